Context: an optimization exercise on an open-source flow, tuned for small area, a short achievable clock period and few clock cycles per item. The choices shown serve that exercise and are no tape-out recipe.
Where RTL was checked, it was by simulation tests only, not by an equivalence proof against the original.
The runs stand in the order in which they began. Some may have run side by side, so a run need not build on the results above it, and the first need not be the original design.
The series may have gaps, and a smaller design here may also do less where the tests do not look.
Function not checked in runs 1 to 5, 16, 18, 20 and 21: the RTL went through the layout flow alone.
No driver is modelled on the clock port, so clocking that relies on it looks cheaper here than on a real chip.
No activity file was given, so power comes from the tool's default toggle rates.

**flow/design.v**
```verilog
module alu(
    input wire clk,
    input wire reset,
    input wire start,
    input wire [1:0] op_select,    
    input wire [15:0] op1,
    input wire [7:0] op2,
    output reg [15:0] res,
    output reg done
);
    wire [15:0] sx = {{8{op2[7]}}, op2};
    wire [15:0] addres = op1 + (sx ^ {16{op_select[0]}}) + {15'd0, op_select[0]};
    wire signed [15:0] prod = $signed(op1[7:0]) * $signed(op2);
    reg        busy;
    reg  [7:0] rem_r;
    reg  [4:0] q_r;
    wire [7:0] rem [0:8];
    wire [7:0] q;
    assign rem[0] = op1[15:8];
    genvar i;
    generate
        for (i = 0; i < 8; i = i + 1) begin : row
            wire [7:0] rin = (i == 5) ? rem_r : rem[i];
            wire [8:0] t = {rin, op1[7-i]};
            wire [9:0] d = {1'b0, t} - {2'b00, op2};
            assign q[7-i] = ~d[9];
            assign rem[i+1] = d[9] ? t[7:0] : d[7:0];
        end
    endgenerate
    always @(posedge clk or posedge reset)
        if (reset) busy <= 1'b0;
        else       busy <= start & op_select[1] & op_select[0];
    always @(posedge clk) begin
        rem_r <= rem[5];
        q_r   <= q[7:3];
    end
    wire [15:0] divres = {q_r, q[2:0], rem[8]};
    wire done_div = busy;
    always @(*) begin
        case (op_select)
            2'b10:   begin res = prod;   done = 1'b1;     end
            2'b11:   begin res = divres; done = done_div; end
            default: begin res = addres; done = 1'b1;     end
        endcase
    end
endmodule
```
**flow/run.sh**
```bash
#!/bin/bash
# synth_recipe.tcl (not shown) runs the flow's synth.tcl, then flattens the netlist and writes it again
# the make line also repeats each setting of config.mk as NAME=value (left out here)
make -C /OpenROAD-flow-scripts/flow DESIGN_CONFIG=/design/flow/config.mk WORK_HOME=/design/flow/orfs CLKGATE_MAP_FILE= SYNTH_SCRIPT=/design/flow/synth_recipe.tcl finish
```
**flow/config.mk**
```make
export PLATFORM = sky130hd
export DESIGN_NAME = alu
export DESIGN_NICKNAME = alu
export VERILOG_FILES = /design/flow/design.v
export SDC_FILE = /design/flow/constraint.sdc
export NUM_CORES = 4
export LEC_CHECK = 0
export CAP_MARGIN = 20
export CORE_MARGIN = 2
export CORE_UTILIZATION = 40
export SLEW_MARGIN = 20
```
**flow/constraint.sdc**
```tcl
create_clock -name core_clock -period 14.0 [get_ports {clk}]
set_input_delay 2.8000 -clock core_clock [delete_from_list [all_inputs] [get_ports {clk}]]
set_output_delay 2.8000 -clock core_clock [all_outputs]
set_load 0.01 [all_outputs]
```
==> results of run 1 <==
==> final cells by class <==
cell class	count	share of cell area, %
clock buffers	4	1.13
well taps	225	3.58
flip-flops and latches	14	3.63
inverters	112	5.38
repair buffers	62	7.36
multi-input cells	716	78.9
==> sequential cells by signal (all words and copies together), names as in the netlist <==
signal	flops
q_r	5
busy	1
rem_r	8
==> worst max-delay path: cells and delay by family <==
| kind | cells | cell delay (ns) |
|---|---|---|
| AOI/OAI and AO/OA | 18 | 3.64 |
| and+or+nand+nor | 10 | 2.34 |
| muxes | 6 | 2.01 |
| adders and majority gates | 5 | 1.47 |
| buffers and inverters | 4 | 1.04 |
==> metal layers <==
layer | wire length (um) | global-route usage [%]
met5 | 0 | 0
met4 | 244 | 3.53
met3 | 667 | 0.783
met2 | 8390 | 35.1
met1 | 8920 | 28.9
==> stage by stage <==
step / cell area, sq um / worst slack (ns)
global route: 7860 / 0.0805
CTS: 7860 / 0.777
floorplan: 6970 / 1.74
global placement: 7770 / 0.891
finish: 7860 / 0.815
detailed placement: 7770 / 0.643
==> cells by family (layout without fill, tap and decap cells) <==
logic type                 after synthesis  count (layout)
xor gates and xnor gates                61              61
muxes                                   53              53
DFF                                     14              14
and+or+nand+nor                        221             221
buffers and inverters                  125             178
adders and majority gates              179             179
AOI/OAI and AO/OA                      202             202
==> cell usage in the layout (no fill, tap or decap), types with 16 or more instances in the layout <==
| cell | instances |
|---|---|
| xor2_1 | 30 |
| nand2_1 | 63 |
| fa_1 | 64 |
| o21ai_0 | 49 |
| o21a_1 | 19 |
| nor2b_1 | 19 |
| ha_1 | 115 |
| clkdlybuf4s50_1 | 45 |
| inv_1 | 108 |
| a21oi_1 | 50 |
| mux2i_1 | 16 |
| nor3_1 | 17 |
| nor2_1 | 81 |
| xnor2_1 | 31 |
| buf_4 | 17 |
| mux2_2 | 26 |
==> worst min path at each step <==
stage / endpoint
floorplan: busy
global placement: busy
detailed placement: busy
CTS: busy
global route: busy
finish: busy
==> impl_metrics.toml, run 1 <==
[critical_path]
cp-endpoint = "rem_r[7]"
critPathLaunchType = "input port"
worstPathMaxFanout = 9
critical-path-max-stage-delay_ns = 0.48
cp_slowest_cell = "clkdlybuf4s50_1"
end_kind = "flop"
crit_type = "in2reg"
crit_start = "op2[2]"
cp_data_required_time_ns = 14.13
cp.arrival_ns = 13.32

[yosys]
synth_top_family_by_area = "adder cells"
synth-seq-area-share_pct = 4.09
synth_commonest_cells = "ha_1, inv_1, nor2_1"
synth_top_cell_by_area = "ha_1"
yosysMostFrequentCell = "ha_1"
synth_cells = 855
ys_ff_latch = 14
synth_compound_area_share_pct = 19.1
synthFlopType = "dfxtp_1"
synth_fa_ha_area_share_pct = 39.0
syn_area_sq_um = 6970
yosys_warnings = 1
ys_top_cells_by_area = "ha_1, fa_1, inv_1"
async_reset_ff_share_pct = 7.14
yosys.area_share.simple_pct = 14.5
synth_mux_area_share_pct = 8.63
ys_types = 68
synth.top_cell.area_share_pct = 20.6
synth-xor-area-share_pct = 7.66
avgSynthCellArea_sq_um = 8.16
synth_edf_count = 0

[finish]
drive_above_1_share_pct = 7.60
nFillCells = 1736
fin_cells = 1133
register_area_sq_um = 285
post-route-util_pct = 45.7
nets = 1117
multiInputGateArea_sq_um = 6200
insertedDiodeCount = 0
area_growth_pct = 12.7

[route]
drtAntennaViolNets = 0
firstDrtPassIters = 5
vias = 6028
vias_per_cell = 5.32
drc_errors = 0
wl_per_cell_um = 16.1
wirelength_mm = 18.2
initialDrtViolationCount = 244

[timing]
timing.final.crit_share_pct = 94.2
relSlewSlack_pct = 30.9
finalHoldViolCount = 0
slew_viol_final = 0
rsz0062_at_grt = "false"
timing.fmax_mhz = 75.8
hold_slack_ns = 2.71
setup_viol = 0
fin_crit_ns = 13.18
worst_slew_pin_slew_ns = 1.03
setup_tns_ns = 0

[job]
drv_cap = 0

[placement]
dp_cells = 1129
place.gp.congestion = 0.868
numPortBuffers = 45
dp_hpwl_mm = 15.2

[outcome]
status = "finished clean"

[cts]
cts_root_buffer = "clkbuf_16"
tritoncts = "built"
cts_setup_buffers = 0
clock_path_buffers = 2
clock_sinks = 14
postCtsHoldBufs = 0
cts_buffers = 3
cts-htree-levels = 1
clkSlewWorstSetupHoldPaths_ns = 0.05
cts-resized-gates = 0

[min_path]
min_path_type = "in2async"

[grt]
grt_max_degree = 30
grt.overflow.total = 0
grt_pass1_vias = 5989
grt_pass1_wl_mm = 30.1
grt_usage_pct = 20.5
antenna_found_initial = 0

[floorplanning]
std_cell_rows = 48
die_y_um = 136
start_util_pct = 40.6
die_area_sq_um = 18500
io_pins = 46
core_sq_um = 17200
dieWidth_um = 136
Power of run 1 is not shown: the default activity estimate is doubtful for this run.
==> run 2, diff against run 1 <==
==> flow/design.v (replaced) <==
module control_unit(
    input wire [2:0] booth_bits,
    output reg [2:0] operation
);
    always @(*) begin
        case (booth_bits)
            3'b000, 3'b111: operation = 3'b000;  
            3'b001, 3'b010: operation = 3'b001;  
            3'b011:         operation = 3'b011;  
            3'b100:         operation = 3'b100;  
            3'b101, 3'b110: operation = 3'b101;  
            default:        operation = 3'b000;
        endcase
    end
endmodule
module fac (
    input  A,
    input  B,
    input  Cin,
    output Sum,
    output Cout
);
    assign Sum  = A ^ B ^ Cin;
    assign Cout = (A & B) | (B & Cin) | (A & Cin);
endmodule
module adder (
    input  [17:0] op1,
    input  [17:0] op2,
    input         s,     
    output [17:0] res
);
    wire [17:0] op2_xor;
    wire [17:0] carry;
    assign op2_xor = op2 ^ {18{s}};
    fac fac0 (
        .A(op1[0]), .B(op2_xor[0]), .Cin(s),   
        .Sum(res[0]), .Cout(carry[0])
    );
    genvar i;
    generate
        for (i = 1; i < 18; i = i + 1) begin : rca_loop
            fac fac (
                .A(op1[i]), .B(op2_xor[i]), .Cin(carry[i-1]),
                .Sum(res[i]), .Cout(carry[i])
            );
        end
    endgenerate
endmodule
module booth_multiplier(
    input wire clk,
    input wire reset,
    input wire start,
    input wire signed [7:0] multiplicand,
    input wire signed [7:0] multiplier,
    output reg signed [15:0] product,
    output reg done
);
    reg [1:0] state, next_state;
    reg signed [17:0] A, next_A;
    reg signed [8:0] M;
    reg signed [8:0] Q;
    wire [2:0] booth_bits;
    wire [2:0] operation;
    reg [2:0] count;
    wire signed [17:0] op1, op2;
    wire signed [17:0] adder_res;
    reg adder_s;
    reg [17:0] M_shifted;
    localparam IDLE = 2'b00, WORK = 2'b01, DONE = 2'b10;
    assign booth_bits = Q[2:0];
    assign op1 = A;
    assign op2 = M_shifted;
    control_unit CU (
        .booth_bits(booth_bits),
        .operation(operation)
    );
    adder ADDER (
        .op1(op1),
        .op2(op2),
        .s(adder_s),
        .res(adder_res)
    );
    always @(posedge clk or posedge reset) begin
        if (reset)
            state <= IDLE;
        else
            state <= next_state;
    end
    always @(*) begin
        case (state)
            IDLE: next_state = start ? WORK : IDLE;
            WORK: next_state = (count == 3) ? DONE : WORK;
            DONE: next_state = IDLE;
            default: next_state = IDLE;
        endcase
    end
    always @(posedge clk or posedge reset) begin
        if (reset) begin
            A <= 0;
            count <= 0;
            done <= 0;
            product <= 0;
            M <= 0;
            Q <= 0;
        end
        else begin
            case (state)
                IDLE: begin
                    A <= 18'd0;
                    count <= 0;
                    done <= 0;
                    M <= {multiplicand[7], multiplicand};  
                    Q <= {multiplier, 1'b0};               
                end
                WORK: begin
                    A <= next_A;
                    Q <= Q >>> 2;
                    count <= count + 1;
                end
                DONE: begin
                    product <= A[15:0];
                    done <= 1;
                end
            endcase
        end
    end
    always @(*) begin
        M_shifted = 0;
        adder_s = 0;
        next_A = A;
        case (operation)
            3'b001, 3'b010: begin  
                M_shifted = {{9{M[8]}}, M} <<< (count * 2);
                adder_s = 0;
                next_A = adder_res;
            end
            3'b011: begin  
                M_shifted = ({{9{M[8]}}, M} <<< 1) <<< (count * 2);
                adder_s = 0;
                next_A = adder_res;
            end
            3'b100: begin  
                M_shifted = ({{9{M[8]}}, M} <<< 1) <<< (count * 2);
                adder_s = 1;
                next_A = adder_res;
            end
            3'b101, 3'b110: begin  
                M_shifted = {{9{M[8]}}, M} <<< (count * 2);
                adder_s = 1;
                next_A = adder_res;
            end
            default: begin
                next_A = A;  
            end
        endcase
    end
endmodule
module non_restoring_division (
    input wire clk,
    input wire rst,        
    input wire start,      
    input wire [15:0] dividend,  
    input wire [7:0] divisor,   
    output reg [7:0] quotient,   
    output reg [7:0] remainder,  
    output reg done              
);
    reg [8:0] A;         
    reg [7:0] Q;        
    reg [7:0] M;        
    reg s;              
    reg [3:0] count;    
    parameter IDLE = 3'b000;
    parameter SHIFT = 3'b001;
    parameter OPERATE = 3'b010;
    parameter CORRECT = 3'b011;  
    parameter DONE = 3'b100;
    reg [2:0] state, next_state;
    reg [7:0] corrected_remainder;
    wire [9:0] op_res = s ? ({s, A} + {2'b00, M}) : ({s, A} - {2'b00, M});
    always @(*) begin
    case (state)
        IDLE: next_state = start ? SHIFT : IDLE;
        SHIFT: next_state = OPERATE;
        OPERATE: next_state = (count == 4'd7) ? CORRECT : SHIFT;
        CORRECT: next_state = DONE;
        DONE: next_state = IDLE;
        default: next_state = IDLE;
    endcase
end
    always @(posedge clk or posedge rst) begin
    if (rst) begin
        state <= IDLE;
        done <= 0;
        quotient <= 0;
        remainder <= 0;
        corrected_remainder <= 0;
        A <= 0;
        Q <= 0;
        M <= 0;
        s <= 0;
        count <= 0;
    end else begin
        state <= next_state;
        case (state)
            IDLE: begin
                done <= 0;
                if (start) begin
                    A <= {1'b0, dividend[15:8]};
                    Q <= dividend[7:0];
                    M <= divisor;
                    s <= 0;
                    count <= 0;
                end
            end
            SHIFT: begin
                {s, A, Q} <= {s, A, Q} << 1;
            end
            OPERATE: begin
                {s, A} <= op_res;
                Q[0] <= ~op_res[9];
                count <= count + 1;
            end
            CORRECT: begin
                if (s == 1)
    			corrected_remainder <= A[7:0] + M;
		else
    			corrected_remainder <= A[7:0];
            end
            DONE: begin
                remainder <= corrected_remainder;
		quotient <= Q;
		done <= 1;
            end
        endcase
    end
end
endmodule
module alu(
    input wire clk,
    input wire reset,
    input wire start, 
    input wire [1:0] op_select,    
    input wire signed [15:0] op1,             
    input wire signed [7:0] op2,             
    output reg signed [15:0] res,             
    output reg done                           
);
    wire signed [15:0] product;
    wire mult_done;
    wire [7:0] quotient;
    wire [7:0] remainder;
    wire div_done;
    wire [17:0] adder_result;
    wire mult_start = start && (op_select == 2'b10);
    wire div_start  = start && (op_select == 2'b11);
    wire [17:0] op1_ext = {{2{op1[15]}}, op1};
    wire [17:0] op2_ext = {{10{op2[7]}}, op2};
    wire adder_sub = (op_select == 2'b01);  
    booth_multiplier mult (
        .clk(clk),
        .reset(reset),
        .start(mult_start),
        .multiplicand(op1[7:0]),
        .multiplier(op2),
        .product(product),
        .done(mult_done)
    );
    non_restoring_division div (
        .clk(clk),
        .rst(reset),
        .start(div_start),
        .dividend(op1),
        .divisor(op2),
        .quotient(quotient),
        .remainder(remainder),
        .done(div_done)
    );
    adder addsub (
        .op1(op1_ext),
        .op2(op2_ext),
        .s(adder_sub),
        .res(adder_result)
    );
    always @(*) begin
        case (op_select)
            2'b00: begin  
                res = adder_result[15:0];
                done = 1'b1;
            end
            2'b01: begin  
                res = adder_result[15:0];
                done = 1'b1;
            end
            2'b10: begin  
                res = product;
                done = mult_done;
            end
            2'b11: begin  
                res = {quotient, remainder};
                done = div_done;
            end
            default: begin
                res = 16'b0;
                done = 1'b0;
            end
        endcase
    end
endmodule
==> impl_metrics.toml, run 2 <==
[floorplanning]
io_pins = 46
die_area_sq_um = 19700
start_util_pct = 41.0
std_cell_rows = 49
die_y_um = 140
dieWidth_um = 140
core_sq_um = 18100

[placement]
place.gp.congestion = 0.844
numPortBuffers = 45
dp_hpwl_mm = 13.8
dp_cells = 969

[route]
dr.max_layer_used = "met4"
firstDrtPassIters = 5
vias_per_cell = 5.44
wl_per_cell_um = 18.6
routed-wl-met2_mm = 9.53
drt-met1-wl_mm = 8.24
wirelength_mm = 18.6
drtAntennaViolNets = 0
drc_errors = 0
initialDrtViolationCount = 331
vias = 5446
wl_met3_um = 490

[cts]
cts-resized-gates = 0
cts-htree-levels = 4
cts_buffers = 17
tritoncts = "built"
clk_latency_ns = 0.41
clock_path_buffers = 2
clock_sinks = 113
cts_root_buffer = "clkbuf_16"
postCtsHoldBufs = 0
clkSlewWorstSetupHoldPaths_ns = 0.05
cts_setup_buffers = 0

[yosys]
synth_commonest_cells = "dfrtp_1, nand2_1, mux2i_1"
synth_cells = 727
synth.top_cell.area_share_pct = 38.0
async_reset_ff_share_pct = 100
yosys_warnings = 4
avgSynthCellArea_sq_um = 10.2
ys_types = 60
ys_ff_latch = 113
yosysMostFrequentCell = "dfrtp_1"
synth_edf_count = 0
synth-seq-area-share_pct = 38.0
synth_top_cell_by_area = "dfrtp_1"
synthFlopType = "dfrtp_1"
syn_area_sq_um = 7450
ys_top_cells_by_area = "dfrtp_1, fa_1, mux2_2"

[finish]
drive_above_1_share_pct = 14.5
nFillCells = 1658
nets = 844
register_area_sq_um = 2830
insertedDiodeCount = 0
multiInputGateArea_sq_um = 4290
layout_common_cells = "dfrtp_1, nand2_1, mux2i_1"
largest_registers = "mult.A (16), mult.product (16)"
area_growth_pct = 16.7
fin_cells = 1001
post-route-util_pct = 47.9
final_common_cell = "dfrtp_1"

[critical_path]
end_kind = "output port"
worstPathMaxFanout = 3
cp.arrival_ns = 10.72
crit_type = "in2out"
cp_data_required_time_ns = 11.20
critPathLaunchType = "input port"

[grt]
grt_pass1_wl_mm = 31.0
grt_max_degree = 60
antenna_found_initial = 0
grt_pass1_vias = 5767
grt_usage_pct = 20.2
grt.overflow.total = 0

[timing]
setup_viol = 0
hold_slack_ns = 0.480
timing.final.crit_share_pct = 96.6
rsz0062_at_grt = "false"
setup_tns_ns = 0
finalHoldViolCount = 0
worst_slew_pin_slew_ns = 1.07
worst_clock_skew_ns = 0.0156
fin_crit_ns = 13.52
slew_viol_final = 0
timing.fmax_mhz = 74.0
relSlewSlack_pct = 28.5

[job]
drv_cap = 0

[min_path]
min_path_type = "reg2reg"

[outcome]
status = "finished clean"
run 2: area by class of cell:
| type | instances | area share (%) |
|---|---|---|
| clock buffer | 17 | 4.89 |
| clock inverter | 15 | 2.40 |
| inverter | 40 | 1.76 |
| multi-input combinational | 536 | 49.4 |
| sequential | 113 | 32.5 |
| tap | 229 | 3.30 |
| timing repair buffer | 51 | 5.70 |
run 2: stage by stage:
stage | area (sq um) | setup WS (ns)
2_1_floorplan | 7450 | 1.82
3_3_place_gp | 8060 | 0.478
3_5_place_dp | 8060 | 0.484
4_1_cts | 8690 | 0.462
5_1_grt | 8690 | 0.184
6_report | 8690 | 0.481
run 2: cell families after synthesis:
| logic type | after synthesis | share of synthesized area (%) |
|---|---|---|
| multiplexers | 112 | 16.3 |
| AO/OA/AOI/OAI | 150 | 13.2 |
| AND/OR/NAND/NOR | 177 | 10.8 |
| flip-flops | 113 | 38.0 |
| buffers and inverters | 78 | 4.38 |
| XOR/XNOR | 41 | 4.92 |
| adder cells (fa/ha/maj) | 56 | 12.4 |
run 2: path summary, 6_finish.rpt:
kind / from / to / slack (ns) / cells past startpoint
setup / recovery: op_select[0] / res[15] / 0.48 / 23
hold / removal: div.corrected_remainder[2] / div.corrected_remainder[2] / 0.48 / 2
setup reg to reg: mult.Q[0] / mult.A[15] / 5.53 / 28
hold reg to reg: div.corrected_remainder[2] / div.corrected_remainder[2] / 0.48 / 2
max in group asynchronous: reset / div.corrected_remainder[4] / 9.89 / 3
min in group asynchronous: reset / div.M[7] / 2.88 / 2
run 2: critical path, cell delays in order:
cell and delay [ns]:
clkdlybuf4s50_1 0.47, nor2b_1 0.50, mux2i_1 0.19, fa_1 0.42, fa_1 0.39, fa_1 0.40, fa_1 0.40, fa_1 0.39
fa_1 0.43, fa_1 0.43, fa_1 0.40, fa_1 0.39, fa_1 0.39, fa_1 0.39, fa_1 0.39, fa_1 0.39
fa_1 0.38, xnor2_1 0.14, xnor2_1 0.13, nand2b_1 0.10, a21oi_1 0.06, a31oi_1 0.15, clkdlybuf4s50_1 0.56
run 2: metal layers:
layer | up-vias | GRT usage (%)
met5 | - | 0
met4 | 0 | 6.21
met3 | 25 | 3.79
met2 | 91 | 35.5
met1 | 2731 | 25.4
li1 | 2599 | -
Power of run 2 is not shown: the default activity estimate is doubtful for this run.
==> run 3, diff against run 2 <==
==> flow/design.v (replaced) <==
module addsub(input mul, input sub, input [15:0] a, input [7:0] b,
              input [15:0] mx, input [15:0] my, output [15:0] y);
    wire [15:0] bx = {{8{b[7]}}, b} ^ {16{sub}};
    wire [15:0] p  = mul ? mx : a;
    wire [15:0] q  = mul ? my : bx;
    assign y = p + q + {15'd0, ~mul & sub};
endmodule
module mul8s_tree(input [7:0] a, input [7:0] b, output [15:0] x, output [15:0] y);
    wire m1 = (a[0] & b[0]);
    wire m2 = (a[0] & b[1]);
    wire m3 = (a[1] & b[0]);
    wire m4 = (a[0] & b[2]);
    wire m5 = (a[1] & b[1]);
    wire m6 = (a[2] & b[0]);
    wire m7 = (a[0] & b[3]);
    wire m8 = (a[1] & b[2]);
    wire m9 = (a[2] & b[1]);
    wire m10 = (a[3] & b[0]);
    wire m11 = (a[0] & b[4]);
    wire m12 = (a[1] & b[3]);
    wire m13 = (a[2] & b[2]);
    wire m14 = (a[3] & b[1]);
    wire m15 = (a[4] & b[0]);
    wire m16 = (a[0] & b[5]);
    wire m17 = (a[1] & b[4]);
    wire m18 = (a[2] & b[3]);
    wire m19 = (a[3] & b[2]);
    wire m20 = (a[4] & b[1]);
    wire m21 = (a[5] & b[0]);
    wire m22 = (a[0] & b[6]);
    wire m23 = (a[1] & b[5]);
    wire m24 = (a[2] & b[4]);
    wire m25 = (a[3] & b[3]);
    wire m26 = (a[4] & b[2]);
    wire m27 = (a[5] & b[1]);
    wire m28 = (a[6] & b[0]);
    wire m29 = ~(a[0] & b[7]);
    wire m30 = (a[1] & b[6]);
    wire m31 = (a[2] & b[5]);
    wire m32 = (a[3] & b[4]);
    wire m33 = (a[4] & b[3]);
    wire m34 = (a[5] & b[2]);
    wire m35 = (a[6] & b[1]);
    wire m36 = ~(a[7] & b[0]);
    wire m37 = ~(a[1] & b[7]);
    wire m38 = (a[2] & b[6]);
    wire m39 = (a[3] & b[5]);
    wire m40 = (a[4] & b[4]);
    wire m41 = (a[5] & b[3]);
    wire m42 = (a[6] & b[2]);
    wire m43 = ~(a[7] & b[1]);
    wire m44 = ~(a[2] & b[7]);
    wire m45 = (a[3] & b[6]);
    wire m46 = (a[4] & b[5]);
    wire m47 = (a[5] & b[4]);
    wire m48 = (a[6] & b[3]);
    wire m49 = ~(a[7] & b[2]);
    wire m50 = ~(a[3] & b[7]);
    wire m51 = (a[4] & b[6]);
    wire m52 = (a[5] & b[5]);
    wire m53 = (a[6] & b[4]);
    wire m54 = ~(a[7] & b[3]);
    wire m55 = ~(a[4] & b[7]);
    wire m56 = (a[5] & b[6]);
    wire m57 = (a[6] & b[5]);
    wire m58 = ~(a[7] & b[4]);
    wire m59 = ~(a[5] & b[7]);
    wire m60 = (a[6] & b[6]);
    wire m61 = ~(a[7] & b[5]);
    wire m62 = ~(a[6] & b[7]);
    wire m63 = ~(a[7] & b[6]);
    wire m64 = (a[7] & b[7]);
    wire m65 = m22 ^ m23;
    wire m66 = m22 & m23;
    wire m67 = m29 ^ m30 ^ m31;
    wire m68 = (m29 & m30) | (m31 & (m29 ^ m30));
    wire m69 = m32 ^ m33;
    wire m70 = m32 & m33;
    wire m71 = m37 ^ m38 ^ m39;
    wire m72 = (m37 & m38) | (m39 & (m37 ^ m38));
    wire m73 = m40 ^ m41 ^ m42;
    wire m74 = (m40 & m41) | (m42 & (m40 ^ m41));
    wire m75 = m44 ^ m45 ^ m46;
    wire m76 = (m44 & m45) | (m46 & (m44 ^ m45));
    wire m77 = m11 ^ m12;
    wire m78 = m11 & m12;
    wire m79 = m16 ^ m17 ^ m18;
    wire m80 = (m16 & m17) | (m18 & (m16 ^ m17));
    wire m81 = m19 ^ m20;
    wire m82 = m19 & m20;
    wire m83 = m24 ^ m25 ^ m26;
    wire m84 = (m24 & m25) | (m26 & (m24 ^ m25));
    wire m85 = m27 ^ m28 ^ m65;
    wire m86 = (m27 & m28) | (m65 & (m27 ^ m28));
    wire m87 = m34 ^ m35 ^ m36;
    wire m88 = (m34 & m35) | (m36 & (m34 ^ m35));
    wire m89 = m67 ^ m69 ^ m66;
    wire m90 = (m67 & m69) | (m66 & (m67 ^ m69));
    wire m91 = m43 ^ 1'b1 ^ m71;
    wire m92 = (m43 & 1'b1) | (m71 & (m43 ^ 1'b1));
    wire m93 = m73 ^ m68 ^ m70;
    wire m94 = (m73 & m68) | (m70 & (m73 ^ m68));
    wire m95 = m47 ^ m48 ^ m49;
    wire m96 = (m47 & m48) | (m49 & (m47 ^ m48));
    wire m97 = m75 ^ m72 ^ m74;
    wire m98 = (m75 & m72) | (m74 & (m75 ^ m72));
    wire m99 = m50 ^ m51 ^ m52;
    wire m100 = (m50 & m51) | (m52 & (m50 ^ m51));
    wire m101 = m53 ^ m54 ^ m76;
    wire m102 = (m53 & m54) | (m76 & (m53 ^ m54));
    wire m103 = m55 ^ m56 ^ m57;
    wire m104 = (m55 & m56) | (m57 & (m55 ^ m56));
    wire m105 = m7 ^ m8;
    wire m106 = m7 & m8;
    wire m107 = m13 ^ m14 ^ m15;
    wire m108 = (m13 & m14) | (m15 & (m13 ^ m14));
    wire m109 = m21 ^ m79 ^ m81;
    wire m110 = (m21 & m79) | (m81 & (m21 ^ m79));
    wire m111 = m83 ^ m85 ^ m80;
    wire m112 = (m83 & m85) | (m80 & (m83 ^ m85));
    wire m113 = m87 ^ m89 ^ m84;
    wire m114 = (m87 & m89) | (m84 & (m87 ^ m89));
    wire m115 = m91 ^ m93 ^ m88;
    wire m116 = (m91 & m93) | (m88 & (m91 ^ m93));
    wire m117 = m95 ^ m97 ^ m92;
    wire m118 = (m95 & m97) | (m92 & (m95 ^ m97));
    wire m119 = m99 ^ m101 ^ m96;
    wire m120 = (m99 & m101) | (m96 & (m99 ^ m101));
    wire m121 = m58 ^ m103 ^ m100;
    wire m122 = (m58 & m103) | (m100 & (m58 ^ m103));
    wire m123 = m59 ^ m60 ^ m61;
    wire m124 = (m59 & m60) | (m61 & (m59 ^ m60));
    wire m125 = m4 ^ m5;
    wire m126 = m4 & m5;
    wire m127 = m9 ^ m10 ^ m105;
    wire m128 = (m9 & m10) | (m105 & (m9 ^ m10));
    wire m129 = m77 ^ m107 ^ m106;
    wire m130 = (m77 & m107) | (m106 & (m77 ^ m107));
    wire m131 = m78 ^ m109 ^ m108;
    wire m132 = (m78 & m109) | (m108 & (m78 ^ m109));
    wire m133 = m82 ^ m111 ^ m110;
    wire m134 = (m82 & m111) | (m110 & (m82 ^ m111));
    wire m135 = m86 ^ m113 ^ m112;
    wire m136 = (m86 & m113) | (m112 & (m86 ^ m113));
    wire m137 = m90 ^ m115 ^ m114;
    wire m138 = (m90 & m115) | (m114 & (m90 ^ m115));
    wire m139 = m94 ^ m117 ^ m116;
    wire m140 = (m94 & m117) | (m116 & (m94 ^ m117));
    wire m141 = m98 ^ m119 ^ m118;
    wire m142 = (m98 & m119) | (m118 & (m98 ^ m119));
    wire m143 = m102 ^ m121 ^ m120;
    wire m144 = (m102 & m121) | (m120 & (m102 ^ m121));
    wire m145 = m104 ^ m123 ^ m122;
    wire m146 = (m104 & m123) | (m122 & (m104 ^ m123));
    wire m147 = m62 ^ m63 ^ m124;
    wire m148 = (m62 & m63) | (m124 & (m62 ^ m63));
    assign x = {1'b1, m64, m147, m145, m143, m141, m139, m137, m135, m133, m131, m129, m127, m6, m2, m1};
    assign y = {1'b0, m148, m146, m144, m142, m140, m138, m136, m134, m132, m130, m128, m126, m125, m3, 1'b0};
endmodule
module divrow(input [8:0] t, input [7:0] d, output c, output [7:0] r);
    wire [7:0] g = t[7:0] & ~d;
    wire [7:0] p = t[7:0] | ~d;
    wire [7:0] x = ~(t[7:0] ^ d);
    wire G1 = g[1] | (p[1] & p[0]);
    wire G2 = g[3] | (p[3] & g[2]);
    wire P2 = p[3] & p[2];
    wire G3 = g[5] | (p[5] & g[4]);
    wire P3 = p[5] & p[4];
    wire G4 = g[7] | (p[7] & g[6]);
    wire P4 = p[7] & p[6];
    wire G5 = g[2] | (p[2] & G1);
    wire G6 = G2 | (P2 & G1);
    wire G7 = g[6] | (p[6] & G3);
    wire P7 = p[6] & P3;
    wire G8 = G4 | (P4 & G3);
    wire P8 = P4 & P3;
    wire G9 = g[4] | (p[4] & G6);
    wire G10 = G3 | (P3 & G6);
    wire G11 = G7 | (P7 & G6);
    wire G12 = G8 | (P8 & G6);
    assign c = t[8] | G12;
    assign r[0] = c ? (x[0] ^ 1'b1) : t[0];
    assign r[1] = c ? (x[1] ^ p[0]) : t[1];
    assign r[2] = c ? (x[2] ^ G1) : t[2];
    assign r[3] = c ? (x[3] ^ G5) : t[3];
    assign r[4] = c ? (x[4] ^ G6) : t[4];
    assign r[5] = c ? (x[5] ^ G9) : t[5];
    assign r[6] = c ? (x[6] ^ G10) : t[6];
    assign r[7] = c ? (x[7] ^ G11) : t[7];
endmodule
module alu(
    input wire clk,
    input wire reset,
    input wire start,
    input wire [1:0] op_select,    
    input wire [15:0] op1,
    input wire [7:0] op2,
    output reg [15:0] res,
    output reg done
);
    wire [15:0] mx, my;
    mul8s_tree u_mul (.a(op1[7:0]), .b(op2), .x(mx), .y(my));
    wire [15:0] sum;
    addsub u_add (.mul(op_select[1]), .sub(op_select[0]), .a(op1), .b(op2),
                  .mx(mx), .my(my), .y(sum));
    wire [7:0] rem1 [0:4];
    wire [7:4] qa;
    assign rem1[0] = op1[15:8];
    genvar i;
    generate
        for (i = 0; i < 4; i = i + 1) begin : s1
            divrow u (.t({rem1[i], op1[7-i]}), .d(op2), .c(qa[7-i]), .r(rem1[i+1]));
        end
    endgenerate
    reg        busy;         
    reg  [7:0] rem_r;        
    reg  [7:4] q_r;          
    reg  [7:0] d_r;          
    reg  [3:0] n_r;          
    always @(posedge clk or posedge reset)
        if (reset) busy <= 1'b0;
        else       busy <= start & op_select[1] & op_select[0];
    always @(posedge clk) begin
        rem_r <= rem1[4];
        q_r   <= qa;
        d_r   <= op2;
        n_r   <= op1[3:0];
    end
    wire [7:0] rem2 [4:8];
    wire [3:0] qb;
    assign rem2[4] = rem_r;
    generate
        for (i = 4; i < 8; i = i + 1) begin : s2
            divrow u (.t({rem2[i], n_r[7-i]}), .d(d_r), .c(qb[7-i]), .r(rem2[i+1]));
        end
    endgenerate
    always @(*) begin
        if (op_select == 2'b11) begin
            res  = {q_r, qb, rem2[8]};
            done = busy;
        end else begin
            res  = sum;
            done = 1'b1;
        end
    end
endmodule
==> flow/flow/run.sh (new file) <==
#!/bin/bash
# Layout flow: the standard synthesis, then the combinational logic re-mapped
# by ABC (flip-flops untouched), then the standard ORFS flow from floorplan on.
# Each tool's output goes to a log file of its own in the work folder.
set -euo pipefail
W=$(pwd)
F=$W/flow
R=$W/orfs/results/${FLOW_PLATFORM}/alu/base
ABC_D=$(cat $F/abc_delay_ps)
bash standard.sh synth > $W/log_1_standard_synth.txt 2>&1
cp $R/1_2_yosys.v $W/standard_1_2_yosys.v
DU=$(make -s -C $FLOW_HOME DESIGN_CONFIG=$FLOW_CONFIG WORK_HOME=$W/orfs print-DONT_USE_CELLS | sed 's/^DONT_USE_CELLS: //')
printf 'set_driving_cell sky130_fd_sc_hd__buf_1\nset_load 5\n' > $W/abc.constr
sed "s/{D}/-D $ABC_D/g" $F/s.abc > $W/resynth.abc
RS_IN=$W/standard_1_2_yosys.v RS_OUT=$W/resynth.v \
  RS_LIB=$FLOW_HOME/platforms/${FLOW_PLATFORM}/lib/sky130_fd_sc_hd__tt_025C_1v80.lib \
  RS_DONTUSE="$DU" RS_D=$ABC_D RS_SCRIPT=$W/resynth.abc RS_CONSTR=$W/abc.constr \
  yosys -c $F/resynth.tcl > $W/log_2_resynth.txt 2>&1
cp $W/resynth.v $R/1_2_yosys.v
rm -f $R/1_synth.odb $R/1_synth.sdc
EXTRA=$(cat $F/orfs_vars 2>/dev/null || true)
bash standard.sh finish $EXTRA > $W/log_3_standard_finish.txt 2>&1
==> flow/flow/abc_delay_ps (new file) <==
3500
==> flow/flow/resynth.tcl (new file) <==
# Re-map the combinational logic of the standard synthesis netlist with ABC.
# The flip-flops are left as they are (same instances, names and cell types).
# env: RS_IN (netlist in), RS_OUT (netlist out), RS_LIB, RS_DONTUSE, RS_D (ABC delay target, ps),
#      RS_SCRIPT (optional ABC script)
yosys -import
set lib $::env(RS_LIB)
set du {}
foreach c $::env(RS_DONTUSE) { lappend du -dont_use $c }
read_liberty -ignore_miss_func $lib
# keep the sequential and tie cells as black boxes
foreach m [split [string trim [tee -q -s result.string select -list-mod sky130_fd_sc_hd__df* sky130_fd_sc_hd__conb_*]] "\n"] {
  blackbox $m
}
read_verilog $::env(RS_IN)
hierarchy -top alu
flatten alu
select -module alu
opt -purge
select -clear
hierarchy -top alu
set abc_args [list -liberty $lib {*}$du -D $::env(RS_D)]
if {[info exists ::env(RS_SCRIPT)] && $::env(RS_SCRIPT) ne ""} { lappend abc_args -script $::env(RS_SCRIPT) }
if {[info exists ::env(RS_CONSTR)] && $::env(RS_CONSTR) ne ""} { lappend abc_args -constr $::env(RS_CONSTR) }
abc {*}$abc_args
opt_clean -purge
hilomap -singleton -hicell sky130_fd_sc_hd__conb_1 HI -locell sky130_fd_sc_hd__conb_1 LO
splitnets
opt_clean -purge
tee -o $::env(RS_OUT).stat stat -liberty $lib
write_verilog -noattr -noexpr -nohex -nodec $::env(RS_OUT)
==> flow/flow/s.abc (new file) <==
strash
&get -n
&fraig -x
&put
scorr
dc2
strash
dch -f
balance
resub -K 6
rewrite
resub -K 6 -N 2
refactor
resub -K 8
balance
resub -K 8 -N 2
rewrite
resub -K 10
rewrite -z
resub -K 10 -N 2
balance
resub -K 12
refactor -z
resub -K 12 -N 2
rewrite -z
balance
dch -f
map {D}
topo
buffer -p
upsize {D}
dnsize {D}
stime -p
==> flow/standard.sh (new file) <==
#!/bin/bash
# synth_recipe.tcl (not shown) runs the flow's synth.tcl, then flattens the netlist and writes it again
# the make line also repeats each setting of config.mk as NAME=value (left out here)
make -C /OpenROAD-flow-scripts/flow DESIGN_CONFIG=/design/flow/config.mk WORK_HOME=/design/flow/orfs CLKGATE_MAP_FILE= SYNTH_SCRIPT=/design/flow/synth_recipe.tcl "${@:-finish}"
removed: flow/run.sh
==> impl_metrics.toml, run 3 <==
[finish]
design_area_sq_um = 6470
layout_common_cells = "nand2_1, nor2_1, inv_1"
drive_above_1_share_pct = 6.77
largest_registers = "d_r (8), rem_r (8)"
nFillCells = 1578
nets = 1093
insertedDiodeCount = 0
area_growth_pct = 11.4
final_common_cell = "nand2_1"
post-route-util_pct = 45.0

[cts]
tritoncts = "built"
cts_buffers = 3
cts-htree-levels = 1
clock_path_buffers = 2
clkSlewWorstSetupHoldPaths_ns = 0.08
cts_setup_buffers = 0
cts-resized-gates = 0
clock_sinks = 25
postCtsHoldBufs = 0
cts_root_buffer = "clkbuf_16"

[timing]
rsz0062_at_grt = "false"
fin_crit_ns = 12.44
timing.final.crit_share_pct = 88.9
slew_viol_final = 0
relSlewSlack_pct = 47.2
layout_setup_ws_ns = 1.56
setup_viol = 0
timing.fmax_mhz = 80.4
finalHoldViolCount = 0
setup_tns_ns = 0
worst_slew_pin_slew_ns = 0.790

[yosys]
yosys_warnings = 1
avgSynthCellArea_sq_um = 5.58
synth_cells = 1040
syn_area_sq_um = 5810

[floorplanning]
die_y_um = 124
io_pins = 46
die_area_sq_um = 15500
dieWidth_um = 124
std_cell_rows = 44
start_util_pct = 40.4
core_sq_um = 14400

[critical_path]
critical-path-max-stage-delay_ns = 0.98
cp.arrival_ns = 9.64
crit_type = "in2out"
cp_slowest_cell = "clkdlybuf4s50_1"
end_kind = "output port"
worstPathMaxFanout = 19
timing.critical_path.mode_cell = "nand2_1"
cp_data_required_time_ns = 11.20
critPathLaunchType = "input port"

[route]
vias = 6731
vias_per_cell = 5.40
wl_per_cell_um = 15.1
firstDrtPassIters = 5
drtAntennaViolNets = 0
initialDrtViolationCount = 476
wirelength_mm = 18.8
drc_errors = 0

[grt]
grt_usage_pct = 24.0
grt_max_degree = 27
grt_pass1_wl_mm = 30.8
antenna_found_initial = 0
grt.overflow.total = 0
grt_pass1_vias = 6182

[placement]
place_area_sq_um = 6390
numPortBuffers = 45
dp_hpwl_mm = 14.8
dp_slack_ns = 1.73
place.gp.congestion = 0.917

[min_path]
min_path_type = "in2async"

[outcome]
status = "finished clean"

[job]
drv_cap = 0
[run 3: critical path, delay by kind of cell]
kind / cells / cell delay, ns
xor+xnor: 2 / 0.33
simple gates: 16 / 2.05
compound gates: 12 / 2.33
buf+inv: 3 / 2.09
[run 3: final timing paths]
path / startpoint / to / slack [ns] / cells past startpoint
max: op2[1] / res[15] / 1.56 / 33
max in group asynchronous: reset / busy / 11.24 / 2
min: reset / busy / 2.67 / 2
min in group core_clock: start / busy / 3.05 / 3
[run 3: final cells by class]
class                   count  area (sq um)  area share [%]
multi-input cells         859          4680            72.4
inverters                 122           458            7.08
clock buffers               3          75.1            1.16
flip-flops and latches     25           505            7.81
repair buffers             53           510            7.89
clock inverters             1          7.51           0.116
well taps                 184           230            3.56
[run 3: layer usage]
| layer | global-route usage [%] | wire [um] |
|---|---|---|
| met5 | 0 | 0 |
| met4 | 8.39 | 569 |
| met2 | 40.1 | 8400 |
| met1 | 32.0 | 8720 |
| met3 | 2.58 | 1150 |
[run 3: stage by stage]
step	hold slack, ns	cells
after detailed placement	2.96	1243
after floorplan	2.53	1040
after global placement	2.95	1243
after global routing	2.69	1247
final	2.67	1247
after CTS	2.67	1247
Power of run 3 is not shown: the default activity estimate is doubtful for this run.
==> run 4, diff against run 3 <==
--- a/flow/design.v
+++ b/flow/design.v
@@ -203,41 +203,39 @@
     wire [15:0] sum;
     addsub u_add (.mul(op_select[1]), .sub(op_select[0]), .a(op1), .b(op2),
                   .mx(mx), .my(my), .y(sum));
-    wire [7:0] rem1 [0:4];
-    wire [7:4] qa;
-    assign rem1[0] = op1[15:8];
+    reg        s1, s2;       
+    reg  [7:0] rem_r;        
+    reg  [3:0] q_r;          
+    reg  [7:0] d_r;          
+    reg  [7:0] n_r;          
+    always @(posedge clk or posedge reset)
+        if (reset) begin
+            s1 <= 1'b0;
+            s2 <= 1'b0;
+        end else begin
+            s1 <= start & op_select[1] & op_select[0];
+            s2 <= s1;
+        end
+    wire [3:0] n = s2 ? n_r[3:0] : n_r[7:4];
+    wire [7:0] rem [0:4];
+    wire [3:0] q;
+    assign rem[0] = rem_r;
     genvar i;
     generate
-        for (i = 0; i < 4; i = i + 1) begin : s1
-            divrow u (.t({rem1[i], op1[7-i]}), .d(op2), .c(qa[7-i]), .r(rem1[i+1]));
+        for (i = 0; i < 4; i = i + 1) begin : rows
+            divrow u (.t({rem[i], n[3-i]}), .d(d_r), .c(q[3-i]), .r(rem[i+1]));
         end
     endgenerate
-    reg        busy;         
-    reg  [7:0] rem_r;        
-    reg  [7:4] q_r;          
-    reg  [7:0] d_r;          
-    reg  [3:0] n_r;          
-    always @(posedge clk or posedge reset)
-        if (reset) busy <= 1'b0;
-        else       busy <= start & op_select[1] & op_select[0];
     always @(posedge clk) begin
-        rem_r <= rem1[4];
-        q_r   <= qa;
+        rem_r <= start ? op1[15:8] : rem[4];
+        q_r   <= q;
         d_r   <= op2;
-        n_r   <= op1[3:0];
+        n_r   <= op1[7:0];
     end
-    wire [7:0] rem2 [4:8];
-    wire [3:0] qb;
-    assign rem2[4] = rem_r;
-    generate
-        for (i = 4; i < 8; i = i + 1) begin : s2
-            divrow u (.t({rem2[i], n_r[7-i]}), .d(d_r), .c(qb[7-i]), .r(rem2[i+1]));
-        end
-    endgenerate
     always @(*) begin
         if (op_select == 2'b11) begin
-            res  = {q_r, qb, rem2[8]};
-            done = busy;
+            res  = {q_r, q, rem[4]};
+            done = s2;
         end else begin
             res  = sum;
             done = 1'b1;
--- a/flow/flow/run.sh
+++ b/flow/flow/run.sh
@@ -18,5 +18,5 @@
   yosys -c $F/resynth.tcl > $W/log_2_resynth.txt 2>&1
 cp $W/resynth.v $R/1_2_yosys.v
 rm -f $R/1_synth.odb $R/1_synth.sdc
-EXTRA=$(cat $F/orfs_vars 2>/dev/null || true)
-bash standard.sh finish $EXTRA > $W/log_3_standard_finish.txt 2>&1
+if [[ -f $F/orfs_env ]]; then source $F/orfs_env; fi
+bash standard.sh finish > $W/log_3_standard_finish.txt 2>&1
==> flow/flow/abc_delay_ps (replaced) <==
5000
==> flow/flow/orfs_env (new file) <==
export BUFFER_PORTS_ARGS="-buffer_cell sky130_fd_sc_hd__buf_4"
==> impl_metrics.toml, run 4 <==
[placement]
place.gp.congestion = 0.897
place_area_sq_um = 4910
dp_hpwl_mm = 11.4
numPortBuffers = 45
dp_cells = 954

[critical_path]
cpLargestDelayFamily = "compound AO/OA/AOI/OAI gates"
critPathLaunchType = "flop"
crit_type = "reg2out"
end_kind = "output port"
cp.arrival_ns = 7.75
cp.depth = 49
timing.critical_path.mode_cell = "nand3_2"
critical-path-max-stage-delay_ns = 0.48
cp_data_required_time_ns = 11.20
worstPathMaxFanout = 12
reg2reg_depth = 49
critPathBufInv = 2
cp_slowest_cell = "a31oi_2"

[cts]
cts_buffers = 5
postCtsHoldBufs = 0
cts-resized-gates = 0
cts_setup_buffers = 0
tritoncts = "built"
clock_path_buffers = 2
clkSlewWorstSetupHoldPaths_ns = 0.06
cts_root_buffer = "clkbuf_8"
cts-htree-levels = 2
clock_sinks = 30
clk_latency_ns = 0.28

[grt]
grt_max_degree = 26
grt_usage_pct = 23.8
grt.overflow.total = 0
grt_pass1_vias = 4741
grt_pass1_wl_mm = 22.8
antenna_found_initial = 0

[floorplanning]
std_cell_rows = 38
core_sq_um = 10900
io_pins = 46
dieWidth_um = 110
die_area_sq_um = 12100
start_util_pct = 41.2
die_y_um = 110

[timing]
fin_crit_ns = 10.55
rsz0062_at_grt = "false"
worst_clock_skew_ns = 0.0105
slew_viol_final = 0
relSlewSlack_pct = 38.5
timing.fmax_mhz = 94.8
setup_tns_ns = 0
setup_viol = 0
worst_slew_pin_slew_ns = 0.920
finalHoldViolCount = 0
timing.final.crit_share_pct = 75.4

[route]
wl_per_cell_um = 14.3
drc_errors = 0
initialDrtViolationCount = 316
wirelength_mm = 13.8
firstDrtPassIters = 5
vias = 5017
vias_per_cell = 5.22
drtAntennaViolNets = 0

[finish]
multiInputGateArea_sq_um = 3450
drive_above_1_share_pct = 12.0
nFillCells = 1206
nets = 850
layout_common_cells = "nand2_1, nor2_1, inv_1"
largest_registers = "d_r (8), n_r (8), rem_r (8)"
register_area_sq_um = 611
design_area_sq_um = 5000
area_growth_pct = 11.6
final_common_cell = "nand2_1"
insertedDiodeCount = 0
fin_cells = 962

[min_path]
min_path_type = "reg2reg"
hold_depth = 0

[yosys]
yosys_warnings = 1
synth_cells = 787
syn_area_sq_um = 4480
avgSynthCellArea_sq_um = 5.70

[outcome]
status = "finished clean"

[job]
drv_cap = 0
run 4: final cells by class:
cell class / instances / share of cell area, %
Sequential cell: 30 / 12.2
Clock inverter: 1 / 0.100
Tap cell: 140 / 3.50
Inverter: 89 / 6.68
Multi-Input combinational cell: 650 / 69.0
Timing Repair Buffer: 45 / 6.75
Clock buffer: 7 / 1.73
run 4: worst register-to-register path, delay by kind of cell, from the launching register on:
family | cells | cell delay, ns
xor gates and xnor gates | 1 | 0.11
DFF | 1 | 0.46
AOI/OAI and AO/OA | 16 | 2.89
buffers and inverters | 1 | 0.13
muxes | 1 | 0.35
and+or+nand+nor | 30 | 3.16
run 4: final timing paths:
path                       start  slack [ns]       end
max in group asynchronous  reset       11.52        s1
max                           s2        3.45    res[6]
min reg2reg                   s1        0.35        s2
max reg2reg                   s2        6.74  rem_r[6]
min in group asynchronous  reset        2.38        s2
min                           s1        0.35        s2
run 4: routing by layer:
layer | track usage, % | wire [um] | vias to the layer above
met2 | 41.8 | 6690 | 86
met3 | 1.19 | 409 | 16
li1 | - | - | 2648
met1 | 31.4 | 6480 | 2267
met4 | 6.78 | 223 | 0
met5 | 0 | 0 | -
run 4: metrics by stage:
stage | utilization, % | hold WS [ns] | worst slack, ns
after floorplan | - | 0.331 | 4.30
after global placement | 45.1 | 0.339 | 3.84
after detailed placement | 45.1 | 0.343 | 3.67
after CTS | 45.9 | 0.353 | 3.46
after global routing | 45.9 | 0.359 | 2.60
final | 45.9 | 0.351 | 3.45
Power of run 4 is not shown: the default activity estimate is doubtful for this run.
==> run 5, diff against run 4 <==
--- a/flow/config.mk
+++ b/flow/config.mk
@@ -8,4 +8,5 @@
 export CAP_MARGIN = 20
 export CORE_MARGIN = 2
 export CORE_UTILIZATION = 40
+export SETUP_SLACK_MARGIN = 2
 export SLEW_MARGIN = 20
==> impl_metrics.toml, run 5 <==
[cts]
clkSlewWorstSetupHoldPaths_ns = 0.06
cts-htree-levels = 2
tritoncts = "built"
cts-resized-gates = 0
postCtsHoldBufs = 0
clock_sinks = 30
clock_path_buffers = 2
cts_setup_buffers = 0
cts_root_buffer = "clkbuf_8"
cts_buffers = 5
clk_latency_ns = 0.28

[finish]
post-route-util_pct = 45.9
design_area_sq_um = 5000
drive_above_1_share_pct = 12.0
area_growth_pct = 11.6
layout_common_cells = "nand2_1, nor2_1, inv_1"
nets = 850
multiInputGateArea_sq_um = 3450
final_common_cell = "nand2_1"
register_area_sq_um = 611
nFillCells = 1206
insertedDiodeCount = 0
largest_registers = "d_r (8), n_r (8), rem_r (8)"

[placement]
numPortBuffers = 45
place.gp.congestion = 0.897
dp_hpwl_mm = 11.4
place_area_sq_um = 4910

[floorplanning]
die_y_um = 110
std_cell_rows = 38
dieWidth_um = 110
core_sq_um = 10900
die_area_sq_um = 12100
io_pins = 46
start_util_pct = 41.2

[outcome]
status = "finished clean"

[timing]
worst_clock_skew_ns = 0.0105
timing.final.crit_share_pct = 75.4
fin_crit_ns = 10.55
timing.fmax_mhz = 94.8
rsz0062_at_grt = "false"
setup_tns_ns = 0
slew_viol_final = 0
relSlewSlack_pct = 38.5
setup_viol = 0
worst_slew_pin_slew_ns = 0.920
finalHoldViolCount = 0

[route]
wirelength_mm = 13.8
wl_per_cell_um = 14.3
drc_errors = 0
firstDrtPassIters = 5
initialDrtViolationCount = 316
vias = 5017
drtAntennaViolNets = 0
vias_per_cell = 5.22

[critical_path]
worstPathMaxFanout = 12
cpLargestDelayFamily = "compound AO/OA/AOI/OAI gates"
critPathLaunchType = "flop"
critical-path-max-stage-delay_ns = 0.48
timing.critical_path.mode_cell = "nand3_2"
end_kind = "output port"
cp_data_required_time_ns = 11.20
critPathBufInv = 2
crit_type = "reg2out"
cp.arrival_ns = 7.75
cp_slowest_cell = "a31oi_2"

[yosys]
synth_cells = 787
avgSynthCellArea_sq_um = 5.70
yosys_warnings = 1
syn_area_sq_um = 4480

[grt]
grt_pass1_vias = 4741
grt_pass1_wl_mm = 22.8
antenna_found_initial = 0
grt_usage_pct = 23.8
grt_max_degree = 26
grt.overflow.total = 0

[min_path]
min_path_type = "reg2reg"

[job]
drv_cap = 0
[run 5: path summary, 6_finish.rpt]
| path | endpoint | cells past startpoint | slack (ns) | from |
|---|---|---|---|---|
| worst max-delay path | res[6] | 49 | 3.45 | s2 |
| worst min-delay path | s2 | 0 | 0.35 | s1 |
| worst max register to register | rem_r[6] | 49 | 6.74 | s2 |
| worst min register to register | s2 | 0 | 0.35 | s1 |
| max in group asynchronous | s1 | 2 | 11.52 | reset |
| min in group asynchronous | s2 | 2 | 2.38 | reset |
[run 5: final cells by class]
| type | instances | share of cell area, % |
|---|---|---|
| multi-input cells | 650 | 69.0 |
| repair buffers | 45 | 6.75 |
| clock buffers | 7 | 1.73 |
| inverters | 89 | 6.68 |
| flip-flops and latches | 30 | 12.2 |
| clock inverters | 1 | 0.100 |
| well taps | 140 | 3.50 |
[run 5: layer usage]
layer | wire length (um) | part of all wire [%] | vias to the layer above | global-route usage [%]
li1 | - | - | 2648 | -
met1 | 6480 | 47 | 2267 | 31.4
met2 | 6690 | 48 | 86 | 41.8
met3 | 409 | 3.0 | 16 | 1.19
met4 | 223 | 1.6 | 0 | 6.78
met5 | 0 | 0 | - | 0
[run 5: per-stage QoR]
step,setup WS (ns),std cells,hold slack (ns)
6_report,3.45,962,0.351
5_1_grt,2.60,962,0.359
4_1_cts,3.46,962,0.353
3_5_place_dp,3.67,954,0.343
3_3_place_gp,3.84,954,0.339
2_1_floorplan,4.30,787,0.331
Power of run 5 is not shown: the default activity estimate is doubtful for this run.
==> run 6, diff against run 5 <==
--- a/flow/design.v
+++ b/flow/design.v
@@ -207,7 +207,7 @@
     reg  [7:0] rem_r;        
     reg  [3:0] q_r;          
     reg  [7:0] d_r;          
-    reg  [7:0] n_r;          
+    reg  [3:0] n_r;          
     always @(posedge clk or posedge reset)
         if (reset) begin
             s1 <= 1'b0;
@@ -216,21 +216,20 @@
             s1 <= start & op_select[1] & op_select[0];
             s2 <= s1;
         end
-    wire [3:0] n = s2 ? n_r[3:0] : n_r[7:4];
     wire [7:0] rem [0:4];
     wire [3:0] q;
     assign rem[0] = rem_r;
     genvar i;
     generate
         for (i = 0; i < 4; i = i + 1) begin : rows
-            divrow u (.t({rem[i], n[3-i]}), .d(d_r), .c(q[3-i]), .r(rem[i+1]));
+            divrow u (.t({rem[i], n_r[3-i]}), .d(d_r), .c(q[3-i]), .r(rem[i+1]));
         end
     endgenerate
     always @(posedge clk) begin
         rem_r <= start ? op1[15:8] : rem[4];
         q_r   <= q;
         d_r   <= op2;
-        n_r   <= op1[7:0];
+        n_r   <= s1 ? op1[3:0] : op1[7:4];
     end
     always @(*) begin
         if (op_select == 2'b11) begin
--- a/flow/config.mk
+++ b/flow/config.mk
@@ -8,5 +8,4 @@
 export CAP_MARGIN = 20
 export CORE_MARGIN = 2
 export CORE_UTILIZATION = 40
-export SETUP_SLACK_MARGIN = 2
 export SLEW_MARGIN = 20
==> impl_metrics.toml, run 6 <==
[route]
vias = 5007
drt-met1-wl_mm = 6.37
wl_per_cell_um = 14.6
drc_errors = 0
firstDrtPassIters = 5
dr.max_layer_used = "met4"
wirelength_mm = 14.0
drtAntennaViolNets = 0
vias_per_cell = 5.22
initialDrtViolationCount = 251
wl_met3_um = 592
routed-wl-met2_mm = 6.84

[floorplanning]
io_pins = 46
core_sq_um = 10900
die_area_sq_um = 12000
dieWidth_um = 110
std_cell_rows = 38
die_y_um = 110
start_util_pct = 41.0

[finish]
area_growth_pct = 10.4
nets = 849
layout_common_cells = "nand2_1, inv_1, nor2_1"
final_common_cell = "nand2_1"
largest_registers = "d_r (8), rem_r (8)"
insertedDiodeCount = 0
drive_above_1_share_pct = 12.9
nFillCells = 1190

[placement]
dp_slack_ns = 3.24
dp_hpwl_mm = 11.6
place.gp.congestion = 0.936
numPortBuffers = 45

[cts]
clk_latency_ns = 0.29
cts_buffers = 3
cts_root_buffer = "clkbuf_8"
postCtsHoldBufs = 0
clkSlewWorstSetupHoldPaths_ns = 0.11
cts-resized-gates = 0
clock_path_buffers = 2
clock_sinks = 26
cts-htree-levels = 1
tritoncts = "built"
cts_setup_buffers = 0

[grt]
grt_pass1_vias = 4831
grt.overflow.total = 0
antenna_found_initial = 0
grt_max_degree = 30
grt_usage_pct = 24.5
grt_pass1_wl_mm = 23.4

[timing]
worst_slew_pin_slew_ns = 0.974
finalHoldViolCount = 0
rsz0062_at_grt = "false"
timing.final.crit_share_pct = 77.0
fin_crit_ns = 10.78
worst_clock_skew_ns = 0.0182
layout_setup_ws_ns = 3.22
slew_viol_final = 0
setup_tns_ns = 0
relSlewSlack_pct = 34.8
setup_viol = 0
timing.fmax_mhz = 92.7

[critical_path]
cp_data_required_time_ns = 11.20
timing.critical_path.mode_cell = "nand2_1"
critical-path-max-stage-delay_ns = 0.49
critPathLaunchType = "input port"
crit_type = "in2out"
worstPathMaxFanout = 29
cp.arrival_ns = 7.98
end_kind = "output port"
cp_slowest_cell = "clkinv_1"

[yosys]
syn_area_sq_um = 4470
avgSynthCellArea_sq_um = 5.64
synth_cells = 793
yosys_warnings = 1

[min_path]
min_path_type = "reg2reg"

[job]
drv_cap = 0

[outcome]
status = "finished clean"
[run 6: path summary, 6_finish.rpt]
| check | start | to | slack, ns | depth (start not counted) |
|---|---|---|---|---|
| min in group asynchronous | reset | s1 | 2.34 | 2 |
| worst min-delay path | s1 | s2 | 0.53 | 0 |
| worst min register to register | s1 | s2 | 0.53 | 0 |
| worst max register to register | d_r[0] | rem_r[5] | 7.07 | 48 |
| worst max-delay path | op_select[1] | res[15] | 3.22 | 34 |
| max in group asynchronous | reset | s2 | 11.55 | 2 |
[run 6: metal layers]
| layer | global-route usage (%) | vias to the layer above |
|---|---|---|
| met1 | 31.0 | 2221 |
| met3 | 1.36 | 15 |
| met2 | 45.5 | 134 |
| li1 | - | 2637 |
| met5 | 0 | - |
| met4 | 5.61 | 0 |
[run 6: final cells by class]
cell class	instances	area (sq um)	share of cell area [%]
Clock buffer	4	55.1	1.12
Inverter	91	342	6.92
Multi-Input combinational cell	652	3490	70.7
Sequential cell	26	531	10.7
Tap cell	140	175	3.55
Timing Repair Buffer	46	345	7.00
[run 6: worst max-delay path, delay by kind of cell]
kind	cells	cell delay (ns)
and+or+nand+nor	21	2.68
AOI/OAI and AO/OA	6	1.30
buffers and inverters	6	1.07
xor gates and xnor gates	1	0.12
[run 6: through the flow]
step                utilization, %  std cells  cell area (sq um)  hold slack, ns
floorplan                        -        793               4470           0.469
global placement              44.8        955               4880           0.518
detailed placement            44.8        955               4880           0.511
CTS                           45.3        959               4940           0.534
global route                  45.3        959               4940           0.571
finish                        45.3        959               4940           0.530
Testbench counts for the RTL of run 6, summed over its fixed seeds: cycles 11,944, ops 8,000.
Power of run 6 is not shown: default switching activity piles up to over one toggle a cycle in this logic, so the estimate is an artifact.
==> run 7, diff against run 6 <==
--- a/flow/config.mk
+++ b/flow/config.mk
@@ -8,4 +8,5 @@
 export CAP_MARGIN = 20
 export CORE_MARGIN = 2
 export CORE_UTILIZATION = 40
+export SETUP_SLACK_MARGIN = 4.5
 export SLEW_MARGIN = 20
==> impl_metrics.toml, run 7 <==
[critical_path]
cp_data_required_time_ns = 11.20
end_kind = "output port"
critical-path-max-stage-delay_ns = 0.26
timing.critical_path.mode_cell = "buf_6"
crit_type = "in2out"
critPathLaunchType = "input port"
cp_slowest_cell = "xor2_1"
rrSetupSlack_ns = 7.71
reg2reg_depth = 50
cp.depth = 35
cp.arrival_ns = 7.12
worstPathMaxFanout = 8
cpLargestDelayFamily = "buffers and inverters"
critPathBufInv = 16

[finish]
nets = 958
area_growth_pct = 47.0
largest_registers = "d_r (8), rem_r (8)"
layout_common_cells = "nand2_1, buf_4, inv_1, nor2_1, a21oi_1"
final_common_cell = "nand2_1"
drive_above_1_share_pct = 35.0
insertedDiodeCount = 0
nFillCells = 1001

[floorplanning]
dieWidth_um = 110
core_sq_um = 10900
std_cell_rows = 38
io_pins = 46
die_area_sq_um = 12000
die_y_um = 110
start_util_pct = 41.0

[timing]
slew_viol_final = 0
timing.fmax_mhz = 101
relSlewSlack_pct = 52.0
fin_crit_ns = 9.92
finalHoldViolCount = 0
setup_viol = 0
timing.final.crit_share_pct = 70.9
setup_tns_ns = 0
worst_clock_skew_ns = 0.00975
rsz0062_at_grt = "true"
worst_slew_pin_slew_ns = 0.720

[grt]
grt.overflow.total = 0
grtUsageMet3_pct = 1.90
grt_max_degree = 30
busiest_layer = "met2"
antenna_found_initial = 0
grt_pass1_wl_mm = 25.9
grt_pass1_vias = 5300
gr-usage-met2_pct = 48.8
globalRouteMet1Util_pct = 33.9
grt_usage_pct = 27.4

[route]
wl_per_cell_um = 16.0
wirelength_mm = 17.1
initialDrtViolationCount = 305
vias_per_cell = 5.30
drtAntennaViolNets = 0
firstDrtPassIters = 9
vias = 5658
drc_errors = 0

[yosys]
synth_cells = 793
avgSynthCellArea_sq_um = 5.64
yosys_warnings = 1
syn_area_sq_um = 4470

[cts]
tritoncts = "built"
clock_path_buffers = 2
cts-htree-levels = 1
clock_sinks = 26
clkSlewWorstSetupHoldPaths_ns = 0.10
cts_buffers = 3
cts_root_buffer = "clkbuf_8"
clk_latency_ns = 0.28

[job]
drv_cap = 0

[min_path]
hold_depth = 0
min_path_type = "reg2reg"

[placement]
place.gp.congestion = 0.977
numPortBuffers = 45
dp_hpwl_mm = 11.5

[outcome]
status = "finished clean"
-- run 7: layer usage --
| layer | share of wire (%) | wire length (um) |
|---|---|---|
| met5 | 0 | 0 |
| met4 | 3.9 | 657 |
| met3 | 4.5 | 773 |
| met2 | 50 | 8470 |
| met1 | 42 | 7150 |
-- run 7: final timing paths --
path	to	start
max in group asynchronous	s1	reset
min	s2	s1
min reg2reg	s2	s1
min in group asynchronous	s2	reset
max	res[9]	op2[6]
max reg2reg	rem_r[2]	d_r[2]
-- run 7: stage by stage --
stage                     worst slack (ns)  hold slack, ns  instances  cell area (sq um)  utilization [%]
after CTS                             4.18           0.548       1037               5880             54.0
final                                 4.08           0.558       1068               6570             60.3
after floorplan                       4.51           0.469        793               4580                -
after global routing                  3.80           0.577       1068               6570             60.3
after detailed placement              3.54           0.520        956               4960             45.5
after global placement                3.69           0.531        956               4960             45.5
-- run 7: final cells by class --
cell class	count	area, sq um	share of cell area (%)
clock buffers	4	45.0	0.686
well taps	140	175	2.67
inverters	91	375	5.71
repair buffers	155	1320	20.1
multi-input cells	652	4110	62.5
flip-flops and latches	26	543	8.27
-- run 7: worst reg2reg max path: cells and delay by family (launching register included) --
kind | cells | cell delay (ns)
flip-flops | 1 | 0.44
buffers and inverters | 4 | 0.45
XOR/XNOR | 2 | 0.34
AO/OA/AOI/OAI | 15 | 1.95
AND/OR/NAND/NOR | 29 | 3.02
-- run 7: timing repair --
action | 4_1_cts | 5_1_grt
resized for setup | 74 | 105
hold buffers | 0 | 0
gates cloned | 0 | 2
pin swaps | 34 | 40
endpoints found under the setup margin | 15 | 15
setup buffers | 77 | 29
Power of run 7 is left out for the same reason.
==> run 8, diff against run 7 <==
==> flow/flow/run.sh (replaced) <==
#!/bin/bash
set -euo pipefail
W=$(pwd)
F=$W/flow
R=$W/orfs/results/${FLOW_PLATFORM}/alu/base
LIB=$FLOW_HOME/platforms/${FLOW_PLATFORM}/lib/sky130_fd_sc_hd__tt_025C_1v80.lib
bash standard.sh synth > $W/log_1_standard_synth.txt 2>&1
cp $R/1_2_yosys.v $W/standard_1_2_yosys.v
DU=$(make -s -C $FLOW_HOME DESIGN_CONFIG=$FLOW_CONFIG WORK_HOME=$W/orfs print-DONT_USE_CELLS | sed 's/^DONT_USE_CELLS: //')
printf 'set_driving_cell sky130_fd_sc_hd__buf_1\nset_load 5\n' > $W/abc.constr
MS_DESIGN=$FLOW_DESIGN MS_OUT=$W/own_synth.v MS_LIB=$LIB MS_DONTUSE="$DU" \
  MS_SCRIPT=$F/s.abc MS_DMAP="$(cat $F/abc_targets)" MS_DDEF=$(cat $F/abc_default) MS_CONSTR=$W/abc.constr \
  yosys -c $F/mysynth.tcl > $W/log_2_own_synth.txt 2>&1
python3 $F/rename_flops.py $W/standard_1_2_yosys.v $W/own_synth.v $W/own_synth_named.v > $W/log_3_rename.txt 2>&1
cp $W/own_synth_named.v $R/1_2_yosys.v
rm -f $R/1_synth.odb $R/1_synth.sdc
if [[ -f $F/orfs_env ]]; then source $F/orfs_env; fi
bash standard.sh finish > $W/log_4_standard_finish.txt 2>&1
==> flow/flow/abc_default (new file) <==
3000
==> flow/flow/abc_targets (new file) <==
divrow:1200 mul8s_tree:1500 addsub:1000
==> flow/flow/mysynth.tcl (new file) <==
# Own synthesis: hierarchical, ABC per module with its own delay target, then flatten.
# env: MS_DESIGN, MS_OUT, MS_LIB, MS_DONTUSE, MS_SCRIPT (abc script with {D}), MS_DMAP ("mod:D mod:D ..."), MS_DDEF
yosys -import
set lib $::env(MS_LIB)
set du {}
foreach c $::env(MS_DONTUSE) { lappend du -dont_use $c }
read_liberty -lib $lib
read_verilog -sv -DSYNTHESIS $::env(MS_DESIGN)
hierarchy -check -top alu
synth -nofsm -noshare -top alu
dfflibmap -liberty $lib {*}$du
opt
set dmap [dict create]
foreach kv $::env(MS_DMAP) { lassign [split $kv :] m d; dict set dmap $m $d }
set mods [yosys tee -q -s result.string select -list-mod *]
foreach m [split [string trim $mods] "\n"] {
  if {[string match {sky130_*} $m] || $m eq ""} continue
  set d $::env(MS_DDEF)
  foreach k [dict keys $dmap] { if {[string match $k $m]} { set d [dict get $dmap $k] } }
  set f [open $::env(MS_OUT).$m.abc w]
  set src [open $::env(MS_SCRIPT) r]; set txt [read $src]; close $src
  puts $f [string map [list "{D}" "-D $d"] $txt]; close $f
  select -module $m
  abc -liberty $lib {*}$du -constr $::env(MS_CONSTR) -script $::env(MS_OUT).$m.abc -D $d
  select -clear
}
flatten
opt_clean -purge
hilomap -singleton -hicell sky130_fd_sc_hd__conb_1 HI -locell sky130_fd_sc_hd__conb_1 LO
splitnets
opt_clean -purge
tee -o $::env(MS_OUT).stat stat -liberty $lib
write_verilog -noattr -noexpr -nohex -nodec $::env(MS_OUT)
==> flow/flow/rename_flops.py (new file) <==
#!/usr/bin/env python3
"""Give the flip-flops of an own-synthesis netlist the instance names of the standard
synthesis netlist's flip-flops, matched by the net on their Q pin, and check that the
two sets agree in count, names and cell types (drive strength aside).
usage: rename_flops.py STANDARD.v OWN.v OUT.v"""
import re, sys

INST = re.compile(r'^\s*(sky130_fd_sc_hd__(\w+?)_(\d+))\s+(\\\S+|\S+)\s*\((.*?)\);', re.S | re.M)

def flops(text):
    out = {}
    for m in INST.finditer(text):
        cell, base, inst, body = m.group(1), m.group(2), m.group(4), m.group(5)
        if not base.startswith('df') and not base.startswith('edf') and not base.startswith('sdf'):
            continue
        q = re.search(r'\.Q\(\s*(\\\S+\s|[^\s\)]+)\s*\)', body)
        if not q:
            sys.exit(f"flop {inst} has no Q net")
        out[q.group(1).strip()] = (inst, base, m.start(4), m.end(4))
    return out

std = open(sys.argv[1]).read()
own = open(sys.argv[2]).read()
fs, fo = flops(std), flops(own)
if set(fs) != set(fo):
    sys.exit(f"flop Q nets differ: only standard {sorted(set(fs)-set(fo))[:10]}, only own {sorted(set(fo)-set(fs))[:10]}")
edits = []
for q, (inst, base, a, b) in fo.items():
    sinst, sbase = fs[q][0], fs[q][1]
    if sbase != base:
        sys.exit(f"flop on {q}: cell {base} here, {sbase} in the standard netlist")
    edits.append((a, b, sinst))
names = set(m.group(4) for m in INST.finditer(own))
for q, (inst, base, a, b) in fo.items():
    pass
for a, b, n in sorted(edits, reverse=True):
    own = own[:a] + n + own[b:]
open(sys.argv[3], 'w').write(own)
print(f"renamed {len(edits)} flip-flops")
--- a/flow/config.mk
+++ b/flow/config.mk
@@ -8,5 +8,4 @@
 export CAP_MARGIN = 20
 export CORE_MARGIN = 2
 export CORE_UTILIZATION = 40
-export SETUP_SLACK_MARGIN = 4.5
 export SLEW_MARGIN = 20
removed: flow/flow/abc_delay_ps
removed: flow/flow/resynth.tcl
==> impl_metrics.toml, run 8 <==
[floorplanning]
std_cell_rows = 41
dieWidth_um = 118
core_sq_um = 12700
start_util_pct = 41.1
die_y_um = 118
die_area_sq_um = 13900
io_pins = 46

[placement]
numPortBuffers = 45
dp_slack_ns = 3.75
dp_hpwl_mm = 11.3
place.gp.congestion = 0.901

[finish]
nFillCells = 1373
nets = 871
final_common_cell = "nand2_1"
multiInputGateArea_sq_um = 4170
largest_registers = "d_r (8), rem_r (8)"
area_growth_pct = 9.66
drive_above_1_share_pct = 21.5
post-route-util_pct = 45.1
insertedDiodeCount = 0
register_area_sq_um = 531
layout_common_cells = "nand2_1, inv_1, nor2_1"

[cts]
cts-htree-levels = 1
clock_path_buffers = 2
cts_setup_buffers = 0
tritoncts = "built"
clock_sinks = 26
postCtsHoldBufs = 0
cts-resized-gates = 0
clkSlewWorstSetupHoldPaths_ns = 0.07
clk_latency_ns = 0.26
cts_root_buffer = "clkbuf_16"
cts_buffers = 3

[grt]
globalRouteMet1Util_pct = 26.7
grt_max_degree = 39
grt_pass1_wl_mm = 23.0
grt_pass1_vias = 4654
grt.overflow.total = 0
gr-usage-met2_pct = 34.5
grt_usage_pct = 19.9
grtUsageMet3_pct = 1.21
antenna_found_initial = 0
busiest_layer = "met2"

[route]
drc_errors = 0
vias_per_cell = 5.00
drtAntennaViolNets = 0
vias = 5063
firstDrtPassIters = 5
initialDrtViolationCount = 274
wl_per_cell_um = 13.7
wirelength_mm = 13.9

[critical_path]
timing.critical_path.mode_cell = "o21ai_2"
rrSetupSlack_ns = 6.57
end_kind = "output port"
r2r_start = "d_r[0]"
crit_start = "d_r[0]"
cp.arrival_ns = 7.71
critPathLaunchType = "flop"
reg2reg_depth = 40
cp_data_required_time_ns = 11.20
crit_type = "reg2out"
critical-path-max-stage-delay_ns = 0.59
worstPathMaxFanout = 13
rr_endpoint = "rem_r[4]"
cp-endpoint = "res[0]"
cp_slowest_cell = "dfxtp_1"

[timing]
setup_viol = 0
timing.final.crit_share_pct = 75.1
hold_slack_ns = 0.570
fin_crit_ns = 10.51
slew_viol_final = 0
layout_setup_ws_ns = 3.49
timing.fmax_mhz = 95.1
worst_slew_pin_slew_ns = 0.820
finalHoldViolCount = 0
setup_tns_ns = 0
rsz0062_at_grt = "false"
worst_clock_skew_ns = 0.00262
relSlewSlack_pct = 45.2

[job]
drv_cap = 0

[yosys]
syn_area_sq_um = 5210
synth_cells = 812
yosys_warnings = 1
avgSynthCellArea_sq_um = 6.41

[min_path]
min_path_type = "reg2reg"

[outcome]
status = "finished clean"
## run 8: cell types whose count changed in the layout (fill, tap and decap cells not counted), moves of 7 or more
cell | before | now
buf_6 | 20 | 0
nand3_4 | 11 | 0
o21ai_2 | 15 | 25
o211ai_1 | 4 | 11
nand2_1 | 194 | 225
a21oi_1 | 40 | 19
nor2_1 | 73 | 57
inv_1 | 73 | 90
nor2_2 | 10 | 3
or2_4 | 8 | 0
buf_4 | 127 | 45
nand2_2 | 20 | 28
xnor2_1 | 22 | 39
nand2_4 | 11 | 0
## run 8: final cells by class
type / count / share of cell area [%]
inverter: 99 / 6.51
timing repair buffer: 45 / 5.92
sequential: 26 / 9.29
clock buffer: 4 / 1.56
tap: 172 / 3.77
multi-input combinational: 667 / 73.0
## run 8: metal layers
metal / part of all wire [%] / wire (um) / vias up
met4: 2.2 / 307 / 0
met5: 0 / 0 / -
li1: - / - / 2693
met1: 47 / 6520 / 2256
met3: 4.1 / 563 / 14
met2: 47 / 6490 / 100
## run 8: worst max-delay path, delay by kind of cell, from the launching register on
family / cells / cell delay, ns
compound gates: 27 / 5.12
simple gates: 11 / 1.43
flops: 1 / 0.59
buf+inv: 3 / 0.30
## run 8: through the flow
stage               cells  area, sq um
floorplan             813         5210
global placement     1009         5620
detailed placement   1009         5620
CTS                  1013         5710
global route         1013         5710
finish               1013         5710
## run 8: worst min path at each step
stage,start,to,slack [ns],cells after the start
detailed placement,s1,s2,0.56,0
CTS,s1,s2,0.56,0
global route,s1,s2,0.58,0
floorplan,s1,s2,0.44,0
global placement,s1,s2,0.55,0
finish,s1,s2,0.57,0
Power of run 8 is left out for the same reason.
==> run 9, diff against run 8 <==
==> flow/flow/run.sh (replaced) <==
#!/bin/bash
# Layout flow: the standard synthesis, then the combinational logic re-mapped
# by ABC (flip-flops untouched), then the standard ORFS flow from floorplan on.
# Each tool's output goes to a log file of its own in the work folder.
set -euo pipefail
W=$(pwd)
F=$W/flow
R=$W/orfs/results/${FLOW_PLATFORM}/alu/base
ABC_D=$(cat $F/abc_delay_ps)
bash standard.sh synth > $W/log_1_standard_synth.txt 2>&1
cp $R/1_2_yosys.v $W/standard_1_2_yosys.v
DU=$(make -s -C $FLOW_HOME DESIGN_CONFIG=$FLOW_CONFIG WORK_HOME=$W/orfs print-DONT_USE_CELLS | sed 's/^DONT_USE_CELLS: //')
printf 'set_driving_cell sky130_fd_sc_hd__buf_1\nset_load 5\n' > $W/abc.constr
sed "s/{D}/-D $ABC_D/g" $F/s.abc > $W/resynth.abc
RS_IN=$W/standard_1_2_yosys.v RS_OUT=$W/resynth.v \
  RS_LIB=$FLOW_HOME/platforms/${FLOW_PLATFORM}/lib/sky130_fd_sc_hd__tt_025C_1v80.lib \
  RS_DONTUSE="$DU" RS_D=$ABC_D RS_SCRIPT=$W/resynth.abc RS_CONSTR=$W/abc.constr \
  yosys -c $F/resynth.tcl > $W/log_2_resynth.txt 2>&1
cp $W/resynth.v $R/1_2_yosys.v
rm -f $R/1_synth.odb $R/1_synth.sdc
if [[ -f $F/orfs_env ]]; then source $F/orfs_env; fi
bash standard.sh finish > $W/log_3_standard_finish.txt 2>&1
==> flow/flow/abc_delay_ps (new file) <==
6000
==> flow/flow/orfs_env (replaced) <==
export BUFFER_PORTS_ARGS="-buffer_cell sky130_fd_sc_hd__buf_2"
==> flow/flow/resynth.tcl (new file) <==
# Re-map the combinational logic of the standard synthesis netlist with ABC.
# The flip-flops are left as they are (same instances, names and cell types).
# env: RS_IN (netlist in), RS_OUT (netlist out), RS_LIB, RS_DONTUSE, RS_D (ABC delay target, ps),
#      RS_SCRIPT (optional ABC script)
yosys -import
set lib $::env(RS_LIB)
set du {}
foreach c $::env(RS_DONTUSE) { lappend du -dont_use $c }
read_liberty -ignore_miss_func $lib
# keep the sequential and tie cells as black boxes
foreach m [split [string trim [tee -q -s result.string select -list-mod sky130_fd_sc_hd__df* sky130_fd_sc_hd__conb_*]] "\n"] {
  blackbox $m
}
read_verilog $::env(RS_IN)
hierarchy -top alu
flatten alu
select -module alu
opt -purge
select -clear
hierarchy -top alu
set abc_args [list -liberty $lib {*}$du -D $::env(RS_D)]
if {[info exists ::env(RS_SCRIPT)] && $::env(RS_SCRIPT) ne ""} { lappend abc_args -script $::env(RS_SCRIPT) }
if {[info exists ::env(RS_CONSTR)] && $::env(RS_CONSTR) ne ""} { lappend abc_args -constr $::env(RS_CONSTR) }
abc {*}$abc_args
opt_clean -purge
hilomap -singleton -hicell sky130_fd_sc_hd__conb_1 HI -locell sky130_fd_sc_hd__conb_1 LO
splitnets
opt_clean -purge
tee -o $::env(RS_OUT).stat stat -liberty $lib
write_verilog -noattr -noexpr -nohex -nodec $::env(RS_OUT)
removed: flow/flow/abc_default
removed: flow/flow/abc_targets
removed: flow/flow/mysynth.tcl
removed: flow/flow/rename_flops.py
==> impl_metrics.toml, run 9 <==
[outcome]
status = "finished clean"

[cts]
cts_buffers = 3
clock_path_buffers = 2
clkSlewWorstSetupHoldPaths_ns = 0.10
cts_root_buffer = "clkbuf_8"
clk_latency_ns = 0.28
clock_sinks = 26
cts-htree-levels = 1
cts-resized-gates = 0
tritoncts = "built"
postCtsHoldBufs = 0
cts_setup_buffers = 0

[yosys]
yosys_warnings = 1
syn_area_sq_um = 4310
synth_cells = 781
avgSynthCellArea_sq_um = 5.51

[finish]
final_common_cell = "nand2_1"
layout_common_cells = "nand2_1, nor2_1, inv_1"
drive_above_1_share_pct = 12.3
nets = 838
largest_registers = "d_r (8), rem_r (8)"
insertedDiodeCount = 0
nFillCells = 1154
area_growth_pct = 8.66
post-route-util_pct = 45.1

[floorplanning]
core_sq_um = 10400
io_pins = 46
start_util_pct = 41.5
die_y_um = 108
die_area_sq_um = 11600
dieWidth_um = 108
std_cell_rows = 37

[critical_path]
rr_endpoint = "rem_r[6]"
rrSetupSlack_ns = 5.81
r2r_start = "d_r[1]"
timing.critical_path.mode_cell = "nand2_1"
cp_slowest_cell = "dfxtp_1"
crit_type = "reg2out"
reg2reg_depth = 59
critPathLaunchType = "flop"
critical-path-max-stage-delay_ns = 0.54
end_kind = "output port"
cp.arrival_ns = 8.53
worstPathMaxFanout = 14
cp_data_required_time_ns = 11.20

[timing]
fin_crit_ns = 11.33
worst_slew_pin_slew_ns = 0.697
finalHoldViolCount = 0
rsz0062_at_grt = "false"
timing.fmax_mhz = 88.3
setup_viol = 0
relSlewSlack_pct = 53.4
setup_tns_ns = 0
timing.final.crit_share_pct = 80.9
slew_viol_final = 0
worst_clock_skew_ns = 0.0126

[job]
drv_cap = 0

[grt]
grt_max_degree = 29
grt_pass1_wl_mm = 22.5
antenna_found_initial = 0
grt_usage_pct = 24.0
grt_pass1_vias = 4716
grt.overflow.total = 0

[route]
vias = 5008
drtAntennaViolNets = 0
drc_errors = 0
wirelength_mm = 13.5
initialDrtViolationCount = 338
vias_per_cell = 5.31
firstDrtPassIters = 5
wl_per_cell_um = 14.3

[min_path]
hold_path_end = "s2"
hp-start = "s1"
hold_depth = 0
min_path_type = "reg2reg"

[placement]
numPortBuffers = 45
dp_hpwl_mm = 10.9
place.gp.congestion = 0.927
[run 9: area by class of cell]
cell class                      count  area (sq um)  area share [%]
Timing Repair Buffer               45           225            4.81
Clock inverter                      1          30.0           0.642
Tap cell                          136           170            3.64
Multi-Input combinational cell    644          3350            71.5
Sequential cell                    26           531            11.3
Clock buffer                        3          41.3           0.883
Inverter                           89           334            7.14
[run 9: critical path, delay by kind of cell (launching register included)]
kind / cells / cell delay, ns
xor+xnor: 3 / 0.73
buf+inv: 2 / 0.29
compound gates: 22 / 3.15
flops: 1 / 0.54
simple gates: 33 / 3.52
[run 9: per-stage QoR]
| step | std cells | area, sq um | worst slack [ns] | hold slack (ns) |
|---|---|---|---|---|
| floorplan | 781 | 4310 | 4.00 | 0.469 |
| global placement | 940 | 4610 | 3.23 | 0.522 |
| detailed placement | 940 | 4610 | 3.04 | 0.521 |
| CTS | 944 | 4680 | 2.69 | 0.547 |
| global route | 944 | 4680 | 1.63 | 0.575 |
| finish | 944 | 4680 | 2.67 | 0.540 |
[run 9: worst max path at each step]
stage	slack [ns]	depth (start not counted)	from	endpoint
finish	2.67	60	d_r[1]	res[6]
global route	1.63	61	d_r[1]	res[0]
CTS	2.69	60	d_r[1]	res[3]
detailed placement	3.04	60	d_r[1]	res[3]
global placement	3.23	34	op_select[1]	res[15]
floorplan	4.00	32	op1[3]	res[15]
[run 9: per-layer routing]
metal  routed length (um)  GRT usage [%]  vias to the layer above
met5                    0              0                        -
met4                  291           6.50                        0
met3                  704           1.88                       21
met2                 6310           42.0                      158
met1                 6160           31.5                     2235
li1                     -              -                     2594
Power of run 9 is not shown: the default activity estimate is doubtful for this run.
==> run 10, diff against run 9 <==
--- a/flow/design.v
+++ b/flow/design.v
@@ -203,38 +203,30 @@
     wire [15:0] sum;
     addsub u_add (.mul(op_select[1]), .sub(op_select[0]), .a(op1), .b(op2),
                   .mx(mx), .my(my), .y(sum));
-    reg        s1, s2;       
+    reg        busy;         
     reg  [7:0] rem_r;        
     reg  [3:0] q_r;          
-    reg  [7:0] d_r;          
-    reg  [3:0] n_r;          
     always @(posedge clk or posedge reset)
-        if (reset) begin
-            s1 <= 1'b0;
-            s2 <= 1'b0;
-        end else begin
-            s1 <= start & op_select[1] & op_select[0];
-            s2 <= s1;
-        end
+        if (reset) busy <= 1'b0;
+        else       busy <= start & op_select[1] & op_select[0];
+    wire [3:0] n = busy ? op1[3:0] : op1[7:4];
     wire [7:0] rem [0:4];
     wire [3:0] q;
-    assign rem[0] = rem_r;
+    assign rem[0] = busy ? rem_r : op1[15:8];
     genvar i;
     generate
         for (i = 0; i < 4; i = i + 1) begin : rows
-            divrow u (.t({rem[i], n_r[3-i]}), .d(d_r), .c(q[3-i]), .r(rem[i+1]));
+            divrow u (.t({rem[i], n[3-i]}), .d(op2), .c(q[3-i]), .r(rem[i+1]));
         end
     endgenerate
     always @(posedge clk) begin
-        rem_r <= start ? op1[15:8] : rem[4];
+        rem_r <= rem[4];
         q_r   <= q;
-        d_r   <= op2;
-        n_r   <= s1 ? op1[3:0] : op1[7:4];
     end
     always @(*) begin
         if (op_select == 2'b11) begin
             res  = {q_r, q, rem[4]};
-            done = s2;
+            done = busy;
         end else begin
             res  = sum;
             done = 1'b1;
==> flow/flow/abc_delay_ps (replaced) <==
3000
==> impl_metrics.toml, run 10 <==
[outcome]
status = "finished clean"

[critical_path]
worstPathMaxFanout = 20
timing.critical_path.mode_cell = "nand2_1"
end_kind = "output port"
rrSetupSlack_ns = 7.31
critical-path-max-stage-delay_ns = 0.36
rr_endpoint = "rem_r[2]"
reg2reg_depth = 36
critPathBufInv = 3
critPathLaunchType = "input port"
cpLargestDelayFamily = "compound AO/OA/AOI/OAI gates"
r2r_start = "busy"
cp_data_required_time_ns = 11.20
cp.arrival_ns = 9.04
cp_slowest_cell = "o211ai_1"
crit_type = "in2out"

[route]
vias_per_cell = 5.52
initialDrtViolationCount = 454
drtAntennaViolNets = 0
wl_per_cell_um = 16.0
drc_errors = 0
vias = 5445
wirelength_mm = 15.8
firstDrtPassIters = 5

[timing]
timing.final.crit_share_pct = 84.6
worst_clock_skew_ns = 0.00887
fin_crit_ns = 11.84
worst_slew_pin_slew_ns = 0.858
relSlewSlack_pct = 42.8
slew_viol_final = 0
rsz0062_at_grt = "false"
setup_tns_ns = 0
timing.fmax_mhz = 84.4
finalHoldViolCount = 0
setup_viol = 0

[placement]
place.gp.congestion = 0.899
numPortBuffers = 45
dp_hpwl_mm = 12.0
dp_cells = 982

[floorplanning]
die_y_um = 110
start_util_pct = 41.3
core_sq_um = 10900
io_pins = 46
die_area_sq_um = 12200
dieWidth_um = 110
std_cell_rows = 38

[power]
peakVddDrop_mv = 0.141
powerDensity_nw_per_um2 = 167
p_leak_nw = 2.45
power.total_mw = 0.815

[cts]
clkSlewWorstSetupHoldPaths_ns = 0.05
tritoncts = "built"
clock_path_buffers = 2
cts-resized-gates = 0
clk_latency_ns = 0.26
clock_sinks = 13
postCtsHoldBufs = 0
cts-htree-levels = 1
cts_setup_buffers = 0
cts_buffers = 3
cts_root_buffer = "clkbuf_16"

[grt]
grt_pass1_vias = 4868
grt_pass1_wl_mm = 25.0
grt.overflow.total = 0
grt_max_degree = 37
grt_usage_pct = 26.6
antenna_found_initial = 0

[min_path]
hold_depth = 2
min_path_type = "reg2reg"
hold_path_end = "q_r[3]"
hp-start = "rem_r[7]"

[finish]
largest_register_ff_count = 8
post-route-util_pct = 44.6
regMostFlops = "rem_r"
final_common_cell = "nand2_1"
layout_common_cells = "nand2_1, nor2_1, inv_1"
drive_above_1_share_pct = 12.3
largest_registers = "rem_r (8), q_r (4), busy (1)"
area_growth_pct = 7.89
fin_cells = 986
nets = 876
nFillCells = 1245
insertedDiodeCount = 0

[job]
drv_cap = 0

[yosys]
syn_area_sq_um = 4520
yosys_warnings = 1
avgSynthCellArea_sq_um = 5.46
synth_cells = 827
==> run 10: report_power, final <==
group          switching [mW]  total (mW)  internal (mW)  leakage, nW
Combinational           0.451       0.687          0.236         2.29
Clock                  0.0214      0.0602         0.0388       0.0382
Sequential             0.0104      0.0679         0.0575        0.114
Total                   0.483       0.815          0.332         2.45
==> run 10: worst reg2reg max path, delay by kind of cell, from the launching register on <==
| family | cells | cell delay (ns) |
|---|---|---|
| xor gates and xnor gates | 1 | 0.25 |
| DFF | 1 | 0.90 |
| and+or+nand+nor | 20 | 2.54 |
| AOI/OAI and AO/OA | 15 | 2.86 |
==> run 10: layer usage <==
metal | routed length, um | GRT usage (%) | share of wire [%] | up-vias
met2 | 6940 | 42.9 | 44 | 206
met4 | 433 | 8.30 | 2.7 | 0
met5 | 0 | 0 | 0 | -
met1 | 7260 | 36.9 | 46 | 2435
met3 | 1140 | 3.12 | 7.2 | 25
li1 | - | - | - | 2779
==> run 10: worst max-delay path by stage <==
stage	from	to	slack [ns]	cells past startpoint
2_1_floorplan	op1[8]	res[0]	3.63	39
3_3_place_gp	op2[2]	res[0]	2.36	35
3_5_place_dp	op2[2]	res[2]	2.28	37
5_1_grt	op2[2]	res[1]	1.54	39
6_report	op2[2]	res[2]	2.16	39
4_1_cts	op2[2]	res[2]	2.25	37
==> run 10: area by class of cell <==
class	instances	area, sq um	share of cell area (%)
Multi-Input combinational cell	686	3750	76.9
Clock buffer	4	78.8	1.62
Tap cell	140	175	3.59
Inverter	95	357	7.32
Timing Repair Buffer	48	248	5.08
Sequential cell	13	265	5.44
==> run 10: stage by stage <==
stage,hold WS (ns),instance area (sq um),worst slack [ns]
6_report,0.813,4870,2.16
5_1_grt,0.868,4870,1.54
4_1_cts,0.812,4870,2.25
3_5_place_dp,0.798,4790,2.28
3_3_place_gp,0.776,4790,2.36
2_1_floorplan,0.663,4520,3.63
Testbench counts for the RTL of run 10, summed over its fixed seeds: cycles 9,972, ops 8,000.
==> run 11, diff against run 10 <==
==> flow/flow/abc_delay_ps (replaced) <==
3500
==> flow/flow/s.abc (replaced) <==
strash
dch -f
map {D}
topo
buffer -p
upsize {D}
dnsize {D}
stime -p
==> impl_metrics.toml, run 11 <==
[outcome]
status = "finished clean"

[cts]
cts-htree-levels = 1
clk_latency_ns = 0.24
cts_root_buffer = "clkbuf_16"
tritoncts = "built"
clock_sinks = 13
clkSlewWorstSetupHoldPaths_ns = 0.05
cts_setup_buffers = 0
cts-resized-gates = 0
cts_buffers = 3
clock_path_buffers = 2
postCtsHoldBufs = 0

[placement]
numPortBuffers = 45
dp_cells = 1065
place.gp.congestion = 0.949
dp_slack_ns = 2.94
dp_hpwl_mm = 13.2

[job]
drv_cap = 0

[yosys]
yosys_warnings = 1
synth_cells = 899
syn_area_sq_um = 4770
avgSynthCellArea_sq_um = 5.31

[route]
routed-wl-met2_mm = 7.97
wl_per_cell_um = 15.4
drc_errors = 0
drtAntennaViolNets = 0
wl_met3_um = 995
dr.max_layer_used = "met4"
initialDrtViolationCount = 458
drt-met1-wl_mm = 7.25
vias_per_cell = 5.31
wirelength_mm = 16.5
vias = 5679
firstDrtPassIters = 18

[grt]
grt.overflow.total = 0
antenna_found_initial = 0
grt_pass1_vias = 5158
grt_pass1_wl_mm = 26.1
grt_max_degree = 27
grt_usage_pct = 25.5

[finish]
layout_common_cells = "nand2_1, nor2_1, inv_1"
nFillCells = 1314
fin_cells = 1069
drive_above_1_share_pct = 11.8
nets = 956
insertedDiodeCount = 0
regMostFlops = "rem_r"
final_common_cell = "nand2_1"
largest_registers = "rem_r (8), q_r (4), busy (1)"
largest_register_ff_count = 8
area_growth_pct = 7.92

[timing]
slew_viol_final = 0
worst_slew_pin_slew_ns = 0.769
hold_slack_ns = 0.849
timing.final.crit_share_pct = 79.7
setup_viol = 0
relSlewSlack_pct = 48.7
timing.fmax_mhz = 89.6
fin_crit_ns = 11.16
layout_setup_ws_ns = 2.84
setup_tns_ns = 0
rsz0062_at_grt = "false"
worst_clock_skew_ns = 0.00203
finalHoldViolCount = 0

[floorplanning]
io_pins = 46
core_sq_um = 11500
std_cell_rows = 39
die_area_sq_um = 12800
dieWidth_um = 113
die_y_um = 113
start_util_pct = 41.4

[critical_path]
reg2reg_depth = 32
rrSetupSlack_ns = 7.88
cp_slowest_cell = "o21ai_2"
cp_data_required_time_ns = 11.20
crit_type = "in2out"
rr_endpoint = "rem_r[2]"
crit_start = "op1[3]"
critical-path-max-stage-delay_ns = 0.51
cp-endpoint = "res[7]"
worstPathMaxFanout = 14
timing.critical_path.mode_cell = "nand2_1"
cp.arrival_ns = 8.36
r2r_start = "busy"
end_kind = "output port"
critPathLaunchType = "input port"

[power]
p_leak_nw = 2.76
peakVddDrop_mv = 0.148
power.total_mw = 0.885
powerDensity_nw_per_um2 = 172

[min_path]
hold_depth = 4
min_path_type = "reg2reg"
==> run 11: area by class of cell <==
cell class              count  area (sq um)  share of cell area (%)
well taps                 143           179                    3.47
flip-flops and latches     13           265                    5.15
clock buffers               3          75.1                    1.46
clock inverters             1          5.00                  0.0972
inverters                 129           484                    9.40
multi-input cells         734          3910                    75.9
repair buffers             46           233                    4.52
==> run 11: where the power goes <==
| group | total, mW | switching [mW] | leakage (nW) | internal, mW |
|---|---|---|---|---|
| Sequential | 0.0669 | 0.00860 | 0.114 | 0.0583 |
| Clock | 0.0552 | 0.0171 | 0.0409 | 0.0381 |
| Combinational | 0.763 | 0.502 | 2.61 | 0.261 |
==> run 11: worst min-delay path by stage <==
stage | startpoint | endpoint | slack, ns
6_report | rem_r[6] | q_r[2] | 0.85
5_1_grt | rem_r[6] | q_r[2] | 0.91
4_1_cts | rem_r[6] | q_r[2] | 0.84
3_5_place_dp | rem_r[6] | q_r[2] | 0.81
3_3_place_gp | rem_r[6] | q_r[2] | 0.81
2_1_floorplan | rem_r[6] | q_r[2] | 0.70
==> run 11: stage by stage <==
| stage | utilization (%) | area, sq um |
|---|---|---|
| 2_1_floorplan | - | 4770 |
| 3_3_place_gp | 44.0 | 5070 |
| 3_5_place_dp | 44.0 | 5070 |
| 4_1_cts | 44.7 | 5150 |
| 5_1_grt | 44.7 | 5150 |
| 6_report | 44.7 | 5150 |
==> run 11: critical path: cells and delay by family <==
family | cells | cell delay [ns]
AOI/OAI and AO/OA | 14 | 2.99
buffers and inverters | 3 | 0.43
and+or+nand+nor | 18 | 2.11
==> run 11: metal layers <==
| metal | GRT usage [%] | vias up |
|---|---|---|
| li1 | - | 2940 |
| met1 | 33.1 | 2498 |
| met2 | 45.1 | 207 |
| met3 | 2.46 | 34 |
| met4 | 6.75 | 0 |
| met5 | 0 | - |
==> run 12, diff against run 11 <==
==> flow/flow/abc_delay_ps (replaced) <==
3000
==> flow/flow/s.abc (replaced) <==
strash
&get -n
&fraig -x
&put
scorr
dc2
strash
dch -f
balance
resub -K 6
rewrite
resub -K 6 -N 2
refactor
resub -K 8
balance
resub -K 8 -N 2
rewrite
resub -K 10
rewrite -z
resub -K 10 -N 2
balance
resub -K 12
refactor -z
resub -K 12 -N 2
rewrite -z
balance
dch -f
map {D}
topo
buffer -p
upsize {D}
dnsize {D}
stime -p
--- a/flow/config.mk
+++ b/flow/config.mk
@@ -7,5 +7,9 @@
 export LEC_CHECK = 0
 export CAP_MARGIN = 20
 export CORE_MARGIN = 2
-export CORE_UTILIZATION = 40
+export CORE_UTILIZATION = 60
+export CTS_BUF_LIST = sky130_fd_sc_hd__clkbuf_4
+export CTS_CLUSTER_DIAMETER = 300
+export CTS_CLUSTER_SIZE = 30
+export PLACE_DENSITY = 0.7
 export SLEW_MARGIN = 20
==> impl_metrics.toml, run 12 <==
[outcome]
status = "finished clean"

[grt]
globalRouteMet1Util_pct = 43.1
antenna_found_initial = 0
gr-usage-met2_pct = 65.2
grt_max_degree = 37
grt.overflow.total = 0
grt_pass1_vias = 5323
grtUsageMet3_pct = 6.01
grt_pass1_wl_mm = 24.9
grt_usage_pct = 37.3
busiest_layer = "met2"

[critical_path]
cp_slowest_cell = "o211ai_1"
r2r_start = "busy"
crit_type = "in2out"
critPathLaunchType = "input port"
end_kind = "output port"
cp_data_required_time_ns = 11.20
cp.arrival_ns = 9.31
crit_start = "op2[2]"
worstPathMaxFanout = 20
critical-path-max-stage-delay_ns = 0.38

[cts]
cts-resized-gates = 0
clkSlewWorstSetupHoldPaths_ns = 0.09
clock_path_buffers = 2
cts_setup_buffers = 0
clk_latency_ns = 0.29
clock_sinks = 13
cts_root_buffer = "clkbuf_4"
tritoncts = "built"
cts_buffers = 3
cts-htree-levels = 1
postCtsHoldBufs = 0

[timing]
setup_tns_ns = 0
timing.fmax_mhz = 82.6
worst_clock_skew_ns = 0.00972
finalHoldViolCount = 0
slew_viol_final = 0
timing.final.crit_share_pct = 86.5
hold_slack_ns = 0.833
setup_viol = 0
relSlewSlack_pct = 47.2
rsz0062_at_grt = "false"
fin_crit_ns = 12.11
layout_setup_ws_ns = 1.89
worst_slew_pin_slew_ns = 0.792

[finish]
largest_registers = "rem_r (8), q_r (4), busy (1)"
drive_above_1_share_pct = 12.1
final_common_cell = "nand2_1"
insertedDiodeCount = 0
layout_common_cells = "nand2_1, nor2_1, inv_1"
nets = 874
largest_register_ff_count = 8
post-route-util_pct = 65.6
regMostFlops = "rem_r"
design_area_sq_um = 4760
area_growth_pct = 5.29
multiInputGateArea_sq_um = 3750
register_area_sq_um = 265
nFillCells = 723

[floorplanning]
die_area_sq_um = 8240
die_y_um = 90.8
io_pins = 46
dieWidth_um = 90.8
start_util_pct = 62.3
core_sq_um = 7250
std_cell_rows = 31

[min_path]
hp-start = "rem_r[7]"
min_path_type = "reg2reg"

[yosys]
yosys_warnings = 1
syn_area_sq_um = 4520
synth_cells = 827
avgSynthCellArea_sq_um = 5.46

[power]
intPower_mw = 0.306
swShare_pct = 60.9
p_leak_nw = 2.42
seqPwrFrac_pct = 8.3
p_sw_mw = 0.475
peakVddDrop_mv = 0.180
pwr-share-comb_pct = 88.3
pwr-share-clk_pct = 3.5
powerDensity_nw_per_um2 = 164

[route]
wirelength_mm = 15.6
firstDrtPassIters = 7
initialDrtViolationCount = 605
drtAntennaViolNets = 0
vias = 5675
wl_per_cell_um = 16.5
vias_per_cell = 6.02
drc_errors = 0

[placement]
place_area_sq_um = 4730
place.gp.congestion = 1.02
numPortBuffers = 45
dp_slack_ns = 2.09
dp_hpwl_mm = 12.0

[job]
drv_cap = 0
-- run 12: per-stage QoR --
stage / std cells / total power [mW]
floorplan: 827 / 0.593
global placement: 939 / 0.727
detailed placement: 939 / 0.742
CTS: 943 / 0.771
global route: 943 / 0.857
finish: 943 / 0.781
-- run 12: critical path: cells and delay by family --
family                 cells  cell delay [ns]
buffers and inverters      3             0.80
XOR/XNOR                   3             0.92
AND/OR/NAND/NOR           13             1.99
AO/OA/AOI/OAI             15             2.77
-- run 12: power groups by stage --
stage                     clock, mW  sequential, mW  combinational (mW)
after floorplan                   0          0.0613               0.532
after global routing         0.0286          0.0655               0.763
final                        0.0270          0.0644               0.689
after detailed placement          0          0.0650               0.677
after global placement            0          0.0650               0.662
after CTS                    0.0266          0.0641               0.680
-- run 12: path summary, 6_finish.rpt --
path                             to  cells after the start  slack, ns
setup reg to reg           rem_r[4]                     33       7.13
hold reg to reg              q_r[3]                      2       0.83
max in group asynchronous      busy                      2      11.59
hold / removal               q_r[3]                      2       0.83
setup / recovery             res[4]                     34       1.89
min in group asynchronous      busy                      2       2.32
-- run 12: per-layer routing --
layer	routed length (um)	vias to the layer above
li1	-	2767
met1	6110	2516
met2	7300	314
met3	1330	78
met4	848	0
met5	0	-
-- run 12: cell type report --
type / instances / share of cell area, %
well taps: 99 / 2.60
clock buffers: 4 / 0.631
flip-flops and latches: 13 / 5.58
repair buffers: 46 / 4.89
multi-input cells: 686 / 78.8
inverters: 95 / 7.50
==> run 13, diff against run 12 <==
==> flow/config.mk (replaced) <==
export PLATFORM = sky130hd
export DESIGN_NAME = alu
export DESIGN_NICKNAME = alu
export VERILOG_FILES = /design/flow/design.v
export SDC_FILE = /design/flow/constraint.sdc
export NUM_CORES = 4
export LEC_CHECK = 0
export CAP_MARGIN = 20
export CORE_MARGIN = 2
export CORE_UTILIZATION = 40
export SETUP_SLACK_MARGIN = 2.6
export SLEW_MARGIN = 20
==> impl_metrics.toml, run 13 <==
[power]
powerDensity_nw_per_um2 = 181
intPower_mw = 0.446
pwr-share-clk_pct = 5.8
swShare_pct = 56.7
p_sw_mw = 0.584
seqPwrFrac_pct = 6.6
pwr-share-comb_pct = 87.5
p_leak_nw = 2.75
peakVddDrop_mv = 0.164

[cts]
cts_root_buffer = "clkbuf_16"
clkSlewWorstSetupHoldPaths_ns = 0.05
cts-htree-levels = 1
clk_latency_ns = 0.26
tritoncts = "built"
postCtsHoldBufs = 0
clock_sinks = 13
cts_buffers = 3
clock_path_buffers = 2

[timing]
worst_slew_pin_slew_ns = 0.973
finalHoldViolCount = 0
setup_tns_ns = 0
rsz0062_at_grt = "true"
hold_slack_ns = 0.837
timing.fmax_mhz = 87.3
slew_viol_final = 0
worst_clock_skew_ns = 0.00769
relSlewSlack_pct = 35.1
fin_crit_ns = 11.45
setup_viol = 0
timing.final.crit_share_pct = 81.8

[yosys]
syn_area_sq_um = 4520
synth_cells = 827
avgSynthCellArea_sq_um = 5.46
yosys_warnings = 1

[critical_path]
end_kind = "output port"
timing.critical_path.mode_cell = "nand2_2"
worstPathMaxFanout = 13
critical-path-max-stage-delay_ns = 0.37
r2r_start = "busy"
rr_endpoint = "rem_r[2]"
critPathLaunchType = "input port"
rrSetupSlack_ns = 7.18
cp_slowest_cell = "o211ai_1"
cp_data_required_time_ns = 11.20
cp.arrival_ns = 8.65
crit_type = "in2out"
reg2reg_depth = 37

[finish]
regMostFlops = "rem_r"
nets = 922
fin_cells = 1032
largest_register_ff_count = 8
final_common_cell = "nand2_1"
post-route-util_pct = 51.9
area_growth_pct = 25.7
layout_common_cells = "nand2_1, nor2_1, inv_1"
drive_above_1_share_pct = 23.1
insertedDiodeCount = 0
largest_registers = "rem_r (8), q_r (4), busy (1)"

[grt]
antenna_found_initial = 0
grt_max_degree = 37
grt.overflow.total = 0
grt_usage_pct = 26.6
grt_pass1_vias = 4887
grt_pass1_wl_mm = 25.0

[floorplanning]
dieWidth_um = 110
die_area_sq_um = 12200
core_sq_um = 10900
die_y_um = 110
start_util_pct = 41.3
std_cell_rows = 38
io_pins = 46

[route]
wl_per_cell_um = 16.9
vias_per_cell = 5.62
firstDrtPassIters = 5
initialDrtViolationCount = 513
drtAntennaViolNets = 0
drc_errors = 0
vias = 5800
wirelength_mm = 17.4

[min_path]
hp-start = "rem_r[6]"
min_path_type = "reg2reg"
hold_path_end = "q_r[3]"
hold_depth = 4

[placement]
dp_cells = 982
numPortBuffers = 45
place.gp.congestion = 0.899
dp_hpwl_mm = 12.0

[job]
drv_cap = 0

[outcome]
status = "finished clean"
run 13: layout make-up:
cell class | count | area (sq um)
repair buffers | 90 | 683
inverters | 95 | 374
well taps | 140 | 175
clock buffers | 4 | 78.8
multi-input cells | 690 | 4100
flip-flops and latches | 13 | 265
fillers | 1158 | 5260
run 13: worst max-delay path, delay by kind of cell:
kind	cells	cell delay (ns)
AO/OA/AOI/OAI	18	3.35
buffers and inverters	4	0.62
AND/OR/NAND/NOR	17	1.83
run 13: per-layer routing:
layer | up-vias | track usage [%] | part of all wire [%]
met5 | - | 0 | 0
met4 | 0 | 8.30 | 2.8
met3 | 36 | 3.00 | 8.2
met2 | 260 | 42.9 | 46
met1 | 2632 | 37.0 | 43
li1 | 2872 | - | -
run 13: worst max-delay path by stage:
| stage | start | end | slack [ns] |
|---|---|---|---|
| after floorplan | op1[8] | res[0] | 3.63 |
| after detailed placement | op2[2] | res[2] | 2.28 |
| after CTS | op2[4] | res[4] | 2.64 |
| after global routing | op1[7] | res[1] | 2.18 |
| final | op2[2] | res[0] | 2.55 |
| after global placement | op2[2] | res[0] | 2.36 |
run 13: through the flow:
stage,total power [mW],instance area [sq um],setup slack (ns)
floorplan,0.593,4520,3.63
global placement,0.747,4790,2.36
detailed placement,0.743,4790,2.28
CTS,0.823,4950,2.64
global route,1.10,5680,2.18
finish,1.03,5680,2.55
run 13: power by group through the flow:
stage / clock network (mW) / logic [mW] / registers (mW)
after floorplan: 0 / 0.532 / 0.0613
final: 0.0601 / 0.902 / 0.0682
after global placement: 0 / 0.679 / 0.0684
after CTS: 0.0605 / 0.695 / 0.0673
after detailed placement: 0 / 0.674 / 0.0681
after global routing: 0.0608 / 0.975 / 0.0687
run 13: repair_timing:
action / CTS / global route
setup buffers: 6 / 35
cloned: 0 / 5
gates resized for setup: 6 / 100
endpoints found under the hold margin: 0 / 0
pin swaps: 1 / 46
setup endpoints to repair: 10 / 10
==> run 14, diff against run 13 <==
--- a/flow/flow/run.sh
+++ b/flow/flow/run.sh
@@ -15,7 +15,7 @@
 RS_IN=$W/standard_1_2_yosys.v RS_OUT=$W/resynth.v \
   RS_LIB=$FLOW_HOME/platforms/${FLOW_PLATFORM}/lib/sky130_fd_sc_hd__tt_025C_1v80.lib \
   RS_DONTUSE="$DU" RS_D=$ABC_D RS_SCRIPT=$W/resynth.abc RS_CONSTR=$W/abc.constr \
-  yosys -c $F/resynth.tcl > $W/log_2_resynth.txt 2>&1
+  RS_KEEP_FA=$(cat $F/keep_fa 2>/dev/null || echo 0) yosys -c $F/resynth.tcl > $W/log_2_resynth.txt 2>&1
 cp $W/resynth.v $R/1_2_yosys.v
 rm -f $R/1_synth.odb $R/1_synth.sdc
 if [[ -f $F/orfs_env ]]; then source $F/orfs_env; fi
==> flow/flow/keep_fa (new file) <==
1
--- a/flow/flow/resynth.tcl
+++ b/flow/flow/resynth.tcl
@@ -13,6 +13,20 @@
 }
 read_verilog $::env(RS_IN)
 hierarchy -top alu
+# Keep the full-adder cells that no flip-flop feeds (the multiplier's tree) as they are.
+if {[info exists ::env(RS_KEEP_FA)] && $::env(RS_KEEP_FA)} {
+  set fh [open $::env(RS_IN) r]; set ntxt [read $fh]; close $fh
+  set fft [lsort -unique [regexp -all -inline {sky130_fd_sc_hd__df[a-z0-9_]+} $ntxt]]
+  set ffsel {}
+  set rules {}
+  foreach m $fft { lappend ffsel "alu/t:$m"; append rules ":-${m}\[D,RESET_B,SET_B\]" }
+  select -set ffs {*}$ffsel
+  select -set regcone @ffs %co*$rules
+  select -set keepfa alu/t:sky130_fd_sc_hd__fa_1 @regcone %d
+  select -count @keepfa
+  setattr -set keep_hierarchy 1 @keepfa
+  select -clear
+}
 flatten alu
 select -module alu
 opt -purge
@@ -23,6 +37,9 @@
 if {[info exists ::env(RS_CONSTR)] && $::env(RS_CONSTR) ne ""} { lappend abc_args -constr $::env(RS_CONSTR) }
 abc {*}$abc_args
 opt_clean -purge
+if {[info exists ::env(RS_KEEP_FA)] && $::env(RS_KEEP_FA)} {
+  blackbox sky130_fd_sc_hd__fa_1
+}
 hilomap -singleton -hicell sky130_fd_sc_hd__conb_1 HI -locell sky130_fd_sc_hd__conb_1 LO
 splitnets
 opt_clean -purge
--- a/flow/config.mk
+++ b/flow/config.mk
@@ -8,5 +8,4 @@
 export CAP_MARGIN = 20
 export CORE_MARGIN = 2
 export CORE_UTILIZATION = 40
-export SETUP_SLACK_MARGIN = 2.6
 export SLEW_MARGIN = 20
==> impl_metrics.toml, run 14 <==
[timing]
timing.fmax_mhz = 82.5
relSlewSlack_pct = 52.4
worst_slew_pin_slew_ns = 0.714
worst_clock_skew_ns = 0.00214
timing.final.crit_share_pct = 86.6
fin_crit_ns = 12.13
setup_tns_ns = 0
slew_viol_final = 0
finalHoldViolCount = 0
rsz0062_at_grt = "false"
layout_setup_ws_ns = 1.87
setup_viol = 0

[cts]
postCtsHoldBufs = 0
clk_latency_ns = 0.25
cts-resized-gates = 0
cts_buffers = 3
cts-htree-levels = 1
clock_sinks = 13
clock_path_buffers = 2
clkSlewWorstSetupHoldPaths_ns = 0.06
tritoncts = "built"
cts_root_buffer = "clkbuf_8"
cts_setup_buffers = 0

[finish]
fin_cells = 884
multiInputGateArea_sq_um = 3540
largest_registers = "rem_r (8), q_r (4), busy (1)"
layout_common_cells = "nand2_1, inv_1, nor2_1"
nets = 811
register_area_sq_um = 265
area_growth_pct = 6.94
final_common_cell = "nand2_1"
largest_register_ff_count = 8
nFillCells = 1199
design_area_sq_um = 4680
regMostFlops = "rem_r"
insertedDiodeCount = 0
drive_above_1_share_pct = 12.8

[route]
initialDrtViolationCount = 224
vias_per_cell = 5.32
drc_errors = 0
wl_per_cell_um = 16.3
wirelength_mm = 14.4
firstDrtPassIters = 5
vias = 4703
drtAntennaViolNets = 0

[critical_path]
critPathLaunchType = "input port"
critical-path-max-stage-delay_ns = 0.42
critPathBufInv = 3
r2r_start = "busy"
worstPathMaxFanout = 19
cp_data_required_time_ns = 11.20
reg2reg_depth = 37
rr_endpoint = "rem_r[5]"
cp_slowest_cell = "a31oi_2"
crit_type = "in2out"
end_kind = "output port"
cpLargestDelayFamily = "compound AO/OA/AOI/OAI gates"
rrSetupSlack_ns = 7.08
cp.arrival_ns = 9.33

[floorplanning]
std_cell_rows = 38
start_util_pct = 40.7
core_sq_um = 10700
dieWidth_um = 109
io_pins = 46
die_area_sq_um = 11800
die_y_um = 109

[job]
drv_cap = 0

[min_path]
hp-start = "rem_r[6]"
min_path_type = "reg2reg"
hold_depth = 4
hold_path_end = "q_r[3]"

[placement]
dp_cells = 880
dp_slack_ns = 2.01
dp_hpwl_mm = 11.7
place.gp.congestion = 0.922
numPortBuffers = 45
place_area_sq_um = 4640

[power]
peakVddDrop_mv = 0.139
powerDensity_nw_per_um2 = 156
p_leak_nw = 2.40

[yosys]
avgSynthCellArea_sq_um = 6.05
syn_area_sq_um = 4380
yosys_warnings = 1
synth_cells = 724

[grt]
grt_pass1_vias = 4585
grt_pass1_wl_mm = 23.0
grt_usage_pct = 25.3
grt.overflow.total = 0
grt_max_degree = 31
antenna_found_initial = 0

[outcome]
status = "finished clean"
## run 14: metrics by stage
| stage | hold slack [ns] | utilization, % | total power [mW] |
|---|---|---|---|
| global placement | 0.841 | 43.2 | 0.682 |
| global route | 0.956 | 43.6 | 0.818 |
| detailed placement | 0.858 | 43.2 | 0.691 |
| CTS | 0.874 | 43.6 | 0.731 |
| finish | 0.874 | 43.6 | 0.732 |
| floorplan | 0.699 | - | 0.563 |
## run 14: layout make-up
| cell class | count | area share (%) |
|---|---|---|
| clock buffer | 4 | 0.962 |
| inverter | 111 | 8.90 |
| multi-input combinational | 569 | 75.6 |
| sequential | 13 | 5.67 |
| tap | 140 | 3.74 |
| timing repair buffer | 47 | 5.13 |
## run 14: per-layer routing
metal / part of all wire [%] / track usage, %
met1: 44 / 31.7
met2: 49 / 45.4
met3: 3.5 / 1.14
met4: 4.2 / 10.4
met5: 0 / 0
## run 14: power by group
part	total [mW]	switching [mW]	leakage, nW	internal (mW)
registers	0.0660	0.00869	0.114	0.0573
logic	0.630	0.402	2.26	0.228
clock network	0.0359	0.0157	0.0228	0.0202
## run 14: worst max-delay path by stage
stage,startpoint,to,cells past startpoint
2_1_floorplan,op1[3],res[2],40
3_3_place_gp,op2[1],res[5],38
3_5_place_dp,op2[1],res[5],38
4_1_cts,op2[1],res[5],38
5_1_grt,op2[1],res[5],38
6_report,op2[1],res[5],38
## run 14: worst reg2reg max path: cells and delay by family, from the launching register on
family | cells | cell delay (ns)
AOI/OAI and AO/OA | 14 | 3.04
and+or+nand+nor | 23 | 2.96
DFF | 1 | 0.80
==> run 15, diff against run 14 <==
--- a/flow/config.mk
+++ b/flow/config.mk
@@ -8,4 +8,5 @@
 export CAP_MARGIN = 20
 export CORE_MARGIN = 2
 export CORE_UTILIZATION = 40
+export CTS_BUF_LIST = sky130_fd_sc_hd__clkbuf_4
 export SLEW_MARGIN = 20
==> impl_metrics.toml, run 15 <==
[outcome]
status = "finished clean"

[power]
intPower_mw = 0.298
seqPwrFrac_pct = 9.1
p_sw_mw = 0.424
powerDensity_nw_per_um2 = 155
peakVddDrop_mv = 0.145
swShare_pct = 58.7
power.total_mw = 0.722
pwr-share-comb_pct = 87.1
p_leak_nw = 2.39
pwr-share-clk_pct = 3.8

[timing]
rsz0062_at_grt = "false"
layout_setup_ws_ns = 1.89
setup_viol = 0
timing.fmax_mhz = 82.6
slew_viol_final = 0
worst_clock_skew_ns = 0.00300
finalHoldViolCount = 0
worst_slew_pin_slew_ns = 0.714
fin_crit_ns = 12.11
timing.final.crit_share_pct = 86.5
setup_tns_ns = 0
relSlewSlack_pct = 52.4

[grt]
grt_max_degree = 31
grt_usage_pct = 25.3
antenna_found_initial = 0
grt_pass1_vias = 4586
grt_pass1_wl_mm = 23.0
grt.overflow.total = 0

[placement]
dp_cells = 880
numPortBuffers = 45
dp_slack_ns = 2.01
place.gp.congestion = 0.922
dp_hpwl_mm = 11.7

[finish]
area_growth_pct = 6.60
final_common_cell = "nand2_1"
largest_register_ff_count = 8
largest_registers = "rem_r (8), q_r (4), busy (1)"
insertedDiodeCount = 0
nets = 811
regMostFlops = "rem_r"
fin_cells = 884
layout_common_cells = "nand2_1, inv_1, nor2_1"
drive_above_1_share_pct = 12.9

[floorplanning]
die_y_um = 109
die_area_sq_um = 11800
start_util_pct = 40.7
io_pins = 46
core_sq_um = 10700
std_cell_rows = 38
dieWidth_um = 109

[route]
drtAntennaViolNets = 0
wl_per_cell_um = 16.3
drt-met1-wl_mm = 6.22
wl_met3_um = 522
dr.max_layer_used = "met4"
drc_errors = 0
initialDrtViolationCount = 218
wirelength_mm = 14.4
vias = 4721
firstDrtPassIters = 5
routed-wl-met2_mm = 7.08
vias_per_cell = 5.34

[critical_path]
critPathBufInv = 3
worstPathMaxFanout = 19
critPathLaunchType = "input port"
critical-path-max-stage-delay_ns = 0.41
cp_data_required_time_ns = 11.20
cp.arrival_ns = 9.31
cpLargestDelayFamily = "compound AO/OA/AOI/OAI gates"
end_kind = "output port"
crit_type = "in2out"
cp_slowest_cell = "a31oi_2"

[cts]
postCtsHoldBufs = 0
clock_path_buffers = 2
clk_latency_ns = 0.29
cts-htree-levels = 1
cts-resized-gates = 0
clkSlewWorstSetupHoldPaths_ns = 0.09
clock_sinks = 13
tritoncts = "built"
cts_setup_buffers = 0
cts_root_buffer = "clkbuf_4"
cts_buffers = 3

[yosys]
yosys_warnings = 1
synth_cells = 724
syn_area_sq_um = 4380
avgSynthCellArea_sq_um = 6.05

[min_path]
min_path_type = "reg2reg"

[job]
drv_cap = 0
==> run 15: power by group through the flow <==
stage / registers, mW / clock network, mW / logic (mW)
2_1_floorplan: 0.0610 / 0 / 0.502
3_3_place_gp: 0.0667 / 0 / 0.615
3_5_place_dp: 0.0669 / 0 / 0.624
4_1_cts: 0.0659 / 0.0285 / 0.629
5_1_grt: 0.0663 / 0.0296 / 0.714
6_report: 0.0658 / 0.0276 / 0.629
==> run 15: metal layers <==
layer,track usage [%],vias up
li1,-,2351
met1,31.7,2228
met2,45.4,111
met3,1.14,31
met4,10.2,0
met5,0,-
==> run 15: layout make-up <==
| type | instances | area (sq um) |
|---|---|---|
| tap | 140 | 175 |
| clock buffer | 4 | 30.0 |
| multi-input combinational | 569 | 3540 |
| fill | 1203 | 6080 |
| sequential | 13 | 265 |
| inverter | 111 | 417 |
| timing repair buffer | 47 | 240 |
==> run 15: metrics by stage <==
stage	hold slack (ns)	utilization, %	instance area [sq um]
2_1_floorplan	0.699	-	4380
3_3_place_gp	0.841	43.2	4640
3_5_place_dp	0.858	43.2	4640
4_1_cts	0.882	43.4	4670
5_1_grt	0.959	43.4	4670
6_report	0.883	43.4	4670
==> run 15: path summary, 6_finish.rpt <==
check / startpoint / endpoint / slack [ns] / cells past startpoint
max: op2[1] / res[5] / 1.89 / 38
min: rem_r[6] / q_r[3] / 0.88 / 4
max reg2reg: busy / rem_r[5] / 7.10 / 37
min reg2reg: rem_r[6] / q_r[3] / 0.88 / 4
max in group asynchronous: reset / busy / 11.58 / 2
min in group asynchronous: reset / busy / 2.33 / 2
==> run 15: worst register-to-register path: cells and delay by family (launching register included) <==
| family | cells | cell delay, ns |
|---|---|---|
| and+or+nand+nor | 23 | 2.95 |
| AOI/OAI and AO/OA | 14 | 3.03 |
| DFF | 1 | 0.81 |
==> run 16, diff against run 15 <==
--- a/flow/design.v
+++ b/flow/design.v
@@ -205,27 +205,27 @@
                   .mx(mx), .my(my), .y(sum));
     reg        busy;         
     reg  [7:0] rem_r;        
-    reg  [3:0] q_r;          
+    reg  [7:3] q_r;          
     always @(posedge clk or posedge reset)
         if (reset) busy <= 1'b0;
         else       busy <= start & op_select[1] & op_select[0];
-    wire [3:0] n = busy ? op1[3:0] : op1[7:4];
-    wire [7:0] rem [0:4];
-    wire [3:0] q;
+    wire [4:0] n = {busy ? op1[2:0] : op1[7:5], op1[4:3]};
+    wire [7:0] rem [0:5];
+    wire [4:0] q;
     assign rem[0] = busy ? rem_r : op1[15:8];
     genvar i;
     generate
-        for (i = 0; i < 4; i = i + 1) begin : rows
-            divrow u (.t({rem[i], n[3-i]}), .d(op2), .c(q[3-i]), .r(rem[i+1]));
+        for (i = 0; i < 5; i = i + 1) begin : rows
+            divrow u (.t({rem[i], n[4-i]}), .d(op2), .c(q[4-i]), .r(rem[i+1]));
         end
     endgenerate
     always @(posedge clk) begin
-        rem_r <= rem[4];
+        rem_r <= rem[5];
         q_r   <= q;
     end
     always @(*) begin
         if (op_select == 2'b11) begin
-            res  = {q_r, q, rem[4]};
+            res  = {q_r, q[4:2], rem[3]};
             done = busy;
         end else begin
             res  = sum;
==> impl_metrics.toml, run 16 <==
[outcome]
status = "finished clean"

[finish]
regMostFlops = "rem_r"
insertedDiodeCount = 0
nets = 895
largest_register_ff_count = 8
layout_common_cells = "nand2_1, inv_1, nor2_1"
largest_registers = "rem_r (8), q_r (5), busy (1)"
final_common_cell = "nand2_1"
area_growth_pct = 5.86
post-route-util_pct = 43.5
nFillCells = 1388
drive_above_1_share_pct = 13.3

[power]
pwr-share-comb_pct = 91.3
swShare_pct = 61.9
intPower_mw = 0.430
powerDensity_nw_per_um2 = 216
pwr-share-clk_pct = 2.2
peakVddDrop_mv = 0.283
p_leak_nw = 2.62
seqPwrFrac_pct = 6.6
p_sw_mw = 0.699

[cts]
cts_buffers = 3
postCtsHoldBufs = 0
clock_path_buffers = 2
clock_sinks = 14
cts-htree-levels = 1
cts-resized-gates = 0
clk_latency_ns = 0.28
cts_root_buffer = "clkbuf_4"
tritoncts = "built"
clkSlewWorstSetupHoldPaths_ns = 0.09
cts_setup_buffers = 0

[floorplanning]
start_util_pct = 41.1
die_area_sq_um = 13200
die_y_um = 115
dieWidth_um = 115
io_pins = 46
core_sq_um = 12000
std_cell_rows = 40

[grt]
grt_max_degree = 31
grt.overflow.total = 0
grt_pass1_wl_mm = 27.0
grt_usage_pct = 26.1
grt_pass1_vias = 5033
antenna_found_initial = 0

[timing]
timing.final.crit_share_pct = 79.1
setup_tns_ns = 0
rsz0062_at_grt = "false"
worst_clock_skew_ns = 0.00251
relSlewSlack_pct = 45.3
slew_viol_final = 0
worst_slew_pin_slew_ns = 0.821
timing.fmax_mhz = 90.3
setup_viol = 0
fin_crit_ns = 11.08
finalHoldViolCount = 0

[route]
wirelength_mm = 16.8
vias = 5323
initialDrtViolationCount = 478
drc_errors = 0
vias_per_cell = 5.46
firstDrtPassIters = 5
wl_per_cell_um = 17.2
drtAntennaViolNets = 0

[critical_path]
critical-path-max-stage-delay_ns = 0.53
critPathBufInv = 5
worstPathMaxFanout = 19
cp_data_required_time_ns = 11.20
critPathLaunchType = "input port"
cpLargestDelayFamily = "compound AO/OA/AOI/OAI gates"
crit_type = "in2out"
cp_slowest_cell = "o21ai_2"
end_kind = "output port"
cp.arrival_ns = 8.28

[yosys]
syn_area_sq_um = 4940
synth_cells = 808
avgSynthCellArea_sq_um = 6.11
yosys_warnings = 1

[placement]
numPortBuffers = 45
place.gp.congestion = 0.942
dp_hpwl_mm = 13.3

[job]
drv_cap = 0

[min_path]
min_path_type = "reg2reg"
## run 16: worst paths after layout
path	from	depth (start not counted)	slack (ns)	end
max	op2[3]	32	2.92	res[4]
min	rem_r[7]	4	0.80	q_r[7]
max reg2reg	busy	48	5.30	rem_r[1]
min reg2reg	rem_r[7]	4	0.80	q_r[7]
max in group asynchronous	reset	2	11.59	busy
min in group asynchronous	reset	2	2.33	busy
## run 16: worst min-delay path, cell delays in order, from the launching register on
cell	delay (ns)
dfxtp_1	0.32
a211oi_1	0.06
o21ai_1	0.17
inv_1	0.11
o31ai_4	0.09
## run 16: power groups by stage
| stage | sequential (mW) | clock [mW] | combinational, mW |
|---|---|---|---|
| floorplan | 0.0707 | 0 | 0.783 |
| global placement | 0.0752 | 0 | 1.02 |
| detailed placement | 0.0748 | 0 | 1.01 |
| CTS | 0.0742 | 0.0253 | 1.02 |
| global route | 0.0755 | 0.0270 | 1.16 |
| finish | 0.0741 | 0.0246 | 1.03 |
## run 16: layout make-up
type	count	area (sq um)	area share [%]
clock inverter	1	3.75	0.0718
inverter	117	439	8.41
multi-input combinational	646	4050	77.5
clock buffer	3	22.5	0.431
tap	147	184	3.52
timing repair buffer	47	240	4.60
sequential	14	285	5.46
## run 16: stage by stage
step	instances	hold WS [ns]	instance area [sq um]	power (mW)	setup WS, ns
floorplan	808	0.693	4940	0.854	4.27
global placement	971	0.749	5200	1.09	3.09
detailed placement	971	0.777	5200	1.09	2.98
CTS	975	0.812	5230	1.12	2.98
global route	975	0.899	5230	1.26	2.41
finish	975	0.797	5230	1.13	2.92
## run 16: metal layers
metal	vias to the layer above	track usage [%]	share of wire, %
li1	2643	-	-
met1	2463	37.9	46
met2	205	43.3	45
met3	12	3.00	7.7
met4	0	3.05	1.2
met5	-	0	0
==> run 17, diff against run 16 <==
--- a/flow/design.v
+++ b/flow/design.v
@@ -205,27 +205,27 @@
                   .mx(mx), .my(my), .y(sum));
     reg        busy;         
     reg  [7:0] rem_r;        
-    reg  [7:3] q_r;          
+    reg  [3:0] q_r;          
     always @(posedge clk or posedge reset)
         if (reset) busy <= 1'b0;
         else       busy <= start & op_select[1] & op_select[0];
-    wire [4:0] n = {busy ? op1[2:0] : op1[7:5], op1[4:3]};
-    wire [7:0] rem [0:5];
-    wire [4:0] q;
+    wire [3:0] n = busy ? op1[3:0] : op1[7:4];
+    wire [7:0] rem [0:4];
+    wire [3:0] q;
     assign rem[0] = busy ? rem_r : op1[15:8];
     genvar i;
     generate
-        for (i = 0; i < 5; i = i + 1) begin : rows
-            divrow u (.t({rem[i], n[4-i]}), .d(op2), .c(q[4-i]), .r(rem[i+1]));
+        for (i = 0; i < 4; i = i + 1) begin : rows
+            divrow u (.t({rem[i], n[3-i]}), .d(op2), .c(q[3-i]), .r(rem[i+1]));
         end
     endgenerate
     always @(posedge clk) begin
-        rem_r <= rem[5];
+        rem_r <= rem[4];
         q_r   <= q;
     end
     always @(*) begin
         if (op_select == 2'b11) begin
-            res  = {q_r, q[4:2], rem[3]};
+            res  = {q_r, q, rem[4]};
             done = busy;
         end else begin
             res  = sum;
==> flow/flow/orfs_env (replaced) <==
export BUFFER_PORTS_ARGS="-buffer_cell sky130_fd_sc_hd__buf_1"
==> impl_metrics.toml, run 17 <==
[finish]
regMostFlops = "rem_r"
nFillCells = 1235
layout_common_cells = "nand2_1, inv_1, nor2_1"
drive_above_1_share_pct = 7.85
insertedDiodeCount = 0
final_common_cell = "nand2_1"
largest_register_ff_count = 8
nets = 819
area_growth_pct = 6.69
largest_registers = "rem_r (8), q_r (4), busy (1)"

[cts]
cts-htree-levels = 1
clock_path_buffers = 2
clk_latency_ns = 0.29
cts_root_buffer = "clkbuf_4"
clock_sinks = 13
tritoncts = "built"
cts-resized-gates = 0
cts_setup_buffers = 0
clkSlewWorstSetupHoldPaths_ns = 0.11
cts_buffers = 3
postCtsHoldBufs = 0

[timing]
relSlewSlack_pct = 45.1
finalHoldViolCount = 0
setup_viol = 0
worst_slew_pin_slew_ns = 0.823
slew_viol_final = 0
rsz0062_at_grt = "false"
timing.fmax_mhz = 83.1
timing.final.crit_share_pct = 85.9
setup_tns_ns = 0
fin_crit_ns = 12.03
worst_clock_skew_ns = 0.00864

[critical_path]
cp.arrival_ns = 9.23
critPathLaunchType = "input port"
critical-path-max-stage-delay_ns = 0.42
crit_type = "in2out"
timing.critical_path.mode_cell = "nand3_2"
end_kind = "output port"
cp_slowest_cell = "a31oi_2"
cp_data_required_time_ns = 11.20
worstPathMaxFanout = 13

[power]
powerDensity_nw_per_um2 = 155
swShare_pct = 59.7
peakVddDrop_mv = 0.135
p_sw_mw = 0.433
power.total_mw = 0.725
p_leak_nw = 2.31
seqPwrFrac_pct = 9.3
pwr-share-comb_pct = 86.7
pwr-share-clk_pct = 4.0
intPower_mw = 0.292

[yosys]
avgSynthCellArea_sq_um = 6.05
yosys_warnings = 1
syn_area_sq_um = 4380
synth_cells = 724

[floorplanning]
io_pins = 46
start_util_pct = 40.7
dieWidth_um = 109
std_cell_rows = 38
die_area_sq_um = 11800
die_y_um = 109
core_sq_um = 10700

[route]
vias_per_cell = 5.29
vias = 4718
wl_met3_um = 657
drt-met1-wl_mm = 6.35
firstDrtPassIters = 5
dr.max_layer_used = "met4"
routed-wl-met2_mm = 7.47
wl_per_cell_um = 16.6
initialDrtViolationCount = 329
drc_errors = 0
drtAntennaViolNets = 0
wirelength_mm = 14.8

[grt]
grt_pass1_vias = 4572
grt_pass1_wl_mm = 23.3
grt_usage_pct = 25.5
grt_max_degree = 31
grt.overflow.total = 0
antenna_found_initial = 0

[placement]
numPortBuffers = 45
place.gp.congestion = 0.891
dp_hpwl_mm = 11.5

[outcome]
status = "finished clean"

[job]
drv_cap = 0

[min_path]
min_path_type = "reg2reg"
==> run 17: final cells by class <==
| cell class | instances | area, sq um | share of cell area, % |
|---|---|---|---|
| clock buffer | 4 | 30.0 | 0.643 |
| inverter | 111 | 417 | 8.92 |
| multi-input combinational | 569 | 3540 | 75.8 |
| sequential | 13 | 265 | 5.68 |
| tap | 140 | 175 | 3.75 |
| timing repair buffer | 55 | 244 | 5.22 |
==> run 17: power by group through the flow <==
stage               clock network [mW]  registers (mW)  logic (mW)
finish                          0.0287          0.0676       0.629
global route                    0.0309          0.0681       0.709
CTS                             0.0297          0.0676       0.626
detailed placement                   0          0.0685       0.620
global placement                     0          0.0684       0.611
floorplan                            0          0.0610       0.502
==> run 17: routing by layer <==
metal	GRT usage, %	vias to the layer above
met5	0	-
met4	6.50	0
met3	1.14	18
met2	46.6	114
met1	32.8	2233
li1	-	2353
==> run 17: worst max-delay path: cells and delay by family <==
| kind | cells | cell delay, ns |
|---|---|---|
| buffers and inverters | 3 | 0.88 |
| and+or+nand+nor | 19 | 2.54 |
| AOI/OAI and AO/OA | 15 | 2.99 |
==> run 17: worst paths after layout <==
path | slack, ns | start | depth (start not counted) | endpoint
setup / recovery | 1.97 | op2[2] | 37 | res[5]
hold / removal | 0.90 | rem_r[6] | 4 | q_r[3]
setup reg to reg | 7.35 | busy | 36 | rem_r[5]
hold reg to reg | 0.90 | rem_r[6] | 4 | q_r[3]
max in group asynchronous | 11.61 | reset | 2 | busy
min in group asynchronous | 2.30 | reset | 2 | busy
==> run 17: metrics by stage <==
| stage | hold slack, ns | instance area (sq um) | worst slack, ns | utilization (%) | instances |
|---|---|---|---|---|---|
| 2_1_floorplan | 0.699 | 4380 | 3.69 | - | 724 |
| 3_3_place_gp | 0.895 | 4640 | 2.40 | 43.2 | 888 |
| 3_5_place_dp | 0.890 | 4640 | 2.09 | 43.2 | 888 |
| 4_1_cts | 0.922 | 4670 | 2.03 | 43.5 | 892 |
| 5_1_grt | 0.984 | 4670 | 1.26 | 43.5 | 892 |
| 6_report | 0.904 | 4670 | 1.97 | 43.5 | 892 |
Testbench counts for the RTL of run 17, summed over its fixed seeds: cycles 9,972, ops 8,000.
==> run 18, diff against run 17 <==
--- a/flow/design.v
+++ b/flow/design.v
@@ -157,36 +157,17 @@
     assign x = {1'b1, m64, m147, m145, m143, m141, m139, m137, m135, m133, m131, m129, m127, m6, m2, m1};
     assign y = {1'b0, m148, m146, m144, m142, m140, m138, m136, m134, m132, m130, m128, m126, m125, m3, 1'b0};
 endmodule
-module divrow(input [8:0] t, input [7:0] d, output c, output [7:0] r);
-    wire [7:0] g = t[7:0] & ~d;
-    wire [7:0] p = t[7:0] | ~d;
-    wire [7:0] x = ~(t[7:0] ^ d);
-    wire G1 = g[1] | (p[1] & p[0]);
-    wire G2 = g[3] | (p[3] & g[2]);
-    wire P2 = p[3] & p[2];
-    wire G3 = g[5] | (p[5] & g[4]);
-    wire P3 = p[5] & p[4];
-    wire G4 = g[7] | (p[7] & g[6]);
-    wire P4 = p[7] & p[6];
-    wire G5 = g[2] | (p[2] & G1);
-    wire G6 = G2 | (P2 & G1);
-    wire G7 = g[6] | (p[6] & G3);
-    wire P7 = p[6] & P3;
-    wire G8 = G4 | (P4 & G3);
-    wire P8 = P4 & P3;
-    wire G9 = g[4] | (p[4] & G6);
-    wire G10 = G3 | (P3 & G6);
-    wire G11 = G7 | (P7 & G6);
-    wire G12 = G8 | (P8 & G6);
-    assign c = t[8] | G12;
-    assign r[0] = c ? (x[0] ^ 1'b1) : t[0];
-    assign r[1] = c ? (x[1] ^ p[0]) : t[1];
-    assign r[2] = c ? (x[2] ^ G1) : t[2];
-    assign r[3] = c ? (x[3] ^ G5) : t[3];
-    assign r[4] = c ? (x[4] ^ G6) : t[4];
-    assign r[5] = c ? (x[5] ^ G9) : t[5];
-    assign r[6] = c ? (x[6] ^ G10) : t[6];
-    assign r[7] = c ? (x[7] ^ G11) : t[7];
+module divstep4(input [7:0] r, input [1:0] b, input [7:0] d, input [9:0] d3,
+                output [1:0] q, output [7:0] rn);
+    wire [9:0]  t  = {r, b};
+    wire [10:0] s1 = {1'b0, t} - {3'b000, d};           
+    wire [10:0] s2 = {1'b0, t} - {2'b00, d, 1'b0};      
+    wire [10:0] s3 = {1'b0, t} - {1'b0, d3};            
+    wire ge1 = ~s1[10];
+    wire ge2 = ~s2[10];
+    wire ge3 = ~s3[10];
+    assign q  = {ge2, ge3 | (ge1 & ~ge2)};
+    assign rn = ge3 ? s3[7:0] : ge2 ? s2[7:0] : ge1 ? s1[7:0] : t[7:0];
 endmodule
 module alu(
     input wire clk,
@@ -209,23 +190,20 @@
     always @(posedge clk or posedge reset)
         if (reset) busy <= 1'b0;
         else       busy <= start & op_select[1] & op_select[0];
-    wire [3:0] n = busy ? op1[3:0] : op1[7:4];
-    wire [7:0] rem [0:4];
+    wire [9:0] d3 = {2'b00, op2} + {1'b0, op2, 1'b0};    
+    wire [3:0] n  = busy ? op1[3:0] : op1[7:4];
+    wire [7:0] r0 = busy ? rem_r : op1[15:8];
+    wire [7:0] r1, r2;
     wire [3:0] q;
-    assign rem[0] = busy ? rem_r : op1[15:8];
-    genvar i;
-    generate
-        for (i = 0; i < 4; i = i + 1) begin : rows
-            divrow u (.t({rem[i], n[3-i]}), .d(op2), .c(q[3-i]), .r(rem[i+1]));
-        end
-    endgenerate
+    divstep4 u0 (.r(r0), .b(n[3:2]), .d(op2), .d3(d3), .q(q[3:2]), .rn(r1));
+    divstep4 u1 (.r(r1), .b(n[1:0]), .d(op2), .d3(d3), .q(q[1:0]), .rn(r2));
     always @(posedge clk) begin
-        rem_r <= rem[4];
+        rem_r <= r2;
         q_r   <= q;
     end
     always @(*) begin
         if (op_select == 2'b11) begin
-            res  = {q_r, q, rem[4]};
+            res  = {q_r, q, r2};
             done = busy;
         end else begin
             res  = sum;
==> flow/flow/keep_fa (replaced) <==
0
==> flow/flow/orfs_env (replaced) <==
export BUFFER_PORTS_ARGS="-buffer_cell sky130_fd_sc_hd__buf_2"
==> impl_metrics.toml, run 18 <==
[timing]
slew_viol_final = 0
timing.final.crit_share_pct = 82.8
finalHoldViolCount = 0
rsz0062_at_grt = "false"
relSlewSlack_pct = 26.9
timing.fmax_mhz = 86.3
setup_viol = 0
setup_tns_ns = 0
worst_clock_skew_ns = 0.0243
fin_crit_ns = 11.59
worst_slew_pin_slew_ns = 1.10

[power]
power.total_mw = 0.711
p_leak_nw = 2.69
powerDensity_nw_per_um2 = 128
peakVddDrop_mv = 0.0493

[critical_path]
critPathBufInv = 3
cp_slowest_cell = "a21oi_1"
worstPathMaxFanout = 17
critPathLaunchType = "input port"
cpLargestDelayFamily = "compound AO/OA/AOI/OAI gates"
rrSetupSlack_ns = 8.25
cp_data_required_time_ns = 11.20
critical-path-max-stage-delay_ns = 0.86
reg2reg_depth = 26
r2r_start = "busy"
timing.critical_path.mode_cell = "nand2_1"
cp.arrival_ns = 8.79
rr_endpoint = "rem_r[3]"
end_kind = "output port"
crit_type = "in2out"

[finish]
area_growth_pct = 6.38
final_common_cell = "nand2_1"
largest_registers = "rem_r (8), q_r (4), busy (1)"
nFillCells = 1436
largest_register_ff_count = 8
nets = 1003
post-route-util_pct = 43.8
regMostFlops = "rem_r"
layout_common_cells = "nand2_1, nor2_1, inv_1"
drive_above_1_share_pct = 14.0
multiInputGateArea_sq_um = 4460
insertedDiodeCount = 0
design_area_sq_um = 5550
register_area_sq_um = 265

[route]
wl_per_cell_um = 16.5
drtAntennaViolNets = 0
initialDrtViolationCount = 580
vias_per_cell = 5.65
drc_errors = 0
vias = 6471
wirelength_mm = 18.8
firstDrtPassIters = 5

[cts]
cts-resized-gates = 0
cts_setup_buffers = 0
cts_root_buffer = "clkbuf_4"
tritoncts = "built"
cts_buffers = 3
cts-htree-levels = 1
clock_sinks = 13
clk_latency_ns = 0.30
postCtsHoldBufs = 0
clkSlewWorstSetupHoldPaths_ns = 0.08
clock_path_buffers = 2

[grt]
grt_pass1_vias = 5969
grt_max_degree = 37
grt_usage_pct = 26.9
antenna_found_initial = 0
grt_pass1_wl_mm = 30.7
grt.overflow.total = 0

[min_path]
min_path_type = "reg2reg"
hp-start = "rem_r[5]"
hold_depth = 5
hold_path_end = "q_r[3]"

[yosys]
yosys_warnings = 1
synth_cells = 956
avgSynthCellArea_sq_um = 5.46
syn_area_sq_um = 5220

[placement]
numPortBuffers = 45
place_area_sq_um = 5520
place.gp.congestion = 0.972
dp_hpwl_mm = 14.7

[floorplanning]
dieWidth_um = 118
start_util_pct = 41.2
io_pins = 46
std_cell_rows = 41
die_y_um = 118
die_area_sq_um = 14000
core_sq_um = 12700

[outcome]
status = "finished clean"

[job]
drv_cap = 0
run 18: routing by layer:
metal  wire (um)  vias up  track usage (%)
li1            -     3240                -
met1        8820     2929             37.9
met2        8070      264             43.5
met3        1540       38             4.01
met4         418        0             4.89
met5           0        -                0
run 18: cell type report:
cell class | count | share of cell area [%]
timing repair buffer | 47 | 4.33
clock buffer | 4 | 0.541
multi-input combinational | 819 | 80.4
sequential | 13 | 4.78
inverter | 90 | 6.08
tap | 172 | 3.88
run 18: tightest hold or removal path, delay by kind of cell, from the launching register on:
| family | cells | cell delay, ns |
|---|---|---|
| and+or+nand+nor | 4 | 0.55 |
| AOI/OAI and AO/OA | 1 | 0.08 |
| DFF | 1 | 0.30 |
run 18: how the worst max path moves through the flow:
| stage | to | depth (start not counted) | slack [ns] | from |
|---|---|---|---|---|
| 6_report | res[1] | 29 | 2.41 | op2[3] |
| 5_1_grt | res[1] | 29 | 1.89 | op2[3] |
| 4_1_cts | res[1] | 29 | 2.65 | op2[3] |
| 3_5_place_dp | res[1] | 28 | 2.66 | op2[3] |
| 3_3_place_gp | res[1] | 28 | 2.64 | op2[3] |
| 2_1_floorplan | res[0] | 29 | 4.87 | op1[3] |
run 18: power breakdown:
group | leakage [nW] | internal [mW] | total, mW | switching (mW)
combinational | 2.56 | 0.211 | 0.621 | 0.410
sequential | 0.114 | 0.0547 | 0.0610 | 0.00628
clock | 0.0184 | 0.0130 | 0.0287 | 0.0157
total | 2.69 | 0.279 | 0.711 | 0.432
run 18: metrics by stage:
step | setup slack (ns) | cells | hold WS (ns)
2_1_floorplan | 4.87 | 956 | 0.864
3_3_place_gp | 2.64 | 1141 | 0.977
3_5_place_dp | 2.66 | 1141 | 0.971
4_1_cts | 2.65 | 1145 | 0.987
5_1_grt | 1.89 | 1145 | 1.03
6_report | 2.41 | 1145 | 0.991
==> run 19, diff against run 18 <==
==> flow/design.v: back to that of run 10 <==
--- a/flow/flow/run.sh
+++ b/flow/flow/run.sh
@@ -9,10 +9,15 @@
 ABC_D=$(cat $F/abc_delay_ps)
 bash standard.sh synth > $W/log_1_standard_synth.txt 2>&1
 cp $R/1_2_yosys.v $W/standard_1_2_yosys.v
+RS_SRC=$W/standard_1_2_yosys.v
+if [[ -f $F/fa_polarity.py ]]; then
+  python3 $F/fa_polarity.py $W/standard_1_2_yosys.v $W/polarity_1_2_yosys.v > $W/log_2a_fa_polarity.txt 2>&1
+  RS_SRC=$W/polarity_1_2_yosys.v
+fi
 DU=$(make -s -C $FLOW_HOME DESIGN_CONFIG=$FLOW_CONFIG WORK_HOME=$W/orfs print-DONT_USE_CELLS | sed 's/^DONT_USE_CELLS: //')
 printf 'set_driving_cell sky130_fd_sc_hd__buf_1\nset_load 5\n' > $W/abc.constr
 sed "s/{D}/-D $ABC_D/g" $F/s.abc > $W/resynth.abc
-RS_IN=$W/standard_1_2_yosys.v RS_OUT=$W/resynth.v \
+RS_IN=$RS_SRC RS_OUT=$W/resynth.v \
   RS_LIB=$FLOW_HOME/platforms/${FLOW_PLATFORM}/lib/sky130_fd_sc_hd__tt_025C_1v80.lib \
   RS_DONTUSE="$DU" RS_D=$ABC_D RS_SCRIPT=$W/resynth.abc RS_CONSTR=$W/abc.constr \
   RS_KEEP_FA=$(cat $F/keep_fa 2>/dev/null || echo 0) yosys -c $F/resynth.tcl > $W/log_2_resynth.txt 2>&1
==> flow/flow/fa_polarity.py (new file) <==
#!/usr/bin/env python3
"""Choose the polarity of full-adder cells to cut the inverters between them.
A full adder is self-dual: FA(~a, ~b, ~c) = (~sum, ~cout). This pass picks, by
local search, which full-adder cells to flip so that fewer full-adder-to-full-adder
connections need an inverter, and rewrites a flipped cell with inverters on all its
inputs and outputs. The inverters next to other logic are left for ABC to absorb.
usage: fa_polarity.py IN.v OUT.v"""
import re, sys, collections, random

text = open(sys.argv[1]).read()
m = re.search(r'^module\s+(\w+)\s*\((.*?)\);(.*?)^endmodule', text, re.S | re.M)
head, body, tail = text[:m.start(3)], m.group(3), text[m.end(3):]
inst_re = re.compile(r'^\s*(sky130_fd_sc_hd__\w+)\s+(\\\S+|\S+)\s*\((.*?)\);\s*$', re.S | re.M)
insts = []
for im in inst_re.finditer(body):
    conns = collections.OrderedDict()
    for pm in re.finditer(r'\.(\w+)\(\s*(.*?)\s*\)\s*(?:,|$)', im.group(3), re.S):
        conns[pm.group(1)] = pm.group(2).strip()
    insts.append([im.group(1), im.group(2), conns])
decls = inst_re.sub('', body)

OUTP = {'X', 'Y', 'Q', 'Q_N', 'SUM', 'COUT', 'HI', 'LO'}
INV = re.compile(r'sky130_fd_sc_hd__(inv|clkinv)_\d+$')
FA = re.compile(r'sky130_fd_sc_hd__fa_\d+$')
drv = {}
for i, (c, n, cs) in enumerate(insts):
    for p, net in cs.items():
        if p in OUTP: drv[net] = i
fas = [i for i, (c, _, _) in enumerate(insts) if FA.match(c)]
idx = {i: k for k, i in enumerate(fas)}

# edges: (src fa, dst fa, parity of inverters between them)
edges = []
for g in fas:
    for p in ('A', 'B', 'CIN'):
        net, par = insts[g][2][p], 0
        while net in drv and INV.match(insts[drv[net]][0]):
            par ^= 1
            net = insts[drv[net]][2]['A']
        if net in drv and FA.match(insts[drv[net]][0]):
            edges.append((idx[drv[net]], idx[g], par))

def cost(v):
    return sum(1 for a, b, e in edges if e ^ v[a] ^ v[b])

best_v, best_c = [0] * len(fas), cost([0] * len(fas))
rng = random.Random(1)
for trial in range(200):
    v = [0] * len(fas) if trial == 0 else [rng.randint(0, 1) for _ in fas]
    c = cost(v)
    improved = True
    while improved:
        improved = False
        for k in range(len(fas)):
            v[k] ^= 1
            c2 = cost(v)
            if c2 < c: c, improved = c2, True
            else: v[k] ^= 1
    if c < best_c: best_v, best_c = v[:], c

n_new = [0]
new_wires = []
def fresh():
    n_new[0] += 1
    w = f"_fapol{n_new[0]}_"
    new_wires.append(w)
    return w
added = []
for k, g in enumerate(fas):
    if not best_v[k]: continue
    cs = insts[g][2]
    for p in ('A', 'B', 'CIN'):
        w = fresh()
        added.append(['sky130_fd_sc_hd__inv_1', f"_fapolinv{n_new[0]}_", collections.OrderedDict([('A', cs[p]), ('Y', w)])])
        cs[p] = w
    for p in ('SUM', 'COUT'):
        if p not in cs or cs[p] == '': continue
        w = fresh()
        added.append(['sky130_fd_sc_hd__inv_1', f"_fapolinv{n_new[0]}_", collections.OrderedDict([('A', w), ('Y', cs[p])])])
        cs[p] = w
insts += added
out = [head, decls.rstrip() + "\n"]
out += [f"  wire {w};\n" for w in new_wires]
for c, n, cs in insts:
    pins = ",\n".join(f"    .{p}({net}{' ' if net.startswith(chr(92)) else ''})" for p, net in cs.items())
    out.append(f"  {c} {n} (\n{pins}\n  );\n")
out.append(tail)
open(sys.argv[2], 'w').write("".join(out))
print(f"{len(fas)} full adders, {len(edges)} links between them; inverted links {cost([0]*len(fas))} -> {best_c}; flipped {sum(best_v)}")
==> flow/flow/keep_fa (replaced) <==
1
==> flow/flow/orfs_env (replaced) <==
export BUFFER_PORTS_ARGS="-buffer_cell sky130_fd_sc_hd__buf_1"
==> impl_metrics.toml, run 19 <==
[power]
p_leak_nw = 2.10
swShare_pct = 60.2
pwr-share-clk_pct = 4.0
seqPwrFrac_pct = 9.7
p_sw_mw = 0.434
intPower_mw = 0.287
pwr-share-comb_pct = 86.3
powerDensity_nw_per_um2 = 158
peakVddDrop_mv = 0.0875

[timing]
relSlewSlack_pct = 51.9
timing.fmax_mhz = 80.9
fin_crit_ns = 12.37
worst_clock_skew_ns = 0.0162
worst_slew_pin_slew_ns = 0.721
rsz0062_at_grt = "false"
setup_viol = 0
setup_tns_ns = 0
finalHoldViolCount = 0
timing.final.crit_share_pct = 88.3
slew_viol_final = 0

[placement]
place_area_sq_um = 4520
place.gp.congestion = 0.899
dp_hpwl_mm = 11.0
numPortBuffers = 45

[critical_path]
cp.arrival_ns = 9.57
critical-path-max-stage-delay_ns = 0.53
reg2reg_depth = 42
r2r_start = "busy"
cp_data_required_time_ns = 11.20
rrSetupSlack_ns = 7.06
rr_endpoint = "rem_r[1]"
critPathLaunchType = "input port"
cp_slowest_cell = "buf_1"
end_kind = "output port"
crit_type = "in2out"
worstPathMaxFanout = 18

[route]
vias = 4697
wl_met3_mm = 1.08
firstDrtPassIters = 5
drt-met1-wl_mm = 6.47
drtAntennaViolNets = 0
vias_per_cell = 5.47
drc_errors = 0
wl_per_cell_um = 16.2
wirelength_mm = 13.9
dr.max_layer_used = "met4"
routed-wl-met2_mm = 6.10
initialDrtViolationCount = 309

[min_path]
hold_path_end = "q_r[3]"
hp-start = "rem_r[7]"
hold_depth = 2
min_path_type = "reg2reg"

[finish]
post-route-util_pct = 44.1
design_area_sq_um = 4550
drive_above_1_share_pct = 8.31
layout_common_cells = "nand2_1, nor2_1, inv_1"
largest_register_ff_count = 8
nets = 789
final_common_cell = "nand2_1"
regMostFlops = "rem_r"
largest_registers = "rem_r (8), q_r (4), busy (1)"
area_growth_pct = 6.68

[grt]
grt_usage_pct = 25.1
grt_max_degree = 32
grt.overflow.total = 0
grt_pass1_vias = 4533
grt_pass1_wl_mm = 22.8
antenna_found_initial = 0

[floorplanning]
die_area_sq_um = 11500
start_util_pct = 41.4
die_y_um = 107
std_cell_rows = 37
core_sq_um = 10300
io_pins = 46
dieWidth_um = 107

[job]
drv_cap = 0

[cts]
cts_buffers = 3
cts-htree-levels = 1
postCtsHoldBufs = 0
tritoncts = "built"
clk_latency_ns = 0.30
cts_setup_buffers = 0
cts-resized-gates = 0
cts_root_buffer = "clkbuf_4"
clock_sinks = 13
clock_path_buffers = 2
clkSlewWorstSetupHoldPaths_ns = 0.10

[yosys]
synth_cells = 694
syn_area_sq_um = 4270
yosys_warnings = 1
avgSynthCellArea_sq_um = 6.15

[outcome]
status = "finished clean"
-- run 19: worst max-delay path by stage --
stage            from     end  depth (start not counted)
2_1_floorplan  op2[2]  res[2]                         40
3_3_place_gp   op2[1]  res[2]                         40
3_5_place_dp   op2[1]  res[1]                         42
4_1_cts        op2[1]  res[1]                         40
5_1_grt        op2[1]  res[3]                         42
6_report       op2[1]  res[2]                         40
-- run 19: final cells by class --
cell class                 count  area [sq um]
timing repair buffer          53           229
tap                          136           170
inverter                      84           315
multi-input combinational    568          3540
fill                        1104          5770
clock buffer                   4          30.0
antenna                        1          2.50
sequential                    13           265
-- run 19: power groups by stage --
stage / Clock [mW] / Combinational, mW / Sequential [mW]
after floorplan: 0 / 0.486 / 0.0603
after global placement: 0 / 0.611 / 0.0708
after detailed placement: 0 / 0.617 / 0.0687
after CTS: 0.0282 / 0.620 / 0.0686
after global routing: 0.0315 / 0.708 / 0.0701
final: 0.0286 / 0.622 / 0.0699
-- run 19: critical path, delay by kind of cell --
family / cells / cell delay [ns]
compound gates: 15 / 3.23
buf+inv: 3 / 0.99
simple gates: 22 / 2.50
-- run 19: per-layer routing --
layer / global-route usage [%] / vias up
li1: - / 2321
met5: 0 / -
met3: 4.54 / 22
met1: 35.1 / 2160
met4: 6.59 / 0
met2: 39.8 / 194
-- run 19: stage by stage --
stage | std cells | total power [mW] | hold slack [ns] | setup slack, ns
final | 859 | 0.721 | 0.721 | 1.63
after CTS | 858 | 0.717 | 0.716 | 1.70
after detailed placement | 854 | 0.686 | 0.695 | 1.74
after floorplan | 694 | 0.547 | 0.699 | 3.44
after global routing | 858 | 0.809 | 0.762 | 1.03
after global placement | 854 | 0.682 | 0.687 | 2.03
Testbench counts for the RTL of run 19, summed over its fixed seeds: cycles 9,972, ops 8,000.
==> run 20, diff against run 19 <==
==> flow/design.v (replaced) <==
module addsub(input mul, input sub, input [15:0] a, input [7:0] b,
              input [15:0] mx, input [15:0] my, output [15:0] y);
    wire [15:0] bx = {{8{b[7]}}, b} ^ {16{sub}};
    wire [15:0] p  = mul ? mx : a;
    wire [15:0] q  = mul ? my : bx;
    assign y = p + q + {15'd0, ~mul & sub};
endmodule
module mul8s_tree(input [7:0] a, input [7:0] b, output [15:0] x, output [15:0] y);
    wire [8:0] bb = {b, 1'b0};
    wire one0 = bb[1] ^ bb[0];
    wire two0 = (bb[2] & ~bb[1] & ~bb[0]) | (~bb[2] & bb[1] & bb[0]);
    wire neg0 = bb[2];
    wire [8:0] pp0 = (({a[7], a} & {9{one0}}) | ({a, 1'b0} & {9{two0}})) ^ {9{neg0}};
    wire one1 = bb[3] ^ bb[2];
    wire two1 = (bb[4] & ~bb[3] & ~bb[2]) | (~bb[4] & bb[3] & bb[2]);
    wire neg1 = bb[4];
    wire [8:0] pp1 = (({a[7], a} & {9{one1}}) | ({a, 1'b0} & {9{two1}})) ^ {9{neg1}};
    wire one2 = bb[5] ^ bb[4];
    wire two2 = (bb[6] & ~bb[5] & ~bb[4]) | (~bb[6] & bb[5] & bb[4]);
    wire neg2 = bb[6];
    wire [8:0] pp2 = (({a[7], a} & {9{one2}}) | ({a, 1'b0} & {9{two2}})) ^ {9{neg2}};
    wire one3 = bb[7] ^ bb[6];
    wire two3 = (bb[8] & ~bb[7] & ~bb[6]) | (~bb[8] & bb[7] & bb[6]);
    wire neg3 = bb[8];
    wire [8:0] pp3 = (({a[7], a} & {9{one3}}) | ({a, 1'b0} & {9{two3}})) ^ {9{neg3}};
    wire m1 = pp0[0];
    wire m2 = neg0;
    wire m3 = pp0[1];
    wire m4 = pp0[2];
    wire m5 = pp1[0];
    wire m6 = neg1;
    wire m7 = pp0[3];
    wire m8 = pp1[1];
    wire m9 = pp0[4];
    wire m10 = pp1[2];
    wire m11 = pp2[0];
    wire m12 = neg2;
    wire m13 = pp0[5];
    wire m14 = pp1[3];
    wire m15 = pp2[1];
    wire m16 = pp0[6];
    wire m17 = pp1[4];
    wire m18 = pp2[2];
    wire m19 = pp3[0];
    wire m20 = neg3;
    wire m21 = pp0[7];
    wire m22 = pp1[5];
    wire m23 = pp2[3];
    wire m24 = pp3[1];
    wire m25 = ~pp0[8];
    wire m26 = pp1[6];
    wire m27 = pp2[4];
    wire m28 = pp3[2];
    wire m29 = pp1[7];
    wire m30 = pp2[5];
    wire m31 = pp3[3];
    wire m32 = ~pp1[8];
    wire m33 = pp2[6];
    wire m34 = pp3[4];
    wire m35 = pp2[7];
    wire m36 = pp3[5];
    wire m37 = ~pp2[8];
    wire m38 = pp3[6];
    wire m39 = pp3[7];
    wire m40 = ~pp3[8];
    wire m41 = m16 ^ m17;
    wire m42 = m16 & m17;
    wire m43 = m21 ^ m22;
    wire m44 = m21 & m22;
    wire m45 = m25 ^ m26 ^ m27;
    wire m46 = (m25 & m26) | (m27 & (m25 ^ m26));
    wire m47 = m29 ^ m30;
    wire m48 = m29 & m30;
    wire m49 = m9 ^ m10;
    wire m50 = m9 & m10;
    wire m51 = m13 ^ m14;
    wire m52 = m13 & m14;
    wire m53 = m18 ^ m19 ^ m20;
    wire m54 = (m18 & m19) | (m20 & (m18 ^ m19));
    wire m55 = m23 ^ m24 ^ m43;
    wire m56 = (m23 & m24) | (m43 & (m23 ^ m24));
    wire m57 = m28 ^ 1'b1 ^ m45;
    wire m58 = (m28 & 1'b1) | (m45 & (m28 ^ 1'b1));
    wire m59 = m31 ^ 1'b1 ^ m47;
    wire m60 = (m31 & 1'b1) | (m47 & (m31 ^ 1'b1));
    wire m61 = m32 ^ m33 ^ m34;
    wire m62 = (m32 & m33) | (m34 & (m32 ^ m33));
    wire m63 = m35 ^ m36;
    wire m64 = m35 & m36;
    wire m65 = m4 ^ m5;
    wire m66 = m4 & m5;
    wire m67 = m7 ^ m8;
    wire m68 = m7 & m8;
    wire m69 = m11 ^ m12 ^ m49;
    wire m70 = (m11 & m12) | (m49 & (m11 ^ m12));
    wire m71 = m15 ^ m51 ^ m50;
    wire m72 = (m15 & m51) | (m50 & (m15 ^ m51));
    wire m73 = m41 ^ m53 ^ m52;
    wire m74 = (m41 & m53) | (m52 & (m41 ^ m53));
    wire m75 = m42 ^ m55 ^ m54;
    wire m76 = (m42 & m55) | (m54 & (m42 ^ m55));
    wire m77 = m44 ^ m57 ^ m56;
    wire m78 = (m44 & m57) | (m56 & (m44 ^ m57));
    wire m79 = m46 ^ m59 ^ m58;
    wire m80 = (m46 & m59) | (m58 & (m46 ^ m59));
    wire m81 = m48 ^ m61 ^ m60;
    wire m82 = (m48 & m61) | (m60 & (m48 ^ m61));
    wire m83 = 1'b1 ^ m63 ^ m62;
    wire m84 = (1'b1 & m63) | (m62 & (1'b1 ^ m63));
    wire m85 = m37 ^ m38 ^ m64;
    wire m86 = (m37 & m38) | (m64 & (m37 ^ m38));
    wire m87 = m39 ^ 1'b1;
    wire m88 = m39 & 1'b1;
    assign x = {1'b1, m40, m87, m85, m83, m81, m79, m77, m75, m73, m71, m69, m67, m6, m3, m1};
    assign y = {1'b0, m88, m86, m84, m82, m80, m78, m76, m74, m72, m70, m68, m66, m65, 1'b0, m2};
endmodule
module divrow(input [8:0] t, input [7:0] d, output c, output [7:0] r);
    wire [7:0] g = t[7:0] & ~d;
    wire [7:0] p = t[7:0] | ~d;
    wire [7:0] x = ~(t[7:0] ^ d);
    wire G1 = g[1] | (p[1] & p[0]);
    wire G2 = g[3] | (p[3] & g[2]);
    wire P2 = p[3] & p[2];
    wire G3 = g[5] | (p[5] & g[4]);
    wire P3 = p[5] & p[4];
    wire G4 = g[7] | (p[7] & g[6]);
    wire P4 = p[7] & p[6];
    wire G5 = g[2] | (p[2] & G1);
    wire G6 = G2 | (P2 & G1);
    wire G7 = g[6] | (p[6] & G3);
    wire P7 = p[6] & P3;
    wire G8 = G4 | (P4 & G3);
    wire P8 = P4 & P3;
    wire G9 = g[4] | (p[4] & G6);
    wire G10 = G3 | (P3 & G6);
    wire G11 = G7 | (P7 & G6);
    wire G12 = G8 | (P8 & G6);
    assign c = t[8] | G12;
    assign r[0] = c ? (x[0] ^ 1'b1) : t[0];
    assign r[1] = c ? (x[1] ^ p[0]) : t[1];
    assign r[2] = c ? (x[2] ^ G1) : t[2];
    assign r[3] = c ? (x[3] ^ G5) : t[3];
    assign r[4] = c ? (x[4] ^ G6) : t[4];
    assign r[5] = c ? (x[5] ^ G9) : t[5];
    assign r[6] = c ? (x[6] ^ G10) : t[6];
    assign r[7] = c ? (x[7] ^ G11) : t[7];
endmodule
module alu(
    input wire clk,
    input wire reset,
    input wire start,
    input wire [1:0] op_select,    
    input wire [15:0] op1,
    input wire [7:0] op2,
    output reg [15:0] res,
    output reg done
);
    wire [15:0] mx, my;
    mul8s_tree u_mul (.a(op1[7:0]), .b(op2), .x(mx), .y(my));
    wire [15:0] sum;
    addsub u_add (.mul(op_select[1]), .sub(op_select[0]), .a(op1), .b(op2),
                  .mx(mx), .my(my), .y(sum));
    reg        busy;         
    reg  [7:0] rem_r;        
    reg  [3:0] q_r;          
    always @(posedge clk or posedge reset)
        if (reset) busy <= 1'b0;
        else       busy <= start & op_select[1] & op_select[0];
    wire [3:0] n = busy ? op1[3:0] : op1[7:4];
    wire [7:0] rem [0:4];
    wire [3:0] q;
    assign rem[0] = busy ? rem_r : op1[15:8];
    genvar i;
    generate
        for (i = 0; i < 4; i = i + 1) begin : rows
            divrow u (.t({rem[i], n[3-i]}), .d(op2), .c(q[3-i]), .r(rem[i+1]));
        end
    endgenerate
    always @(posedge clk) begin
        rem_r <= rem[4];
        q_r   <= q;
    end
    always @(*) begin
        if (op_select == 2'b11) begin
            res  = {q_r, q, rem[4]};
            done = busy;
        end else begin
            res  = sum;
            done = 1'b1;
        end
    end
endmodule
--- a/flow/flow/run.sh
+++ b/flow/flow/run.sh
@@ -9,15 +9,10 @@
 ABC_D=$(cat $F/abc_delay_ps)
 bash standard.sh synth > $W/log_1_standard_synth.txt 2>&1
 cp $R/1_2_yosys.v $W/standard_1_2_yosys.v
-RS_SRC=$W/standard_1_2_yosys.v
-if [[ -f $F/fa_polarity.py ]]; then
-  python3 $F/fa_polarity.py $W/standard_1_2_yosys.v $W/polarity_1_2_yosys.v > $W/log_2a_fa_polarity.txt 2>&1
-  RS_SRC=$W/polarity_1_2_yosys.v
-fi
 DU=$(make -s -C $FLOW_HOME DESIGN_CONFIG=$FLOW_CONFIG WORK_HOME=$W/orfs print-DONT_USE_CELLS | sed 's/^DONT_USE_CELLS: //')
 printf 'set_driving_cell sky130_fd_sc_hd__buf_1\nset_load 5\n' > $W/abc.constr
 sed "s/{D}/-D $ABC_D/g" $F/s.abc > $W/resynth.abc
-RS_IN=$RS_SRC RS_OUT=$W/resynth.v \
+RS_IN=$W/standard_1_2_yosys.v RS_OUT=$W/resynth.v \
   RS_LIB=$FLOW_HOME/platforms/${FLOW_PLATFORM}/lib/sky130_fd_sc_hd__tt_025C_1v80.lib \
   RS_DONTUSE="$DU" RS_D=$ABC_D RS_SCRIPT=$W/resynth.abc RS_CONSTR=$W/abc.constr \
   RS_KEEP_FA=$(cat $F/keep_fa 2>/dev/null || echo 0) yosys -c $F/resynth.tcl > $W/log_2_resynth.txt 2>&1
removed: flow/flow/fa_polarity.py
==> impl_metrics.toml, run 20 <==
[yosys]
avgSynthCellArea_sq_um = 5.86
synth_cells = 791
syn_area_sq_um = 4640
yosys_warnings = 1

[route]
wirelength_mm = 16.1
initialDrtViolationCount = 434
vias = 5435
drc_errors = 0
firstDrtPassIters = 5
drtAntennaViolNets = 0
wl_per_cell_um = 16.8
vias_per_cell = 5.69

[critical_path]
crit_type = "in2out"
timing.critical_path.mode_cell = "nand3_2"
end_kind = "output port"
cp.arrival_ns = 9.96
cp_slowest_cell = "buf_1"
critPathLaunchType = "input port"
worstPathMaxFanout = 16
cp_data_required_time_ns = 11.20
critical-path-max-stage-delay_ns = 0.55

[timing]
fin_crit_ns = 12.76
setup_viol = 0
worst_clock_skew_ns = 0.0105
rsz0062_at_grt = "false"
finalHoldViolCount = 0
slew_viol_final = 0
setup_tns_ns = 0
worst_slew_pin_slew_ns = 0.746
relSlewSlack_pct = 50.3
timing.final.crit_share_pct = 91.1
timing.fmax_mhz = 78.4

[floorplanning]
std_cell_rows = 39
die_area_sq_um = 12500
core_sq_um = 11400
io_pins = 46
die_y_um = 112
dieWidth_um = 112
start_util_pct = 40.8

[placement]
numPortBuffers = 45
dp_hpwl_mm = 12.8
place_area_sq_um = 4750
place.gp.congestion = 0.938

[finish]
register_area_sq_um = 265
final_common_cell = "nand2_1"
design_area_sq_um = 4780
insertedDiodeCount = 0
drive_above_1_share_pct = 8.13
nFillCells = 1277
nets = 854
area_growth_pct = 3.13
layout_common_cells = "nand2_1, nor2_1, inv_1"
multiInputGateArea_sq_um = 3710
largest_registers = "rem_r (8), q_r (4), busy (1)"
largest_register_ff_count = 8
regMostFlops = "rem_r"
post-route-util_pct = 42.1

[outcome]
status = "finished clean"

[power]
p_leak_nw = 2.21
peakVddDrop_mv = 0.0801
powerDensity_nw_per_um2 = 142

[grt]
grt_pass1_wl_mm = 25.3
antenna_found_initial = 0
grt_usage_pct = 25.0
grt_max_degree = 29
grt_pass1_vias = 4963
grt.overflow.total = 0

[cts]
cts_root_buffer = "clkbuf_4"
cts_buffers = 3
cts-resized-gates = 0
clkSlewWorstSetupHoldPaths_ns = 0.09
clock_sinks = 13
postCtsHoldBufs = 0
tritoncts = "built"
clk_latency_ns = 0.29
cts_setup_buffers = 0
cts-htree-levels = 1
clock_path_buffers = 2

[min_path]
min_path_type = "reg2reg"

[job]
drv_cap = 0
## run 20: path summary, 6_finish.rpt
kind | from | end | slack, ns | cells past startpoint
setup reg to reg | busy | rem_r[5] | 7.23 | 37
max in group asynchronous | reset | busy | 11.61 | 2
hold reg to reg | rem_r[7] | q_r[3] | 0.71 | 4
min in group asynchronous | reset | busy | 2.30 | 2
setup / recovery | op2[1] | res[4] | 1.24 | 37
hold / removal | rem_r[7] | q_r[3] | 0.71 | 4
## run 20: final cells by class
| type | instances | area share [%] |
|---|---|---|
| timing repair buffer | 53 | 4.79 |
| sequential | 13 | 5.55 |
| clock buffer | 4 | 0.628 |
| multi-input combinational | 645 | 77.6 |
| tap | 143 | 3.74 |
| inverter | 97 | 7.67 |
## run 20: routing by layer
layer	track usage, %	up-vias	routed length (um)
met5	0	-	0
met4	8.81	0	527
met3	0.925	35	1120
met2	42.7	247	7480
met1	33.8	2434	6930
li1	-	2719	-
## run 20: metrics by stage
| step | cells | hold slack, ns | total power [mW] | worst slack, ns |
|---|---|---|---|---|
| CTS | 955 | 0.706 | 0.675 | 1.38 |
| floorplan | 791 | 0.611 | 0.531 | 3.80 |
| global placement | 951 | 0.684 | 0.646 | 1.53 |
| finish | 955 | 0.711 | 0.681 | 1.24 |
| detailed placement | 951 | 0.681 | 0.645 | 1.40 |
| global route | 955 | 0.763 | 0.749 | 0.644 |
## run 20: critical path, delay by kind of cell
family | cells | cell delay (ns)
AOI/OAI and AO/OA | 14 | 3.16
buffers and inverters | 3 | 1.19
and+or+nand+nor | 20 | 2.79
## run 20: power by group
| group | internal, mW | leakage, nW | switching (mW) |
|---|---|---|---|
| Combinational | 0.202 | 2.08 | 0.389 |
| Sequential | 0.0566 | 0.114 | 0.00467 |
| Clock | 0.0130 | 0.0184 | 0.0157 |
| Total | 0.272 | 2.21 | 0.409 |
==> run 21, diff against run 20 <==
==> flow/design.v (replaced) <==
module addsub(input mul, input sub, input [15:0] a, input [7:0] b,
              input [15:0] mx, input [15:0] my, output [15:0] y);
    wire [15:0] bx = {{8{b[7]}}, b} ^ {16{sub}};
    wire [15:0] p  = mul ? mx : a;
    wire [15:0] q  = mul ? my : bx;
    assign y = p + q + {15'd0, ~mul & sub};
endmodule
module mul8s_tree(input [7:0] a, input [7:0] b, output [15:0] x, output [15:0] y);
    wire m1 = (a[0] & b[0]);
    wire m2 = (a[0] & b[1]);
    wire m3 = (a[1] & b[0]);
    wire m4 = (a[0] & b[2]);
    wire m5 = (a[1] & b[1]);
    wire m6 = (a[2] & b[0]);
    wire m7 = (a[0] & b[3]);
    wire m8 = (a[1] & b[2]);
    wire m9 = (a[2] & b[1]);
    wire m10 = (a[3] & b[0]);
    wire m11 = (a[0] & b[4]);
    wire m12 = (a[1] & b[3]);
    wire m13 = (a[2] & b[2]);
    wire m14 = (a[3] & b[1]);
    wire m15 = (a[4] & b[0]);
    wire m16 = (a[0] & b[5]);
    wire m17 = (a[1] & b[4]);
    wire m18 = (a[2] & b[3]);
    wire m19 = (a[3] & b[2]);
    wire m20 = (a[4] & b[1]);
    wire m21 = (a[5] & b[0]);
    wire m22 = (a[0] & b[6]);
    wire m23 = (a[1] & b[5]);
    wire m24 = (a[2] & b[4]);
    wire m25 = (a[3] & b[3]);
    wire m26 = (a[4] & b[2]);
    wire m27 = (a[5] & b[1]);
    wire m28 = (a[6] & b[0]);
    wire m29 = ~(a[0] & b[7]);
    wire m30 = (a[1] & b[6]);
    wire m31 = (a[2] & b[5]);
    wire m32 = (a[3] & b[4]);
    wire m33 = (a[4] & b[3]);
    wire m34 = (a[5] & b[2]);
    wire m35 = (a[6] & b[1]);
    wire m36 = ~(a[7] & b[0]);
    wire m37 = ~(a[1] & b[7]);
    wire m38 = (a[2] & b[6]);
    wire m39 = (a[3] & b[5]);
    wire m40 = (a[4] & b[4]);
    wire m41 = (a[5] & b[3]);
    wire m42 = (a[6] & b[2]);
    wire m43 = ~(a[7] & b[1]);
    wire m44 = ~(a[2] & b[7]);
    wire m45 = (a[3] & b[6]);
    wire m46 = (a[4] & b[5]);
    wire m47 = (a[5] & b[4]);
    wire m48 = (a[6] & b[3]);
    wire m49 = ~(a[7] & b[2]);
    wire m50 = ~(a[3] & b[7]);
    wire m51 = (a[4] & b[6]);
    wire m52 = (a[5] & b[5]);
    wire m53 = (a[6] & b[4]);
    wire m54 = ~(a[7] & b[3]);
    wire m55 = ~(a[4] & b[7]);
    wire m56 = (a[5] & b[6]);
    wire m57 = (a[6] & b[5]);
    wire m58 = ~(a[7] & b[4]);
    wire m59 = ~(a[5] & b[7]);
    wire m60 = (a[6] & b[6]);
    wire m61 = ~(a[7] & b[5]);
    wire m62 = ~(a[6] & b[7]);
    wire m63 = ~(a[7] & b[6]);
    wire m64 = (a[7] & b[7]);
    wire m65 = m22 ^ m23;
    wire m66 = m22 & m23;
    wire m67 = m29 ^ m30 ^ m31;
    wire m68 = (m29 & m30) | (m31 & (m29 ^ m30));
    wire m69 = m32 ^ m33;
    wire m70 = m32 & m33;
    wire m71 = m37 ^ m38 ^ m39;
    wire m72 = (m37 & m38) | (m39 & (m37 ^ m38));
    wire m73 = m40 ^ m41 ^ m42;
    wire m74 = (m40 & m41) | (m42 & (m40 ^ m41));
    wire m75 = m44 ^ m45 ^ m46;
    wire m76 = (m44 & m45) | (m46 & (m44 ^ m45));
    wire m77 = m11 ^ m12;
    wire m78 = m11 & m12;
    wire m79 = m16 ^ m17 ^ m18;
    wire m80 = (m16 & m17) | (m18 & (m16 ^ m17));
    wire m81 = m19 ^ m20;
    wire m82 = m19 & m20;
    wire m83 = m24 ^ m25 ^ m26;
    wire m84 = (m24 & m25) | (m26 & (m24 ^ m25));
    wire m85 = m27 ^ m28 ^ m65;
    wire m86 = (m27 & m28) | (m65 & (m27 ^ m28));
    wire m87 = m34 ^ m35 ^ m36;
    wire m88 = (m34 & m35) | (m36 & (m34 ^ m35));
    wire m89 = m67 ^ m69 ^ m66;
    wire m90 = (m67 & m69) | (m66 & (m67 ^ m69));
    wire m91 = m43 ^ 1'b1 ^ m71;
    wire m92 = (m43 & 1'b1) | (m71 & (m43 ^ 1'b1));
    wire m93 = m73 ^ m68 ^ m70;
    wire m94 = (m73 & m68) | (m70 & (m73 ^ m68));
    wire m95 = m47 ^ m48 ^ m49;
    wire m96 = (m47 & m48) | (m49 & (m47 ^ m48));
    wire m97 = m75 ^ m72 ^ m74;
    wire m98 = (m75 & m72) | (m74 & (m75 ^ m72));
    wire m99 = m50 ^ m51 ^ m52;
    wire m100 = (m50 & m51) | (m52 & (m50 ^ m51));
    wire m101 = m53 ^ m54 ^ m76;
    wire m102 = (m53 & m54) | (m76 & (m53 ^ m54));
    wire m103 = m55 ^ m56 ^ m57;
    wire m104 = (m55 & m56) | (m57 & (m55 ^ m56));
    wire m105 = m7 ^ m8;
    wire m106 = m7 & m8;
    wire m107 = m13 ^ m14 ^ m15;
    wire m108 = (m13 & m14) | (m15 & (m13 ^ m14));
    wire m109 = m21 ^ m79 ^ m81;
    wire m110 = (m21 & m79) | (m81 & (m21 ^ m79));
    wire m111 = m83 ^ m85 ^ m80;
    wire m112 = (m83 & m85) | (m80 & (m83 ^ m85));
    wire m113 = m87 ^ m89 ^ m84;
    wire m114 = (m87 & m89) | (m84 & (m87 ^ m89));
    wire m115 = m91 ^ m93 ^ m88;
    wire m116 = (m91 & m93) | (m88 & (m91 ^ m93));
    wire m117 = m95 ^ m97 ^ m92;
    wire m118 = (m95 & m97) | (m92 & (m95 ^ m97));
    wire m119 = m99 ^ m101 ^ m96;
    wire m120 = (m99 & m101) | (m96 & (m99 ^ m101));
    wire m121 = m58 ^ m103 ^ m100;
    wire m122 = (m58 & m103) | (m100 & (m58 ^ m103));
    wire m123 = m59 ^ m60 ^ m61;
    wire m124 = (m59 & m60) | (m61 & (m59 ^ m60));
    wire m125 = m4 ^ m5;
    wire m126 = m4 & m5;
    wire m127 = m9 ^ m10 ^ m105;
    wire m128 = (m9 & m10) | (m105 & (m9 ^ m10));
    wire m129 = m77 ^ m107 ^ m106;
    wire m130 = (m77 & m107) | (m106 & (m77 ^ m107));
    wire m131 = m78 ^ m109 ^ m108;
    wire m132 = (m78 & m109) | (m108 & (m78 ^ m109));
    wire m133 = m82 ^ m111 ^ m110;
    wire m134 = (m82 & m111) | (m110 & (m82 ^ m111));
    wire m135 = m86 ^ m113 ^ m112;
    wire m136 = (m86 & m113) | (m112 & (m86 ^ m113));
    wire m137 = m90 ^ m115 ^ m114;
    wire m138 = (m90 & m115) | (m114 & (m90 ^ m115));
    wire m139 = m94 ^ m117 ^ m116;
    wire m140 = (m94 & m117) | (m116 & (m94 ^ m117));
    wire m141 = m98 ^ m119 ^ m118;
    wire m142 = (m98 & m119) | (m118 & (m98 ^ m119));
    wire m143 = m102 ^ m121 ^ m120;
    wire m144 = (m102 & m121) | (m120 & (m102 ^ m121));
    wire m145 = m104 ^ m123 ^ m122;
    wire m146 = (m104 & m123) | (m122 & (m104 ^ m123));
    wire m147 = m62 ^ m63 ^ m124;
    wire m148 = (m62 & m63) | (m124 & (m62 ^ m63));
    assign x = {1'b1, m64, m147, m145, m143, m141, m139, m137, m135, m133, m131, m129, m127, m6, m2, m1};
    assign y = {1'b0, m148, m146, m144, m142, m140, m138, m136, m134, m132, m130, m128, m126, m125, m3, 1'b0};
endmodule
module divrow(input [8:0] t, input [7:0] d, output c, output [7:0] r);
    wire [7:0] g = t[7:0] & ~d;
    wire [7:0] p = t[7:0] | ~d;
    wire [7:0] x = ~(t[7:0] ^ d);
    wire G1 = g[1] | (p[1] & p[0]);
    wire G2 = g[3] | (p[3] & g[2]);
    wire P2 = p[3] & p[2];
    wire G3 = g[5] | (p[5] & g[4]);
    wire P3 = p[5] & p[4];
    wire G4 = g[7] | (p[7] & g[6]);
    wire P4 = p[7] & p[6];
    wire G5 = g[2] | (p[2] & G1);
    wire G6 = G2 | (P2 & G1);
    wire G7 = g[6] | (p[6] & G3);
    wire P7 = p[6] & P3;
    wire G8 = G4 | (P4 & G3);
    wire P8 = P4 & P3;
    wire G9 = g[4] | (p[4] & G6);
    wire G10 = G3 | (P3 & G6);
    wire G11 = G7 | (P7 & G6);
    wire G12 = G8 | (P8 & G6);
    assign c = t[8] | G12;
    assign r[0] = c ? (x[0] ^ 1'b1) : t[0];
    assign r[1] = c ? (x[1] ^ p[0]) : t[1];
    assign r[2] = c ? (x[2] ^ G1) : t[2];
    assign r[3] = c ? (x[3] ^ G5) : t[3];
    assign r[4] = c ? (x[4] ^ G6) : t[4];
    assign r[5] = c ? (x[5] ^ G9) : t[5];
    assign r[6] = c ? (x[6] ^ G10) : t[6];
    assign r[7] = c ? (x[7] ^ G11) : t[7];
endmodule
module alu(
    input wire clk,
    input wire reset,
    input wire start,
    input wire [1:0] op_select,    
    input wire [15:0] op1,
    input wire [7:0] op2,
    output reg [15:0] res,
    output reg done
);
    wire [15:0] mx, my;
    mul8s_tree u_mul (.a(op1[7:0]), .b(op2), .x(mx), .y(my));
    wire [15:0] sum;
    addsub u_add (.mul(op_select[1]), .sub(op_select[0]), .a(op1), .b(op2),
                  .mx(mx), .my(my), .y(sum));
    wire       is_div = op_select[1] & op_select[0];
    reg        busy;         
    reg        retry;        
    reg  [7:0] rem_r;        
    reg  [3:0] q_r;          
    wire       quick = (op1[15:8] == 8'd0) & ~retry;
    wire       fits  = (op2[7:4] != 4'd0) | (op1[7:4] < op2[3:0]);
    wire [3:0] n = (busy | quick) ? op1[3:0] : op1[7:4];
    wire [7:0] rem [0:4];
    wire [3:0] q;
    assign rem[0] = busy ? rem_r : {op1[15:12], quick ? op1[7:4] : op1[11:8]};
    genvar i;
    generate
        for (i = 0; i < 4; i = i + 1) begin : rows
            divrow u (.t({rem[i], n[3-i]}), .d(op2), .c(q[3-i]), .r(rem[i+1]));
        end
    endgenerate
    always @(posedge clk or posedge reset)
        if (reset) begin
            busy  <= 1'b0;
            retry <= 1'b0;
        end else begin
            busy  <= (start & is_div & ~quick) | retry;
            retry <=  start & is_div & quick & ~fits;
        end
    always @(posedge clk) begin
        rem_r <= rem[4];
        q_r   <= q;
    end
    always @(*) begin
        if (is_div) begin
            res  = {busy ? q_r : 4'd0, q, rem[4]};
            done = busy | (quick & fits);
        end else begin
            res  = sum;
            done = 1'b1;
        end
    end
endmodule
==> impl_metrics.toml, run 21 <==
[outcome]
status = "finished clean"

[critical_path]
crit_start = "op1[13]"
reg2reg_depth = 38
critPathLaunchType = "input port"
cp-endpoint = "res[2]"
r2r_start = "busy"
cp.depth = 44
critical-path-max-stage-delay_ns = 0.51
timing.critical_path.mode_cell = "nand2_1"
rrSetupSlack_ns = 6.85
critPathBufInv = 2
end_kind = "output port"
crit_type = "in2out"
rr_endpoint = "rem_r[2]"
cp_slowest_cell = "a31oi_2"
cp_data_required_time_ns = 11.20
cp.arrival_ns = 9.75
worstPathMaxFanout = 14
cpLargestDelayFamily = "compound AO/OA/AOI/OAI gates"

[placement]
numPortBuffers = 45
place.gp.congestion = 0.904
dp_hpwl_mm = 12.5

[finish]
nFillCells = 1241
largest_registers = "rem_r (8), q_r (4)"
final_common_cell = "nand2_1"
regMostFlops = "rem_r"
insertedDiodeCount = 0
nets = 864
drive_above_1_share_pct = 7.15
layout_common_cells = "nand2_1, inv_1, nor2_1"
area_growth_pct = 6.81
largest_register_ff_count = 8

[power]
powerDensity_nw_per_um2 = 155
power.total_mw = 0.771
p_leak_nw = 2.45
peakVddDrop_mv = 0.132

[min_path]
min_path_type = "reg2reg"
hold_depth = 2

[cts]
tritoncts = "built"
clk_latency_ns = 0.29
postCtsHoldBufs = 0
clock_path_buffers = 2
clkSlewWorstSetupHoldPaths_ns = 0.09
cts-htree-levels = 1
cts_setup_buffers = 0
clock_sinks = 14
cts-resized-gates = 0
cts_buffers = 3
cts_root_buffer = "clkbuf_4"

[yosys]
syn_area_sq_um = 4650
avgSynthCellArea_sq_um = 6.04
synth_cells = 769
yosys_warnings = 1

[route]
firstDrtPassIters = 6
vias = 5252
drtAntennaViolNets = 0
wirelength_mm = 15.8
initialDrtViolationCount = 512
wl_per_cell_um = 16.8
vias_per_cell = 5.59
drc_errors = 0

[job]
drv_cap = 0

[timing]
relSlewSlack_pct = 56.8
finalHoldViolCount = 0
timing.final.crit_share_pct = 89.6
worst_slew_pin_slew_ns = 0.646
worst_clock_skew_ns = 0.00221
setup_tns_ns = 0
fin_crit_ns = 12.55
setup_viol = 0
slew_viol_final = 0
rsz0062_at_grt = "false"
timing.fmax_mhz = 79.7

[grt]
grt_max_degree = 39
grt_usage_pct = 25.5
grt.overflow.total = 0
grt_pass1_vias = 5075
antenna_found_initial = 0
grt_pass1_wl_mm = 25.7

[floorplanning]
die_area_sq_um = 12500
dieWidth_um = 112
core_sq_um = 11400
io_pins = 46
start_util_pct = 40.9
die_y_um = 112
std_cell_rows = 39
run 21: power by group:
group	total [mW]	switching (mW)	internal (mW)	leakage (nW)
Sequential	0.0756	0.0142	0.0614	0.128
Clock	0.0256	0.0152	0.0104	0.0154
Combinational	0.670	0.439	0.231	2.30
Total	0.771	0.469	0.303	2.45
run 21: cell type report:
cell class / count / area (sq um) / area share, %
clock buffers: 3 / 22.5 / 0.454
inverters: 120 / 450 / 9.07
repair buffers: 56 / 251 / 5.07
clock inverters: 1 / 3.75 / 0.0756
well taps: 143 / 179 / 3.60
flip-flops and latches: 14 / 290 / 5.85
multi-input cells: 603 / 3770 / 75.9
run 21: worst min path at each step:
stage                end  startpoint  slack [ns]
global placement    busy       retry        0.57
floorplan           busy       retry        0.49
CTS                 busy       retry        0.59
detailed placement  busy       retry        0.57
global route        busy       retry        0.65
finish              busy       retry        0.62
run 21: worst reg2reg max path: cells and delay by family (launching register included):
kind	cells	cell delay [ns]
and+or+nand+nor	21	2.44
AOI/OAI and AO/OA	15	3.53
buffers and inverters	2	0.35
DFF	1	0.70
run 21: per-stage QoR:
| stage | area (sq um) | utilization (%) | cells | hold slack, ns | setup WS, ns |
|---|---|---|---|---|---|
| final | 4960 | 43.7 | 940 | 0.619 | 1.45 |
| after global routing | 4960 | 43.7 | 940 | 0.648 | 0.596 |
| after CTS | 4960 | 43.7 | 940 | 0.594 | 1.57 |
| after detailed placement | 4940 | 43.4 | 936 | 0.574 | 1.57 |
| after global placement | 4940 | 43.4 | 936 | 0.568 | 1.79 |
| after floorplan | 4650 | - | 769 | 0.487 | 3.12 |
run 21: routing by layer:
metal	wire length, um	global-route usage (%)	vias up
met3	1130	3.76	52
li1	-	-	2543
met1	7060	35.2	2444
met5	0	0	-
met4	640	10.9	0
met2	6940	39.8	213
==> run 22, diff against run 21 <==
--- a/flow/design.v
+++ b/flow/design.v
@@ -203,39 +203,35 @@
     wire [15:0] sum;
     addsub u_add (.mul(op_select[1]), .sub(op_select[0]), .a(op1), .b(op2),
                   .mx(mx), .my(my), .y(sum));
-    wire       is_div = op_select[1] & op_select[0];
-    reg        busy;         
-    reg        retry;        
+    reg        s1, s2;       
     reg  [7:0] rem_r;        
-    reg  [3:0] q_r;          
-    wire       quick = (op1[15:8] == 8'd0) & ~retry;
-    wire       fits  = (op2[7:4] != 4'd0) | (op1[7:4] < op2[3:0]);
-    wire [3:0] n = (busy | quick) ? op1[3:0] : op1[7:4];
-    wire [7:0] rem [0:4];
-    wire [3:0] q;
-    assign rem[0] = busy ? rem_r : {op1[15:12], quick ? op1[7:4] : op1[11:8]};
+    reg  [5:0] q_r;          
+    always @(posedge clk or posedge reset)
+        if (reset) begin
+            s1 <= 1'b0;
+            s2 <= 1'b0;
+        end else begin
+            s1 <= start & op_select[1] & op_select[0];
+            s2 <= s1;
+        end
+    wire [2:0] n = s2 ? {op1[1:0], 1'b0} : s1 ? op1[4:2] : op1[7:5];
+    wire [7:0] rem [0:3];
+    wire [2:0] q;
+    assign rem[0] = (s1 | s2) ? rem_r : op1[15:8];
     genvar i;
     generate
-        for (i = 0; i < 4; i = i + 1) begin : rows
-            divrow u (.t({rem[i], n[3-i]}), .d(op2), .c(q[3-i]), .r(rem[i+1]));
+        for (i = 0; i < 3; i = i + 1) begin : rows
+            divrow u (.t({rem[i], n[2-i]}), .d(op2), .c(q[2-i]), .r(rem[i+1]));
         end
     endgenerate
-    always @(posedge clk or posedge reset)
-        if (reset) begin
-            busy  <= 1'b0;
-            retry <= 1'b0;
-        end else begin
-            busy  <= (start & is_div & ~quick) | retry;
-            retry <=  start & is_div & quick & ~fits;
-        end
     always @(posedge clk) begin
-        rem_r <= rem[4];
-        q_r   <= q;
+        rem_r <= rem[3];
+        q_r   <= {q_r[2:0], q};
     end
     always @(*) begin
-        if (is_div) begin
-            res  = {busy ? q_r : 4'd0, q, rem[4]};
-            done = busy | (quick & fits);
+        if (op_select == 2'b11) begin
+            res  = {q_r, q[2:1], rem[2]};
+            done = s2;
         end else begin
             res  = sum;
             done = 1'b1;
==> flow/flow/abc_delay_ps (replaced) <==
4500
==> impl_metrics.toml, run 22 <==
[critical_path]
end_kind = "output port"
worstPathMaxFanout = 13
cp_slowest_cell = "fa_1"
crit_type = "in2out"
critPathBufInv = 5
cp_data_required_time_ns = 11.20
critPathLaunchType = "input port"
cp.arrival_ns = 7.89
cp.depth = 23
cpLargestDelayFamily = "adder cells"
worstPathCellList = "buf_1 -> inv_1 -> nor2_1 -> fa_1 -> fa_1 -> fa_1 -> inv_1 -> fa_1 -> nand2_1 -> o21ai_0 -> or2_2 -> nand3_1 -> nand2_1 -> o21ai_0 -> a21oi_1 -> a311oi_1 -> nand2_1 -> nand3_1 -> nand2_1 -> xor2_1 -> inv_1 -> o31ai_1 -> buf_1"
reg2reg_depth = 37
critical-path-max-stage-delay_ns = 0.52

[min_path]
min_path_type = "reg2reg"
hold_depth = 0

[outcome]
status = "finished clean"

[cts]
clkSlewWorstSetupHoldPaths_ns = 0.11
cts_setup_buffers = 0
clock_sinks = 16
cts-resized-gates = 0
tritoncts = "built"
cts_root_buffer = "clkbuf_4"
cts-htree-levels = 1
cts_buffers = 3
clock_path_buffers = 2
clk_latency_ns = 0.30
postCtsHoldBufs = 0

[placement]
numPortBuffers = 45
place.gp.congestion = 0.929
dp_slack_ns = 3.36
dp_hpwl_mm = 10.2

[timing]
worst_clock_skew_ns = 0.00204
timing.fmax_mhz = 93.5
slew_viol_final = 0
setup_tns_ns = 0
finalHoldViolCount = 0
relSlewSlack_pct = 45.0
fin_crit_ns = 10.69
setup_viol = 0
worst_slew_pin_slew_ns = 0.825
layout_setup_ws_ns = 3.31
rsz0062_at_grt = "false"
timing.final.crit_share_pct = 76.4

[route]
drc_errors = 0
firstDrtPassIters = 5
vias = 4213
initialDrtViolationCount = 388
wl_per_cell_um = 15.2
drtAntennaViolNets = 0
wirelength_mm = 12.3
vias_per_cell = 5.18

[yosys]
synth_cells = 653
yosys_warnings = 1
syn_area_sq_um = 4060
avgSynthCellArea_sq_um = 6.22

[finish]
largest_registers = "rem_r (8), q_r (6)"
area_growth_pct = 5.42
largest_register_ff_count = 8
final_common_cell = "nand2_1"
insertedDiodeCount = 0
nets = 748
layout_common_cells = "nand2_1, inv_1, nor2_1"
drive_above_1_share_pct = 7.20
regMostFlops = "rem_r"

[grt]
grt.overflow.total = 0
grt_pass1_wl_mm = 20.3
grt_max_degree = 35
grt_pass1_vias = 4084
antenna_found_initial = 0
grt_usage_pct = 22.8

[floorplanning]
die_y_um = 105
die_area_sq_um = 11000
io_pins = 46
start_util_pct = 41.4
core_sq_um = 9820
dieWidth_um = 105
std_cell_rows = 36

[power]
peakVddDrop_mv = 0.0656
p_leak_nw = 2.12
powerDensity_nw_per_um2 = 150

[job]
drv_cap = 0
[run 22: cell type report]
class | instances | area [sq um]
multi-input combinational | 499 | 3130
fill | 1110 | 5540
sequential | 16 | 330
clock inverter | 1 | 3.75
inverter | 113 | 429
timing repair buffer | 49 | 199
clock buffer | 3 | 22.5
tap | 133 | 166
[run 22: power breakdown]
part	internal (mW)	total [mW]	switching (mW)	leakage, nW
Combinational	0.194	0.542	0.348	1.96
Clock	0.0104	0.0287	0.0183	0.0154
Sequential	0.0672	0.0736	0.00643	0.144
Total	0.271	0.644	0.373	2.12
[run 22: path summary, 6_finish.rpt]
| check | startpoint | end | slack (ns) |
|---|---|---|---|
| setup / recovery | op2[5] | res[15] | 3.31 |
| hold / removal | q_r[1] | q_r[4] | 0.36 |
| setup reg to reg | s1 | rem_r[2] | 7.29 |
| hold reg to reg | q_r[1] | q_r[4] | 0.36 |
| max in group asynchronous | reset | s2 | 11.59 |
| min in group asynchronous | reset | s1 | 2.30 |
[run 22: metal layers]
layer | up-vias | global-route usage [%] | share of wire (%)
li1 | 2083 | - | -
met1 | 1963 | 31.7 | 47
met2 | 145 | 36.8 | 45
met3 | 22 | 3.81 | 5.3
met4 | 0 | 5.43 | 2.2
met5 | - | 0 | 0
[run 22: metrics by stage]
step           instances  util (%)  hold WS [ns]  area, sq um  total power, mW
3_5_place_dp         810      43.3         0.345         4260            0.611
6_report             814      43.6         0.361         4280            0.644
4_1_cts              814      43.6         0.364         4280            0.642
5_1_grt              814      43.6         0.369         4280            0.714
3_3_place_gp         810      43.3         0.341         4260            0.603
2_1_floorplan        653         -         0.331         4060            0.484
Testbench counts for the RTL of run 22, summed over its fixed seeds: cycles 11,944, ops 8,000.
==> run 23, diff against run 22 <==
==> flow/flow/keep_fa (replaced) <==
0
--- a/flow/config.mk
+++ b/flow/config.mk
@@ -8,5 +8,4 @@
 export CAP_MARGIN = 20
 export CORE_MARGIN = 2
 export CORE_UTILIZATION = 40
-export CTS_BUF_LIST = sky130_fd_sc_hd__clkbuf_4
 export SLEW_MARGIN = 20
==> impl_metrics.toml, run 23 <==
[yosys]
syn_area_sq_um = 4100
avgSynthCellArea_sq_um = 5.52
yosys_warnings = 1
synth_cells = 743

[route]
wirelength_mm = 13.8
drc_errors = 0
firstDrtPassIters = 5
initialDrtViolationCount = 430
vias = 4999
vias_per_cell = 5.50
drtAntennaViolNets = 0
wl_per_cell_um = 15.2

[power]
p_sw_mw = 0.363
intPower_mw = 0.278
pwr-share-comb_pct = 81.7
pwr-share-clk_pct = 6.7
p_leak_nw = 2.11
peakVddDrop_mv = 0.104
seqPwrFrac_pct = 11.5
powerDensity_nw_per_um2 = 145
swShare_pct = 56.6

[critical_path]
critical-path-max-stage-delay_ns = 0.60
cp_slowest_cell = "buf_1"
end_kind = "output port"
worstPathMaxFanout = 13
cp_data_required_time_ns = 11.20
cp.arrival_ns = 8.09
critPathLaunchType = "input port"
crit_type = "in2out"
timing.critical_path.mode_cell = "nor2_1"
rrSetupSlack_ns = 7.70

[min_path]
min_path_type = "reg2reg"

[timing]
worst_clock_skew_ns = 0.00342
relSlewSlack_pct = 30.6
finalHoldViolCount = 0
slew_viol_final = 0
fin_crit_ns = 10.89
setup_viol = 0
timing.final.crit_share_pct = 77.8
worst_slew_pin_slew_ns = 1.04
rsz0062_at_grt = "false"
setup_tns_ns = 0
timing.fmax_mhz = 91.8

[grt]
busiest_layer = "met2"
gr-usage-met2_pct = 41.6
grt_pass1_vias = 4784
grt.overflow.total = 0
globalRouteMet1Util_pct = 32.9
antenna_found_initial = 0
grt_pass1_wl_mm = 22.9
grtUsageMet3_pct = 4.95
grt_max_degree = 25
grt_usage_pct = 25.1

[floorplanning]
core_sq_um = 9860
start_util_pct = 41.6
dieWidth_um = 105
std_cell_rows = 36
io_pins = 46
die_y_um = 105
die_area_sq_um = 11100

[cts]
clock_path_buffers = 2
cts-resized-gates = 0
cts_root_buffer = "clkbuf_8"
postCtsHoldBufs = 0
cts_setup_buffers = 0
clk_latency_ns = 0.26
clock_sinks = 16
clkSlewWorstSetupHoldPaths_ns = 0.07
tritoncts = "built"
cts-htree-levels = 1
cts_buffers = 3

[outcome]
status = "finished clean"

[finish]
area_growth_pct = 8.14
nets = 806
regMostFlops = "rem_r"
final_common_cell = "nand2_1"
drive_above_1_share_pct = 6.96
post-route-util_pct = 45.0
layout_common_cells = "nand2_1, nor2_1, inv_1"
insertedDiodeCount = 0
largest_register_ff_count = 8
fin_cells = 909
largest_registers = "rem_r (8), q_r (6)"

[placement]
numPortBuffers = 45
dp_cells = 905
place.gp.congestion = 0.895
dp_hpwl_mm = 11.1

[job]
drv_cap = 0
[run 23: power groups by stage]
stage	sequential [mW]	clock [mW]	combinational, mW
floorplan	0.0717	0	0.409
global route	0.0755	0.0456	0.587
finish	0.0740	0.0433	0.524
global placement	0.0745	0	0.511
detailed placement	0.0749	0	0.518
CTS	0.0738	0.0432	0.521
[run 23: path summary, 6_finish.rpt]
| kind | from | to | cells after the start |
|---|---|---|---|
| setup / recovery | op2[5] | res[15] | 31 |
| hold / removal | q_r[2] | q_r[5] | 0 |
| setup reg to reg | s1 | rem_r[3] | 44 |
| hold reg to reg | q_r[2] | q_r[5] | 0 |
| max in group asynchronous | reset | s2 | 2 |
| min in group asynchronous | reset | s1 | 2 |
[run 23: cell type report]
class | count | area, sq um
inverters | 92 | 350
well taps | 133 | 166
clock buffers | 4 | 55.1
repair buffers | 50 | 206
flip-flops and latches | 16 | 330
multi-input cells | 614 | 3330
fillers | 1089 | 5430
[run 23: through the flow]
stage               power, mW  hold WS, ns  instance area [sq um]  worst slack, ns
floorplan               0.481        0.331                   4100             4.45
global placement        0.586        0.336                   4380             3.46
detailed placement      0.593        0.341                   4380             3.24
CTS                     0.638        0.354                   4440             3.22
global route            0.709        0.358                   4440             2.39
finish                  0.641        0.354                   4440             3.11
[run 23: metal layers]
layer | share of wire, % | routed length, um
met4 | 3.1 | 427
met5 | 0 | 0
met2 | 45 | 6210
met3 | 8.6 | 1190
met1 | 43 | 6000
[run 23: worst max-delay path: cells and delay by family]
family / cells / cell delay (ns)
buffers and inverters: 6 / 1.37
AO/OA/AOI/OAI: 8 / 1.32
XOR/XNOR: 4 / 0.77
AND/OR/NAND/NOR: 13 / 1.84
==> run 24, diff against run 23 <==
==> flow/flow/keep_fa (replaced) <==
1
==> impl_metrics.toml, run 24 <==
[grt]
grt_usage_pct = 22.8
antenna_found_initial = 0
grt_max_degree = 35
grt.overflow.total = 0
grt_pass1_vias = 4073
grt_pass1_wl_mm = 20.3

[cts]
cts_buffers = 3
postCtsHoldBufs = 0
cts-resized-gates = 0
cts-htree-levels = 1
clock_path_buffers = 2
clock_sinks = 16
clk_latency_ns = 0.26
clkSlewWorstSetupHoldPaths_ns = 0.07
cts_root_buffer = "clkbuf_8"
cts_setup_buffers = 0
tritoncts = "built"

[critical_path]
reg2reg_depth = 37
critPathBufInv = 5
r2r_start = "s1"
cp_slowest_cell = "fa_1"
cp.arrival_ns = 7.89
crit_type = "in2out"
end_kind = "output port"
critPathLaunchType = "input port"
worstPathCellList = "buf_1 -> inv_1 -> nor2_1 -> fa_1 -> fa_1 -> fa_1 -> inv_1 -> fa_1 -> nand2_1 -> o21ai_0 -> or2_2 -> nand3_1 -> nand2_1 -> o21ai_0 -> a21oi_1 -> a311oi_1 -> nand2_1 -> nand3_1 -> nand2_1 -> xor2_1 -> inv_1 -> o31ai_1 -> buf_1"
rr_endpoint = "rem_r[2]"
cpLargestDelayFamily = "adder cells"
cp.depth = 23
crit_start = "op2[5]"
cp_data_required_time_ns = 11.20
rrSetupSlack_ns = 7.29
cp-endpoint = "res[15]"
worstPathMaxFanout = 13
critical-path-max-stage-delay_ns = 0.52

[yosys]
yosys_warnings = 1
synth_cells = 653
syn_area_sq_um = 4060
avgSynthCellArea_sq_um = 6.22

[floorplanning]
core_sq_um = 9820
start_util_pct = 41.4
io_pins = 46
die_area_sq_um = 11000
std_cell_rows = 36
dieWidth_um = 105
die_y_um = 105

[timing]
slew_viol_final = 0
worst_clock_skew_ns = 0.00135
fin_crit_ns = 10.69
finalHoldViolCount = 0
timing.fmax_mhz = 93.5
timing.final.crit_share_pct = 76.4
setup_viol = 0
relSlewSlack_pct = 46.8
hold_slack_ns = 0.356
setup_tns_ns = 0
rsz0062_at_grt = "false"
worst_slew_pin_slew_ns = 0.799

[finish]
insertedDiodeCount = 0
nFillCells = 1102
drive_above_1_share_pct = 7.34
fin_cells = 814
area_growth_pct = 6.13
layout_common_cells = "nand2_1, inv_1, nor2_1"
design_area_sq_um = 4310
nets = 748
regMostFlops = "rem_r"
post-route-util_pct = 43.9
largest_register_ff_count = 8
largest_registers = "rem_r (8), q_r (6)"
final_common_cell = "nand2_1"

[route]
vias = 4230
vias_per_cell = 5.20
drc_errors = 0
wl_per_cell_um = 15.2
wirelength_mm = 12.3
drtAntennaViolNets = 0
firstDrtPassIters = 5
initialDrtViolationCount = 372

[power]
peakVddDrop_mv = 0.0656
powerDensity_nw_per_um2 = 153
p_leak_nw = 2.13

[job]
drv_cap = 0

[placement]
place_area_sq_um = 4260
numPortBuffers = 45
dp_hpwl_mm = 10.2
place.gp.congestion = 0.929
dp_cells = 810

[outcome]
status = "finished clean"

[min_path]
min_path_type = "reg2reg"
-- run 24: power by group --
part           internal [mW]  leakage (nW)  switching [mW]
sequential            0.0673         0.144         0.00645
clock                 0.0250        0.0288          0.0188
combinational          0.194          1.96           0.348
-- run 24: how the worst min path moves through the flow --
stage | start | endpoint | cells past startpoint
2_1_floorplan | q_r[0] | q_r[3] | 0
3_3_place_gp | q_r[0] | q_r[3] | 0
3_5_place_dp | q_r[1] | q_r[4] | 0
4_1_cts | q_r[1] | q_r[4] | 0
5_1_grt | q_r[1] | q_r[4] | 0
6_report | q_r[1] | q_r[4] | 0
-- run 24: stage by stage --
step                worst slack [ns]  total power, mW
floorplan                       4.17            0.484
global placement                3.44            0.603
detailed placement              3.36            0.611
CTS                             3.35            0.658
global route                    2.83            0.731
finish                          3.31            0.659
-- run 24: worst register-to-register path: cells and delay by family (launching register included) --
| kind | cells | cell delay, ns |
|---|---|---|
| compound gates | 8 | 1.88 |
| buf+inv | 2 | 0.28 |
| flops | 1 | 0.47 |
| simple gates | 24 | 3.10 |
| xor+xnor | 3 | 0.83 |
-- run 24: final cells by class --
type	count	area (sq um)	area share (%)
clock buffers	4	55.1	1.28
inverters	113	429	9.96
multi-input cells	499	3130	72.6
flip-flops and latches	16	330	7.66
well taps	133	166	3.86
repair buffers	49	199	4.62
-- run 24: metal layers --
layer  global-route usage, %  part of all wire, %
met5                       0                    0
met4                    5.43                  2.4
met3                    3.81                  6.8
met2                    36.7                   45
met1                    31.7                   46
==> run 25, diff against run 24 <==
--- a/flow/flow/run.sh
+++ b/flow/flow/run.sh
@@ -19,4 +19,11 @@
 cp $W/resynth.v $R/1_2_yosys.v
 rm -f $R/1_synth.odb $R/1_synth.sdc
 if [[ -f $F/orfs_env ]]; then source $F/orfs_env; fi
-bash standard.sh finish > $W/log_3_standard_finish.txt 2>&1
+bash standard.sh cts > $W/log_3_standard_cts.txt 2>&1
+# upsize weak high-fanout drivers on the worst paths, then legalize
+SZ_IN=$R/4_cts.odb SZ_SDC=$R/4_cts.sdc SZ_OUT=$W/4_cts_sized.odb \
+  SZ_LIB=$FLOW_HOME/platforms/${FLOW_PLATFORM}/lib/sky130_fd_sc_hd__tt_025C_1v80.lib \
+  SZ_RC=$FLOW_HOME/platforms/${FLOW_PLATFORM}/setRC.tcl \
+  openroad -no_init -exit $F/size_critical.tcl > $W/log_4_size_critical.txt 2>&1
+cp $W/4_cts_sized.odb $R/4_cts.odb
+bash standard.sh finish > $W/log_5_standard_finish.txt 2>&1
==> flow/flow/size_critical.tcl (new file) <==
# Upsize weak, high-fanout drivers on the worst setup paths after CTS, then
# legalize. env: SZ_IN (odb), SZ_SDC, SZ_OUT (odb), SZ_LIB, SZ_RC (setRC.tcl)
read_db $::env(SZ_IN)
read_liberty $::env(SZ_LIB)
read_sdc $::env(SZ_SDC)
source $::env(SZ_RC)
set_propagated_clock [all_clocks]
estimate_parasitics -placement
puts "before: worst slack [worst_slack -max]"
set done {}
for {set pass 0} {$pass < 3} {incr pass} {
  set changed 0
  foreach path [find_timing_paths -path_delay max -group_path_count 30 -endpoint_path_count 1 -sort_by_slack] {
    foreach pt [get_property $path points] {
      set pin [get_property $pt pin]
      if {[get_property $pin direction] ne "output"} continue
      set inst [get_cells -of_objects $pin]
      set name [get_full_name $inst]
      if {[lsearch -exact $done $name] >= 0} continue
      set ref [get_property $inst ref_name]
      if {![regexp {^(sky130_fd_sc_hd__(?:buf|inv|clkinv|nand2|nor2))_(0|1)$} $ref -> fam strength]} continue
      set net [get_nets -of_objects $pin]
      set fo [llength [get_pins -of_objects $net -filter "direction==input"]]
      if {$fo < 6} continue
      set new ${fam}_4
      if {[get_lib_cells -quiet */$new] eq ""} { set new ${fam}_2 }
      replace_cell $inst [get_lib_cells */$new]
      lappend done $name
      incr changed
      puts "upsized $name $ref -> $new (fanout $fo)"
    }
  }
  estimate_parasitics -placement
  if {!$changed} break
}
puts "after: worst slack [worst_slack -max]"
detailed_placement
check_placement
estimate_parasitics -placement
puts "after legalize: worst slack [worst_slack -max]"
write_db $::env(SZ_OUT)
==> impl_metrics.toml, run 25 <==
[yosys]
yosys_warnings = 1
avgSynthCellArea_sq_um = 6.22
synth_cells = 653
syn_area_sq_um = 4060

[grt]
grt_usage_pct = 22.8
antenna_found_initial = 0
grt_pass1_vias = 4071
grt_pass1_wl_mm = 20.3
grt_max_degree = 35
grt.overflow.total = 0

[floorplanning]
std_cell_rows = 36
die_area_sq_um = 11000
start_util_pct = 41.4
core_sq_um = 9820
io_pins = 46
die_y_um = 105
dieWidth_um = 105

[critical_path]
crit_type = "in2out"
end_kind = "output port"
r2r_start = "s1"
rr_endpoint = "rem_r[2]"
cp-endpoint = "res[15]"
reg2reg_depth = 37
cp_data_required_time_ns = 11.20
rrSetupSlack_ns = 7.31
critPathLaunchType = "input port"
worstPathMaxFanout = 15
cp.arrival_ns = 7.74
crit_start = "op2[4]"

[timing]
finalHoldViolCount = 0
fin_crit_ns = 10.54
timing.final.crit_share_pct = 75.3
timing.fmax_mhz = 94.9
slew_viol_final = 0
hold_slack_ns = 0.355
setup_tns_ns = 0
worst_clock_skew_ns = 0.00337
worst_slew_pin_slew_ns = 0.794
setup_viol = 0
rsz0062_at_grt = "false"
relSlewSlack_pct = 47.1

[finish]
largest_register_ff_count = 8
nets = 748
regMostFlops = "rem_r"
fin_cells = 814
nFillCells = 1099
post-route-util_pct = 44.3
largest_registers = "rem_r (8), q_r (6)"
area_growth_pct = 7.18
final_common_cell = "nand2_1"
insertedDiodeCount = 0
layout_common_cells = "nand2_1, inv_1, nor2_1"
drive_above_1_share_pct = 9.25

[power]
pwr-share-comb_pct = 82.2
pwr-share-clk_pct = 6.7
intPower_mw = 0.287
p_leak_nw = 2.16
seqPwrFrac_pct = 11.1
powerDensity_nw_per_um2 = 152
swShare_pct = 56.5
peakVddDrop_mv = 0.0647
p_sw_mw = 0.373

[cts]
cts-htree-levels = 1
cts_setup_buffers = 0
clock_sinks = 16
tritoncts = "built"
cts-resized-gates = 0
postCtsHoldBufs = 0
clock_path_buffers = 2
clkSlewWorstSetupHoldPaths_ns = 0.07
clk_latency_ns = 0.26
cts_root_buffer = "clkbuf_8"
cts_buffers = 3

[min_path]
min_path_type = "reg2reg"
hp-start = "q_r[1]"

[route]
initialDrtViolationCount = 319
firstDrtPassIters = 5
wl_per_cell_um = 15.2
drtAntennaViolNets = 0
drc_errors = 0
vias = 4210
wirelength_mm = 12.4
vias_per_cell = 5.17

[job]
drv_cap = 0

[placement]
dp_hpwl_mm = 10.2
dp_cells = 810
place.gp.congestion = 0.929
numPortBuffers = 45

[outcome]
status = "finished clean"
[run 25: cell types whose count changed in the layout (fill, tap and decap cells not counted)]
cell	change
buf_1	-8
inv_1	-5
inv_4	+5
buf_4	+8
[run 25: worst min path at each step]
stage,cells past startpoint,to,slack [ns]
after global routing,0,q_r[4],0.36
after global placement,0,q_r[3],0.34
final,0,q_r[4],0.36
after floorplan,0,q_r[3],0.33
after detailed placement,0,q_r[4],0.35
after CTS,0,q_r[4],0.36
[run 25: metal layers]
| layer | global-route usage [%] | vias up | part of all wire [%] |
|---|---|---|---|
| li1 | - | 2088 | - |
| met3 | 3.68 | 18 | 6.7 |
| met2 | 36.8 | 154 | 45 |
| met5 | 0 | - | 0 |
| met4 | 5.43 | 0 | 2.1 |
| met1 | 31.9 | 1950 | 46 |
[run 25: area by class of cell]
| class | count | area, sq um | area share [%] |
|---|---|---|---|
| clock buffer | 4 | 55.1 | 1.26 |
| inverter | 113 | 442 | 10.1 |
| multi-input combinational | 499 | 3130 | 71.9 |
| sequential | 16 | 330 | 7.59 |
| tap | 133 | 166 | 3.82 |
| timing repair buffer | 49 | 229 | 5.26 |
[run 25: stage by stage]
step	total power, mW	setup WS (ns)	instance area (sq um)
after floorplan	0.484	4.17	4060
after global placement	0.603	3.44	4260
after detailed placement	0.611	3.36	4260
after CTS	0.658	3.35	4310
after global routing	0.733	3.01	4350
final	0.661	3.46	4350
[run 25: power groups by stage]
stage	sequential, mW	clock (mW)	combinational [mW]
2_1_floorplan	0.0719	0	0.412
3_3_place_gp	0.0747	0	0.528
3_5_place_dp	0.0753	0	0.536
4_1_cts	0.0742	0.0454	0.538
5_1_grt	0.0755	0.0472	0.610
6_report	0.0737	0.0442	0.543
[run 25: critical path, cell delays in order]
cell      delay [ns]
buf_1           0.58
nand2_1         0.15
fa_1            0.51
inv_1           0.05
fa_1            0.46
fa_1            0.51
inv_1           0.05
fa_1            0.51
a21oi_1         0.08
or2_2           0.35
nand3_1         0.14
nand2_1         0.09
o21ai_0         0.21
a21oi_1         0.09
a311oi_1        0.30
nand2_1         0.12
nand3_1         0.08
nand2_1         0.06
xor2_1          0.12
inv_1           0.07
o31ai_1         0.23
buf_1           0.18
==> run 26, diff against run 25 <==
--- a/flow/flow/run.sh
+++ b/flow/flow/run.sh
@@ -19,11 +19,4 @@
 cp $W/resynth.v $R/1_2_yosys.v
 rm -f $R/1_synth.odb $R/1_synth.sdc
 if [[ -f $F/orfs_env ]]; then source $F/orfs_env; fi
-bash standard.sh cts > $W/log_3_standard_cts.txt 2>&1
-# upsize weak high-fanout drivers on the worst paths, then legalize
-SZ_IN=$R/4_cts.odb SZ_SDC=$R/4_cts.sdc SZ_OUT=$W/4_cts_sized.odb \
-  SZ_LIB=$FLOW_HOME/platforms/${FLOW_PLATFORM}/lib/sky130_fd_sc_hd__tt_025C_1v80.lib \
-  SZ_RC=$FLOW_HOME/platforms/${FLOW_PLATFORM}/setRC.tcl \
-  openroad -no_init -exit $F/size_critical.tcl > $W/log_4_size_critical.txt 2>&1
-cp $W/4_cts_sized.odb $R/4_cts.odb
-bash standard.sh finish > $W/log_5_standard_finish.txt 2>&1
+bash standard.sh finish > $W/log_3_standard_finish.txt 2>&1
==> flow/flow/orfs_env (replaced) <==
export BUFFER_PORTS_ARGS="-buffer_cell sky130_fd_sc_hd__buf_2"
removed: flow/flow/size_critical.tcl
==> impl_metrics.toml, run 26 <==
[floorplanning]
start_util_pct = 41.4
io_pins = 46
die_area_sq_um = 11000
core_sq_um = 9820
dieWidth_um = 105
die_y_um = 105
std_cell_rows = 36

[critical_path]
cp_data_required_time_ns = 11.20
cp.arrival_ns = 7.47
cp-endpoint = "res[15]"
crit_start = "op2[6]"
reg2reg_depth = 39
rrSetupSlack_ns = 7.57
rr_endpoint = "rem_r[2]"
crit_type = "in2out"
r2r_start = "s1"
critPathLaunchType = "input port"
worstPathMaxFanout = 11
end_kind = "output port"

[cts]
cts_buffers = 3
clkSlewWorstSetupHoldPaths_ns = 0.07
cts_setup_buffers = 0
postCtsHoldBufs = 0
clk_latency_ns = 0.26
clock_sinks = 16
cts_root_buffer = "clkbuf_8"
cts-htree-levels = 1
cts-resized-gates = 0
clock_path_buffers = 2
tritoncts = "built"

[grt]
grt.overflow.total = 0
busiest_layer = "met2"
gr-usage-met2_pct = 36.9
grt_pass1_vias = 4011
antenna_found_initial = 0
grt_pass1_wl_mm = 20.2
grt_max_degree = 35
grtUsageMet3_pct = 3.06
grt_usage_pct = 22.6
globalRouteMet1Util_pct = 32.1

[min_path]
min_path_type = "reg2reg"
hp-start = "q_r[1]"

[finish]
largest_register_ff_count = 8
insertedDiodeCount = 0
design_area_sq_um = 4340
largest_registers = "rem_r (8), q_r (6)"
final_common_cell = "nand2_1"
nets = 745
drive_above_1_share_pct = 13.6
regMostFlops = "rem_r"
area_growth_pct = 6.96
layout_common_cells = "nand2_1, inv_1, nor2_1"

[timing]
timing.fmax_mhz = 97.4
relSlewSlack_pct = 56.7
finalHoldViolCount = 0
layout_setup_ws_ns = 3.73
hold_slack_ns = 0.362
timing.final.crit_share_pct = 73.4
setup_tns_ns = 0
worst_slew_pin_slew_ns = 0.650
worst_clock_skew_ns = 0.00708
setup_viol = 0
slew_viol_final = 0
rsz0062_at_grt = "false"
fin_crit_ns = 10.27

[yosys]
syn_area_sq_um = 4060
synth_cells = 653
yosys_warnings = 1
avgSynthCellArea_sq_um = 6.22

[route]
wirelength_mm = 12.2
vias = 4193
drtAntennaViolNets = 0
drc_errors = 0
vias_per_cell = 5.17
initialDrtViolationCount = 292
firstDrtPassIters = 5
wl_per_cell_um = 15.0

[power]
peakVddDrop_mv = 0.0672
powerDensity_nw_per_um2 = 152
p_leak_nw = 2.24

[placement]
place.gp.congestion = 0.916
place_area_sq_um = 4290
dp_slack_ns = 3.72
dp_hpwl_mm = 10.1
numPortBuffers = 45

[outcome]
status = "finished clean"

[job]
drv_cap = 0
## run 26: critical path, cell delays in order
cell      delay [ns]
buf_2           0.23
inv_1           0.17
nor2_1          0.18
fa_1            0.46
fa_1            0.47
fa_1            0.51
inv_1           0.05
fa_1            0.44
nand2_1         0.07
o21ai_0         0.10
or2_2           0.35
nand3_1         0.14
nand2_1         0.08
o21ai_0         0.21
a21oi_1         0.10
a311oi_1        0.29
nand2_1         0.11
nand3_1         0.08
nand2_1         0.06
xor2_1          0.13
inv_1           0.07
o31ai_1         0.22
buf_2           0.17
## run 26: how the worst min path moves through the flow
stage / end / slack [ns] / cells past startpoint
6_report: q_r[4] / 0.36 / 0
5_1_grt: q_r[4] / 0.37 / 0
4_1_cts: q_r[3] / 0.36 / 0
3_5_place_dp: q_r[3] / 0.35 / 0
3_3_place_gp: q_r[3] / 0.34 / 0
2_1_floorplan: q_r[3] / 0.33 / 0
## run 26: metal layers
layer / up-vias / share of wire, %
li1: 2083 / -
met1: 1934 / 47
met2: 152 / 45
met3: 24 / 6.0
met4: 0 / 2.5
met5: - / 0
## run 26: layout make-up
cell class | count | area [sq um]
clock buffer | 4 | 55.1
fill | 1083 | 5480
inverter | 113 | 429
multi-input combinational | 499 | 3130
sequential | 16 | 330
tap | 133 | 166
timing repair buffer | 46 | 233
## run 26: per-stage QoR
step | power (mW) | util [%] | instances
3_3_place_gp | 0.609 | 43.7 | 807
4_1_cts | 0.660 | 44.2 | 811
6_report | 0.659 | 44.2 | 811
5_1_grt | 0.735 | 44.2 | 811
3_5_place_dp | 0.615 | 43.7 | 807
2_1_floorplan | 0.484 | - | 653
## run 26: power by group
group / switching [mW] / internal [mW]
combinational: 0.342 / 0.199
clock: 0.0187 / 0.0250
sequential: 0.00629 / 0.0673
==> run 27, diff against run 26 <==
--- a/flow/flow/run.sh
+++ b/flow/flow/run.sh
@@ -19,4 +19,11 @@
 cp $W/resynth.v $R/1_2_yosys.v
 rm -f $R/1_synth.odb $R/1_synth.sdc
 if [[ -f $F/orfs_env ]]; then source $F/orfs_env; fi
-bash standard.sh finish > $W/log_3_standard_finish.txt 2>&1
+bash standard.sh cts > $W/log_3_standard_cts.txt 2>&1
+# upsize weak high-fanout drivers on the worst paths, then legalize
+SZ_IN=$R/4_cts.odb SZ_SDC=$R/4_cts.sdc SZ_OUT=$W/4_cts_sized.odb \
+  SZ_LIB=$FLOW_HOME/platforms/${FLOW_PLATFORM}/lib/sky130_fd_sc_hd__tt_025C_1v80.lib \
+  SZ_RC=$FLOW_HOME/platforms/${FLOW_PLATFORM}/setRC.tcl \
+  openroad -no_init -exit $F/size_critical.tcl > $W/log_4_size_critical.txt 2>&1
+cp $W/4_cts_sized.odb $R/4_cts.odb
+bash standard.sh finish > $W/log_5_standard_finish.txt 2>&1
==> flow/flow/size_critical.tcl (new file) <==
# Upsize weak, high-fanout drivers on the worst setup paths after CTS, then
# legalize. env: SZ_IN (odb), SZ_SDC, SZ_OUT (odb), SZ_LIB, SZ_RC (setRC.tcl)
read_db $::env(SZ_IN)
read_liberty $::env(SZ_LIB)
read_sdc $::env(SZ_SDC)
source $::env(SZ_RC)
set_propagated_clock [all_clocks]
estimate_parasitics -placement
puts "before: worst slack [worst_slack -max]"
set done {}
for {set pass 0} {$pass < 3} {incr pass} {
  set changed 0
  foreach path [find_timing_paths -path_delay max -group_path_count 30 -endpoint_path_count 1 -sort_by_slack] {
    foreach pt [get_property $path points] {
      set pin [get_property $pt pin]
      if {[get_property $pin direction] ne "output"} continue
      set inst [get_cells -of_objects $pin]
      set name [get_full_name $inst]
      if {[lsearch -exact $done $name] >= 0} continue
      set ref [get_property $inst ref_name]
      if {![regexp {^(sky130_fd_sc_hd__(?:buf|inv|clkinv|nand2|nor2))_(0|1)$} $ref -> fam strength]} continue
      set net [get_nets -of_objects $pin]
      set fo [llength [get_pins -of_objects $net -filter "direction==input"]]
      if {$fo < 6} continue
      set new ${fam}_4
      if {[get_lib_cells -quiet */$new] eq ""} { set new ${fam}_2 }
      replace_cell $inst [get_lib_cells */$new]
      lappend done $name
      incr changed
      puts "upsized $name $ref -> $new (fanout $fo)"
    }
  }
  estimate_parasitics -placement
  if {!$changed} break
}
puts "after: worst slack [worst_slack -max]"
detailed_placement
check_placement
estimate_parasitics -placement
puts "after legalize: worst slack [worst_slack -max]"
write_db $::env(SZ_OUT)
==> impl_metrics.toml, run 27 <==
[finish]
design_area_sq_um = 4360
drive_above_1_share_pct = 14.3
register_area_sq_um = 330
insertedDiodeCount = 0
largest_registers = "rem_r (8), q_r (6)"
nets = 745
layout_common_cells = "nand2_1, inv_1, nor2_1"
fin_cells = 811
regMostFlops = "rem_r"
nFillCells = 1086
multiInputGateArea_sq_um = 3130
area_growth_pct = 7.27
largest_register_ff_count = 8
post-route-util_pct = 44.4
final_common_cell = "nand2_1"

[grt]
grt_usage_pct = 22.6
antenna_found_initial = 0
grt.overflow.total = 0
grt_max_degree = 35
grt_pass1_wl_mm = 20.2
grt_pass1_vias = 4008

[floorplanning]
core_sq_um = 9820
std_cell_rows = 36
die_area_sq_um = 11000
die_y_um = 105
io_pins = 46
dieWidth_um = 105
start_util_pct = 41.4

[timing]
fin_crit_ns = 10.23
worst_clock_skew_ns = 0.00724
rsz0062_at_grt = "false"
setup_viol = 0
setup_tns_ns = 0
relSlewSlack_pct = 54.4
timing.fmax_mhz = 97.7
timing.final.crit_share_pct = 73.1
finalHoldViolCount = 0
worst_slew_pin_slew_ns = 0.684
slew_viol_final = 0
hold_slack_ns = 0.362

[placement]
place_area_sq_um = 4290
dp_cells = 807
numPortBuffers = 45
place.gp.congestion = 0.916
dp_hpwl_mm = 10.1

[critical_path]
worstPathMaxFanout = 13
r2r_start = "s1"
critPathLaunchType = "input port"
cp.arrival_ns = 7.43
reg2reg_depth = 42
crit_type = "in2out"
cp_data_required_time_ns = 11.20
crit_start = "op2[5]"
end_kind = "output port"

[cts]
postCtsHoldBufs = 0
cts_root_buffer = "clkbuf_8"
clock_path_buffers = 2
clock_sinks = 16
cts_buffers = 3
clk_latency_ns = 0.26
cts-resized-gates = 0
clkSlewWorstSetupHoldPaths_ns = 0.07
tritoncts = "built"
cts_setup_buffers = 0
cts-htree-levels = 1

[route]
drc_errors = 0
drtAntennaViolNets = 0
wirelength_mm = 12.2
firstDrtPassIters = 5
initialDrtViolationCount = 282
wl_per_cell_um = 15.1
vias_per_cell = 5.18
vias = 4205

[yosys]
synth_cells = 653
syn_area_sq_um = 4060
yosys_warnings = 1
avgSynthCellArea_sq_um = 6.22

[power]
intPower_mw = 0.292
swShare_pct = 55.8
p_sw_mw = 0.369
peakVddDrop_mv = 0.0671
p_leak_nw = 2.24
seqPwrFrac_pct = 11.2
pwr-share-comb_pct = 82.2
pwr-share-clk_pct = 6.6
powerDensity_nw_per_um2 = 152

[min_path]
hold_depth = 0
min_path_type = "reg2reg"
hp-start = "q_r[1]"

[outcome]
status = "finished clean"

[job]
drv_cap = 0
## run 27: final timing paths
path / to / slack (ns)
hold reg to reg: q_r[4] / 0.36
hold / removal: q_r[4] / 0.36
min in group asynchronous: s1 / 2.37
max in group asynchronous: s2 / 11.52
setup / recovery: res[15] / 3.77
setup reg to reg: rem_r[2] / 7.58
## run 27: cell type report
type / instances / area share [%]
inverters: 113 / 10.1
well taps: 133 / 3.82
clock buffers: 4 / 1.26
flip-flops and latches: 16 / 7.58
repair buffers: 46 / 5.34
multi-input cells: 499 / 71.9
## run 27: critical path: stages
cell	delay [ns]
buf_2	0.26
inv_1	0.14
nor2_1	0.16
fa_1	0.44
fa_1	0.47
fa_1	0.51
inv_1	0.05
fa_1	0.44
nand2_1	0.07
o21ai_0	0.10
or2_2	0.35
nand3_1	0.14
nand2_1	0.08
o21ai_0	0.21
a21oi_1	0.10
a311oi_1	0.29
nand2_1	0.11
nand3_1	0.08
nand2_1	0.06
xor2_1	0.13
inv_1	0.07
o31ai_1	0.22
buf_2	0.17
## run 27: through the flow
stage                     setup slack, ns  power (mW)
after detailed placement             3.72       0.615
after global routing                 3.14       0.735
after global placement               3.82       0.609
final                                3.77       0.660
after CTS                            3.72       0.660
after floorplan                      4.17       0.484
## run 27: per-layer routing
layer / vias to the layer above / share of wire, % / GRT usage [%]
met5: - / 0 / 0
met2: 150 / 45 / 36.9
met1: 1948 / 47 / 32.1
li1: 2091 / - / -
met3: 16 / 6.7 / 3.06
met4: 0 / 2.1 / 4.38
## run 27: power by group through the flow
stage	Sequential, mW	Clock, mW	Combinational [mW]
5_1_grt	0.0754	0.0458	0.614
4_1_cts	0.0741	0.0437	0.542
3_5_place_dp	0.0752	0	0.540
3_3_place_gp	0.0747	0	0.534
6_report	0.0737	0.0436	0.543
2_1_floorplan	0.0719	0	0.412
==> run 28, diff against run 27 <==
--- a/flow/flow/run.sh
+++ b/flow/flow/run.sh
@@ -19,11 +19,4 @@
 cp $W/resynth.v $R/1_2_yosys.v
 rm -f $R/1_synth.odb $R/1_synth.sdc
 if [[ -f $F/orfs_env ]]; then source $F/orfs_env; fi
-bash standard.sh cts > $W/log_3_standard_cts.txt 2>&1
-# upsize weak high-fanout drivers on the worst paths, then legalize
-SZ_IN=$R/4_cts.odb SZ_SDC=$R/4_cts.sdc SZ_OUT=$W/4_cts_sized.odb \
-  SZ_LIB=$FLOW_HOME/platforms/${FLOW_PLATFORM}/lib/sky130_fd_sc_hd__tt_025C_1v80.lib \
-  SZ_RC=$FLOW_HOME/platforms/${FLOW_PLATFORM}/setRC.tcl \
-  openroad -no_init -exit $F/size_critical.tcl > $W/log_4_size_critical.txt 2>&1
-cp $W/4_cts_sized.odb $R/4_cts.odb
-bash standard.sh finish > $W/log_5_standard_finish.txt 2>&1
+bash standard.sh finish > $W/log_3_standard_finish.txt 2>&1
==> flow/flow/abc_delay_ps (replaced) <==
3800
removed: flow/flow/size_critical.tcl
==> impl_metrics.toml, run 28 <==
[grt]
grt_pass1_vias = 4385
grt.overflow.total = 0
grt_usage_pct = 24.6
antenna_found_initial = 0
grt_max_degree = 35
grt_pass1_wl_mm = 21.9

[yosys]
syn_area_sq_um = 4150
synth_cells = 667
avgSynthCellArea_sq_um = 6.22
yosys_warnings = 1

[critical_path]
rrSetupSlack_ns = 7.80
end_kind = "output port"
rr_endpoint = "rem_r[5]"
worstPathCellList = "buf_2 -> inv_1 -> nor2_1 -> fa_1 -> fa_1 -> fa_1 -> inv_1 -> fa_1 -> nand2_1 -> o21ai_0 -> or2_2 -> nand3_1 -> nand2_1 -> o21ai_0 -> a21oi_1 -> a311oi_1 -> nand2_1 -> nand3_1 -> nand2_1 -> xor2_1 -> inv_1 -> o31ai_1 -> buf_2"
critPathLaunchType = "input port"
crit_start = "op2[5]"
critical-path-max-stage-delay_ns = 0.51
r2r_start = "s1"
cp-endpoint = "res[15]"
cp_slowest_cell = "fa_1"
cp.arrival_ns = 7.65
worstPathMaxFanout = 13
cp_data_required_time_ns = 11.20
crit_type = "in2out"
reg2reg_depth = 36

[cts]
postCtsHoldBufs = 0
tritoncts = "built"
clk_latency_ns = 0.26
cts_root_buffer = "clkbuf_8"
cts_setup_buffers = 0
clock_sinks = 16
cts-resized-gates = 0
clkSlewWorstSetupHoldPaths_ns = 0.06
cts_buffers = 3
clock_path_buffers = 2
cts-htree-levels = 1

[route]
wirelength_mm = 13.5
routed-wl-met2_mm = 6.30
vias = 4467
drt-met1-wl_mm = 5.94
wl_per_cell_um = 16.3
vias_per_cell = 5.40
dr.max_layer_used = "met4"
drtAntennaViolNets = 0
firstDrtPassIters = 5
initialDrtViolationCount = 330
wl_met3_um = 986
drc_errors = 0

[finish]
layout_common_cells = "nand2_1, inv_1, nor2_1"
regMostFlops = "rem_r"
nets = 758
final_common_cell = "nand2_1"
post-route-util_pct = 43.9
insertedDiodeCount = 0
nFillCells = 1124
multiInputGateArea_sq_um = 3260
fin_cells = 827
largest_register_ff_count = 8
design_area_sq_um = 4470
register_area_sq_um = 330
largest_registers = "rem_r (8), q_r (6)"
area_growth_pct = 7.91
drive_above_1_share_pct = 14.0

[floorplanning]
die_area_sq_um = 11200
start_util_pct = 40.7
std_cell_rows = 37
io_pins = 46
dieWidth_um = 106
die_y_um = 106
core_sq_um = 10200

[timing]
layout_setup_ws_ns = 3.55
hold_slack_ns = 0.351
setup_viol = 0
timing.final.crit_share_pct = 74.7
worst_clock_skew_ns = 0.00480
rsz0062_at_grt = "false"
timing.fmax_mhz = 95.7
fin_crit_ns = 10.45
relSlewSlack_pct = 45.8
slew_viol_final = 0
finalHoldViolCount = 0
setup_tns_ns = 0
worst_slew_pin_slew_ns = 0.810

[power]
powerDensity_nw_per_um2 = 158
swShare_pct = 57.6
pwr-share-clk_pct = 6.1
seqPwrFrac_pct = 10.5
p_leak_nw = 2.29
power.total_mw = 0.705
pwr-share-comb_pct = 83.5
intPower_mw = 0.299
p_sw_mw = 0.406
peakVddDrop_mv = 0.0691

[placement]
numPortBuffers = 45
dp_cells = 823
place_area_sq_um = 4420
dp_slack_ns = 3.58
dp_hpwl_mm = 10.8
place.gp.congestion = 0.969

[job]
drv_cap = 0

[min_path]
min_path_type = "reg2reg"

[outcome]
status = "finished clean"
-- run 28: cell types whose count changed in the layout (fill, tap and decap cells not counted), moves of 5 or more --
cell | before | now
a21oi_1 | 32 | 27
nand3_2 | 4 | 9
nor2_1 | 90 | 82
inv_1 | 103 | 108
o21ai_1 | 5 | 13
-- run 28: worst min path at each step --
stage	cells after the start	from	slack [ns]	end
2_1_floorplan	0	q_r[0]	0.33	q_r[3]
3_3_place_gp	0	q_r[1]	0.34	q_r[4]
3_5_place_dp	0	q_r[1]	0.34	q_r[4]
4_1_cts	0	q_r[1]	0.35	q_r[4]
5_1_grt	0	q_r[1]	0.36	q_r[4]
6_report	0	q_r[1]	0.35	q_r[4]
-- run 28: layout make-up --
cell class | instances | area share, %
Clock buffer | 4 | 1.23
Tap cell | 136 | 3.80
Timing Repair Buffer | 46 | 5.20
Inverter | 113 | 9.54
Sequential cell | 16 | 7.38
Multi-Input combinational cell | 512 | 72.8
-- run 28: power by group through the flow --
stage / combinational (mW) / sequential (mW) / clock [mW]
finish: 0.589 / 0.0737 / 0.0429
global route: 0.656 / 0.0755 / 0.0453
CTS: 0.580 / 0.0739 / 0.0428
detailed placement: 0.578 / 0.0750 / 0
global placement: 0.568 / 0.0745 / 0
floorplan: 0.439 / 0.0720 / 0
-- run 28: worst max-delay path: cells and delay by family --
kind	cells	cell delay, ns
adder cells (fa/ha/maj)	4	1.88
AND/OR/NAND/NOR	8	1.12
buffers and inverters	5	0.78
XOR/XNOR	1	0.14
AO/OA/AOI/OAI	5	0.93
-- run 28: routing by layer --
metal	GRT usage, %	vias up
met5	0	-
met4	6.20	0
met3	3.28	26
met2	41.1	170
met1	33.7	2122
li1	-	2149
==> run 29, diff against run 28 <==
==> flow/flow/abc_delay_ps (replaced) <==
5500
==> impl_metrics.toml, run 29 <==
[outcome]
status = "finished clean"

[finish]
design_area_sq_um = 4190
nFillCells = 1055
final_common_cell = "nand2_1"
largest_registers = "rem_r (8), q_r (6)"
regMostFlops = "rem_r"
area_growth_pct = 9.17
nets = 740
drive_above_1_share_pct = 9.21
layout_common_cells = "nand2_1, inv_1, nor2_1"
multiInputGateArea_sq_um = 3000
largest_register_ff_count = 8
insertedDiodeCount = 0
register_area_sq_um = 330

[timing]
slew_viol_final = 0
setup_tns_ns = 0
finalHoldViolCount = 0
relSlewSlack_pct = 37.5
worst_slew_pin_slew_ns = 0.933
setup_viol = 0
timing.fmax_mhz = 92.5
worst_clock_skew_ns = 0.0157
timing.final.crit_share_pct = 77.2
rsz0062_at_grt = "false"
layout_setup_ws_ns = 3.19
fin_crit_ns = 10.81

[floorplanning]
io_pins = 46
start_util_pct = 41.3
core_sq_um = 9280
die_area_sq_um = 10400
dieWidth_um = 102
std_cell_rows = 35
die_y_um = 102

[grt]
grt_pass1_vias = 4002
grtUsageMet3_pct = 2.53
busiest_layer = "met2"
grt_pass1_wl_mm = 20.1
globalRouteMet1Util_pct = 35.3
antenna_found_initial = 0
gr-usage-met2_pct = 41.3
grt_usage_pct = 24.8
grt.overflow.total = 0
grt_max_degree = 35

[yosys]
synth_cells = 649
avgSynthCellArea_sq_um = 5.91
syn_area_sq_um = 3840
yosys_warnings = 1

[route]
wirelength_mm = 12.5
drtAntennaViolNets = 0
wl_per_cell_um = 15.6
firstDrtPassIters = 5
vias_per_cell = 5.24
drc_errors = 0
initialDrtViolationCount = 344
vias = 4202

[cts]
cts_buffers = 3
cts_root_buffer = "clkbuf_8"
clock_path_buffers = 2
cts_setup_buffers = 0
clkSlewWorstSetupHoldPaths_ns = 0.06
cts-resized-gates = 0
clk_latency_ns = 0.27
tritoncts = "built"
cts-htree-levels = 1
clock_sinks = 16
postCtsHoldBufs = 0

[critical_path]
critical-path-max-stage-delay_ns = 0.38
reg2reg_depth = 44
critPathLaunchType = "input port"
cp_slowest_cell = "o21ai_0"
timing.critical_path.mode_cell = "nand2_1"
worstPathMaxFanout = 13
cp_data_required_time_ns = 11.20
end_kind = "output port"
cp.arrival_ns = 8.01
crit_type = "in2out"

[job]
drv_cap = 0

[placement]
dp_slack_ns = 3.32
place_area_sq_um = 4130
numPortBuffers = 45
dp_hpwl_mm = 10.2
place.gp.congestion = 0.945

[power]
power.total_mw = 0.624
p_sw_mw = 0.353
swShare_pct = 56.5
pwr-share-clk_pct = 7.1
seqPwrFrac_pct = 11.8
peakVddDrop_mv = 0.0738
powerDensity_nw_per_um2 = 149
intPower_mw = 0.271
p_leak_nw = 2.20
pwr-share-comb_pct = 81.1

[min_path]
hold_depth = 0
min_path_type = "reg2reg"
run 29: area by class of cell:
class                   instances  area share, %
clock buffers                   4           1.31
inverters                     109           9.77
multi-input cells             498           71.6
flip-flops and latches         16           7.89
well taps                     129           3.85
repair buffers                 46           5.56
run 29: final timing paths:
kind,start,end,slack [ns]
max reg2reg,s1,rem_r[2],6.20
min in group asynchronous,reset,s1,2.36
min,q_r[0],q_r[3],0.36
max in group asynchronous,reset,s2,11.53
max,op1[1],res[6],3.19
min reg2reg,q_r[0],q_r[3],0.36
run 29: worst max-delay path, delay by kind of cell:
family	cells	cell delay, ns
AO/OA/AOI/OAI	8	1.42
XOR/XNOR	1	0.18
adder cells (fa/ha/maj)	1	0.36
buffers and inverters	6	0.93
AND/OR/NAND/NOR	18	2.30
run 29: power groups by stage:
stage	registers [mW]	logic [mW]	clock network, mW
3_3_place_gp	0.0745	0.495	0
3_5_place_dp	0.0746	0.499	0
6_report	0.0735	0.506	0.0446
2_1_floorplan	0.0718	0.367	0
4_1_cts	0.0736	0.502	0.0449
5_1_grt	0.0758	0.570	0.0474
run 29: metrics by stage:
step / util (%) / hold slack, ns / cells
after global routing: 45.1 / 0.377 / 802
after floorplan: - / 0.331 / 649
after CTS: 45.1 / 0.360 / 802
after global placement: 44.5 / 0.339 / 798
final: 45.1 / 0.360 / 802
after detailed placement: 44.5 / 0.342 / 798
run 29: per-layer routing:
metal  vias up  share of wire [%]
li1       2080                  -
met1      1958                 47
met2       153                 46
met3        11                6.3
met4         0               0.98
met5         -                  0

==> re-timing with driven ports <==
The flow's constraints put no driver on any port. The routed layouts listed below were extracted and timed again, unchanged, in two steps. Step 1 sets driving cells, clkbuf_16 on the clock port and buf_2 on the other inputs (assumed; they add their load-dependent delay and slew). Step 2 also shifts input and output timing later by t, the mid clock arrival at the registers, as if the neighbouring blocks saw the same clock. Three values: ideal, step 1, step 2; two values: the first two.
run	t (ns)	slack for setup (ns)	hold WS [ns]	clock arrival spread, ns	worst slew at a driven data input, ns
run 1	0.277	0.815 / 0.827 / 0.550	2.708 / 2.696 / 2.973	0.002 / 0.002	0.04
run 2	0.453	0.481 / 0.448 / 0.448	0.480 / 0.480 / 0.480	0.016 / 0.016	0.04
run 3	0.310	1.560 / 1.491 / 1.491	2.671 / 2.657 / 2.967	0.004 / 0.004	0.07
run 4	0.297	3.446 / 3.419 / 3.504	0.351 / 0.351 / 0.351	0.011 / 0.010	0.04
run 5	0.297	3.446 / 3.419 / 3.504	0.351 / 0.351 / 0.351	0.011 / 0.010	0.04
run 6	0.311	3.216 / 3.168 / 3.168	0.530 / 0.530 / 0.530	0.018 / 0.018	0.05
run 7	0.308	4.081 / 4.029 / 4.029	0.558 / 0.558 / 0.558	0.010 / 0.010	0.06
run 8	0.299	3.486 / 3.446 / 3.746	0.570 / 0.570 / 0.570	0.003 / 0.003	0.05
run 9	0.301	2.674 / 2.643 / 2.944	0.540 / 0.540 / 0.540	0.012 / 0.012	0.03
run 10	0.285	2.158 / 2.138 / 2.138	0.813 / 0.813 / 0.813	0.009 / 0.009	0.03
run 11	0.273	2.840 / 2.819 / 2.819	0.849 / 0.849 / 0.849	0.002 / 0.002	0.03
run 12	0.310	1.887 / 1.860 / 1.860	0.833 / 0.833 / 0.833	0.010 / 0.010	0.03
run 13	0.286	2.550 / 2.487 / 2.487	0.837 / 0.837 / 0.837	0.008 / 0.008	0.10
run 14	0.278	1.874 / 1.853 / 1.853	0.874 / 0.874 / 0.874	0.002 / 0.002	0.03
run 15	0.315	1.893 / 1.872 / 1.872	0.883 / 0.883 / 0.883	0.003 / 0.003	0.03
run 16	0.306	2.924 / 2.902 / 2.902	0.797 / 0.797 / 0.797	0.003 / 0.002	0.04
run 17	0.311	1.972 / 1.949 / 1.949	0.904 / 0.904 / 0.904	0.009 / 0.009	0.04
run 18	0.318	2.415 / 2.393 / 2.393	0.991 / 0.991 / 0.991	0.024 / 0.024	0.03
run 19	0.322	1.631 / 1.599 / 1.599	0.721 / 0.721 / 0.721	0.016 / 0.016	0.03
run 20	0.309	1.240 / 1.207 / 1.207	0.711 / 0.711 / 0.711	0.010 / 0.011	0.03
run 21	0.320	1.450 / 1.428 / 1.428	0.619 / 0.619 / 0.619	0.003 / 0.002	0.03
run 22	0.328	3.308 / 3.275 / 3.275	0.361 / 0.361 / 0.361	0.002 / 0.002	0.03
run 23	0.280	3.111 / 3.085 / 3.085	0.354 / 0.354 / 0.354	0.003 / 0.004	0.04
run 24	0.284	3.309 / 3.279 / 3.279	0.356 / 0.356 / 0.356	0.001 / 0.002	0.03
run 25	0.286	3.462 / 3.437 / 3.437	0.355 / 0.355 / 0.355	0.003 / 0.004	0.03
run 26	0.285	3.729 / 3.704 / 3.704	0.362 / 0.362 / 0.362	0.007 / 0.007	0.04
run 27	0.285	3.766 / 3.741 / 3.741	0.362 / 0.362 / 0.362	0.007 / 0.007	0.04
run 28	0.283	3.549 / 3.528 / 3.528	0.351 / 0.351 / 0.351	0.005 / 0.004	0.04
run 29	0.288	3.187 / 3.167 / 3.167	0.360 / 0.360 / 0.360	0.015 / 0.015	0.04
After both steps setup and hold are still met in every run listed. The setup slack of run 1, which loses most, moves by +0.012 ns with the drivers and by -0.265 ns with both steps.
